Context: an optimization exercise on an open-source flow, tuned for small area and a short achievable clock period. The choices shown serve that exercise and are no tape-out recipe. RTL that was checked went through simulation tests only; none was proved equivalent to the original. The runs stand in the order in which they began. Some may have run side by side, so a run need not build on the results above it, and the first need not be the original design. Not every run is shown, and edits may drop behaviour that the tests do not exercise. Function not checked in runs 2, 3, 8, 12 to 14 and 17: the RTL went through the layout flow alone. Power figures rest on the tool's default switching activity, not on a simulated workload.

==> flow/design.v <==
module fulladder (A, B, cin, sum, cout);
	input logic A, B, cin;
	output logic sum, cout;
	assign sum = A ^ B ^ cin;
	assign cout = A&B | cin & (A^B);
endmodule
module fulladder32 (A, B, cin, sum, cout);
	input logic [31:0] A;
	input logic [31:0] B;
	input logic cin;
	output logic [31:0] sum;
	output logic cout;
	logic c0, c1, c2, c3, c4, c5, c6, c7, c8, c9, c10, c11, c12, c13, c14, c15, c16, c17, c18, c19, c20, c21, c22, c23, c24, c25, c26, c27, c28, c29, c30;
	fulladder FA0(.A(A[0]), .B(B[0]), .cin(cin), .sum(sum[0]), .cout(c0));
	fulladder FA1(.A(A[1]), .B(B[1]), .cin(c0), .sum(sum[1]), .cout(c1));
	fulladder FA2(.A(A[2]), .B(B[2]), .cin(c1), .sum(sum[2]), .cout(c2));
	fulladder FA3(.A(A[3]), .B(B[3]), .cin(c2), .sum(sum[3]), .cout(c3));
	fulladder FA4(.A(A[4]), .B(B[4]), .cin(c3), .sum(sum[4]), .cout(c4));
	fulladder FA5(.A(A[5]), .B(B[5]), .cin(c4), .sum(sum[5]), .cout(c5));
	fulladder FA6(.A(A[6]), .B(B[6]), .cin(c5), .sum(sum[6]), .cout(c6));
	fulladder FA7(.A(A[7]), .B(B[7]), .cin(c6), .sum(sum[7]), .cout(c7));
	fulladder FA8(.A(A[8]), .B(B[8]), .cin(c7), .sum(sum[8]), .cout(c8));
	fulladder FA9(.A(A[9]), .B(B[9]), .cin(c8), .sum(sum[9]), .cout(c9));
	fulladder FA10(.A(A[10]), .B(B[10]), .cin(c9), .sum(sum[10]), .cout(c10));
	fulladder FA11(.A(A[11]), .B(B[11]), .cin(c10), .sum(sum[11]), .cout(c11));
	fulladder FA12(.A(A[12]), .B(B[12]), .cin(c11), .sum(sum[12]), .cout(c12));
	fulladder FA13(.A(A[13]), .B(B[13]), .cin(c12), .sum(sum[13]), .cout(c13));
	fulladder FA14(.A(A[14]), .B(B[14]), .cin(c13), .sum(sum[14]), .cout(c14));
	fulladder FA15(.A(A[15]), .B(B[15]), .cin(c14), .sum(sum[15]), .cout(c15));
	fulladder FA16(.A(A[16]), .B(B[16]), .cin(c15), .sum(sum[16]), .cout(c16));
	fulladder FA17(.A(A[17]), .B(B[17]), .cin(c16), .sum(sum[17]), .cout(c17));
	fulladder FA18(.A(A[18]), .B(B[18]), .cin(c17), .sum(sum[18]), .cout(c18));
	fulladder FA19(.A(A[19]), .B(B[19]), .cin(c18), .sum(sum[19]), .cout(c19));
	fulladder FA20(.A(A[20]), .B(B[20]), .cin(c19), .sum(sum[20]), .cout(c20));
	fulladder FA21(.A(A[21]), .B(B[21]), .cin(c20), .sum(sum[21]), .cout(c21));
	fulladder FA22(.A(A[22]), .B(B[22]), .cin(c21), .sum(sum[22]), .cout(c22));
	fulladder FA23(.A(A[23]), .B(B[23]), .cin(c22), .sum(sum[23]), .cout(c23));
	fulladder FA24(.A(A[24]), .B(B[24]), .cin(c23), .sum(sum[24]), .cout(c24));
	fulladder FA25(.A(A[25]), .B(B[25]), .cin(c24), .sum(sum[25]), .cout(c25));
	fulladder FA26(.A(A[26]), .B(B[26]), .cin(c25), .sum(sum[26]), .cout(c26));
	fulladder FA27(.A(A[27]), .B(B[27]), .cin(c26), .sum(sum[27]), .cout(c27));
	fulladder FA28(.A(A[28]), .B(B[28]), .cin(c27), .sum(sum[28]), .cout(c28));
	fulladder FA29(.A(A[29]), .B(B[29]), .cin(c28), .sum(sum[29]), .cout(c29));
	fulladder FA30(.A(A[30]), .B(B[30]), .cin(c29), .sum(sum[30]), .cout(c30));
	fulladder FA31(.A(A[31]), .B(B[31]), .cin(c30), .sum(sum[31]), .cout(cout));
endmodule
module alu (a, b, ALUControl, Result, ALUFlags);
	input  logic  [31:0] a, b;
	input  logic [1:0] ALUControl;
	output logic [31:0] Result;
	output logic [3:0] ALUFlags;
	logic cout, x, diff_sign;
	logic [31:0] sum, b_mod;
	assign x = ~ALUControl[0] & ~ALUControl[1] & (a[31] == b[31]);
	assign diff_sign = a[31] ^ sum[31];
	fulladder32 FA(.A(a), .B(b_mod), .cin(ALUControl[0]), .sum(sum), .cout(cout));
   always_comb begin
		case (ALUControl[0])
			1'b0: b_mod = b;
			1'b1: b_mod = ~b;
		endcase;
		case (ALUControl)
			2'b00: Result = sum; 
         2'b01: Result = sum; 
			2'b10: Result = a & b;
			2'b11: Result = a | b;
      endcase
      ALUFlags[3] = Result[31];
      ALUFlags[2] = (Result == 32'b0);
		ALUFlags[1] = ~ALUControl[1] & cout;
      ALUFlags[0] = x & diff_sign & ~ALUControl[1];
	end
endmodule
module cond_unit (cond, flags, ALUFlags, flag_write, flags_out, cond_ex);
	input	 logic [3:0] cond, flags, ALUFlags;
	input  logic [1:0] flag_write;
	output logic cond_ex;
	output logic [3:0] flags_out;
	always_comb begin
		case (cond)
			4'b0000: cond_ex = flags[2];
			4'b0001: cond_ex = !flags[2];
			4'b0010: cond_ex = flags[1];
			4'b0011: cond_ex = !flags[1];
			4'b0100: cond_ex = flags[3];
			4'b0101: cond_ex = !flags[3];
			4'b0110: cond_ex = flags[0];
			4'b0111: cond_ex = !flags[0];
			4'b1000: cond_ex = !flags[2] && flags[1];
			4'b1001: cond_ex = flags[2] || !flags[1];
			4'b1010: cond_ex = !(flags[3] ^ flags[0]);
			4'b1011: cond_ex = flags[3] ^ flags[0];
			4'b1100: cond_ex = !flags[2] && !(flags[3] ^ flags[0]);
			4'b1101: cond_ex = flags[2] || (flags[3] ^ flags[0]);
			4'b1110: cond_ex = 1;
			default: cond_ex = 0;
		endcase
		case (flag_write)
			2'b11: flags_out = ALUFlags;
			2'b10: flags_out = {ALUFlags[3:2], 2'b00};
			2'b01: flags_out = {2'b00, ALUFlags[1:0]};
			2'b00: flags_out = 4'b0000;
			default: flags_out = 4'b0000;
		endcase
	end
endmodule
module hazard_unit (
	input logic Match_1E_M, Match_2E_M,
	input logic Match_1E_W, Match_2E_W,
	input logic Match_12D_E,
	input logic RegWriteM, RegWriteW, MemtoRegE, BranchTakenE, PCWrPendingF, PCSrcW,
	output logic [1:0] ForwardAE, ForwardBE, 
	output logic StallF, StallD, FlushD, FlushE
	);
	logic ldrStallD;
	assign ldrStallD = Match_12D_E & MemtoRegE;
	assign StallF = ldrStallD + PCWrPendingF;
	assign FlushD = PCWrPendingF + PCSrcW + BranchTakenE;
	assign FlushE = ldrStallD + BranchTakenE;
	assign StallD = ldrStallD;
	always_comb begin
		if 	  (Match_1E_M && RegWriteM) ForwardAE = 2'b10;
		else if (Match_1E_W && RegWriteW) ForwardAE = 2'b01;
		else 										 ForwardAE = 2'b00;
		if 	  (Match_2E_M && RegWriteM) ForwardBE = 2'b10;
		else if (Match_2E_W && RegWriteW) ForwardBE = 2'b01;
		else 										 ForwardBE = 2'b00;
	end
endmodule
module reg_file (clk, rst, wr_en, write_data, write_addr, read_addr1, read_addr2, read_data1, read_data2);
	input  logic  clk, rst, wr_en;
	input	 logic [3:0] write_addr, read_addr1, read_addr2;
	input	 logic [31:0] write_data;
	output logic [31:0] read_data1, read_data2;
	logic [31:0] memory [15:0];
	always_ff @(posedge clk) begin
		if(rst) begin
			for (int i = 0; i < 16; i++) memory[i] <= 32'b0;
		end else if(wr_en) begin
			memory[write_addr] <= write_data;
		end
	end
	always_comb begin
		read_data1 = (wr_en && write_addr == read_addr1) ? write_data : memory[read_addr1];
		read_data2 = (wr_en && write_addr == read_addr2) ? write_data : memory[read_addr2];
	end
endmodule
module arm (
    input  logic        clk, rst,
    input  logic [31:0] Instr,
    input  logic [31:0] ReadData,
    output logic [31:0] WriteData, 
    output logic [31:0] PC, ALUResult,
    output logic        MemWrite
);
    logic [31:0] PCF, PCPrime, PCPlus4F, PCPlus8D;  
    logic [ 3:0] RA1D, RA2D, RA1E, RA2E;                   
    logic [31:0] RD1D, RD2D, RD1E, RD2E;                   
    logic [ 3:0] ALUFlags, FlagsD, FlagsE;                 
    logic [31:0] ExtImmD, ExtImmE, SrcAE, SrcBE;         
    logic [31:0] ResultW;                     
    logic PCSrcD, PCSrcE, PCSrcM, PCSrcW, PCWrPendingF;
	 logic RegWriteD, RegWriteE, RegWriteM, RegWriteW;
	 logic MemtoRegD, MemtoRegE, MemtoRegM, MemtoRegW;
	 logic MemWriteD, MemWriteE, MemWriteM;
	 logic [1:0] ALUControlD, ALUControlE;
	 logic BranchD, BranchE;
	 logic ALUSrcD, ALUSrcE;
	 logic [1:0] ImmSrcD;
	 logic Match_1E_M, Match_2E_M;
	 logic Match_1E_W, Match_2E_W;
	 logic Match_12D_E;
	 logic BranchTakenE, StallF, StallD, FlushD, FlushE, ldrStallD, CondEx, CondExE;
	 logic [1:0] FlagWriteD, FlagWriteE, RegSrcD; 
	 logic [1:0] ForwardAE, ForwardBE;
	 logic [3:0] CondE, WA3E, WA3M, WA3W;
	 logic [31:0] ALUOutW, ALUOutM;
	 logic [31:0] InstrF, InstrD;
	 logic [31:0] ReadDataM, ReadDataW;
	 logic [31:0] WriteDataE, WriteDataM;
	 logic [31:0] ALUResultE;
	 assign InstrF = Instr;
	 assign ReadDataM = ReadData;
	 assign WriteData = WriteDataM;
	 assign MemWrite = MemWriteM;
	 assign PC = PCF;
	 assign ALUResult = ALUOutM;
    assign PCPrime = BranchTakenE ? ALUResultE : (PCSrcW ? ResultW : PCPlus4F);   
	 assign PCPlus4F = PCF + 'd4;                   
    assign PCPlus8D = PCPlus4F;              
    always_ff @(posedge clk) begin
        if (rst)          PCF <= '0; 
        else if (!StallF) PCF <= PCPrime;
		  else              PCF <= PCF;
    end
    assign RA1D = RegSrcD[0] ? 4'd15         : InstrD[19:16];
    assign RA2D = RegSrcD[1] ? InstrD[15:12] : InstrD[ 3: 0];
    reg_file u_reg_file (
        .clk       (clk),
        .rst       (rst),
        .wr_en     (RegWriteW),
        .write_data(ResultW),
        .write_addr(WA3W),
        .read_addr1(RA1D), 
        .read_addr2(RA2D),
        .read_data1(RD1D), 
        .read_data2(RD2D)
    );
    always_comb begin
        if      (ImmSrcD == 'b00) ExtImmD = {{24{InstrD[7]}},InstrD[7:0]};           
        else if (ImmSrcD == 'b01) ExtImmD = {20'b0, InstrD[11:0]};                  
        else                      ExtImmD = {{6{InstrD[23]}}, InstrD[23:0], 2'b00};  
    end
    assign SrcBE = ALUSrcE ? ExtImmE : WriteDataE;      
	 always_comb begin
		case (ForwardAE)
			2'b00: SrcAE = (RA1E == 'd15) ? (BranchTakenE ? PCPlus8D : PCF) : RD1E;  
			2'b01: SrcAE = ResultW;
			2'b10: SrcAE = ALUOutM;
			default: SrcAE = RD1E;
		endcase
		case (ForwardBE)
			2'b00: WriteDataE = (RA2E == 'd15) ? (BranchTakenE ? PCPlus8D : PCF) : RD2E;  
			2'b01: WriteDataE = ResultW;
			2'b10: WriteDataE = ALUOutM;
			default: WriteDataE = RD2E;
		endcase
	 end
    alu u_alu (
        .a          (SrcAE), 
        .b          (SrcBE),
        .ALUControl (ALUControlE),
        .Result     (ALUResultE),
        .ALUFlags   (ALUFlags)
    );
    assign ResultW = MemtoRegW ? ReadDataW : ALUOutW;     
	 assign Match_1E_M = (RA1E == WA3M);
	 assign Match_2E_M = (RA2E == WA3M);
	 assign Match_1E_W = (RA1E == WA3W);
	 assign Match_2E_W = (RA2E == WA3W);
	 assign Match_12D_E = ((RA1D == WA3E) + (RA2D == WA3E));
	 assign PCWrPendingF = (PCSrcD + PCSrcE + PCSrcM) & !BranchTakenE;
	 assign BranchTakenE = BranchE & CondExE;
	 cond_unit u_cond_unit (
			.cond			(CondE),
			.flags		(FlagsE),
			.ALUFlags   (ALUFlags),
			.flag_write (FlagWriteE),
			.flags_out  (FlagsD),
			.cond_ex		(CondExE)
	 );
	 hazard_unit u_hazard_unit (
			.Match_1E_M	(Match_1E_M),
			.Match_2E_M (Match_2E_M),
			.Match_1E_W (Match_1E_W),
			.Match_2E_W (Match_2E_W),
			.Match_12D_E(Match_12D_E),
			.RegWriteM  (RegWriteM),
			.RegWriteW  (RegWriteW),
			.MemtoRegE  (MemtoRegE),
			.BranchTakenE (BranchTakenE),
			.PCWrPendingF (PCWrPendingF),
			.PCSrcW (PCSrcW),
			.ForwardAE	(ForwardAE),
			.ForwardBE	(ForwardBE),
			.StallF (StallF),
			.StallD (StallD),
			.FlushD (FlushD),
			.FlushE (FlushE)
	 );
	 always_ff @(posedge clk) begin
			if (FlushD || rst) InstrD <= 32'b0;
			else if (!rst && !StallD) InstrD <= InstrF;
			if (!FlushE) begin
				PCSrcE <= PCSrcD;
				RegWriteE <= RegWriteD;
				MemtoRegE <= MemtoRegD;
				MemWriteE <= MemWriteD;
				ALUControlE <= ALUControlD;
				BranchE <= BranchD;
				ALUSrcE <= ALUSrcD;
				FlagWriteE <= FlagWriteD;
				CondE <= InstrD[31:28];
				FlagsE <= FlagsD;
				RD1E <= RD1D;
				RD2E <= RD2D;
				RA1E <= RA1D;
				RA2E <= RA2D;
				WA3E <= InstrD[15:12];
				ExtImmE <= ExtImmD;
			end else begin
				PCSrcE <= 0;
				RegWriteE <= 0;
				MemtoRegE <= 0;
				MemWriteE <= 0;
				ALUControlE <= 0;
				BranchE <= 0;
				ALUSrcE <= 0;
				FlagWriteE <= 0;
				CondE <= 4'b1111;
				FlagsE <= 0;
				RD1E <= 0;
				RD2E <= 0;
				WA3E <= 0;
				ExtImmE <= 0;
			end
			if (!BranchTakenE) begin
				PCSrcM <= PCSrcE & CondExE;
				RegWriteM <= RegWriteE & CondExE;
				MemtoRegM <= MemtoRegE;
				MemWriteM <= MemWriteE & CondExE;
				WriteDataM <= WriteDataE;
				ALUOutM <= ALUResultE;
				WA3M <= WA3E;
			end
			ReadDataW <= ReadDataM;
			ALUOutW <= ALUOutM;
			WA3W <= WA3M;
			PCSrcW <= PCSrcM;
			RegWriteW <= RegWriteM;
			MemtoRegW <= MemtoRegM;	
	 end
    always_comb begin
        casez (InstrD[27:20])
            8'b00?_0100_? : begin    
                PCSrcD    = 0;
                MemtoRegD = 0; 
                MemWriteD = 0; 
                ALUSrcD   = InstrD[25];  
                RegWriteD = 1;
                RegSrcD   = 'b00;
                ImmSrcD   = 'b00; 
                ALUControlD = 'b00;
					 FlagWriteD = {InstrD[20], InstrD[20]};
					 BranchD = 0;
            end
            8'b00?_0010_? : begin    
                PCSrcD    = 0; 
                MemtoRegD = 0; 
                MemWriteD = 0; 
                ALUSrcD   = InstrD[25];  
                RegWriteD = 1;
                RegSrcD   = 'b00;
                ImmSrcD   = 'b00; 
                ALUControlD = 'b01;
					 FlagWriteD = {InstrD[20], InstrD[20]};
					 BranchD = 0;
            end
            8'b000_0000_? : begin
                PCSrcD    = 0; 
                MemtoRegD = 0; 
                MemWriteD = 0; 
                ALUSrcD   = 0; 
                RegWriteD = 1;
                RegSrcD   = 'b00;
                ImmSrcD   = 'b00;     
                ALUControlD = 'b10; 
					 FlagWriteD = {InstrD[20], 1'b0};
					 BranchD = 0;
            end
            8'b000_1100_? : begin
                PCSrcD    = 0; 
                MemtoRegD = 0; 
                MemWriteD = 0; 
                ALUSrcD   = 0; 
                RegWriteD = 1;
                RegSrcD   = 'b00;
                ImmSrcD   = 'b00;     
                ALUControlD = 'b11;
					 FlagWriteD = {InstrD[20], 1'b0};
					 BranchD = 0;
            end
            8'b010_1100_1 : begin
                PCSrcD    = 0; 
                MemtoRegD = 1; 
                MemWriteD = 0; 
                ALUSrcD   = 1;
                RegWriteD = 1;
                RegSrcD   = 'b10;     
                ImmSrcD   = 'b01; 
                ALUControlD = 'b00;   
					 FlagWriteD = 00;
					 BranchD = 0;
            end
            8'b010_1100_0 : begin
					 PCSrcD    = 0; 
					 MemtoRegD = 0;  
					 MemWriteD = 1; 
					 ALUSrcD   = 1;
					 RegWriteD = 0;
					 RegSrcD   = 'b10;     
					 ImmSrcD   = 'b01; 
					 ALUControlD = 'b00;   
					 FlagWriteD = 00;
					 BranchD = 0;
            end
            8'b1010_???? : begin
					if(CondExE) begin
						 PCSrcD    = 1; 
						 MemtoRegD = 0;
						 MemWriteD = 0; 
						 ALUSrcD   = 1;
						 RegWriteD = 0;
						 RegSrcD   = 'b01;
						 ImmSrcD   = 'b10; 
						 ALUControlD = 'b00;   
						 FlagWriteD = 00;
						 BranchD = 1;
					 end else begin
						 PCSrcD    = 0; 
						 MemtoRegD = 0; 
						 MemWriteD = 0; 
						 ALUSrcD   = 0; 
						 RegWriteD = 0;
						 RegSrcD   = 'b00;
						 ImmSrcD   = 'b00;     
						 ALUControlD = 'b00;
						 FlagWriteD = 00;
						 BranchD = 0;
					 end
            end
			default: begin
					  PCSrcD    = 0; 
					  MemtoRegD = 0;  
					  MemWriteD = 0; 
					  ALUSrcD   = 0;
					  RegWriteD = 0;
					  RegSrcD   = 'b00;
					  ImmSrcD   = 'b00; 
					  ALUControlD = 'b00;   
					  FlagWriteD = 00;
					  BranchD = 0;
			end
        endcase
    end
endmodule
==> flow/run.sh <==
#!/bin/bash
# synth_recipe.tcl (not shown) runs the flow's synth.tcl, then flattens the netlist and writes it again
# the make line also repeats each setting of config.mk as NAME=value (left out here)
make -C /OpenROAD-flow-scripts/flow DESIGN_CONFIG=/design/flow/config.mk WORK_HOME=/design/flow/orfs CLKGATE_MAP_FILE= SYNTH_SCRIPT=/design/flow/synth_recipe.tcl finish
==> flow/config.mk <==
export PLATFORM = sky130hd
export DESIGN_NAME = arm
export DESIGN_NICKNAME = arm
export VERILOG_FILES = /design/flow/design.v
export SDC_FILE = /design/flow/constraint.sdc
export NUM_CORES = 4
export LEC_CHECK = 0
export CAP_MARGIN = 20
export CORE_MARGIN = 2
export CORE_UTILIZATION = 40
export SETUP_SLACK_MARGIN = 0.5
export SLEW_MARGIN = 20
==> flow/constraint.sdc <==
create_clock -name core_clock -period 16.0 [get_ports {clk}]
set_input_delay 3.2000 -clock core_clock [delete_from_list [all_inputs] [get_ports {clk}]]
set_output_delay 3.2000 -clock core_clock [all_outputs]
set_load 0.01 [all_outputs]
==> flow_summary.toml, run 1 <==
[critical_path]
path_buf_inv = 4
worstReg2RegEnd = "FlagsE[2]"
crit_family = "adder cells"
rr_worst_depth = 47
worstSetupPathType = "reg2reg"
worst_setup_path_end_kind = "flop"
ff2ff_setup_slack_ps = 850
critical_path.most_common_cell = "fa_2"
path_max_fanout = 3
timing.rr.start = "RA2E[3]"
worstPathRequired_ps = 16590
worst_setup_path_start_kind = "flop"
max_stage_delay_ps = 490
slowest_stage = "fa_1"
worst_ep_arrival_time_ps = 15740

[timing]
hold_slack_ps = 371.4
rsz0062_at_grt = "no"
finalSetupViolCount = 0
drv_slew = 0
fin_skew_ps = 29.68
layout_min_cycle_time_ps = 15150
hold_violations = 0
timing.fmax_mhz = 66.01
tightest_slew_ps = 1144
slew_headroom_pct = 22.64
final.period_utilization_pct = 94.69

[detailed_routing]
drc_errors = 0
viasPerCell = 6.408
firstDrtPassIters = 14
drt_wl_total_um = 200100
wl_per_cell_um = 30.41
drtAntennaViolNets = 0
drt_iter0_markers = 5972
vias = 42160

[layout]
area_growth_pct = 15.32
drive_gt1_share_pct = 11.76
seq_area_um2 = 22670
multi_input_area_um2 = 21400
nets = 5099
fill_cells = 10630

[pwr]
leakage_nw = 18.75
p_per_area_nw_per_um2 = 123.9
total_power_mw = 6.482
ir_worst_vdd_uv = 68.84

[yosys]
ys_seq_area_share_pct = 49.91
synthDistinctLibCells = 95
ys_ff_latch = 836
synthCells = 5009
syn_area_um2 = 45380
async_flop_share_pct = 0
avgSynthCellArea_um2 = 9.060
ys.flop_type = "edfxtp_1"
synth_warnings = 5
synth_edf_count = 591

[global_route]
gr-usage-all-layers_pct = 33.49
grt_pass1_wl_um = 283200
gr-total-overflow = 0
grt_max_degree = 133
grt_pass1_vias = 38980
antenna_found_initial = 4

[hold_path]
holdPathStages = 0
hp-start = "MemtoRegM"
whs_endpoint = "MemtoRegW"
holdCritPathClass = "reg2reg"

[place]
dp_hpwl_um = 121700
place_congestion = 1.007
io_buffers = 162

[clock_network]
cts_max_path_buffers = 3
cts-root-buf = "clkbuf_16"
htreeDepth = 3
cts_inserted_buffers = 91
hold_buffers = 0
cts_tree = "yes"
clock-sinks = 836
clkLatencyLatePin_ps = 700
path_clk_slew_ps = 70

[die]
die_h_um = 340.8
initial_core_util_pct = 40.34
core_area_um2 = 112500
rows = 123
dieArea_um2 = 116200
ios = 163
die_w_um = 340.8

[status]
status = "finished clean"

[flow_run]
max_cap_violations = 0
## sequential cells by signal, summed over array words and instances, names as in the netlist, 4 cells and up
register and cells:
u_reg_file.memory 512, CondE 4, RA2E 4, WA3W 4, PCF 32, RD2E 32, WA3M 4, RD1E 32
WriteDataM 32, ALUOutM 32, FlagsE 4, WA3E 4, InstrD 32, RA1E 4, ALUOutW 32, ExtImmE 26
ReadDataW 32
## cell type report
type                    instances  area share (%)
diodes                          3         0.01434
clock buffers                 126           4.973
clock inverters                46          0.6766
inverters                      48          0.3753
multi-input cells            3651           40.89
flip-flops and latches        836           43.32
well taps                    1500           3.586
repair buffers                370           6.163
## cells in the mapped netlist, drive strengths merged (31+ instances only)
cell type	n	area share [%]
fa	31	1.4
dfxtp	245	11
mux2i	152	3.4
clkbuf	401	3.3
and2	48	0.67
xnor2	59	1.2
edfxtp	591	39
nor2b	75	1.0
nand3	372	4.1
a311oi	141	2.7
inv	45	0.37
o21a	65	1.1
o221ai	37	0.71
a211oi	79	1.3
o221a	33	0.82
a21oi	188	2.1
o211ai	50	0.83
nand2	847	7.0
nor2	710	5.9
o21ai	194	2.1
and3	70	0.96
buf	71	0.78
nor3	93	1.0
## stage by stage
step | util [%] | cells | setup WS (ps) | area (um2) | setup TNS [ps]
finish | 46.52 | 6580 | 850.0 | 52340 | 0
floorplan | - | 5009 | 511.4 | 45480 | 0
global placement | 43.60 | 6396 | 82.77 | 49050 | 0
CTS | 46.34 | 6573 | 555.8 | 52130 | 0
detailed placement | 43.60 | 6396 | -12.94 | 49050 | -12.94
global route | 46.52 | 6577 | 416.7 | 52330 | 0
## per-layer routing
| layer | GRT usage [%] | part of all wire, % |
|---|---|---|
| met3 | 6.824 | 12 |
| met2 | 52.15 | 45 |
| met5 | 0 | 0 |
| met1 | 43.15 | 37 |
| met4 | 19.85 | 6.8 |
## placed cells by master (no fill, tap or decap), types with 65 or more instances in the layout
cell type        netlist  routed
nand2_1              847     817
nor2_1               708     701
edfxtp_1             591     591
nand3_1              372     366
dfxtp_1              245     233
buf_4                  9     201
a21oi_1              188     182
o21ai_0              166     165
clkdlybuf4s50_1        0     161
a311oi_1             141     141
mux2i_1              150     114
clkbuf_16              0      94
nor3_1                92      88
a211oi_1              79      79
nor2b_1               75      75
and3_1                70      68
o21a_1                65      65
## report_power, final
| group | switching, mW | total, mW | leakage [nW] | internal [mW] |
|---|---|---|---|---|
| combinational | 1.09 | 1.62 | 9.07 | 0.537 |
| clock | 0.951 | 2.12 | 1.46 | 1.17 |
| sequential | 0.213 | 2.74 | 8.22 | 2.53 |
## worst max-delay path by stage
stage	from	endpoint	slack, ps	cells after the start
floorplan	WA3W[0]	FlagsE[2]	510	50
global placement	RA2E[2]	FlagsE[2]	80	47
detailed placement	RA2E[2]	FlagsE[2]	-10	47
CTS	RA2E[1]	FlagsE[2]	560	48
global route	RA2E[0]	FlagsE[2]	420	49
finish	RA2E[3]	FlagsE[2]	850	47
## worst register-to-register path: cells and delay by family (launching register included)
family          cells  cell delay, ps
fa+ha+maj          31           11770
simple gates        5            1270
mux                 2             470
compound gates      3             470
flops               1             450
xor+xnor            2             370
buf+inv             4             270
## cells by family after synthesis
group | share of synthesized area (%)
compound gates | 15.99
xor+xnor | 1.442
fa+ha+maj | 1.632
buf+inv | 4.532
flops | 49.91
mux | 3.562
simple gates | 22.93
## what timing repair did
item,4_1_cts,5_1_grt
setup endpoints to repair,1,1
setup buffers,5,4
gates resized for setup,18,37
pin swaps,23,44
==> run 2, diff against run 1 <==
==> flow/design.v (replaced) <==
module arm (
    input  logic        clk, rst,
    input  logic [31:0] Instr,
    input  logic [31:0] ReadData,
    output logic [31:0] WriteData,
    output logic [31:0] PC, ALUResult,
    output logic        MemWrite
);
    logic [31:0] PCF, InstrD;
    logic        RegWriteE, MemtoRegE, MemWriteE, BranchE, ALUSrcE, FlagWE;
    logic [1:0]  ALUCtlE;
    logic [3:0]  CondE, FlagsE, RA1E, RA2E, WA3E;
    logic [31:0] RD1E, RD2E, ExtImmE;
    logic        RegWriteM, MemtoRegM, MemWriteM;
    logic [3:0]  WA3M;
    logic [31:0] ALUOutM, WriteDataM;
    logic        RegWriteW;
    logic [3:0]  WA3W;
    logic [31:0] ResultW;
    logic [31:0] rf [0:14];
    logic [14:0] rf_valid;
    assign PC        = PCF;
    assign ALUResult = ALUOutM;
    assign WriteData = WriteDataM;
    assign MemWrite  = MemWriteM;
    logic CondExE, BranchTakenE;
    logic fN, fZ, fC, fV;
    assign {fN, fZ, fC, fV} = FlagsE;
    always_comb begin
        case (CondE)
            4'b0000: CondExE = fZ;
            4'b0001: CondExE = !fZ;
            4'b0010: CondExE = fC;
            4'b0011: CondExE = !fC;
            4'b0100: CondExE = fN;
            4'b0101: CondExE = !fN;
            4'b0110: CondExE = fV;
            4'b0111: CondExE = !fV;
            4'b1000: CondExE = !fZ && fC;
            4'b1001: CondExE = fZ || !fC;
            4'b1010: CondExE = !(fN ^ fV);
            4'b1011: CondExE = fN ^ fV;
            4'b1100: CondExE = !fZ && !(fN ^ fV);
            4'b1101: CondExE = fZ || (fN ^ fV);
            4'b1110: CondExE = 1'b1;
            default: CondExE = 1'b0;
        endcase
    end
    assign BranchTakenE = BranchE & CondExE;
    logic isDP, isADD, isSUB, isAND, isORR, isLDR, isSTR, isB, isBT;
    assign isADD = (InstrD[27:26] == 2'b00) && (InstrD[24:21] == 4'b0100);
    assign isSUB = (InstrD[27:26] == 2'b00) && (InstrD[24:21] == 4'b0010);
    assign isAND = (InstrD[27:21] == 7'b0000000);
    assign isORR = (InstrD[27:21] == 7'b0001100);
    assign isLDR = (InstrD[27:20] == 8'b01011001);
    assign isSTR = (InstrD[27:20] == 8'b01011000);
    assign isB   = (InstrD[27:24] == 4'b1010);
    assign isBT  = isB & CondExE;        
    assign isDP  = isADD | isSUB | isAND | isORR;
    logic        RegWriteD, MemtoRegD, MemWriteD, ALUSrcD, FlagWD;
    logic [1:0]  ALUCtlD;
    logic [3:0]  RA1D, RA2D;
    logic [31:0] ExtImmD;
    assign RegWriteD = isDP | isLDR;
    assign MemtoRegD = isLDR;
    assign MemWriteD = isSTR;
    assign ALUSrcD   = ((isADD | isSUB) & InstrD[25]) | isLDR | isSTR | isBT;
    assign FlagWD    = isDP & InstrD[20];
    assign ALUCtlD   = {isAND | isORR, isSUB | isORR};
    assign RA1D      = isBT ? 4'd15 : InstrD[19:16];
    assign RA2D      = (isLDR | isSTR) ? InstrD[15:12] : InstrD[3:0];
    always_comb begin
        if (isLDR | isSTR) ExtImmD = {20'b0, InstrD[11:0]};
        else if (isBT)     ExtImmD = {{6{InstrD[23]}}, InstrD[23:0], 2'b00};
        else               ExtImmD = {{24{InstrD[7]}}, InstrD[7:0]};
    end
    logic ldrStallD, PCWrPendingF, StallF, FlushD, FlushE;
    assign ldrStallD    = ((RA1D == WA3E) ^ (RA2D == WA3E)) & MemtoRegE;
    assign PCWrPendingF = BranchE ? !CondExE : isBT;
    assign StallF       = ldrStallD ^ PCWrPendingF;
    assign FlushD       = PCWrPendingF | BranchTakenE;
    assign FlushE       = ldrStallD ^ BranchTakenE;
    logic [31:0] RD1D, RD2D;
    logic byp1, byp2;
    assign byp1 = RegWriteW && (WA3W == RA1D);
    assign byp2 = RegWriteW && (WA3W == RA2D);
    always_comb begin
        RD1D = byp1 ? ResultW : 32'b0;
        RD2D = byp2 ? ResultW : 32'b0;
        for (int i = 0; i < 15; i++) begin
            if (!byp1 && rf_valid[i] && RA1D == i) RD1D = RD1D | rf[i];
            if (!byp2 && rf_valid[i] && RA2D == i) RD2D = RD2D | rf[i];
        end
    end
    logic [31:0] PCPlus4F, R15E, SrcAE, SrcBE, WriteDataE;
    assign PCPlus4F = PCF + 32'd4;
    assign R15E     = BranchTakenE ? PCPlus4F : PCF;
    logic fA_M, fA_W, fB_M, fB_W;
    assign fA_M = RegWriteM && (RA1E == WA3M);
    assign fA_W = RegWriteW && (RA1E == WA3W);
    assign fB_M = RegWriteM && (RA2E == WA3M);
    assign fB_W = RegWriteW && (RA2E == WA3W);
    always_comb begin
        if (fA_M)              SrcAE = ALUOutM;
        else if (fA_W)         SrcAE = ResultW;
        else if (RA1E == 4'd15) SrcAE = R15E;
        else                   SrcAE = RD1E;
        if (fB_M)              WriteDataE = ALUOutM;
        else if (fB_W)         WriteDataE = ResultW;
        else if (RA2E == 4'd15) WriteDataE = PCF;
        else                   WriteDataE = RD2E;
    end
    assign SrcBE = ALUSrcE ? ExtImmE : WriteDataE;
    logic        sub;
    logic [31:0] bm, sum, logicRes, ALUResultE;
    logic        cout;
    logic [33:0] sum34;
    assign sub   = ALUCtlE[0];
    assign bm    = SrcBE ^ {32{sub}};
    assign sum34 = {1'b0, SrcAE, 1'b1} + {1'b0, bm, sub};
    assign sum   = sum34[32:1];
    assign cout  = sum34[33];
    assign logicRes   = ALUCtlE[0] ? (SrcAE | SrcBE) : (SrcAE & SrcBE);
    assign ALUResultE = ALUCtlE[1] ? logicRes : sum;
    logic [31:0] prop, need;
    logic zSum, zLog;
    assign prop = SrcAE ^ bm;
    assign need = {SrcAE[30:0] | bm[30:0], sub};
    assign zSum = &(~(prop ^ need));
    assign zLog = ~|logicRes;
    logic [3:0] FlagsD;
    logic aN, aZ, aC, aV;
    assign aN = ALUResultE[31];
    assign aZ = ALUCtlE[1] ? zLog : zSum;
    assign aC = ~ALUCtlE[1] & cout;
    assign aV = (ALUCtlE == 2'b00) & (SrcAE[31] == SrcBE[31]) & (SrcAE[31] ^ sum[31]);
    assign FlagsD = FlagWE ? {aN, aZ, aC, aV} : 4'b0;
    logic [31:0] PCPrime;
    assign PCPrime = BranchTakenE ? sum : PCPlus4F;
    always_ff @(posedge clk) begin
        if (rst)          PCF <= 32'b0;
        else if (!StallF) PCF <= PCPrime;
        if (FlushD || rst)   InstrD <= 32'b0;
        else if (!ldrStallD) InstrD <= Instr;
        if (!FlushE) begin
            RegWriteE <= RegWriteD;
            MemtoRegE <= MemtoRegD;
            MemWriteE <= MemWriteD;
            ALUCtlE   <= ALUCtlD;
            BranchE   <= isBT;
            ALUSrcE   <= ALUSrcD;
            FlagWE    <= FlagWD;
            CondE     <= InstrD[31:28];
            FlagsE    <= FlagsD;
            RD1E      <= RD1D;
            RD2E      <= RD2D;
            RA1E      <= RA1D;
            RA2E      <= RA2D;
            WA3E      <= InstrD[15:12];
            ExtImmE   <= ExtImmD;
        end else begin
            RegWriteE <= 1'b0;
            MemtoRegE <= 1'b0;
            MemWriteE <= 1'b0;
            ALUCtlE   <= 2'b0;
            BranchE   <= 1'b0;
            ALUSrcE   <= 1'b0;
            FlagWE    <= 1'b0;
            CondE     <= 4'b1111;
            FlagsE    <= 4'b0;
            RD1E      <= 32'b0;
            RD2E      <= 32'b0;
            WA3E      <= 4'b0;
            ExtImmE   <= 32'b0;
        end
        if (!BranchTakenE) begin
            RegWriteM  <= RegWriteE & CondExE;
            MemtoRegM  <= MemtoRegE;
            MemWriteM  <= MemWriteE & CondExE;
            WriteDataM <= WriteDataE;
            ALUOutM    <= ALUResultE;
            WA3M       <= WA3E;
        end
        RegWriteW <= RegWriteM;
        WA3W      <= WA3M;
        ResultW   <= MemtoRegM ? ReadData : ALUOutM;
        for (int i = 0; i < 15; i++)
            if (RegWriteW && WA3W == i) rf[i] <= ResultW;
        if (rst) rf_valid <= 15'b0;
        else     rf_valid <= rf_valid | ({14'b0, RegWriteW} << WA3W);
    end
endmodule
==> flow_summary.toml, run 2 <==
[timing]
slew_headroom_pct = 17.56
fin_setup_tns_ps = 0
hold_violations = 0
rsz0062_at_grt = "no"
timing.fmax_mhz = 131.0
fin_skew_ps = 30.54
finalSetupViolCount = 0
drv_slew = 0
tightest_slew_ps = 1233
layout_min_cycle_time_ps = 7632
final.period_utilization_pct = 47.70
finalWorstSetupSlack_ps = 8368

[critical_path]
worstPathRequired_ps = 16600
worst_ep_arrival_time_ps = 8230
crit_family = "compound AO/OA/AOI/OAI gates"
worst_setup_path_end_kind = "flop"
worst_setup_path_start_kind = "flop"
path_cells = "nor3_1, o311a_1, o31ai_2, nand3_2, inv_4, buf_4, o311ai_0, o2111a_1, o22a_1, ha_1, inv_1, o21bai_1, a21oi_1, o21ai_0, a21oi_1, o21ai_0, a21oi_1, o21ai_0, a311oi_1, o21a_1, and3_1"
worstReg2RegEnd = "FlagsE[3]"
ff2ff_setup_slack_ps = 8370
path_buf_inv = 3
timing.rr.start = "CondE[0]"
rr_worst_depth = 21
worstSetupPathType = "reg2reg"
path_max_fanout = 55
slowest_stage = "a311oi_1"
max_stage_delay_ps = 930

[die]
rows = 113
initial_core_util_pct = 40.47
die_w_um = 314.5
ios = 163
die_h_um = 314.5
core_area_um2 = 95290
dieArea_um2 = 98910

[global_route]
grt_pass1_vias = 30330
gr-usage-all-layers_pct = 31.55
gr-total-overflow = 0
grt_pass1_wl_um = 223200
antenna_found_initial = 9
grt_max_degree = 66

[yosys]
synth.area.top_cells = "edfxtp_1 44%, dfxtp_1 12%, a22oi_1 3.9%"
synthDistinctLibCells = 93
avgSynthCellArea_um2 = 11.17
synth_warnings = 2
synth_commonest_cells = "559 x edfxtp_1, 271 x nand2_1, 226 x dfxtp_1, 221 x nor2_1, 211 x clkbuf_1"
ys_seq_area_share_pct = 55.26
synthCells = 3454
synth_edf_count = 559
ys_ff_latch = 785
synth_top_area_cell = "edfxtp_1"
synth_top_area_share_pct = 43.53
syn_area_um2 = 38570
ys.flop_type = "edfxtp_1"
async_flop_share_pct = 0
yosysMostFrequentCell = "edfxtp_1"

[detailed_routing]
firstDrtPassIters = 7
drc_errors = 0
drtAntennaViolNets = 0
viasPerCell = 6.629
wl_per_cell_um = 33.16
drt_iter0_markers = 5246
drt_wl_total_um = 161000
vias = 32190

[hold_path]
whs_endpoint = "RegWriteW"
holdPathStages = 0
hp-start = "RegWriteM"
holdCritPathClass = "reg2reg"

[layout]
largest-register = "rf"
area_growth_pct = 14.99
layout_common_cells = "559 x edfxtp_1, 270 x nand2_1, 223 x dfxtp_1"
final_common_cell = "edfxtp_1"
nets = 3651
drive_gt1_share_pct = 9.950
largest_reg_flops = 480

[place]
place_ws_ps = 8632
dp_hpwl_um = 98640
io_buffers = 162
place_congestion = 1.025

[pwr]
ir_worst_vdd_uv = 74.46
p_per_area_nw_per_um2 = 109.5
leakage_nw = 15.34

[clock_network]
cts_max_path_buffers = 3
cts_setup_buffers = 0
clock-sinks = 785
cts_tree = "yes"
htreeDepth = 3
cts_resized = 0
path_clk_slew_ps = 70
cts-root-buf = "clkbuf_16"
cts_inserted_buffers = 85
clkLatencyLatePin_ps = 660
hold_buffers = 0

[status]
status = "finished clean"

[flow_run]
max_cap_violations = 0
==> run 2: cell count changes after synthesis, moves of 139 or more <==
cell      change
a22oi_1     +184
nand2_1     -576
nor2_1      -487
clkbuf_1    -190
a311oi_1    -139
nand3_1     -306
==> run 2: kinds of logic (layout without fill, tap and decap cells) <==
kind of cell,count (synthesis),in the layout,synth area share (%)
compound gates,1037,1037,19.45
fa+ha+maj,81,81,2.531
xor+xnor,141,141,3.251
buf+inv,375,509,3.857
flops,785,785,55.26
mux,145,145,3.997
simple gates,890,890,11.65
other cells,0,3,0
==> run 2: how the worst max path moves through the flow <==
stage                     startpoint        end  slack (ps)  cells after the start
after floorplan             CondE[2]     PCF[1]       10850                     12
after global placement      CondE[0]  FlagsE[3]        8770                     20
after detailed placement    CondE[0]  FlagsE[3]        8630                     21
after CTS                   CondE[0]  FlagsE[3]        8600                     21
after global routing        CondE[0]  FlagsE[3]        7890                     21
final                       CondE[0]  FlagsE[3]        8370                     21
==> run 2: metrics by stage <==
stage | hold slack [ps] | util [%] | power, mW | std cells | area (um2)
2_1_floorplan | 374.5 | - | 2.629 | 3454 | 38570
3_3_place_gp | 454.7 | 43.59 | 2.875 | 4697 | 41530
3_5_place_dp | 435.2 | 43.59 | 2.876 | 4697 | 41530
4_1_cts | 467.2 | 46.53 | 4.850 | 4853 | 44340
5_1_grt | 473.0 | 46.53 | 4.972 | 4853 | 44340
6_report | 476.1 | 46.54 | 4.854 | 4856 | 44350
==> run 2: cell type report <==
type	count	area [um2]
inverters	105	396.6
flip-flops and latches	785	21310
fillers	8728	50950
clock buffers	110	2333
well taps	1265	1583
diodes	3	7.507
repair buffers	248	2262
clock inverters	46	470.5
multi-input cells	2294	15980
==> run 2: routing by layer <==
layer / up-vias / part of all wire, % / GRT usage (%)
li1: 13510 / - / -
met1: 15600 / 37 / 41.18
met2: 2532 / 43 / 47.42
met3: 555 / 13 / 7.701
met4: 0 / 6.7 / 19.02
met5: - / 0 / 0
==> run 2: power by group <==
group / switching, mW / internal [mW] / total [mW]
sequential: 0.158 / 2.29 / 2.45
combinational: 0.243 / 0.160 / 0.403
clock: 0.854 / 1.15 / 2.00
total: 1.25 / 3.60 / 4.85
==> run 3, diff against run 2 <==
==> flow/design.v (replaced) <==
module arm (
    input  logic        clk, rst,
    input  logic [31:0] Instr,
    input  logic [31:0] ReadData,
    output logic [31:0] WriteData,
    output logic [31:0] PC, ALUResult,
    output logic        MemWrite
);
    logic [31:0] PCF, InstrD;
    logic        RegWriteE, MemtoRegE, MemWriteE, BranchE, ALUSrcE, FlagWE;
    logic        CondExE, BranchTakenE;
    logic [1:0]  ALUCtlE;
    logic [3:0]  RA1E, RA2E, WA3E;
    logic [31:0] RD1E, RD2E, ExtImmE;
    logic        selAM, selAW, selAP, selBM, selBW, selBP;    
    logic        RegWriteM, MemtoRegM, MemWriteM;
    logic [3:0]  WA3M;
    logic [31:0] ALUOutM, WriteDataM;
    logic        RegWriteW;
    logic [3:0]  WA3W;
    logic [31:0] ResultW;
    logic [31:0] rf [0:14];
    logic [14:0] rf_valid;
    assign PC        = PCF;
    assign ALUResult = ALUOutM;
    assign WriteData = WriteDataM;
    assign MemWrite  = MemWriteM;
    logic isDP, isADD, isSUB, isAND, isORR, isLDR, isSTR, isMEM, isB, isBT;
    assign isADD = (InstrD[27:26] == 2'b00) && (InstrD[24:21] == 4'b0100);
    assign isSUB = (InstrD[27:26] == 2'b00) && (InstrD[24:21] == 4'b0010);
    assign isAND = (InstrD[27:21] == 7'b0000000);
    assign isORR = (InstrD[27:21] == 7'b0001100);
    assign isLDR = (InstrD[27:20] == 8'b01011001);
    assign isSTR = (InstrD[27:20] == 8'b01011000);
    assign isMEM = isLDR | isSTR;
    assign isB   = (InstrD[27:24] == 4'b1010);
    assign isBT  = isB & CondExE;        
    assign isDP  = isADD | isSUB | isAND | isORR;
    logic        RegWriteD, ALUSrcD, FlagWD;
    logic [1:0]  ALUCtlD;
    logic [3:0]  RA1D, RA2D;
    logic [31:0] ExtImmD;
    assign RegWriteD = isDP | isLDR;
    assign ALUSrcD   = ((isADD | isSUB) & InstrD[25]) | isMEM | isBT;
    assign FlagWD    = isDP & InstrD[20];
    assign ALUCtlD   = {isAND | isORR, isSUB | isORR};
    assign RA1D      = isBT ? 4'd15 : InstrD[19:16];
    assign RA2D      = isMEM ? InstrD[15:12] : InstrD[3:0];
    always_comb begin
        if (isMEM)     ExtImmD = {20'b0, InstrD[11:0]};
        else if (isBT) ExtImmD = {{6{InstrD[23]}}, InstrD[23:0], 2'b00};
        else           ExtImmD = {{24{InstrD[7]}}, InstrD[7:0]};
    end
    logic ldrStallD, PCWrPendingF, StallF, FlushD, FlushE;
    assign ldrStallD    = ((RA1D == WA3E) ^ (RA2D == WA3E)) & MemtoRegE;
    assign PCWrPendingF = BranchE ? !CondExE : isBT;
    assign StallF       = ldrStallD ^ PCWrPendingF;
    assign FlushD       = PCWrPendingF | BranchTakenE;
    assign FlushE       = ldrStallD ^ BranchTakenE;
    logic [31:0] PCPlus4F, RD1D, RD2D;
    logic [3:0]  rn;
    logic byp1, byp2;
    assign PCPlus4F = PCF + 32'd4;
    assign rn   = InstrD[19:16];
    assign byp1 = RegWriteW && (WA3W == rn);
    assign byp2 = RegWriteW && (WA3W == RA2D);
    always_comb begin
        RD1D = isBT ? PCPlus4F : (byp1 ? ResultW : 32'b0);
        RD2D = byp2 ? ResultW : 32'b0;
        for (int i = 0; i < 15; i++) begin
            if (!isBT && !byp1 && rf_valid[i] && rn == i) RD1D = RD1D | rf[i];
            if (!byp2 && rf_valid[i] && RA2D == i)       RD2D = RD2D | rf[i];
        end
    end
    logic [31:0] SrcAE, SrcBE, WriteDataE;
    logic selAPc, selARd;
    assign selAPc = selAP & !BranchTakenE;
    assign selARd = !(selAM | selAW | selAPc);
    assign SrcAE = ({32{selAM}}  & ALUOutM) | ({32{selAW}}  & ResultW) |
                   ({32{selAPc}} & PCF)     | ({32{selARd}} & RD1E);
    assign WriteDataE = ({32{selBM}} & ALUOutM) | ({32{selBW}} & ResultW) |
                        ({32{selBP}} & PCF)     | ({32{!(selBM | selBW | selBP)}} & RD2E);
    assign SrcBE = ALUSrcE ? ExtImmE : WriteDataE;
    logic        sub;
    logic [31:0] bm, sum, logicRes, ALUResultE;
    logic        cout;
    logic [33:0] sum34;
    assign sub   = ALUCtlE[0];
    assign bm    = SrcBE ^ {32{sub}};
    assign sum34 = {1'b0, SrcAE, 1'b1} + {1'b0, bm, sub};
    assign sum   = sum34[32:1];
    assign cout  = sum34[33];
    assign logicRes   = ALUCtlE[0] ? (SrcAE | SrcBE) : (SrcAE & SrcBE);
    assign ALUResultE = ALUCtlE[1] ? logicRes : sum;
    logic [31:0] prop, need;
    logic zSum, zLog;
    assign prop = SrcAE ^ bm;
    assign need = {SrcAE[30:0] | bm[30:0], sub};
    assign zSum = &(~(prop ^ need));
    assign zLog = ~|logicRes;
    logic fN, fZ, fC, fV;
    assign fN = FlagWE & ALUResultE[31];
    assign fZ = FlagWE & (ALUCtlE[1] ? zLog : zSum);
    assign fC = FlagWE & ~ALUCtlE[1] & cout;
    assign fV = FlagWE & (ALUCtlE == 2'b00) & (SrcAE[31] == SrcBE[31]) & (SrcAE[31] ^ sum[31]);
    logic CondExD;
    always_comb begin
        case (InstrD[31:28])
            4'b0000: CondExD = fZ;
            4'b0001: CondExD = !fZ;
            4'b0010: CondExD = fC;
            4'b0011: CondExD = !fC;
            4'b0100: CondExD = fN;
            4'b0101: CondExD = !fN;
            4'b0110: CondExD = fV;
            4'b0111: CondExD = !fV;
            4'b1000: CondExD = !fZ && fC;
            4'b1001: CondExD = fZ || !fC;
            4'b1010: CondExD = !(fN ^ fV);
            4'b1011: CondExD = fN ^ fV;
            4'b1100: CondExD = !fZ && !(fN ^ fV);
            4'b1101: CondExD = fZ || (fN ^ fV);
            4'b1110: CondExD = 1'b1;
            default: CondExD = 1'b0;
        endcase
    end
    logic [31:0] PCPrime;
    assign PCPrime = BranchTakenE ? sum : PCPlus4F;
    logic [3:0] nRA1E, nRA2E, nWA3M;
    logic       nRWM, nAM, nAW, nBM, nBW;
    assign nRA1E = FlushE ? RA1E : RA1D;
    assign nRA2E = FlushE ? RA2E : RA2D;
    assign nWA3M = BranchTakenE ? WA3M : WA3E;
    assign nRWM  = BranchTakenE ? RegWriteM : (RegWriteE & CondExE);
    assign nAM   = nRWM & (nRA1E == nWA3M);
    assign nAW   = !nAM & RegWriteM & (nRA1E == WA3M);
    assign nBM   = nRWM & (nRA2E == nWA3M);
    assign nBW   = !nBM & RegWriteM & (nRA2E == WA3M);
    always_ff @(posedge clk) begin
        if (rst)          PCF <= 32'b0;
        else if (!StallF) PCF <= PCPrime;
        if (FlushD || rst)   InstrD <= 32'b0;
        else if (!ldrStallD) InstrD <= Instr;
        RA1E  <= nRA1E;
        RA2E  <= nRA2E;
        selAM <= nAM;
        selAW <= nAW;
        selAP <= !nAM & !nAW & (nRA1E == 4'd15);
        selBM <= nBM;
        selBW <= nBW;
        selBP <= !nBM & !nBW & (nRA2E == 4'd15);
        WA3E    <= InstrD[15:12];
        ExtImmE <= ExtImmD;
        if (!FlushE) begin
            RegWriteE    <= RegWriteD;
            MemtoRegE    <= isLDR;
            MemWriteE    <= isSTR;
            ALUCtlE      <= ALUCtlD;
            BranchE      <= isBT;
            ALUSrcE      <= ALUSrcD;
            FlagWE       <= FlagWD;
            CondExE      <= CondExD;
            BranchTakenE <= isBT & CondExD;
            RD1E         <= RD1D;
            RD2E         <= RD2D;
        end else begin
            RegWriteE    <= 1'b0;
            MemtoRegE    <= 1'b0;
            MemWriteE    <= 1'b0;
            ALUCtlE      <= 2'b0;
            BranchE      <= 1'b0;
            ALUSrcE      <= 1'b0;
            FlagWE       <= 1'b0;
            CondExE      <= 1'b0;
            BranchTakenE <= 1'b0;
            RD1E         <= 32'b0;
            RD2E         <= 32'b0;
        end
        if (!BranchTakenE) begin
            RegWriteM  <= RegWriteE & CondExE;
            MemtoRegM  <= MemtoRegE;
            MemWriteM  <= MemWriteE & CondExE;
            WriteDataM <= WriteDataE;
            ALUOutM    <= ALUResultE;
            WA3M       <= WA3E;
        end
        RegWriteW <= RegWriteM;
        WA3W      <= WA3M;
        ResultW   <= MemtoRegM ? ReadData : ALUOutM;
        for (int i = 0; i < 15; i++)
            if (RegWriteW && WA3W == i) rf[i] <= ResultW;
        if (rst) rf_valid <= 15'b0;
        else     rf_valid <= rf_valid | ({14'b0, RegWriteW} << WA3W);
    end
endmodule
==> flow_summary.toml, run 3 <==
[status]
status = "finished clean"

[critical_path]
worstSetupPathType = "reg2reg"
worst_ep_arrival_time_ps = 6460
worstPathRequired_ps = 16530
worst_setup_path_end_kind = "flop"
worst_setup_path_start_kind = "flop"
path_max_fanout = 51

[yosys]
synthDistinctLibCells = 95
synthCells = 3531
ys_ff_latch = 785
synth_top_area_share_pct = 42.34
yosysMostFrequentCell = "edfxtp_1"
syn_area_um2 = 38730
synth_top_area_cell = "edfxtp_1"
async_flop_share_pct = 0
synth_edf_count = 546
avgSynthCellArea_um2 = 10.97
synth.area.top_cells = "edfxtp_1 42%, dfxtp_1 12%, a22oi_1 4.4%"
synth_commonest_cells = "546 x edfxtp_1, 303 x nand2_1, 239 x dfxtp_1, 228 x a22oi_1, 228 x clkbuf_1"
ys.flop_type = "edfxtp_1"
synth_warnings = 2
ys_seq_area_share_pct = 54.69

[pwr]
switching_share_pct = 26.33
leakage_nw = 15.06
intPower_mw = 3.580
p_clk_share_pct = 41.7
ir_worst_vdd_uv = 74.51
p_sw_mw = 1.279
seq_power_share_pct = 50.3
comb_power_share_pct = 8.0
p_per_area_nw_per_um2 = 109.0

[place]
dp_hpwl_um = 98210
dp.cells = 4759
io_buffers = 162
place_congestion = 1.008

[timing]
drv_slew = 0
tightest_slew_ps = 1145
finalSetupViolCount = 0
layout_min_cycle_time_ps = 5937
slew_headroom_pct = 23.26
timing.fmax_mhz = 168.4
hold_slack_ps = 419.2
hold_violations = 0
fin_skew_ps = 42.84
final.period_utilization_pct = 37.11
rsz0062_at_grt = "no"
fin_setup_tns_ps = 0

[die]
rows = 114
die_h_um = 315.2
die_w_um = 315.2
ios = 163
dieArea_um2 = 99330
core_area_um2 = 96280
initial_core_util_pct = 40.22

[global_route]
gr-usage-all-layers_pct = 30.85
grt_pass1_wl_um = 222000
gr-total-overflow = 0
grt_max_degree = 76
grt_pass1_vias = 31020
antenna_found_initial = 7

[clock_network]
hold_buffers = 0
cts_inserted_buffers = 83
cts_setup_buffers = 0
clkLatencyLatePin_ps = 690
cts_max_path_buffers = 3
cts_tree = "yes"
cts_resized = 0
htreeDepth = 3
path_clk_slew_ps = 60
clock-sinks = 785
cts-root-buf = "clkbuf_16"

[detailed_routing]
vias = 33270
drtAntennaViolNets = 0
drt_iter0_markers = 6103
firstDrtPassIters = 13
viasPerCell = 6.767
drc_errors = 0
wl_per_cell_um = 32.28
drt_wl_total_um = 158700

[layout]
nets = 3700
layout_common_cells = "546 x edfxtp_1, 303 x nand2_1, 233 x dfxtp_1"
finalNonFillerCells = 4916
utilization_pct = 46.32
largest-register = "rf"
area_growth_pct = 15.16
drive_gt1_share_pct = 10.33
largest_reg_flops = 480
final_common_cell = "edfxtp_1"

[hold_path]
holdCritPathClass = "reg2reg"

[flow_run]
max_cap_violations = 0
run 3: cell types whose count changed in the layout (fill, tap and decap cells not counted), moves of 26 or more:
cell | before | now
and4_1 | 52 | 15
nor2_1 | 208 | 161
and3_1 | 22 | 49
a22o_1 | 80 | 136
nand3_1 | 65 | 95
a22oi_1 | 202 | 228
nand2_1 | 270 | 303
mux2i_1 | 88 | 8
run 3: layer usage:
metal  part of all wire [%]  vias up  GRT usage [%]
li1                       -    13890              -
met1                     37    16130          40.48
met2                     42     2745          45.50
met3                     14      501          8.861
met4                    6.4        4          17.59
met5                  0.019        -              0
run 3: logic make-up after synthesis:
family,count (synthesis),share of synthesized area (%)
multiplexers,50,1.428
adder cells (fa/ha/maj),83,2.572
AND/OR/NAND/NOR,924,11.97
flip-flops,785,54.69
buffers and inverters,417,4.216
AO/OA/AOI/OAI,1135,22.03
XOR/XNOR,137,3.098
run 3: worst paths after layout:
| path | startpoint | slack [ps] | cells after the start | end |
|---|---|---|---|---|
| min reg2reg | InstrD[14] | 420 | 0 | WA3E[2] |
| max | selBM | 10060 | 16 | BranchTakenE |
| min | InstrD[14] | 420 | 0 | WA3E[2] |
| max reg2reg | selBM | 10060 | 16 | BranchTakenE |
run 3: through the flow:
| step | cell area [um2] | setup WS (ps) | power (mW) |
|---|---|---|---|
| floorplan | 38730 | 11380 | 2.612 |
| global placement | 41700 | 10300 | 2.857 |
| detailed placement | 41700 | 10240 | 2.856 |
| CTS | 44590 | 10230 | 4.852 |
| global route | 44600 | 9894 | 4.978 |
| finish | 44600 | 10060 | 4.860 |
run 3: power by group through the flow:
| stage | clock network, mW | registers [mW] | logic (mW) |
|---|---|---|---|
| after CTS | 2.04 | 2.43 | 0.382 |
| after detailed placement | 0 | 2.48 | 0.380 |
| after global routing | 2.12 | 2.45 | 0.413 |
| final | 2.03 | 2.44 | 0.391 |
| after global placement | 0 | 2.48 | 0.380 |
| after floorplan | 0 | 2.39 | 0.222 |
run 3: layout make-up:
cell class	instances	area, um2
diodes	1	2.502
clock buffers	111	2352
clock inverters	45	543.0
fillers	8665	51680
inverters	117	441.7
multi-input cells	2329	16180
flip-flops and latches	785	21190
well taps	1276	1597
repair buffers	252	2292
run 3: worst max-delay path: stages, from the launching register on:
cell and delay, ps:
dfxtp_2 310, buf_4 260, nor3_2 980, nand2_1 210, a41oi_1 420, xnor2_1 140
ha_1 500, nand4_1 200, or3_1 380, nor4_1 370, a21boi_0 820, nor2_1 160
a41oi_1 300, a311oi_1 140, a311o_1 350, o21ai_1 140, o32ai_1 80
==> run 4, diff against run 3 <==
==> flow/design.v (replaced) <==
module arm (
    input  logic        clk, rst,
    input  logic [31:0] Instr,
    input  logic [31:0] ReadData,
    output logic [31:0] WriteData,
    output logic [31:0] PC, ALUResult,
    output logic        MemWrite
);
    logic [31:0] PCF, InstrD;
    logic        RegWriteE, MemtoRegE, MemWriteE, BranchE, ALUSrcE, FlagWE;
    logic        CondExE, BranchTakenE;
    logic        SubE, LogE, OrrE;               
    logic [3:0]  RA1E, RA2E, WA3E;
    logic [31:0] RD1E, RD2E;
    logic [23:0] ImmE;
    logic        ImmMemE, ImmBrE;                
    logic        selAM, selAP, selAR, selBM, selBP, selBR;    
    logic        RegWriteM, MemtoRegM, MemWriteM;
    logic [3:0]  WA3M;
    logic [31:0] ALUOutM, WriteDataM;
    logic [31:0] rf [0:14];
    logic [14:0] rf_valid;
    assign PC        = PCF;
    assign ALUResult = ALUOutM;
    assign WriteData = WriteDataM;
    assign MemWrite  = MemWriteM;
    logic isDP, isADD, isSUB, isAND, isORR, isLDR, isSTR, isMEM, isB, isBT;
    assign isADD = (InstrD[27:26] == 2'b00) && (InstrD[24:21] == 4'b0100);
    assign isSUB = (InstrD[27:26] == 2'b00) && (InstrD[24:21] == 4'b0010);
    assign isAND = (InstrD[27:21] == 7'b0000000);
    assign isORR = (InstrD[27:21] == 7'b0001100);
    assign isLDR = (InstrD[27:20] == 8'b01011001);
    assign isSTR = (InstrD[27:20] == 8'b01011000);
    assign isMEM = isLDR | isSTR;
    assign isB   = (InstrD[27:24] == 4'b1010);
    assign isBT  = isB & CondExE;        
    assign isDP  = isADD | isSUB | isAND | isORR;
    logic [3:0] rn, RA1D, RA2D;
    assign rn   = InstrD[19:16];
    assign RA1D = isBT ? 4'd15 : rn;
    assign RA2D = isMEM ? InstrD[15:12] : InstrD[3:0];
    logic ldrStallD, PCWrPendingF, StallF, FlushD, FlushE;
    assign ldrStallD    = ((RA1D == WA3E) ^ (RA2D == WA3E)) & MemtoRegE;
    assign PCWrPendingF = BranchE ? !CondExE : isBT;
    assign StallF       = ldrStallD ^ PCWrPendingF;
    assign FlushD       = PCWrPendingF | BranchTakenE;
    assign FlushE       = ldrStallD ^ BranchTakenE;
    logic [31:0] PCPlus4F, ResultM, RD1D, RD2D, AO1, AO2;
    logic [3:0]  nRA1E, nRA2E;
    logic        fwdW1, fwdW2;
    logic [14:0] rs1, rs2;
    assign PCPlus4F = PCF + 32'd4;
    assign ResultM  = MemtoRegM ? ReadData : ALUOutM;
    assign nRA1E = FlushE ? RA1E : RA1D;
    assign nRA2E = FlushE ? RA2E : RA2D;
    assign fwdW1 = RegWriteM && (FlushE ? (RA1E == WA3M) : (RA1D == WA3M));
    assign fwdW2 = RegWriteM && (FlushE ? (RA2E == WA3M) : (RA2D == WA3M));
    always_comb
        for (int i = 0; i < 15; i++) begin
            rs1[i] = !isBT && rf_valid[i] && rn == i;
            rs2[i] = rf_valid[i] && RA2D == i;
        end
    assign RD1D = fwdW1 ? ResultM : AO1;
    assign RD2D = fwdW2 ? ResultM : AO2;
    for (genvar b = 0; b < 32; b++) begin : g_rd
        logic [17:0] c1, s1, c2, s2;
        logic [5:0]  n1, n2;
        for (genvar i = 0; i < 15; i++) begin : g_col
            assign c1[i] = rf[i][b];
            assign c2[i] = rf[i][b];
        end
        assign c1[17:15] = {2'b0, PCPlus4F[b]};
        assign s1        = {2'b0, isBT, rs1};
        assign c2[17:15] = 3'b0;
        assign s2        = {3'b0, rs2};
        for (genvar k = 0; k < 5; k++) begin : g_ao
            rf_aoi222 u1 (.a0(c1[3*k]), .s0(s1[3*k]), .a1(c1[3*k+1]), .s1(s1[3*k+1]),
                          .a2(c1[3*k+2]), .s2(s1[3*k+2]), .yn(n1[k]));
            rf_aoi222 u2 (.a0(c2[3*k]), .s0(s2[3*k]), .a1(c2[3*k+1]), .s1(s2[3*k+1]),
                          .a2(c2[3*k+2]), .s2(s2[3*k+2]), .yn(n2[k]));
        end
        rf_nand2 u1x (.a(c1[15]), .b(s1[15]), .y(n1[5]));
        rf_nand6 u1o (.a(n1), .y(AO1[b]));
        rf_nand5 u2o (.a(n2[4:0]), .y(AO2[b]));
        assign n2[5] = 1'b1;
    end
    logic [31:0] ExtImmE, SrcAE, SrcBE, WriteDataE;
    logic selAPc, selARd;
    always_comb begin
        if (ImmMemE)     ExtImmE = {20'b0, ImmE[11:0]};
        else if (ImmBrE) ExtImmE = {{6{ImmE[23]}}, ImmE[23:0], 2'b00};
        else             ExtImmE = {{24{ImmE[7]}}, ImmE[7:0]};
    end
    assign selAPc = selAP & !BranchTakenE;
    assign selARd = selAR | (selAP & BranchTakenE);
    assign SrcAE = ({32{selAM}} & ALUOutM) | ({32{selAPc}} & PCF) | ({32{selARd}} & RD1E);
    assign WriteDataE = ({32{selBM}} & ALUOutM) | ({32{selBP}} & PCF) | ({32{selBR}} & RD2E);
    assign SrcBE = ALUSrcE ? ExtImmE : WriteDataE;
    logic [31:0] bm, sum, gen, prp, ALUResultE;
    logic        cout;
    logic [33:0] sum34;
    assign bm    = SrcBE ^ {32{SubE}};
    assign sum34 = {1'b0, SrcAE, 1'b1} + {1'b0, bm, SubE};
    assign sum   = sum34[32:1];
    assign cout  = sum34[33];
    assign gen   = SrcAE & bm;         
    assign prp   = SrcAE ^ bm;
    assign ALUResultE = LogE ? (OrrE ? (gen | prp) : gen) : sum;
    logic [31:0] need;
    logic zSum, zLog;
    assign need = {SrcAE[30:0] | bm[30:0], SubE};
    assign zSum = &(~(prp ^ need));
    assign zLog = ~|(OrrE ? (gen | prp) : gen);
    logic fN, fZ, fC, fV;
    assign fN = FlagWE & ALUResultE[31];
    assign fZ = FlagWE & (LogE ? zLog : zSum);
    assign fC = FlagWE & ~LogE & cout;
    assign fV = FlagWE & ~LogE & ~SubE & (SrcAE[31] == SrcBE[31]) & (SrcAE[31] ^ sum[31]);
    logic CondExD;
    always_comb begin
        case (InstrD[31:28])
            4'b0000: CondExD = fZ;
            4'b0001: CondExD = !fZ;
            4'b0010: CondExD = fC;
            4'b0011: CondExD = !fC;
            4'b0100: CondExD = fN;
            4'b0101: CondExD = !fN;
            4'b0110: CondExD = fV;
            4'b0111: CondExD = !fV;
            4'b1000: CondExD = !fZ && fC;
            4'b1001: CondExD = fZ || !fC;
            4'b1010: CondExD = !(fN ^ fV);
            4'b1011: CondExD = fN ^ fV;
            4'b1100: CondExD = !fZ && !(fN ^ fV);
            4'b1101: CondExD = fZ || (fN ^ fV);
            4'b1110: CondExD = 1'b1;
            default: CondExD = 1'b0;
        endcase
    end
    logic [31:0] PCPrime;
    assign PCPrime = BranchTakenE ? sum : PCPlus4F;
    logic [3:0] nWA3M;
    logic       nRWM, nAM, nBM;
    assign nWA3M = BranchTakenE ? WA3M : WA3E;
    assign nRWM  = BranchTakenE ? RegWriteM : (RegWriteE & CondExE);
    assign nAM   = nRWM & (nRA1E == nWA3M);
    assign nBM   = nRWM & (nRA2E == nWA3M);
    always_ff @(posedge clk) begin
        if (rst)          PCF <= 32'b0;
        else if (!StallF) PCF <= PCPrime;
        if (FlushD || rst)   InstrD <= 32'b0;
        else if (!ldrStallD) InstrD <= Instr;
        RA1E    <= nRA1E;
        RA2E    <= nRA2E;
        selAM   <= nAM;
        selAP   <= !nAM & !fwdW1 & (nRA1E == 4'd15);
        selAR   <= !nAM & (fwdW1 | (!FlushE & (nRA1E != 4'd15)));
        selBM   <= nBM;
        selBP   <= !nBM & !fwdW2 & (nRA2E == 4'd15);
        selBR   <= !nBM & (fwdW2 | (!FlushE & (nRA2E != 4'd15)));
        WA3E    <= InstrD[15:12];
        RD1E    <= RD1D;
        RD2E    <= RD2D;
        ImmE    <= InstrD[23:0];
        ImmMemE <= isMEM;
        ImmBrE  <= isBT;
        if (!FlushE) begin
            RegWriteE    <= isDP | isLDR;
            MemtoRegE    <= isLDR;
            MemWriteE    <= isSTR;
            SubE         <= isSUB;
            LogE         <= isAND | isORR;
            OrrE         <= isORR;
            BranchE      <= isBT;
            ALUSrcE      <= ((isADD | isSUB) & InstrD[25]) | isMEM | isBT;
            FlagWE       <= isDP & InstrD[20];
            CondExE      <= CondExD;
            BranchTakenE <= isBT & CondExD;
        end else begin
            RegWriteE    <= 1'b0;
            MemtoRegE    <= 1'b0;
            MemWriteE    <= 1'b0;
            SubE         <= 1'b0;
            LogE         <= 1'b0;
            OrrE         <= 1'b0;
            BranchE      <= 1'b0;
            ALUSrcE      <= 1'b0;
            FlagWE       <= 1'b0;
            CondExE      <= 1'b0;
            BranchTakenE <= 1'b0;
        end
        if (!BranchTakenE) begin
            RegWriteM  <= RegWriteE & CondExE;
            MemtoRegM  <= MemtoRegE;
            MemWriteM  <= MemWriteE & CondExE;
            WriteDataM <= WriteDataE;
            ALUOutM    <= ALUResultE;
            WA3M       <= WA3E;
        end
        for (int i = 0; i < 15; i++)
            if (RegWriteM && WA3M == i) rf[i] <= ResultM;
        rf_valid <= (rst ? 15'b0 : rf_valid) | ({14'b0, RegWriteM} << WA3M);
    end
endmodule
module rf_aoi222 (
    input  logic a0, s0, a1, s1, a2, s2,
    output logic yn
);
    assign yn = ~((a0 & s0) | (a1 & s1) | (a2 & s2));
endmodule
module rf_nand5 (
    input  logic [4:0] a,
    output logic       y
);
    assign y = ~&a;
endmodule
module rf_nand2 (
    input  logic a, b,
    output logic y
);
    assign y = ~(a & b);
endmodule
module rf_nand6 (
    input  logic [5:0] a,
    output logic       y
);
    assign y = ~&a;
endmodule
==> flow/flow/run.sh (new file) <==
#!/bin/bash
# Layout flow: the standard ORFS flow, with
#  - port buffers of a fast, small cell instead of the default delay buffer,
#  - a clock tree without dummy balancing loads,
#  - timing repair aimed below the 16 ns clock (the clock and the SDC are unchanged;
#    repair only tries to leave more slack than the default margin).
set -euo pipefail
cd "$(dirname "$0")/.."
export BUFFER_PORTS_ARGS="-buffer_cell sky130_fd_sc_hd__buf_2"
export SETUP_SLACK_MARGIN=11.5
export CTS_ARGS="-sink_clustering_enable -repair_clock_nets -dont_use_dummy_load"
bash standard.sh > standard.log 2>&1
==> flow/standard.sh (new file) <==
#!/bin/bash
# synth_recipe.tcl (not shown) runs the flow's synth.tcl, then flattens the netlist and writes it again
# the make line also repeats each setting of config.mk as NAME=value (left out here)
make -C /OpenROAD-flow-scripts/flow DESIGN_CONFIG=/design/flow/config.mk WORK_HOME=/design/flow/orfs CLKGATE_MAP_FILE= SYNTH_SCRIPT=/design/flow/synth_recipe.tcl "${@:-finish}"
--- a/flow/config.mk
+++ b/flow/config.mk
@@ -10,3 +10,4 @@
 export CORE_UTILIZATION = 40
-export SETUP_SLACK_MARGIN = 0.5
 export SLEW_MARGIN = 20
+export SYNTH_HIERARCHICAL = 1
+export SYNTH_MINIMUM_KEEP_SIZE = 0
removed: flow/run.sh
==> flow_summary.toml, run 4 <==
[critical_path]
worstPathRequired_ps = 12800
worst_setup_path_start_kind = "flop"
slowest_stage = "edfxtp_1"
worst_ep_arrival_time_ps = 1360
path_max_fanout = 4
worstSetupPathType = "reg2out"
worst_setup_path_end_kind = "output pin"
path_cells = "buf_2"
max_stage_delay_ps = 520
path_buf_inv = 1
crit_family = "flip-flops"
ff2ff_setup_slack_ps = 11560

[clock_network]
hold_buffers = 0
cts_tree = "yes"
htreeDepth = 3
clock-sinks = 745
cts_max_path_buffers = 3
cts-root-buf = "clkbuf_16"
path_clk_slew_ps = 60
cts_inserted_buffers = 82
clkLatencyLatePin_ps = 670

[layout]
utilization_pct = 46.69
nets = 3415
seq_area_um2 = 20460
fill_cells = 8120
largest_reg_flops = 480
drive_gt1_share_pct = 19.73
final_common_cell = "edfxtp_1"
finalNonFillerCells = 4426
multi_input_area_um2 = 14780
largest-register = "rf"
final_area_um2 = 41390
layout_common_cells = "546 x edfxtp_1, 368 x a222oi_1, 265 x nand2_1"
area_growth_pct = 15.41

[timing]
final.period_utilization_pct = 28.51
finalSetupViolCount = 0
fin_skew_ps = 98.76
hold_violations = 0
layout_min_cycle_time_ps = 4561
timing.fmax_mhz = 219.3
drv_slew = 0
tightest_slew_ps = 1113
slew_headroom_pct = 25.80
rsz0062_at_grt = "yes"
fin_setup_tns_ps = 0

[yosys]
synthCells = 3012
synth_warnings = 8
avgSynthCellArea_um2 = 11.91
synth_edf_count = 546
synth.area.top_cells = "edfxtp_1 46%, dfxtp_1 11%, a222oi_1 10%"
synth_top_area_cell = "edfxtp_1"
syn_area_um2 = 35860
ys.flop_type = "edfxtp_1"
yosysMostFrequentCell = "edfxtp_1"
ys_ff_latch = 745
async_flop_share_pct = 0
ys_seq_area_share_pct = 56.83
synth_commonest_cells = "546 x edfxtp_1, 368 x a222oi_1, 266 x nand2_1, 199 x dfxtp_1, 129 x nand3_1"
synth_top_area_share_pct = 45.72
synthDistinctLibCells = 81

[global_route]
gr-usage-all-layers_pct = 32.26
grt_pass1_wl_um = 208900
grt_max_degree = 67
gr-total-overflow = 0
grt_pass1_vias = 28480
antenna_found_initial = 6

[pwr]
switching_share_pct = 24.32
comb_power_share_pct = 9.4
intPower_mw = 3.179
seq_power_share_pct = 52.3
p_clk_share_pct = 38.3
leakage_nw = 15.32
p_sw_mw = 1.022
ir_worst_vdd_uv = 75.33
p_per_area_nw_per_um2 = 101.5

[place]
dp.cells = 4257
place_congestion = 1.066
dpl_cell_area_um2 = 38240
dp_hpwl_um = 94120
io_buffers = 162

[detailed_routing]
firstDrtPassIters = 13
drtAntennaViolNets = 0
drt_wl_total_um = 153000
viasPerCell = 6.914
wl_per_cell_um = 34.56
vias = 30600
drt_iter0_markers = 6127
drc_errors = 0

[status]
status = "finished clean"

[die]
initial_core_util_pct = 40.46
rows = 109
die_h_um = 303.4
die_w_um = 303.4
dieArea_um2 = 92070
core_area_um2 = 88650
ios = 163

[hold_path]
holdCritPathClass = "reg2reg"

[flow_run]
max_cap_violations = 0
-- run 4: changes by cell type in the layout (fill, tap and decap cells not counted), sizes merged, moves of 32 or more --
| cell | previous run | this run |
|---|---|---|
| a222oi | 89 | 368 |
| a22oi | 229 | 28 |
| clkinv | 35 | 3 |
| nor2 | 176 | 126 |
| clkdlybuf4s50 | 161 | 0 |
| dfxtp | 239 | 199 |
| a221oi | 122 | 5 |
| nand3 | 95 | 130 |
| buf | 91 | 319 |
| a31oi | 90 | 10 |
| nand2 | 306 | 266 |
| mux2 | 42 | 103 |
| a22o | 136 | 1 |
-- run 4: final timing paths --
kind / from / end / cells after the start
max: ALUOutM[18] / ALUResult[18] / 1
min: InstrD[5] / ImmE[5] / 0
max reg2reg: selBP / BranchTakenE / 17
min reg2reg: InstrD[5] / ImmE[5] / 0
-- run 4: power groups by stage --
stage / clock, mW / sequential [mW] / combinational [mW]
detailed placement: 0 / 2.24 / 0.335
floorplan: 0 / 2.21 / 0.209
CTS: 1.61 / 2.20 / 0.365
global placement: 0 / 2.24 / 0.336
global route: 1.69 / 2.20 / 0.421
finish: 1.61 / 2.20 / 0.396
-- run 4: cells by family (layout without fill, tap and decap cells) --
logic type	count (synthesis)	count (layout)	synth area share [%]
AO/OA/AOI/OAI	808	808	18.02
XOR/XNOR	135	135	3.297
adder cells (fa/ha/maj)	88	88	3.070
buffers and inverters	272	519	2.990
flip-flops	745	745	56.83
multiplexers	129	129	3.995
other	0	2	0
AND/OR/NAND/NOR	835	835	11.80
-- run 4: Yosys stat by module, one instance, submodules excluded --
module / flops+latches / cell area (um2) / cells inside / copies in the design
arm: 745 / 31740 / 2532 / 1
rf_nand5: 0 / 11.26 / 2 / 32
rf_aoi222: 0 / 10.01 / 1 / 320
rf_nand6: 0 / 13.76 / 2 / 32
rf_nand2: 0 / 3.754 / 1 / 32
-- run 4: metal layers --
| layer | share of wire (%) | track usage, % |
|---|---|---|
| met5 | 0.015 | 0 |
| met4 | 5.2 | 14.73 |
| met3 | 14 | 10.20 |
| met2 | 42 | 47.91 |
| met1 | 38 | 43.04 |
-- run 4: area by class of cell --
| class | instances | area share, % |
|---|---|---|
| diodes | 2 | 0.01209 |
| well taps | 1165 | 3.522 |
| clock buffers | 82 | 4.958 |
| inverters | 117 | 1.079 |
| repair buffers | 320 | 5.284 |
| flip-flops and latches | 745 | 49.43 |
| multi-input cells | 1995 | 35.72 |
-- run 4: per-stage QoR --
step | setup slack (ps) | hold slack (ps) | power, mW
6_report | 11440 | 348.0 | 4.201
5_1_grt | 11390 | 359.1 | 4.310
4_1_cts | 11370 | 350.2 | 4.173
3_5_place_dp | 10530 | 338.4 | 2.579
3_3_place_gp | 10520 | 335.3 | 2.580
2_1_floorplan | 11770 | 325.8 | 2.423
-- run 4: what timing repair did --
action	4_1_cts	5_1_grt
setup endpoints to repair	184	124
resized for setup	59	67
pin swaps	12	36
setup buffers	39	46
==> run 5, diff against run 4 <==
--- a/flow/config.mk
+++ b/flow/config.mk
@@ -9,3 +9,4 @@
 export CORE_MARGIN = 2
-export CORE_UTILIZATION = 40
+export CORE_UTILIZATION = 55
+export CTS_BUF_LIST = sky130_fd_sc_hd__clkbuf_4 sky130_fd_sc_hd__clkbuf_8
 export SLEW_MARGIN = 20
==> flow_summary.toml, run 5 <==
[status]
status = "finished clean"

[detailed_routing]
drt_iter0_markers = 6789
vias = 30730
drt_wl_total_um = 142500
wl_per_cell_um = 34.57
firstDrtPassIters = 14
viasPerCell = 7.456
drtAntennaViolNets = 0
drc_errors = 0

[yosys]
synthMuxAreaShare_pct = 3.995
syn_area_um2 = 35860
ys_ff_latch = 745
async_flop_share_pct = 0
synth-adder-area-share_pct = 3.070
yosysMostFrequentCell = "edfxtp_1"
synth_top_family_by_area = "compound AO/OA/AOI/OAI gates"
synthXorXnorAreaFrac_pct = 3.297
synthCells = 3012
synth_commonest_cells = "546 x edfxtp_1, 368 x a222oi_1, 266 x nand2_1, 199 x dfxtp_1, 129 x nand3_1"
synth_simple_gate_area_share_pct = 11.80
synth_top_area_cell = "edfxtp_1"
synth_compound_area_share_pct = 18.02
synth_warnings = 8
synth.area.top_cells = "edfxtp_1 46%, dfxtp_1 11%, a222oi_1 10%"
synth_top_area_share_pct = 45.72
synth_edf_count = 546
ys.flop_type = "edfxtp_1"
synthDistinctLibCells = 81
avgSynthCellArea_um2 = 11.91
ys_seq_area_share_pct = 56.83

[global_route]
met1_usage_pct = 55.20
grt_max_degree = 84
grtUsageMet2_pct = 61.24
grt_pass1_vias = 29020
top_usage_layer = "met2"
antenna_found_initial = 6
met3_usage_pct = 9.959
grt_pass1_wl_um = 199200
gr-usage-all-layers_pct = 41.08
gr-total-overflow = 0

[layout]
area_growth_pct = 13.93
finalNonFillerCells = 4122
largest-register = "rf"
utilization_pct = 63.38
nets = 3422
final_common_cell = "edfxtp_1"
largest_reg_flops = 480
layout_common_cells = "546 x edfxtp_1, 368 x a222oi_1, 264 x nand2_1"
fill_cells = 5131
drive_gt1_share_pct = 19.20

[pwr]
ir_worst_vdd_uv = 82.67
p_per_area_nw_per_um2 = 101.2
leakage_nw = 15.26

[critical_path]
slowest_stage = "dfxtp_2"
worstSetupPathType = "reg2out"
worst_ep_arrival_time_ps = 1310
path_cells = "buf_2"
max_stage_delay_ps = 500
crit_family = "flip-flops"
worst_setup_path_end_kind = "output pin"
path_buf_inv = 1
path_max_fanout = 9
worst_setup_path_start_kind = "flop"
worstPathRequired_ps = 12800

[place]
dp_hpwl_um = 88700
dp.cells = 3944
place_congestion = 0.9885
io_buffers = 162
place_ws_ps = 10520

[die]
initial_core_util_pct = 55.63
die_h_um = 259.4
rows = 93
core_area_um2 = 64460
ios = 163
die_w_um = 259.4
dieArea_um2 = 67270

[clock_network]
cts_inserted_buffers = 78
path_clk_slew_ps = 60
cts_tree = "yes"
htreeDepth = 3
clkLatencyLatePin_ps = 650
cts_max_path_buffers = 3
cts-root-buf = "clkbuf_16"
clock-sinks = 745

[timing]
final.period_utilization_pct = 28.20
slew_headroom_pct = 27.47
drv_slew = 0
hold_slack_ps = 347.6
fin_setup_tns_ps = 0
finalSetupViolCount = 0
tightest_slew_ps = 1088
timing.fmax_mhz = 221.7
hold_violations = 0
fin_skew_ps = 77.65
layout_min_cycle_time_ps = 4511
finalWorstSetupSlack_ps = 11490
rsz0062_at_grt = "yes"

[flow_run]
max_cap_violations = 0

[hold_path]
holdCritPathClass = "reg2reg"
## run 5: cells by family (layout without fill, tap and decap cells)
logic type               Yosys count  after routing
AND/OR/NAND/NOR                  835            836
AO/OA/AOI/OAI                    808            808
flip-flops                       745            745
buffers and inverters            272            525
XOR/XNOR                         135            135
multiplexers                     129            129
adder cells (fa/ha/maj)           88             88
other                              0              1
## run 5: path summary, 6_finish.rpt
check / start / endpoint / slack, ps / depth (start not counted)
max: PCF[25] / PC[25] / 11490 / 1
max reg2reg: ALUOutM[17] / CondExE / 11580 / 18
min: InstrD[7] / ImmE[7] / 350 / 0
min reg2reg: InstrD[7] / ImmE[7] / 350 / 0
## run 5: stage by stage
step           power [mW]  instance area, um2
3_3_place_gp        2.579               37790
6_report            4.133               40860
5_1_grt             4.225               40860
2_1_floorplan       2.423               35860
4_1_cts             4.112               40340
3_5_place_dp        2.585               37790
## run 5: layout make-up
type | instances | area, um2 | area share, %
Sequential cell | 745 | 20430 | 49.99
Tap cell | 855 | 1070 | 2.618
Timing Repair Buffer | 330 | 2152 | 5.267
Multi-Input combinational cell | 1996 | 14810 | 36.25
Inverter | 117 | 446.7 | 1.093
Clock buffer | 78 | 1952 | 4.777
Antenna cell | 1 | 2.502 | 0.006124
## run 5: metal layers
layer  up-vias  wire length [um]
li1      12690                 -
met1     14950             51090
met2      2620             61380
met3       464             20490
met4         2              9519
met5         -                 9
## run 5: worst register-to-register path, cell delays in order, from the launching register on
cell and delay, ps:
edfxtp_1 510, buf_4 200, a222oi_1 310, buf_4 190, o22ai_1 100, xor2_2 190, ha_4 250, a21oi_1 220
o21ai_1 220, or3_1 420, or4_1 470, o211ai_1 190, buf_4 160, buf_4 150, a211o_1 110, a21oi_1 70
nor4_2 280, buf_4 170, a21oi_1 60
## run 5: what timing repair did
item                       4_1_cts  5_1_grt
hold buffers                     0        0
buffers inserted                66       31
setup endpoints to repair      162       91
gates resized for setup         43       63
cloned                           1        1
pin swaps                       35       27
## run 5: Yosys stat by module (local to each module, per instance)
module,times used,flip-flops and latches
rf_nand2,32,0
rf_nand6,32,0
rf_aoi222,320,0
rf_nand5,32,0
arm,1,745
## run 5: power by group
part	switching [mW]	leakage [nW]	total, mW	internal [mW]
clock	0.696	0.961	1.55	0.852
sequential	0.0521	6.87	2.20	2.15
combinational	0.259	7.44	0.387	0.128
==> run 6, diff against run 5 <==
--- a/flow/flow/run.sh
+++ b/flow/flow/run.sh
@@ -9,3 +9,3 @@
 export BUFFER_PORTS_ARGS="-buffer_cell sky130_fd_sc_hd__buf_2"
-export SETUP_SLACK_MARGIN=11.5
+export SETUP_SLACK_MARGIN=12.5
 export CTS_ARGS="-sink_clustering_enable -repair_clock_nets -dont_use_dummy_load"
--- a/flow/config.mk
+++ b/flow/config.mk
@@ -9,4 +9,3 @@
 export CORE_MARGIN = 2
-export CORE_UTILIZATION = 55
-export CTS_BUF_LIST = sky130_fd_sc_hd__clkbuf_4 sky130_fd_sc_hd__clkbuf_8
+export CORE_UTILIZATION = 40
 export SLEW_MARGIN = 20
==> flow_summary.toml, run 6 <==
[pwr]
seq_power_share_pct = 50.5
comb_power_share_pct = 12.3
p_clk_share_pct = 37.3
total_power_mw = 4.340
leakage_nw = 17.32
switching_share_pct = 25.22
intPower_mw = 3.246
ir_worst_vdd_uv = 69.94
p_per_area_nw_per_um2 = 93.54
p_sw_mw = 1.095

[layout]
area_growth_pct = 29.38
layout_common_cells = "546 x edfxtp_1, 368 x a222oi_1, 284 x buf_4"
drive_gt1_share_pct = 31.46
final_common_cell = "edfxtp_1"
utilization_pct = 52.34
finalNonFillerCells = 4670
nets = 3656
largest_reg_flops = 480
final_area_um2 = 46400
largest-register = "rf"

[detailed_routing]
drc_errors = 0
drtAntennaViolNets = 0
vias = 32420
viasPerCell = 6.943
drt_wl_total_um = 162200
wl_per_cell_um = 34.72
drt_iter0_markers = 6526
firstDrtPassIters = 15

[status]
status = "finished clean"

[critical_path]
rr_worst_depth = 17
path_buf_inv = 1
worst_setup_path_start_kind = "flop"
crit_family = "flip-flops"
worstPathRequired_ps = 12800
path_cells = "buf_2"
timing.rr.start = "ALUOutM[1]"
worstSetupPathType = "reg2out"
max_stage_delay_ps = 590
worst_setup_path_end_kind = "output pin"
worstReg2RegEnd = "ALUOutM[30]"
slowest_stage = "edfxtp_1"
worst_ep_arrival_time_ps = 1410
ff2ff_setup_slack_ps = 11580
path_max_fanout = 4

[timing]
final.period_utilization_pct = 28.83
fin_setup_tns_ps = 0
drv_slew = 0
rsz0062_at_grt = "yes"
layout_min_cycle_time_ps = 4612
finalSetupViolCount = 0
hold_violations = 0
timing.fmax_mhz = 216.8
tightest_slew_ps = 1050
fin_skew_ps = 44.54
hold_slack_ps = 349.1
finalWorstSetupSlack_ps = 11390
slew_headroom_pct = 30.03

[yosys]
synth_top_area_cell = "edfxtp_1"
synthDistinctLibCells = 81
synth_commonest_cells = "546 x edfxtp_1, 368 x a222oi_1, 266 x nand2_1, 199 x dfxtp_1, 129 x nand3_1"
ys.flop_type = "edfxtp_1"
synth_edf_count = 546
ys_seq_area_share_pct = 56.83
synth_warnings = 8
syn_area_um2 = 35860
synthCells = 3012
async_flop_share_pct = 0
ys_ff_latch = 745
yosysMostFrequentCell = "edfxtp_1"
synth.area.top_cells = "edfxtp_1 46%, dfxtp_1 11%, a222oi_1 10%"
avgSynthCellArea_um2 = 11.91
synth_top_area_share_pct = 45.72

[die]
core_area_um2 = 88650
die_h_um = 303.4
dieArea_um2 = 92070
rows = 109
die_w_um = 303.4
initial_core_util_pct = 40.46
ios = 163

[global_route]
grt_pass1_vias = 30740
met3_usage_pct = 9.866
grtUsageMet2_pct = 50.44
grt_max_degree = 67
antenna_found_initial = 11
gr-usage-all-layers_pct = 34.24
gr-total-overflow = 0
met1_usage_pct = 46.11
top_usage_layer = "met2"
grt_pass1_wl_um = 224700

[clock_network]
htreeDepth = 3
cts_inserted_buffers = 82
cts_tree = "yes"
path_clk_slew_ps = 60
cts_max_path_buffers = 3
clkLatencyLatePin_ps = 650
clock-sinks = 745
cts-root-buf = "clkbuf_16"

[place]
place_congestion = 0.9682
dpl_cell_area_um2 = 38940
io_buffers = 162
dp_hpwl_um = 93270
place_ws_ps = 10750
dp.cells = 4260

[flow_run]
max_cap_violations = 0

[hold_path]
holdCritPathClass = "reg2reg"
hp-start = "InstrD[11]"
holdPathStages = 0
whs_endpoint = "ImmE[11]"
==> run 6: worst max path at each step <==
stage | from | to | slack, ps | cells after the start
after detailed placement | InstrD[23] | RD2E[6] | 10750 | 12
after floorplan | rst | InstrD[10] | 12040 | 4
after CTS | ALUOutM[25] | ALUResult[25] | 11400 | 1
final | ALUOutM[24] | ALUResult[24] | 11390 | 1
after global placement | InstrD[23] | RD2E[13] | 10920 | 12
after global routing | ALUOutM[24] | ALUResult[24] | 11410 | 1
==> run 6: Yosys stat by module (local to each module, per instance) <==
module     flip-flops and latches  cells inside
arm                           745          2532
rf_nand6                        0             2
rf_nand5                        0             2
rf_aoi222                       0             1
rf_nand2                        0             1
==> run 6: cell type report <==
| class | count | area (um2) |
|---|---|---|
| fill | 7534 | 42250 |
| sequential | 745 | 20540 |
| multi-input combinational | 1998 | 16890 |
| timing repair buffer | 558 | 4971 |
| clock buffer | 82 | 2052 |
| tap | 1165 | 1458 |
| inverter | 117 | 480.5 |
| antenna | 5 | 12.51 |
==> run 6: per-layer routing <==
metal / part of all wire (%) / wire [um] / up-vias
met4: 5.5 / 8886 / 12
li1: - / - / 13160
met1: 37 / 60800 / 15980
met5: 0.060 / 98 / -
met2: 43 / 69540 / 2718
met3: 14 / 22840 / 562
==> run 6: cell families after synthesis <==
| logic type | synth area share [%] |
|---|---|
| XOR/XNOR | 3.297 |
| adder cells (fa/ha/maj) | 3.070 |
| AO/OA/AOI/OAI | 18.02 |
| buffers and inverters | 2.990 |
| flip-flops | 56.83 |
| AND/OR/NAND/NOR | 11.80 |
| multiplexers | 3.995 |
==> run 6: power by group through the flow <==
stage | sequential, mW | combinational, mW | clock [mW]
after floorplan | 2.21 | 0.231 | 0
after detailed placement | 2.24 | 0.362 | 0
after CTS | 2.19 | 0.481 | 1.62
after global placement | 2.24 | 0.358 | 0
after global routing | 2.19 | 0.556 | 1.70
final | 2.19 | 0.533 | 1.62
==> run 6: repair_timing <==
item | CTS | global route
pin swaps | 141 | 111
setup buffers | 236 | 67
gates cloned | 19 | 1
hold buffers | 0 | 0
setup endpoints to repair | 292 | 249
resized for setup | 409 | 157
==> run 7, diff against run 6 <==
--- a/flow/flow/run.sh
+++ b/flow/flow/run.sh
@@ -9,4 +9,4 @@
 export BUFFER_PORTS_ARGS="-buffer_cell sky130_fd_sc_hd__buf_2"
-export SETUP_SLACK_MARGIN=12.5
-export CTS_ARGS="-sink_clustering_enable -repair_clock_nets -dont_use_dummy_load"
+export SETUP_SLACK_MARGIN=11.5
+export CTS_ARGS="-sink_clustering_enable -repair_clock_nets -dont_use_dummy_load -buf_list {sky130_fd_sc_hd__clkbuf_8 sky130_fd_sc_hd__clkbuf_16} -sink_clustering_size 30 -sink_clustering_max_diameter 80"
 bash standard.sh > standard.log 2>&1
--- a/flow/config.mk
+++ b/flow/config.mk
@@ -9,3 +9,3 @@
 export CORE_MARGIN = 2
-export CORE_UTILIZATION = 40
+export CORE_UTILIZATION = 55
 export SLEW_MARGIN = 20
==> flow_summary.toml, run 7 <==
[status]
status = "finished clean"

[layout]
area_growth_pct = 11.55
largest_reg_flops = 480
drive_gt1_share_pct = 18.91
utilization_pct = 62.06
multi_input_area_um2 = 14860
largest-register = "rf"
final_common_cell = "edfxtp_1"
seq_area_um2 = 20440
fill_cells = 5237
layout_common_cells = "546 x edfxtp_1, 368 x a222oi_1, 262 x nand2_1"
nets = 3397

[clock_network]
path_clk_slew_ps = 120
cts_inserted_buffers = 38
clock-sinks = 745
clkLatencyLatePin_ps = 650
cts_max_path_buffers = 3
htreeDepth = 2
cts_tree = "yes"
cts-root-buf = "clkbuf_16"

[global_route]
grtUsageMet2_pct = 60.53
grt_pass1_vias = 28470
grt_max_degree = 84
antenna_found_initial = 3
met1_usage_pct = 55.19
gr-usage-all-layers_pct = 40.57
met3_usage_pct = 8.846
top_usage_layer = "met2"
gr-total-overflow = 0
grt_pass1_wl_um = 196600

[timing]
finalSetupViolCount = 0
layout_min_cycle_time_ps = 4567
fin_skew_ps = 113.3
hold_violations = 0
rsz0062_at_grt = "yes"
slew_headroom_pct = 29.16
finalWorstSetupSlack_ps = 11430
tightest_slew_ps = 1063
final.period_utilization_pct = 28.54
fin_setup_tns_ps = 0
drv_slew = 0
timing.fmax_mhz = 219.0

[die]
rows = 93
ios = 163
initial_core_util_pct = 55.63
dieArea_um2 = 67270
die_w_um = 259.4
die_h_um = 259.4
core_area_um2 = 64460

[yosys]
ys_ff_latch = 745
synth_top_area_share_pct = 45.72
syn_area_um2 = 35860
async_flop_share_pct = 0
avgSynthCellArea_um2 = 11.91
ys_seq_area_share_pct = 56.83
synth_commonest_cells = "546 x edfxtp_1, 368 x a222oi_1, 266 x nand2_1, 199 x dfxtp_1, 129 x nand3_1"
yosysMostFrequentCell = "edfxtp_1"
synth_warnings = 8
synth_top_area_cell = "edfxtp_1"
synth_edf_count = 546
synth.area.top_cells = "edfxtp_1 46%, dfxtp_1 11%, a222oi_1 10%"
synthDistinctLibCells = 81
synthCells = 3012
ys.flop_type = "edfxtp_1"

[detailed_routing]
drc_errors = 0
drtAntennaViolNets = 0
drt_wl_total_um = 141200
vias = 30530
drt_iter0_markers = 6864
viasPerCell = 7.451
wl_per_cell_um = 34.45
firstDrtPassIters = 14

[pwr]
leakage_nw = 14.84
p_per_area_nw_per_um2 = 90.31
ir_worst_vdd_uv = 79.75

[flow_run]
max_cap_violations = 0

[critical_path]
path_cells = "buf_2"
path_buf_inv = 1
max_stage_delay_ps = 520
slowest_stage = "edfxtp_1"
crit_family = "flip-flops"
worst_ep_arrival_time_ps = 1370
worst_setup_path_end_kind = "output pin"
worstSetupPathType = "reg2out"
path_max_fanout = 2
worstPathRequired_ps = 12800
worst_setup_path_start_kind = "flop"

[place]
io_buffers = 162
dp_hpwl_um = 88700
place_congestion = 0.9885
place_ws_ps = 10520

[hold_path]
holdCritPathClass = "reg2reg"
## run 7: what timing repair did
| item | 4_1_cts | 5_1_grt |
|---|---|---|
| gates resized for setup | 45 | 74 |
| pin swaps | 36 | 26 |
| gates cloned | 1 | 1 |
| hold endpoints to repair | 0 | 0 |
| setup buffers | 68 | 44 |
| setup endpoints to repair | 146 | 113 |
| hold buffers | 0 | 0 |
## run 7: cell families (layout without fill, tap and decap cells)
logic type	count (synthesis)	count (layout)	synth area share, %
AND/OR/NAND/NOR	835	836	11.80
AO/OA/AOI/OAI	808	808	18.02
flip-flops	745	745	56.83
buffers and inverters	272	500	2.990
XOR/XNOR	135	135	3.297
multiplexers	129	129	3.995
adder cells (fa/ha/maj)	88	88	3.070
other	0	1	0
## run 7: worst register-to-register path: stages (launching register included)
cell,delay (ps)
dfxtp_1,460
and4bb_2,290
nand3_2,170
clkinvlp_4,190
buf_4,140
buf_4,120
mux2i_1,640
nor2_1,240
and3_1,440
buf_4,410
a222oi_1,360
and3_1,200
nand3_1,300
mux2_1,410
## run 7: final timing paths
| path | end | slack (ps) | start | cells after the start |
|---|---|---|---|---|
| setup / recovery | ALUResult[25] | 11430 | ALUOutM[25] | 1 |
| hold / removal | ImmE[9] | 350 | InstrD[9] | 0 |
| hold reg to reg | ImmE[9] | 350 | InstrD[9] | 0 |
| setup reg to reg | RD2E[5] | 11590 | InstrD[24] | 13 |
## run 7: layout make-up
type / count / share of cell area, %
flip-flops and latches: 745 / 51.08
multi-input cells: 1996 / 37.13
repair buffers: 345 / 5.611
well taps: 855 / 2.674
clock buffers: 38 / 2.377
inverters: 117 / 1.117
diodes: 1 / 0.006255
## run 7: layer usage
layer  routed length [um]  vias up
li1                     -    12630
met1                50970    14920
met2                61350     2557
met3                19620      424
met4                 9208        0
met5                    0        -
## run 7: per-module statistics from Yosys (local to each module, per instance)
module     cells  cell area, um2  flops+latches
arm         2532           31740            745
rf_nand6       2           13.76              0
rf_nand5       2           11.26              0
rf_aoi222      1           10.01              0
rf_nand2       1           3.754              0
## run 7: power by group
part           internal [mW]  switching, mW
registers               2.14         0.0505
clock network          0.426          0.602
logic                  0.132          0.261
total                   2.70          0.913
## run 7: per-stage QoR
step | total power [mW] | cells | instance area [um2] | hold slack (ps)
finish | 3.613 | 4097 | 40010 | 345.5
detailed placement | 2.585 | 3944 | 37790 | 340.0
global route | 3.695 | 4096 | 40000 | 353.2
floorplan | 2.423 | 3012 | 35860 | 325.8
global placement | 2.579 | 3944 | 37790 | 335.5
CTS | 3.583 | 4051 | 39370 | 349.9
==> run 8, diff against run 7 <==
--- a/flow/design.v
+++ b/flow/design.v
@@ -20,2 +20,3 @@
     logic [31:0] ALUOutM, WriteDataM;
+    logic [31:0] ALUOutMo;                       
     logic [31:0] rf [0:14];
@@ -23,3 +24,3 @@
     assign PC        = PCF;
-    assign ALUResult = ALUOutM;
+    assign ALUResult = ALUOutMo;
     assign WriteData = WriteDataM;
@@ -199,2 +200,3 @@
         end
+        if (!(BranchE & CondExE)) ALUOutMo <= ALUResultE;
         for (int i = 0; i < 15; i++)
--- a/flow/flow/run.sh
+++ b/flow/flow/run.sh
@@ -10,3 +10,3 @@
 export SETUP_SLACK_MARGIN=11.5
-export CTS_ARGS="-sink_clustering_enable -repair_clock_nets -dont_use_dummy_load -buf_list {sky130_fd_sc_hd__clkbuf_8 sky130_fd_sc_hd__clkbuf_16} -sink_clustering_size 30 -sink_clustering_max_diameter 80"
+export CTS_ARGS="-sink_clustering_enable -repair_clock_nets -dont_use_dummy_load -buf_list {sky130_fd_sc_hd__clkbuf_8 sky130_fd_sc_hd__clkbuf_16} -sink_clustering_size 24 -sink_clustering_max_diameter 60"
 bash standard.sh > standard.log 2>&1
==> flow_summary.toml, run 8 <==
[status]
status = "finished clean"

[timing]
fin_skew_ps = 103.7
final.period_utilization_pct = 28.49
drv_slew = 0
tightest_slew_ps = 1001
finalSetupViolCount = 0
rsz0062_at_grt = "yes"
fin_setup_tns_ps = 0
slew_headroom_pct = 33.05
layout_min_cycle_time_ps = 4559
timing.fmax_mhz = 219.4
hold_violations = 0

[layout]
largest-register = "rf"
final_common_cell = "edfxtp_1"
layout_common_cells = "578 x edfxtp_1, 371 x a222oi_1, 250 x nand2_1"
largest_reg_flops = 480
fill_cells = 5263
drive_gt1_share_pct = 19.75
nets = 3487
area_growth_pct = 13.75
utilization_pct = 62.93

[pwr]
ir_worst_vdd_uv = 114.5
leakage_nw = 15.86
total_power_mw = 4.128
p_per_area_nw_per_um2 = 98.03

[clock_network]
path_clk_slew_ps = 100
cts_inserted_buffers = 51
hold_buffers = 0
htreeDepth = 2
cts-root-buf = "clkbuf_16"
cts_max_path_buffers = 3
clkLatencyLatePin_ps = 660
clock-sinks = 777
cts_tree = "yes"

[yosys]
ys_ff_latch = 777
synthDistinctLibCells = 82
async_flop_share_pct = 0
synth_warnings = 8
ys_seq_area_share_pct = 57.65
avgSynthCellArea_um2 = 12.05
synth_edf_count = 578
synth.area.top_cells = "edfxtp_1 47%, dfxtp_1 11%, a222oi_1 10%"
synth_commonest_cells = "578 x edfxtp_1, 371 x a222oi_1, 256 x nand2_1, 199 x dfxtp_1, 154 x nor2_1"
synth_top_area_cell = "edfxtp_1"
ys.flop_type = "edfxtp_1"
synthCells = 3072
synth_top_area_share_pct = 46.89
syn_area_um2 = 37020
yosysMostFrequentCell = "edfxtp_1"

[die]
dieArea_um2 = 69400
core_area_um2 = 66920
ios = 163
rows = 95
die_h_um = 263.4
initial_core_util_pct = 55.32
die_w_um = 263.4

[global_route]
grt_max_degree = 80
gr-total-overflow = 0
gr-usage-all-layers_pct = 40.82
grt_pass1_wl_um = 205700
antenna_found_initial = 5
grt_pass1_vias = 29760

[detailed_routing]
viasPerCell = 7.450
drt_wl_total_um = 147600
firstDrtPassIters = 14
vias = 31370
drtAntennaViolNets = 0
drt_iter0_markers = 6494
drc_errors = 0
wl_per_cell_um = 35.07

[flow_run]
max_cap_violations = 0

[place]
place_congestion = 0.9892
io_buffers = 162
dp_hpwl_um = 92110

[critical_path]
worst_ep_arrival_time_ps = 5030
worstSetupPathType = "reg2reg"
worstPathRequired_ps = 16470
path_max_fanout = 23
worst_setup_path_end_kind = "flop"
worst_setup_path_start_kind = "flop"
ff2ff_setup_slack_ps = 11440

[hold_path]
holdCritPathClass = "reg2reg"
run 8: cell types whose count changed after synthesis, sizes merged, moves of 14 or more:
cell    previous run  this run
and3              68        87
nor2             126       156
nand3            130       103
edfxtp           546       578
xnor2             82        68
or3               20         5
run 8: path summary, 6_finish.rpt:
check,from,to,depth (start not counted)
max reg2reg,ALUSrcE,CondExE,19
min,InstrD[8],ImmE[8],0
min reg2reg,InstrD[8],ImmE[8],0
max,ALUSrcE,CondExE,19
run 8: critical path: stages, from the launching register on:
cell and delay [ps]:
dfxtp_2 440, buf_12 220, o211ai_1 130, buf_6 150, buf_4 150, a21oi_1 160
a311oi_2 80, xnor2_2 190, ha_4 330, nand2_2 50, or4_4 510, o211ai_1 170
buf_4 160, a31oi_4 50, a21oi_4 310, mux2i_4 390, mux2i_2 310, o311ai_2 120
a211oi_2 320, a21oi_1 100
run 8: where the power goes:
part	switching [mW]	leakage (nW)	total [mW]	internal (mW)
combinational	0.370	8.00	0.551	0.181
clock	0.651	0.629	1.21	0.561
sequential	0.0716	7.24	2.36	2.29
run 8: modules after synthesis, one instance, submodules excluded:
module	cells	flops+latches
rf_nand2	1	0
rf_nand6	2	0
rf_aoi222	1	0
arm	2592	777
rf_nand5	2	0
run 8: cell type report:
type                            instances  area [um2]  share of cell area, %
Sequential cell                       777       21410                  50.85
Inverter                              128       484.2                  1.150
Antenna cell                            6       15.01                0.03565
Clock buffer                           51        1276                  3.031
Timing Repair Buffer                  365        2519                  5.981
Multi-Input combinational cell       2010       15310                  36.36
Tap cell                              873        1092                  2.594
run 8: logic make-up after synthesis:
group / Yosys count / share of synthesized area, %
AND/OR/NAND/NOR: 855 / 11.76
AO/OA/AOI/OAI: 814 / 17.81
flip-flops: 777 / 57.65
buffers and inverters: 288 / 3.035
XOR/XNOR: 127 / 3.005
multiplexers: 123 / 3.772
adder cells (fa/ha/maj): 88 / 2.974
run 8: stage by stage:
step                hold slack (ps)  std cells  cell area (um2)  worst slack [ps]
global placement              337.4       4015            38960             10000
detailed placement            340.7       4015            38960              9872
finish                        311.5       4210            42110             11440
floorplan                     330.6       3072            37030             11520
CTS                           314.6       4165            41350             11450
global route                  307.5       4205            42100             11310
run 8: metal layers:
metal | GRT usage (%) | up-vias | part of all wire, %
li1 | - | 12920 | -
met1 | 55.53 | 15250 | 37
met2 | 60.60 | 2711 | 42
met3 | 9.709 | 483 | 14
met4 | 22.21 | 6 | 6.7
met5 | 0 | - | 0.070
run 8: what timing repair did:
action	in CTS	in global routing
gates cloned	3	4
setup endpoints to repair	203	150
resized for setup	103	91
pin swaps	60	45
buffers inserted	96	34
==> run 9, diff against run 8 <==
--- a/flow/design.v
+++ b/flow/design.v
@@ -20,3 +20,2 @@
     logic [31:0] ALUOutM, WriteDataM;
-    logic [31:0] ALUOutMo;                       
     logic [31:0] rf [0:14];
@@ -24,3 +23,3 @@
     assign PC        = PCF;
-    assign ALUResult = ALUOutMo;
+    assign ALUResult = ALUOutM;
     assign WriteData = WriteDataM;
@@ -200,3 +199,2 @@
         end
-        if (!(BranchE & CondExE)) ALUOutMo <= ALUResultE;
         for (int i = 0; i < 15; i++)
==> flow_summary.toml, run 9 <==
[status]
status = "finished clean"

[critical_path]
max_stage_delay_ps = 540
path_cells = "buf_6"
worstSetupPathType = "reg2out"
worst_setup_path_start_kind = "flop"
worst_ep_arrival_time_ps = 1390
crit_family = "flip-flops"
slowest_stage = "edfxtp_1"
path_buf_inv = 1
worstPathRequired_ps = 12800
worst_setup_path_end_kind = "output pin"
path_max_fanout = 3
ff2ff_setup_slack_ps = 11590

[clock_network]
htreeDepth = 2
cts_inserted_buffers = 50
cts-root-buf = "clkbuf_16"
path_clk_slew_ps = 100
cts_max_path_buffers = 3
clkLatencyLatePin_ps = 680
hold_buffers = 0
cts_tree = "yes"
clock-sinks = 745

[layout]
finalNonFillerCells = 4107
drive_gt1_share_pct = 19.00
largest_reg_flops = 480
largest-register = "rf"
area_growth_pct = 12.36
final_area_um2 = 40300
final_common_cell = "edfxtp_1"
nets = 3403
utilization_pct = 62.51
layout_common_cells = "546 x edfxtp_1, 368 x a222oi_1, 264 x nand2_1"

[detailed_routing]
wl_per_cell_um = 34.42
drt_wl_total_um = 141400
drt_iter0_markers = 6497
drtAntennaViolNets = 0
firstDrtPassIters = 13
vias = 30520
viasPerCell = 7.431
drc_errors = 0

[flow_run]
max_cap_violations = 0

[yosys]
ys.flop_type = "edfxtp_1"
yosysMostFrequentCell = "edfxtp_1"
syn_area_um2 = 35860
synthDistinctLibCells = 81
ys_ff_latch = 745
synth.area.top_cells = "edfxtp_1 46%, dfxtp_1 11%, a222oi_1 10%"
synth_top_area_share_pct = 45.72
synth_edf_count = 546
synth_warnings = 8
synthCells = 3012
avgSynthCellArea_um2 = 11.91
synth_commonest_cells = "546 x edfxtp_1, 368 x a222oi_1, 266 x nand2_1, 199 x dfxtp_1, 129 x nand3_1"
ys_seq_area_share_pct = 56.83
synth_top_area_cell = "edfxtp_1"
async_flop_share_pct = 0

[die]
die_w_um = 259.4
rows = 93
die_h_um = 259.4
initial_core_util_pct = 55.63
dieArea_um2 = 67270
ios = 163
core_area_um2 = 64460

[pwr]
leakage_nw = 14.98
ir_worst_vdd_uv = 93.14
total_power_mw = 3.768
p_per_area_nw_per_um2 = 93.50

[place]
dp_hpwl_um = 88700
dp.cells = 3944
dpl_cell_area_um2 = 37790
io_buffers = 162
place_congestion = 0.9885
place_ws_ps = 10520

[timing]
fin_setup_tns_ps = 0
fin_skew_ps = 126.1
drv_slew = 0
layout_min_cycle_time_ps = 4590
final.period_utilization_pct = 28.69
timing.fmax_mhz = 217.9
hold_violations = 0
finalWorstSetupSlack_ps = 11410
tightest_slew_ps = 1120
hold_slack_ps = 346.2
slew_headroom_pct = 25.31
rsz0062_at_grt = "yes"
finalSetupViolCount = 0

[global_route]
grt_max_degree = 84
grt_pass1_wl_um = 197400
gr-usage-all-layers_pct = 40.69
grt_pass1_vias = 28590
antenna_found_initial = 3
gr-total-overflow = 0

[hold_path]
holdCritPathClass = "reg2reg"
## run 9: cell count changes in the layout (fill, tap and decap cells not counted), sizes merged, moves of 14 or more
| cell | previous run | this run |
|---|---|---|
| and3 | 87 | 68 |
| buf | 359 | 338 |
| edfxtp | 578 | 546 |
| nand3 | 103 | 130 |
| nor2 | 158 | 126 |
| or3 | 5 | 20 |
| xnor2 | 68 | 82 |
## run 9: Yosys stat by module (local to each module, per instance)
module / area [um2] / flip-flops and latches / cells inside
rf_aoi222: 10.01 / 0 / 1
rf_nand5: 11.26 / 0 / 2
arm: 31740 / 745 / 2532
rf_nand6: 13.76 / 0 / 2
rf_nand2: 3.754 / 0 / 1
## run 9: worst reg2reg max path: cells and delay by family (launching register included)
kind	cells	cell delay [ps]
AND/OR/NAND/NOR	7	1640
AO/OA/AOI/OAI	6	1010
flip-flops	1	520
buffers and inverters	3	500
adder cells (fa/ha/maj)	1	400
XOR/XNOR	1	140
## run 9: cell type report
cell class / count / area, um2
clock buffer: 50 / 1251
fill: 5221 / 24170
tap: 855 / 1070
antenna: 5 / 12.51
inverter: 117 / 446.7
timing repair buffer: 339 / 2205
sequential: 745 / 20440
multi-input combinational: 1996 / 14880
## run 9: per-layer routing
metal / global-route usage, % / wire, um
met5: 0 / 0
met4: 21.01 / 8596
met3: 9.695 / 19980
met2: 61.49 / 62060
met1: 54.79 / 50730
## run 9: kinds of logic (layout without fill, tap and decap cells)
family,after synthesis,in the layout,synth area share [%]
simple gates,835,836,11.80
compound gates,808,808,18.02
flops,745,745,56.83
buf+inv,272,506,2.990
xor+xnor,135,135,3.297
mux,129,129,3.995
fa+ha+maj,88,88,3.070
other cells,0,5,0
## run 9: final timing paths
kind                     from            end  depth (start not counted)
setup / recovery  ALUOutM[17]  ALUResult[17]                          1
hold / removal      InstrD[7]        ImmE[7]                          0
setup reg to reg  ALUOutM[25]   BranchTakenE                         18
hold reg to reg     InstrD[7]        ImmE[7]                          0
## run 9: timing repair
action                                  in CTS  in global routing
gates resized for setup                     49                 75
pin swaps                                   37                 23
endpoints found under the setup margin     155                100
cloned                                       1                  1
buffers inserted                            74                 32
## run 9: report_power, final
part / switching [mW] / internal [mW] / leakage (nW)
clock: 0.630 / 0.550 / 0.616
combinational: 0.263 / 0.133 / 7.49
sequential: 0.0501 / 2.14 / 6.87
total: 0.943 / 2.83 / 15.0
==> run 10, diff against run 9 <==
--- a/flow/flow/run.sh
+++ b/flow/flow/run.sh
@@ -9,3 +9,3 @@
 export BUFFER_PORTS_ARGS="-buffer_cell sky130_fd_sc_hd__buf_2"
-export SETUP_SLACK_MARGIN=11.5
+export SETUP_SLACK_MARGIN=11.0
 export CTS_ARGS="-sink_clustering_enable -repair_clock_nets -dont_use_dummy_load -buf_list {sky130_fd_sc_hd__clkbuf_8 sky130_fd_sc_hd__clkbuf_16} -sink_clustering_size 24 -sink_clustering_max_diameter 60"
==> flow_summary.toml, run 10 <==
[global_route]
grt_pass1_wl_um = 195200
grt_pass1_vias = 28240
grt_max_degree = 84
gr-usage-all-layers_pct = 40.30
antenna_found_initial = 3
gr-total-overflow = 0

[critical_path]
ff2ff_setup_slack_ps = 11180
timing.rr.start = "BranchTakenE"
path_buf_inv = 2
worstSetupPathType = "reg2reg"
critPathCapture = "BranchTakenE"
path_cells = "a21o_1, buf_4, a222oi_1, inv_1, ha_1, a21oi_1, o21ai_0, a21o_1, or4_1, o211ai_1, nor2_1, a211o_1, nor4_2, a21boi_0"
path_max_fanout = 32
crit_family = "compound AO/OA/AOI/OAI gates"
max_stage_delay_ps = 710
worst_setup_path_end_kind = "flop"
path_depth = 14
slowest_stage = "a222oi_1"
worstReg2RegEnd = "BranchTakenE"
worstPathRequired_ps = 16470
critical_path.most_common_cell = "a21o_1"
critPathLaunch = "BranchTakenE"
worst_setup_path_start_kind = "flop"
worst_ep_arrival_time_ps = 5280
rr_worst_depth = 14

[clock_network]
cts_inserted_buffers = 50
cts_max_path_buffers = 3
path_clk_slew_ps = 80
cts_tree = "yes"
clkLatencyLatePin_ps = 680
clock-sinks = 745
htreeDepth = 2
hold_buffers = 0
cts-root-buf = "clkbuf_16"

[detailed_routing]
firstDrtPassIters = 15
drt_wl_total_um = 140100
vias = 30140
wl_per_cell_um = 34.89
viasPerCell = 7.506
drtAntennaViolNets = 0
drt_iter0_markers = 6409
drc_errors = 0

[yosys]
ys_seq_area_share_pct = 56.83
synth_edf_count = 546
synth_commonest_cells = "546 x edfxtp_1, 368 x a222oi_1, 266 x nand2_1, 199 x dfxtp_1, 129 x nand3_1"
synth_top_area_share_pct = 45.72
synth_top_area_cell = "edfxtp_1"
synth_warnings = 8
synthCells = 3012
synthDistinctLibCells = 81
avgSynthCellArea_um2 = 11.91
ys.flop_type = "edfxtp_1"
syn_area_um2 = 35860
yosysMostFrequentCell = "edfxtp_1"
async_flop_share_pct = 0
synth.area.top_cells = "edfxtp_1 46%, dfxtp_1 11%, a222oi_1 10%"
ys_ff_latch = 745

[layout]
final_common_cell = "edfxtp_1"
drive_gt1_share_pct = 14.55
largest-register = "rf"
fill_cells = 5293
largest_reg_flops = 480
diodes = 0
layout_common_cells = "546 x edfxtp_1, 368 x a222oi_1, 265 x nand2_1"
finalNonFillerCells = 4016
area_growth_pct = 9.528
nets = 3317

[die]
initial_core_util_pct = 55.63
ios = 163
dieArea_um2 = 67270
die_h_um = 259.4
rows = 93
die_w_um = 259.4
core_area_um2 = 64460

[timing]
fin_setup_tns_ps = 0
hold_violations = 0
fin_skew_ps = 127.5
rsz0062_at_grt = "yes"
drv_slew = 0
slew_headroom_pct = 28.21
tightest_slew_ps = 1077
finalSetupViolCount = 0
hold_slack_ps = 355.5
final.period_utilization_pct = 30.11
timing.fmax_mhz = 207.6
layout_min_cycle_time_ps = 4818

[status]
status = "finished clean"

[hold_path]
holdCritPathClass = "reg2reg"

[pwr]
p_per_area_nw_per_um2 = 95.16
total_power_mw = 3.738
leakage_nw = 14.58
ir_worst_vdd_uv = 94.86

[place]
dp.cells = 3944
io_buffers = 162
dp_hpwl_um = 88700
place_congestion = 0.9885

[flow_run]
max_cap_violations = 0
[run 10: cell counts after synthesis]
No cell type changed its count.
[run 10: per-stage QoR]
step / util (%) / worst slack (ps) / area [um2]
after floorplan: - / 11770 / 35860
after global placement: 58.62 / 10590 / 37790
after detailed placement: 58.62 / 10520 / 37790
after CTS: 60.58 / 11000 / 39050
after global routing: 60.93 / 10990 / 39280
final: 60.93 / 11180 / 39280
[run 10: cell families (layout without fill, tap and decap cells)]
family / Yosys count / in the layout / share of synthesized area (%)
and+or+nand+nor: 835 / 836 / 11.80
AOI/OAI and AO/OA: 808 / 808 / 18.02
DFF: 745 / 745 / 56.83
buffers and inverters: 272 / 420 / 2.990
xor gates and xnor gates: 135 / 135 / 3.297
muxes: 129 / 129 / 3.995
adders and majority gates: 88 / 88 / 3.070
[run 10: Yosys stat by module (local to each module, per instance)]
module	flip-flops and latches	cells inside	area (um2)
arm	745	2532	31740
rf_nand6	0	2	13.76
rf_nand5	0	2	11.26
rf_aoi222	0	1	10.01
rf_nand2	0	1	3.754
[run 10: worst min path at each step]
| stage | startpoint | end | depth (start not counted) |
|---|---|---|---|
| after floorplan | InstrD[23] | ImmE[23] | 0 |
| after detailed placement | InstrD[9] | ImmE[9] | 0 |
| final | InstrD[9] | ImmE[9] | 0 |
| after global routing | InstrD[7] | ImmE[7] | 0 |
| after CTS | InstrD[7] | ImmE[7] | 0 |
| after global placement | InstrD[10] | ImmE[10] | 0 |
[run 10: timing repair]
item | in CTS | in global routing
pin swaps | 3 | 18
buffers inserted | 1 | 19
hold endpoints to repair | 0 | 0
cloned | 0 | 1
gates resized for setup | 2 | 11
endpoints found under the setup margin | 67 | 81
[run 10: worst register-to-register path, cell delays in order, from the launching register on]
cell	delay, ps
dfxtp_4	400
a21o_1	200
buf_4	250
a222oi_1	720
inv_1	100
ha_1	470
a21oi_1	330
o21ai_0	200
a21o_1	240
or4_1	500
o211ai_1	340
nor2_1	130
a211o_1	280
nor4_2	390
a21boi_0	140
[run 10: cell type report]
cell class / instances / area, um2 / share of cell area, %
Multi-Input combinational cell: 1996 / 14610 / 37.19
Inverter: 117 / 441.7 / 1.124
Tap cell: 855 / 1070 / 2.723
Sequential cell: 745 / 20390 / 51.90
Timing Repair Buffer: 253 / 1521 / 3.873
Clock buffer: 50 / 1251 / 3.185
[run 10: power breakdown]
part	total (mW)	internal (mW)	switching (mW)
Sequential	2.20	2.14	0.0575
Combinational	0.358	0.113	0.245
Clock	1.18	0.550	0.629
Total	3.74	2.81	0.932
[run 10: metal layers]
metal | global-route usage [%] | part of all wire (%) | vias up
li1 | - | - | 12470
met1 | 54.09 | 36 | 14660
met2 | 60.61 | 43 | 2566
met3 | 9.959 | 14 | 447
met4 | 21.26 | 6.3 | 2
met5 | 0 | 0.011 | -
==> run 11, diff against run 10 <==
--- a/flow/flow/run.sh
+++ b/flow/flow/run.sh
@@ -9,3 +9,3 @@
 export BUFFER_PORTS_ARGS="-buffer_cell sky130_fd_sc_hd__buf_2"
-export SETUP_SLACK_MARGIN=11.0
+export SETUP_SLACK_MARGIN=11.8
 export CTS_ARGS="-sink_clustering_enable -repair_clock_nets -dont_use_dummy_load -buf_list {sky130_fd_sc_hd__clkbuf_8 sky130_fd_sc_hd__clkbuf_16} -sink_clustering_size 24 -sink_clustering_max_diameter 60"
==> flow_summary.toml, run 11 <==
[status]
status = "finished clean"

[timing]
rsz0062_at_grt = "yes"
hold_violations = 0
fin_skew_ps = 112.9
tightest_slew_ps = 886.2
layout_min_cycle_time_ps = 4582
finalSetupViolCount = 0
hold_slack_ps = 348.8
slew_headroom_pct = 40.84
drv_slew = 0
timing.fmax_mhz = 218.2
final.period_utilization_pct = 28.64
fin_setup_tns_ps = 0

[yosys]
ys_ff_latch = 745
syn_area_um2 = 35860
synthDistinctLibCells = 81
avgSynthCellArea_um2 = 11.91
synth.area.top_cells = "edfxtp_1 46%, dfxtp_1 11%, a222oi_1 10%"
async_flop_share_pct = 0
ys_seq_area_share_pct = 56.83
synth_warnings = 8
synthCells = 3012
ys.flop_type = "edfxtp_1"
synth_edf_count = 546
synth_top_area_share_pct = 45.72
yosysMostFrequentCell = "edfxtp_1"
synth_commonest_cells = "546 x edfxtp_1, 368 x a222oi_1, 266 x nand2_1, 199 x dfxtp_1, 129 x nand3_1"
synth_top_area_cell = "edfxtp_1"

[flow_run]
max_cap_violations = 0

[die]
dieArea_um2 = 67270
rows = 93
initial_core_util_pct = 55.63
core_area_um2 = 64460
die_h_um = 259.4
die_w_um = 259.4
ios = 163

[detailed_routing]
viasPerCell = 7.409
drt_wl_total_um = 144400
drt_iter0_markers = 6548
drc_errors = 0
wl_per_cell_um = 34.20
vias = 31290
firstDrtPassIters = 12
drtAntennaViolNets = 0

[layout]
final_common_cell = "edfxtp_1"
drive_gt1_share_pct = 23.81
layout_common_cells = "546 x edfxtp_1, 368 x a222oi_1, 267 x buf_4"
largest-register = "rf"
final_area_um2 = 42210
largest_reg_flops = 480
nets = 3520
area_growth_pct = 17.70

[critical_path]
path_buf_inv = 1
path_cells = "buf_2"
worst_setup_path_start_kind = "flop"
worstPathRequired_ps = 12800
path_max_fanout = 4
crit_family = "flip-flops"
worst_setup_path_end_kind = "output pin"
worstSetupPathType = "reg2out"
worst_ep_arrival_time_ps = 1380
max_stage_delay_ps = 550
slowest_stage = "edfxtp_1"

[place]
dpl_cell_area_um2 = 37790
dp_hpwl_um = 89380
place_congestion = 0.9999
io_buffers = 162

[global_route]
grt_pass1_wl_um = 200600
gr-usage-all-layers_pct = 41.12
antenna_found_initial = 2
gr-total-overflow = 0
grt_pass1_vias = 29550
grt_max_degree = 67

[pwr]
switching_share_pct = 25.19
ir_worst_vdd_uv = 78.92
p_per_area_nw_per_um2 = 90.56
p_sw_mw = 0.9627
comb_power_share_pct = 11.7
seq_power_share_pct = 57.1
intPower_mw = 2.860
p_clk_share_pct = 31.3
leakage_nw = 15.79

[clock_network]
path_clk_slew_ps = 70
hold_buffers = 0
clock-sinks = 745
cts_max_path_buffers = 3
cts-root-buf = "clkbuf_16"
htreeDepth = 2
cts_tree = "yes"
cts_inserted_buffers = 51
clkLatencyLatePin_ps = 670

[hold_path]
holdCritPathClass = "reg2reg"
==> run 11: layout make-up <==
| cell class | instances | area (um2) |
|---|---|---|
| clock buffers | 51 | 1276 |
| fillers | 4934 | 22260 |
| multi-input cells | 1995 | 15320 |
| inverters | 117 | 446.7 |
| repair inverters | 1 | 5.005 |
| well taps | 855 | 1070 |
| flip-flops and latches | 745 | 20530 |
| repair buffers | 455 | 3546 |
| diodes | 4 | 10.01 |
==> run 11: timing repair <==
action,in CTS,in global routing
gates resized for setup,211,119
setup buffers,179,34
gates cloned,5,5
setup endpoints to repair,241,185
pin swaps,70,66
==> run 11: cells by family (layout without fill, tap and decap cells) <==
kind of cell | after synthesis | count (layout) | synth area share (%)
simple gates | 835 | 835 | 11.80
xor+xnor | 135 | 135 | 3.297
other cells | 0 | 4 | 0
buf+inv | 272 | 624 | 2.990
compound gates | 808 | 808 | 18.02
mux | 129 | 129 | 3.995
fa+ha+maj | 88 | 88 | 3.070
flops | 745 | 745 | 56.83
==> run 11: routing by layer <==
layer / wire length (um) / global-route usage (%)
met1: 52110 / 56.49
met2: 61670 / 60.60
met3: 21020 / 9.305
met4: 9596 / 22.51
met5: 10 / 0
==> run 11: modules after synthesis (local to each module, per instance) <==
module	cells inside	copies in the design	area, um2
rf_nand6	2	32	13.76
rf_aoi222	1	320	10.01
arm	2532	1	31740
rf_nand2	1	32	3.754
rf_nand5	2	32	11.26
==> run 11: through the flow <==
stage / power (mW) / std cells / utilization [%] / setup WS, ps
final: 3.823 / 4223 / 65.48 / 11420
after global routing: 3.910 / 4219 / 65.46 / 11440
after CTS: 3.777 / 4180 / 64.09 / 11450
after detailed placement: 2.586 / 3945 / 58.62 / 10400
after global placement: 2.579 / 3945 / 58.62 / 10630
after floorplan: 2.423 / 3012 / - / 11860
==> run 11: path summary, 6_finish.rpt <==
kind / from / to / slack [ps] / cells after the start
worst max-delay path: ALUOutM[17] / ALUResult[17] / 11420 / 1
worst min-delay path: InstrD[7] / ImmE[7] / 350 / 0
worst max register to register: BranchTakenE / BranchTakenE / 11620 / 20
worst min register to register: InstrD[7] / ImmE[7] / 350 / 0
==> run 11: power by group through the flow <==
stage               clock [mW]  combinational, mW  sequential [mW]
floorplan                    0              0.209             2.21
global placement             0              0.341             2.24
detailed placement           0              0.347             2.24
CTS                       1.19              0.407             2.18
global route              1.26              0.467             2.18
finish                    1.20              0.446             2.18
==> run 12, diff against run 11 <==
--- a/flow/design.v
+++ b/flow/design.v
@@ -9,3 +9,3 @@
     logic [31:0] PCF, InstrD;
-    logic        RegWriteE, MemtoRegE, MemWriteE, BranchE, ALUSrcE, FlagWE;
+    logic        RegWriteE, MemtoRegE, MemWriteE, BranchE, FlagWE;
     logic        CondExE, BranchTakenE;
@@ -17,2 +17,3 @@
     logic        selAM, selAP, selAR, selBM, selBP, selBR;    
+    logic        selSM, selSP, selSR, selSI;                 
     logic        RegWriteM, MemtoRegM, MemWriteM;
@@ -31,6 +32,8 @@
     assign isORR = (InstrD[27:21] == 7'b0001100);
-    assign isLDR = (InstrD[27:20] == 8'b01011001);
-    assign isSTR = (InstrD[27:20] == 8'b01011000);
-    assign isMEM = isLDR | isSTR;
-    assign isB   = (InstrD[27:24] == 4'b1010);
+    logic isLDRr, isSTRr, isMEMr, isBr;
+    logic [3:0] RA2Dr;
+    assign isLDR = isLDRr;
+    assign isSTR = isSTRr;
+    assign isMEM = isMEMr;
+    assign isB   = isBr;
     assign isBT  = isB & CondExE;        
@@ -40,3 +43,3 @@
     assign RA1D = isBT ? 4'd15 : rn;
-    assign RA2D = isMEM ? InstrD[15:12] : InstrD[3:0];
+    assign RA2D = RA2Dr;
     logic ldrStallD, PCWrPendingF, StallF, FlushD, FlushE;
@@ -97,3 +100,4 @@
     assign WriteDataE = ({32{selBM}} & ALUOutM) | ({32{selBP}} & PCF) | ({32{selBR}} & RD2E);
-    assign SrcBE = ALUSrcE ? ExtImmE : WriteDataE;
+    assign SrcBE = ({32{selSM}} & ALUOutM) | ({32{selSP}} & PCF) | ({32{selSR}} & RD2E) |
+                   ({32{selSI}} & ExtImmE);
     logic [31:0] bm, sum, gen, prp, ALUResultE;
@@ -147,2 +151,8 @@
     assign nBM   = nRWM & (nRA2E == nWA3M);
+    logic ALUSrcD, nALUSrc;
+    assign ALUSrcD = ((isADD | isSUB) & InstrD[25]) | isMEM | isBT;
+    assign nALUSrc = !FlushE & ALUSrcD;
+    logic pLDR, pSTR;
+    assign pLDR = Instr[27:20] == 8'b01011001;
+    assign pSTR = Instr[27:20] == 8'b01011000;
     always_ff @(posedge clk) begin
@@ -150,4 +160,17 @@
         else if (!StallF) PCF <= PCPrime;
-        if (FlushD || rst)   InstrD <= 32'b0;
-        else if (!ldrStallD) InstrD <= Instr;
+        if (FlushD || rst) begin
+            InstrD <= 32'b0;
+            isLDRr <= 1'b0;
+            isSTRr <= 1'b0;
+            isMEMr <= 1'b0;
+            isBr   <= 1'b0;
+            RA2Dr  <= 4'b0;
+        end else if (!ldrStallD) begin
+            InstrD <= Instr;
+            isLDRr <= pLDR;
+            isSTRr <= pSTR;
+            isMEMr <= pLDR | pSTR;
+            isBr   <= Instr[27:24] == 4'b1010;
+            RA2Dr  <= (pLDR | pSTR) ? Instr[15:12] : Instr[3:0];
+        end
         RA1E    <= nRA1E;
@@ -160,2 +183,6 @@
         selBR   <= !nBM & (fwdW2 | (!FlushE & (nRA2E != 4'd15)));
+        selSI   <= nALUSrc;
+        selSM   <= !nALUSrc & nBM;
+        selSP   <= !nALUSrc & !nBM & !fwdW2 & (nRA2E == 4'd15);
+        selSR   <= !nALUSrc & !nBM & (fwdW2 | (!FlushE & (nRA2E != 4'd15)));
         WA3E    <= InstrD[15:12];
@@ -174,3 +201,2 @@
             BranchE      <= isBT;
-            ALUSrcE      <= ((isADD | isSUB) & InstrD[25]) | isMEM | isBT;
             FlagWE       <= isDP & InstrD[20];
@@ -186,3 +212,2 @@
             BranchE      <= 1'b0;
-            ALUSrcE      <= 1'b0;
             FlagWE       <= 1'b0;
--- a/flow/flow/run.sh
+++ b/flow/flow/run.sh
@@ -9,3 +9,3 @@
 export BUFFER_PORTS_ARGS="-buffer_cell sky130_fd_sc_hd__buf_2"
-export SETUP_SLACK_MARGIN=11.8
+export SETUP_SLACK_MARGIN=11.5
 export CTS_ARGS="-sink_clustering_enable -repair_clock_nets -dont_use_dummy_load -buf_list {sky130_fd_sc_hd__clkbuf_8 sky130_fd_sc_hd__clkbuf_16} -sink_clustering_size 24 -sink_clustering_max_diameter 60"
==> flow_summary.toml, run 12 <==
[status]
status = "finished clean"

[hold_path]
hp-start = "InstrD[5]"
whs_endpoint = "ImmE[5]"
holdCritPathClass = "reg2reg"
holdPathStages = 0

[yosys]
synth_commonest_cells = "546 x edfxtp_1, 414 x a222oi_1, 210 x dfxtp_1, 172 x nand2_1, 148 x nor2_1"
synthDistinctLibCells = 82
synth_edf_count = 546
avgSynthCellArea_um2 = 12.34
synth_warnings = 8
ys_ff_latch = 756
synthCells = 2925
syn_area_um2 = 36110
synth_top_area_cell = "edfxtp_1"
ys.flop_type = "edfxtp_1"
synth.area.top_cells = "edfxtp_1 45%, dfxtp_1 12%, a222oi_1 11%"
synth_top_area_share_pct = 45.41
ys_seq_area_share_pct = 57.05
yosysMostFrequentCell = "edfxtp_1"
async_flop_share_pct = 0

[critical_path]
timing.rr.start = "ImmE[7]"
worst_setup_path_start_kind = "flop"
worst_ep_arrival_time_ps = 5000
rr_worst_depth = 14
ff2ff_setup_slack_ps = 11460
worstReg2RegEnd = "BranchTakenE"
path_max_fanout = 9
worst_setup_path_end_kind = "flop"
worstSetupPathType = "reg2reg"
worstPathRequired_ps = 16460

[global_route]
grt_pass1_vias = 28430
grt_pass1_wl_um = 197000
antenna_found_initial = 3
grt_max_degree = 69
gr-usage-all-layers_pct = 40.59
gr-total-overflow = 0

[clock_network]
cts_tree = "yes"
path_clk_slew_ps = 60
clkLatencyLatePin_ps = 660
cts_max_path_buffers = 3
clock-sinks = 756
cts_inserted_buffers = 51
htreeDepth = 2
hold_buffers = 0
cts-root-buf = "clkbuf_16"

[pwr]
switching_share_pct = 24.78
ir_worst_vdd_uv = 119.2
p_clk_share_pct = 31.7
total_power_mw = 3.794
comb_power_share_pct = 10.1
seq_power_share_pct = 58.2
leakage_nw = 15.56
p_per_area_nw_per_um2 = 93.44
p_sw_mw = 0.9400
intPower_mw = 2.854

[timing]
finalSetupViolCount = 0
fin_setup_tns_ps = 0
slew_headroom_pct = 36.61
drv_slew = 0
tightest_slew_ps = 947.3
rsz0062_at_grt = "yes"
layout_min_cycle_time_ps = 4537
fin_skew_ps = 84.48
timing.fmax_mhz = 220.4
hold_violations = 0
final.period_utilization_pct = 28.36
hold_slack_ps = 339.1

[die]
die_w_um = 260.2
rows = 93
initial_core_util_pct = 55.81
core_area_um2 = 64700
ios = 163
dieArea_um2 = 67710
die_h_um = 260.2

[detailed_routing]
drt_wl_total_um = 140600
firstDrtPassIters = 14
viasPerCell = 7.417
wl_per_cell_um = 35.00
drc_errors = 0
drtAntennaViolNets = 0
vias = 29790
drt_iter0_markers = 6655

[place]
dp_hpwl_um = 87970
io_buffers = 162
dpl_cell_area_um2 = 37990
place_congestion = 1.013

[layout]
final_area_um2 = 40600
drive_gt1_share_pct = 18.87
area_growth_pct = 12.45
multi_input_area_um2 = 14780
seq_area_um2 = 20670
final_common_cell = "edfxtp_1"
largest-register = "rf"
nets = 3314
largest_reg_flops = 480
fill_cells = 5159
layout_common_cells = "546 x edfxtp_1, 414 x a222oi_1, 173 x dfxtp_1"

[flow_run]
max_cap_violations = 0
## run 12: changes by cell type in the layout (fill, tap and decap cells not counted), sizes merged, moves of 25 or more
| cell | change |
|---|---|
| xnor2 | +25 |
| nand2 | -92 |
| a222oi | +46 |
| o21ai | -27 |
| buf | -113 |
| a21oi | -57 |
| mux2i | +49 |
## run 12: modules after synthesis, one instance, submodules excluded
module / area [um2] / times used / cells / flip-flops and latches
arm: 31980 / 1 / 2445 / 756
rf_nand6: 13.76 / 32 / 2 / 0
rf_nand5: 11.26 / 32 / 2 / 0
rf_aoi222: 10.01 / 320 / 1 / 0
rf_nand2: 3.754 / 32 / 1 / 0
## run 12: repair_timing
item | CTS | global route
gates cloned | 3 | 1
resized for setup | 82 | 39
endpoints found under the setup margin | 167 | 86
buffers inserted | 91 | 16
pin swaps | 36 | 23
## run 12: per-layer routing
| metal | global-route usage, % | up-vias | part of all wire, % |
|---|---|---|---|
| met4 | 21.32 | 2 | 6.2 |
| met1 | 54.38 | 14440 | 36 |
| met2 | 61.67 | 2520 | 44 |
| met5 | 0 | - | 0.011 |
| li1 | - | 12390 | - |
| met3 | 9.425 | 433 | 14 |
## run 12: critical path: stages, from the launching register on
cell and delay (ps):
dfxtp_1 550, mux2i_1 160, o31ai_1 750, xnor2_1 230, ha_1 470, xnor2_1 280, nor4_1 330, nand4_1 140
or3_1 480, o41ai_1 160, nor4b_1 120, mux2i_1 210, o2111ai_2 160, o31ai_2 240, o211ai_1 130
## run 12: how the worst max path moves through the flow
stage / start / to / slack, ps / cells past startpoint
after global placement: BranchTakenE / CondExE / 10820 / 16
after CTS: BranchTakenE / BranchTakenE / 11450 / 16
final: ImmE[7] / BranchTakenE / 11460 / 14
after floorplan: selSI / CondExE / 11530 / 21
after global routing: BranchTakenE / BranchTakenE / 11380 / 16
after detailed placement: selSI / BranchTakenE / 10770 / 16
## run 12: power groups by stage
stage | combinational [mW] | clock, mW | sequential [mW]
floorplan | 0.197 | 0 | 2.23
global placement | 0.310 | 0 | 2.27
detailed placement | 0.315 | 0 | 2.27
CTS | 0.363 | 1.20 | 2.21
global route | 0.404 | 1.26 | 2.21
finish | 0.383 | 1.20 | 2.21
## run 12: stage by stage
| step | std cells | worst slack (ps) | utilization (%) |
|---|---|---|---|
| after detailed placement | 3850 | 10770 | 58.71 |
| after global placement | 3850 | 10820 | 58.71 |
| after floorplan | 2925 | 11530 | - |
| final | 4016 | 11460 | 62.76 |
| after global routing | 4013 | 11380 | 62.75 |
| after CTS | 3995 | 11450 | 62.27 |
## run 12: cell families (layout without fill, tap and decap cells)
kind of cell,Yosys count,count (layout),synth area share (%)
mux,178,178,5.330
flops,756,756,57.05
other cells,0,3,0
compound gates,729,729,17.22
buf+inv,291,523,3.223
fa+ha+maj,88,88,3.050
xor+xnor,153,153,3.815
simple gates,730,731,10.31
## run 12: final cells by class
type	instances	share of cell area [%]
antenna	3	0.01849
sequential	756	50.90
tap	855	2.635
timing repair buffer	337	5.605
clock buffer	51	3.143
multi-input combinational	1879	36.41
inverter	135	1.294
==> run 13, diff against run 12 <==
--- a/flow/design.v
+++ b/flow/design.v
@@ -66,3 +66,5 @@
     assign RD1D = fwdW1 ? ResultM : AO1;
-    assign RD2D = fwdW2 ? ResultM : AO2;
+    logic invD;
+    assign invD = isSUB & !FlushE;
+    assign RD2D = (fwdW2 ? ResultM : AO2) ^ {32{invD}};
     for (genvar b = 0; b < 32; b++) begin : g_rd
@@ -89,3 +91,3 @@
     end
-    logic [31:0] ExtImmE, SrcAE, SrcBE, WriteDataE;
+    logic [31:0] ExtImmE, SrcAE, WriteDataE, bm;
     logic selAPc, selARd;
@@ -100,8 +102,9 @@
     assign WriteDataE = ({32{selBM}} & ALUOutM) | ({32{selBP}} & PCF) | ({32{selBR}} & RD2E);
-    assign SrcBE = ({32{selSM}} & ALUOutM) | ({32{selSP}} & PCF) | ({32{selSR}} & RD2E) |
-                   ({32{selSI}} & ExtImmE);
-    logic [31:0] bm, sum, gen, prp, ALUResultE;
+    logic [31:0] SubMask;
+    assign SubMask = {32{SubE}};
+    assign bm = ({32{selSM}} & (ALUOutM ^ SubMask)) | ({32{selSP}} & (PCF ^ SubMask)) |
+                ({32{selSR}} & RD2E) | ({32{selSI}} & (ExtImmE ^ SubMask));
+    logic [31:0] sum, gen, prp, ALUResultE;
     logic        cout;
     logic [33:0] sum34;
-    assign bm    = SrcBE ^ {32{SubE}};
     assign sum34 = {1'b0, SrcAE, 1'b1} + {1'b0, bm, SubE};
@@ -121,3 +124,3 @@
     assign fC = FlagWE & ~LogE & cout;
-    assign fV = FlagWE & ~LogE & ~SubE & (SrcAE[31] == SrcBE[31]) & (SrcAE[31] ^ sum[31]);
+    assign fV = FlagWE & ~LogE & ~SubE & (SrcAE[31] == bm[31]) & (SrcAE[31] ^ sum[31]);
     logic CondExD;
==> flow_summary.toml, run 13 <==
[hold_path]
hp-start = "InstrD[2]"
holdPathStages = 0
whs_endpoint = "ImmE[2]"
holdCritPathClass = "reg2reg"

[die]
initial_core_util_pct = 55.35
die_w_um = 263.5
core_area_um2 = 66920
die_h_um = 263.5
ios = 163
rows = 95
dieArea_um2 = 69440

[timing]
slew_headroom_pct = 31.44
tightest_slew_ps = 1028
rsz0062_at_grt = "yes"
finalWorstSetupSlack_ps = 11440
drv_slew = 0
layout_min_cycle_time_ps = 4564
final.period_utilization_pct = 28.52
finalSetupViolCount = 0
fin_setup_tns_ps = 0
fin_skew_ps = 106.4
timing.fmax_mhz = 219.1
hold_violations = 0

[yosys]
ys_ff_latch = 756
avgSynthCellArea_um2 = 12.00
synthCells = 3087
async_flop_share_pct = 0
synthDistinctLibCells = 84
syn_area_um2 = 37040
synth_commonest_cells = "546 x edfxtp_1, 392 x a222oi_1, 210 x dfxtp_1, 207 x nand2_1, 156 x nor2_1"
synth_top_area_cell = "edfxtp_1"
ys_seq_area_share_pct = 55.61
synth.area.top_cells = "edfxtp_1 44%, dfxtp_1 11%, a222oi_1 11%"
synth_warnings = 8
ys.flop_type = "edfxtp_1"
synth_top_area_share_pct = 44.26
yosysMostFrequentCell = "edfxtp_1"
synth_edf_count = 546

[pwr]
total_power_mw = 3.998
ir_worst_vdd_uv = 109.8
leakage_nw = 15.72
p_per_area_nw_per_um2 = 96.16

[critical_path]
worst_setup_path_start_kind = "flop"
ff2ff_setup_slack_ps = 11440
worstSetupPathType = "reg2reg"
worstReg2RegEnd = "CondExE"
path_buf_inv = 3
path_cells = "nor2b_2, buf_4, a222oi_1, inv_1, ha_2, nor2b_1, o311a_1, o21ai_2, a2111oi_4, buf_4, nor3_1, or3b_1, a32oi_2, xnor2_2, a221oi_2, o211ai_1"
worst_setup_path_end_kind = "flop"
crit_family = "compound AO/OA/AOI/OAI gates"
max_stage_delay_ps = 510
timing.rr.start = "BranchTakenE"
critical_path.most_common_cell = "buf_4"
slowest_stage = "a222oi_1"
worst_ep_arrival_time_ps = 5070
path_max_fanout = 32
worstPathRequired_ps = 16500
rr_worst_depth = 16

[layout]
nets = 3423
layout_common_cells = "546 x edfxtp_1, 392 x a222oi_1, 205 x nand2_1"
area_growth_pct = 12.25
fill_cells = 5345
largest_reg_flops = 480
largest-register = "rf"
final_common_cell = "edfxtp_1"
drive_gt1_share_pct = 17.49

[global_route]
antenna_found_initial = 5
grt_max_degree = 72
grt_pass1_wl_um = 203400
gr-total-overflow = 0
gr-usage-all-layers_pct = 40.18
grt_pass1_vias = 29170

[detailed_routing]
viasPerCell = 7.502
firstDrtPassIters = 12
drc_errors = 0
drt_wl_total_um = 145300
wl_per_cell_um = 35.11
vias = 31050
drt_iter0_markers = 6596
drtAntennaViolNets = 0

[flow_run]
max_cap_violations = 0

[place]
io_buffers = 162
dp_hpwl_um = 90690
place_congestion = 1.047
place_ws_ps = 10380

[clock_network]
cts_tree = "yes"
cts_inserted_buffers = 54
cts-root-buf = "clkbuf_16"
path_clk_slew_ps = 70
clkLatencyLatePin_ps = 670
cts_max_path_buffers = 3
hold_buffers = 0
clock-sinks = 756
htreeDepth = 2

[status]
status = "finished clean"
[run 13: cell count changes after synthesis, moves of 18 or more]
cell / before / now
o21a_1: 5 / 24
mux2i_1: 73 / 103
xor2_1: 46 / 94
a21oi_1: 61 / 104
clkbuf_1: 121 / 145
nand3_1: 121 / 101
a222oi_1: 414 / 392
mux2_2: 83 / 41
o211ai_1: 29 / 61
nand2_1: 172 / 207
nor3_1: 44 / 26
[run 13: stage by stage]
step / hold WS, ps / cell area, um2 / std cells / util (%)
floorplan: 325.8 / 37050 / 3087 / -
global placement: 339.5 / 38890 / 4005 / 58.12
detailed placement: 338.3 / 38890 / 4005 / 58.12
CTS: 350.8 / 41040 / 4109 / 61.32
global route: 353.9 / 41570 / 4137 / 62.13
finish: 351.1 / 41580 / 4138 / 62.13
[run 13: final cells by class]
type	instances	area (um2)	share of cell area (%)
diodes	1	2.502	0.006019
clock buffers	54	1351	3.250
well taps	873	1092	2.627
flip-flops and latches	756	20700	49.78
repair buffers	313	2102	5.056
repair inverters	1	7.507	0.01806
inverters	138	538.0	1.294
multi-input cells	2002	15790	37.97
[run 13: per-layer routing]
| metal | track usage (%) | part of all wire [%] |
|---|---|---|
| met1 | 52.68 | 36 |
| met2 | 61.03 | 44 |
| met3 | 11.74 | 14 |
| met5 | 0 | 0.028 |
| met4 | 19.95 | 5.9 |
[run 13: what timing repair did]
action	in CTS	in global routing
resized for setup	121	68
setup buffers	49	25
gates cloned	1	3
setup endpoints to repair	165	71
pin swaps	15	30
[run 13: where the power goes]
part           total, mW  internal, mW  switching, mW
Sequential          2.26          2.19         0.0643
Clock               1.24         0.591          0.646
Combinational      0.505         0.167          0.338
Total               4.00          2.95           1.05
[run 13: Yosys stat by module, one instance, submodules excluded]
module	cells inside	times used	area (um2)
arm	2607	1	32920
rf_aoi222	1	320	10.01
rf_nand2	1	32	3.754
rf_nand5	2	32	11.26
rf_nand6	2	32	13.76
[run 13: worst register-to-register path: stages, from the launching register on]
cell and delay [ps]:
dfxtp_2 500, nor2b_2 70, buf_4 280, a222oi_1 540, inv_1 110, ha_2 410, nor2b_1 290, o311a_1 290
o21ai_2 110, a2111oi_4 340, buf_4 200, nor3_1 60, or3b_1 430, a32oi_2 240, xnor2_2 90, a221oi_2 350
o211ai_1 130
[run 13: worst max-delay path by stage]
stage | from | to | slack [ps] | cells after the start
final | BranchTakenE | CondExE | 11440 | 16
after global placement | SubE | BranchTakenE | 10510 | 16
after CTS | ALUOutM[27] | ALUResult[27] | 11490 | 1
after detailed placement | SubE | BranchTakenE | 10380 | 16
after floorplan | ImmMemE | BranchTakenE | 11510 | 19
after global routing | ImmBrE | BranchTakenE | 11330 | 18
[run 13: cell families (layout without fill, tap and decap cells)]
group                      count (synthesis)  count (layout)  synth area share [%]
xor gates and xnor gates                 191             191                 4.587
muxes                                    173             173                 4.918
other                                      0               1                     0
buffers and inverters                    330             506                 3.570
adders and majority gates                 91              91                 3.094
DFF                                      756             756                 55.61
and+or+nand+nor                          725             726                 9.850
AOI/OAI and AO/OA                        821             821                 18.37
==> run 14, diff against run 13 <==
--- a/flow/design.v
+++ b/flow/design.v
@@ -105,3 +105,3 @@
     assign bm = ({32{selSM}} & (ALUOutM ^ SubMask)) | ({32{selSP}} & (PCF ^ SubMask)) |
-                ({32{selSR}} & RD2E) | ({32{selSI}} & (ExtImmE ^ SubMask));
+                ({32{selSR}} & RD2E) | ({32{selSI}} & ExtImmE);
     logic [31:0] sum, gen, prp, ALUResultE;
@@ -120,28 +120,16 @@
     assign zLog = ~|(OrrE ? (gen | prp) : gen);
-    logic fN, fZ, fC, fV;
-    assign fN = FlagWE & ALUResultE[31];
-    assign fZ = FlagWE & (LogE ? zLog : zSum);
-    assign fC = FlagWE & ~LogE & cout;
-    assign fV = FlagWE & ~LogE & ~SubE & (SrcAE[31] == bm[31]) & (SrcAE[31] ^ sum[31]);
-    logic CondExD;
-    always_comb begin
-        case (InstrD[31:28])
-            4'b0000: CondExD = fZ;
-            4'b0001: CondExD = !fZ;
-            4'b0010: CondExD = fC;
-            4'b0011: CondExD = !fC;
-            4'b0100: CondExD = fN;
-            4'b0101: CondExD = !fN;
-            4'b0110: CondExD = fV;
-            4'b0111: CondExD = !fV;
-            4'b1000: CondExD = !fZ && fC;
-            4'b1001: CondExD = fZ || !fC;
-            4'b1010: CondExD = !(fN ^ fV);
-            4'b1011: CondExD = fN ^ fV;
-            4'b1100: CondExD = !fZ && !(fN ^ fV);
-            4'b1101: CondExD = fZ || (fN ^ fV);
-            4'b1110: CondExD = 1'b1;
-            default: CondExD = 1'b0;
-        endcase
-    end
+    logic fN, fC, fV, zRaw;
+    assign fN   = FlagWE & ALUResultE[31];
+    assign zRaw = LogE ? zLog : zSum;
+    assign fC   = FlagWE & ~LogE & cout;
+    assign fV   = FlagWE & ~LogE & ~SubE & (SrcAE[31] == bm[31]) & (SrcAE[31] ^ sum[31]);
+    logic ce0, ce1, cx0, cx1, bt0, bt1, nCondExE, nBranchTakenE;
+    cond_eval u_ce0 (.c(InstrD[31:28]), .n(fN), .z(1'b0),   .cc(fC), .v(fV), .y(ce0));
+    cond_eval u_ce1 (.c(InstrD[31:28]), .n(fN), .z(FlagWE), .cc(fC), .v(fV), .y(ce1));
+    assign cx0 = !FlushE & ce0;
+    assign cx1 = !FlushE & ce1;
+    assign bt0 = cx0 & isBT;
+    assign bt1 = cx1 & isBT;
+    zsel_mux u_zc (.s(zRaw), .a0(cx0), .a1(cx1), .y(nCondExE));
+    zsel_mux u_zb (.s(zRaw), .a0(bt0), .a1(bt1), .y(nBranchTakenE));
     logic [31:0] PCPrime;
@@ -178,2 +166,4 @@
         end
+        CondExE      <= nCondExE;
+        BranchTakenE <= nBranchTakenE;
         RA1E    <= nRA1E;
@@ -193,3 +183,3 @@
         RD2E    <= RD2D;
-        ImmE    <= InstrD[23:0];
+        ImmE    <= InstrD[23:0] ^ {24{isSUB}};    
         ImmMemE <= isMEM;
@@ -205,4 +195,2 @@
             FlagWE       <= isDP & InstrD[20];
-            CondExE      <= CondExD;
-            BranchTakenE <= isBT & CondExD;
         end else begin
@@ -216,4 +204,2 @@
             FlagWE       <= 1'b0;
-            CondExE      <= 1'b0;
-            BranchTakenE <= 1'b0;
         end
@@ -256 +242,33 @@
 endmodule
+module cond_eval (
+    input  logic [3:0] c,
+    input  logic       n, z, cc, v,
+    output logic       y
+);
+    always_comb begin
+        case (c)
+            4'b0000: y = z;
+            4'b0001: y = !z;
+            4'b0010: y = cc;
+            4'b0011: y = !cc;
+            4'b0100: y = n;
+            4'b0101: y = !n;
+            4'b0110: y = v;
+            4'b0111: y = !v;
+            4'b1000: y = !z && cc;
+            4'b1001: y = z || !cc;
+            4'b1010: y = !(n ^ v);
+            4'b1011: y = n ^ v;
+            4'b1100: y = !z && !(n ^ v);
+            4'b1101: y = z || (n ^ v);
+            4'b1110: y = 1'b1;
+            default: y = 1'b0;
+        endcase
+    end
+endmodule
+module zsel_mux (
+    input  logic s, a0, a1,
+    output logic y
+);
+    assign y = s ? a1 : a0;
+endmodule
==> flow_summary.toml, run 14 <==
[yosys]
synth_commonest_cells = "546 x edfxtp_1, 384 x a222oi_1, 214 x dfxtp_1, 200 x nand2_1, 150 x nor2_1"
async_flop_share_pct = 0
synth_warnings = 9
yosysMostFrequentCell = "edfxtp_1"
syn_area_um2 = 37060
synthDistinctLibCells = 81
synth_top_area_share_pct = 44.25
synth.area.top_cells = "edfxtp_1 44%, dfxtp_1 12%, a222oi_1 10%"
synth_edf_count = 546
ys_seq_area_share_pct = 55.81
synthCells = 3104
ys_ff_latch = 760
ys.flop_type = "edfxtp_1"
avgSynthCellArea_um2 = 11.94
synth_top_area_cell = "edfxtp_1"

[timing]
hold_slack_ps = 419.2
final.period_utilization_pct = 31.99
finalSetupViolCount = 0
tightest_slew_ps = 929.9
hold_violations = 0
fin_skew_ps = 101.8
finalWorstSetupSlack_ps = 10880
drv_slew = 0
rsz0062_at_grt = "yes"
fin_setup_tns_ps = 0
slew_headroom_pct = 38.01
timing.fmax_mhz = 195.4
layout_min_cycle_time_ps = 5119

[critical_path]
rr_worst_depth = 22
ff2ff_setup_slack_ps = 10880
worstSetupPathType = "reg2reg"
slowest_stage = "a222oi_1"
worst_setup_path_end_kind = "flop"
max_stage_delay_ps = 400
worstPathRequired_ps = 16460
path_cells = "buf_12, a21o_4, buf_12, a222oi_1, inv_1, ha_4, nor2b_2, o21ai_2, a21oi_2, o31a_1, a21oi_4, o211ai_1, nand3_2, xnor2_2, nor4_4, buf_6, xnor2_2, o22ai_1, a211o_1, a211o_1, and2_1, mux2_4"
worst_setup_path_start_kind = "flop"
path_max_fanout = 18
timing.rr.start = "BranchTakenE"
worst_ep_arrival_time_ps = 5580
worstReg2RegEnd = "CondExE"

[detailed_routing]
wl_met1_um = 54470
highest_layer = "met5"
viasPerCell = 7.474
firstDrtPassIters = 13
drc_errors = 0
vias = 31960
dr_wl_met3_um = 23360
drtAntennaViolNets = 0
drt_wl_total_um = 152300
met2_length_um = 64610
drt_iter0_markers = 6890
wl_per_cell_um = 35.61

[layout]
finalNonFillerCells = 4276
nets = 3561
utilization_pct = 63.48
final_common_cell = "edfxtp_1"
largest-register = "rf"
largest_reg_flops = 480
area_growth_pct = 14.65
drive_gt1_share_pct = 19.06
layout_common_cells = "546 x edfxtp_1, 384 x a222oi_1, 230 x buf_4"

[place]
place_congestion = 1.033
io_buffers = 162
place_ws_ps = 9802
dp.cells = 4039
dp_hpwl_um = 95230

[pwr]
leakage_nw = 15.89
p_sw_mw = 1.104
seq_power_share_pct = 56.1
p_clk_share_pct = 29.6
comb_power_share_pct = 14.3
switching_share_pct = 26.81
ir_worst_vdd_uv = 89.79
p_per_area_nw_per_um2 = 96.93
intPower_mw = 3.014

[clock_network]
path_clk_slew_ps = 90
cts-root-buf = "clkbuf_16"
htreeDepth = 2
cts_inserted_buffers = 53
clkLatencyLatePin_ps = 660
cts_tree = "yes"
cts_max_path_buffers = 3
clock-sinks = 760

[global_route]
gr-total-overflow = 0
grt_pass1_vias = 30330
grt_pass1_wl_um = 213800
grt_max_degree = 63
gr-usage-all-layers_pct = 42.56
antenna_found_initial = 6

[hold_path]
hp-start = "InstrD[14]"
holdPathStages = 0
whs_endpoint = "WA3E[2]"
holdCritPathClass = "reg2reg"

[die]
die_h_um = 263.6
dieArea_um2 = 69470
ios = 163
rows = 95
die_w_um = 263.6
core_area_um2 = 66920
initial_core_util_pct = 55.37

[flow_run]
max_cap_violations = 0

[status]
status = "finished clean"
-- run 14: changes by cell type in the layout (fill, tap and decap cells not counted), sizes merged, moves of 10 or more --
| cell | previous run | this run |
|---|---|---|
| buf | 311 | 412 |
| xor2 | 94 | 61 |
| o211ai | 61 | 32 |
| o22ai | 4 | 30 |
| xnor2 | 97 | 119 |
| o21ai | 87 | 106 |
| mux2i | 104 | 89 |
| nor3 | 26 | 40 |
| a211o | 0 | 12 |
| a22oi | 11 | 22 |
| a211oi | 19 | 9 |
| nand2 | 210 | 200 |
| o21a | 24 | 14 |
-- run 14: worst max-delay path: cells and delay by family, from the launching register on --
| family | cells | cell delay, ps |
|---|---|---|
| AO/OA/AOI/OAI | 10 | 2300 |
| AND/OR/NAND/NOR | 4 | 740 |
| buffers and inverters | 4 | 630 |
| flip-flops | 1 | 350 |
| XOR/XNOR | 2 | 340 |
| adder cells (fa/ha/maj) | 1 | 300 |
| multiplexers | 1 | 260 |
-- run 14: how the worst max path moves through the flow --
stage | cells past startpoint | start | slack (ps) | to
after floorplan | 22 | BranchTakenE | 11110 | BranchTakenE
after global placement | 21 | SubE | 9840 | BranchTakenE
after detailed placement | 21 | SubE | 9800 | BranchTakenE
after CTS | 22 | BranchTakenE | 11030 | CondExE
after global routing | 22 | BranchTakenE | 10770 | CondExE
final | 22 | BranchTakenE | 10880 | CondExE
-- run 14: power by group through the flow --
stage                     Sequential, mW  Clock (mW)  Combinational, mW
after global placement              2.36           0              0.476
after detailed placement            2.36           0              0.481
after CTS                           2.31        1.22              0.560
after floorplan                     2.31           0              0.294
final                               2.31        1.22              0.589
after global routing                2.31        1.28              0.614
-- run 14: timing repair --
action | in CTS | in global routing
setup buffers | 155 | 17
gates resized for setup | 129 | 21
cloned | 9 | 0
pin swaps | 47 | 8
hold buffers | 0 | 0
setup endpoints to repair | 146 | 89
-- run 14: metal layers --
layer	global-route usage [%]	up-vias
met3	12.13	477
met5	0.2772	-
met1	57.07	15410
li1	-	13120
met4	22.84	4
met2	62.61	2944
-- run 14: modules after synthesis, one instance, submodules excluded --
module | cells inside | times used | flip-flops and latches
arm | 2566 | 1 | 760
cond_eval | 28 | 2 | 0
zsel_mux | 1 | 2 | 0
rf_nand6 | 2 | 32 | 0
rf_nand5 | 2 | 32 | 0
rf_aoi222 | 1 | 320 | 0
rf_nand2 | 1 | 32 | 0
-- run 14: per-stage QoR --
| step | power (mW) | area [um2] |
|---|---|---|
| after global placement | 2.838 | 39090 |
| after global routing | 4.206 | 42480 |
| after CTS | 4.084 | 42270 |
| after detailed placement | 2.844 | 39110 |
| final | 4.118 | 42480 |
| after floorplan | 2.603 | 37170 |
-- run 14: logic make-up (layout without fill, tap and decap cells) --
logic type	count (synthesis)	count (layout)	synth area share (%)
compound gates	841	842	18.48
xor+xnor	180	180	4.315
fa+ha+maj	93	93	3.160
buf+inv	323	614	3.377
flops	760	760	55.81
mux	162	163	4.700
other cells	1	7	0.01012
simple gates	744	744	10.15
-- run 14: final cells by class --
cell class	count	area [um2]
Sequential cell	760	20770
Antenna cell	3	7.507
Timing Repair inverter	1	7.507
Timing Repair Buffer	417	3038
Inverter	143	554.3
Fill cell	5202	24440
Multi-Input combinational cell	2026	15690
Clock buffer	53	1326
Tap cell	873	1092
==> run 15, diff against run 14 <==
==> flow/design.v: back to that of run 4 <==
--- a/flow/config.mk
+++ b/flow/config.mk
@@ -7,6 +7,6 @@
 export LEC_CHECK = 0
-export CAP_MARGIN = 20
+export CAP_MARGIN = 10
 export CORE_MARGIN = 2
-export CORE_UTILIZATION = 55
-export SLEW_MARGIN = 20
+export CORE_UTILIZATION = 65
+export SLEW_MARGIN = 10
 export SYNTH_HIERARCHICAL = 1
==> flow_summary.toml, run 15 <==
[timing]
drv_slew = 0
rsz0062_at_grt = "yes"
timing.fmax_mhz = 218.1
slew_headroom_pct = 16.26
layout_min_cycle_time_ps = 4586
tightest_slew_ps = 1256
finalWorstSetupSlack_ps = 11410
fin_setup_tns_ps = 0
final.period_utilization_pct = 28.66
fin_skew_ps = 103.1
hold_violations = 0
finalSetupViolCount = 0

[die]
core_area_um2 = 54770
die_h_um = 238.9
ios = 163
initial_core_util_pct = 65.48
rows = 86
dieArea_um2 = 57070
die_w_um = 238.9

[pwr]
ir_worst_vdd_uv = 116.6
total_power_mw = 3.725
p_per_area_nw_per_um2 = 93.19
leakage_nw = 14.93

[yosys]
yosysMostFrequentCell = "edfxtp_1"
avgSynthCellArea_um2 = 11.91
synth_edf_count = 546
ys_seq_area_share_pct = 56.83
synthCells = 3012
synth_commonest_cells = "546 x edfxtp_1, 368 x a222oi_1, 266 x nand2_1, 199 x dfxtp_1, 129 x nand3_1"
synth_top_area_share_pct = 45.72
synthDistinctLibCells = 81
syn_area_um2 = 35860
async_flop_share_pct = 0
ys.flop_type = "edfxtp_1"
synth_top_area_cell = "edfxtp_1"
ys_ff_latch = 745
synth_warnings = 8
synth.area.top_cells = "edfxtp_1 46%, dfxtp_1 11%, a222oi_1 10%"

[detailed_routing]
wl_per_cell_um = 34.52
vias = 31170
viasPerCell = 7.899
drt_iter0_markers = 6628
drt_wl_total_um = 136200
drc_errors = 0
drtAntennaViolNets = 0
firstDrtPassIters = 20

[critical_path]
ff2ff_setup_slack_ps = 11580
worst_setup_path_end_kind = "output pin"
path_buf_inv = 1
path_max_fanout = 4
worst_ep_arrival_time_ps = 1390
path_cells = "buf_2"
max_stage_delay_ps = 590
worstReg2RegEnd = "BranchTakenE"
crit_family = "flip-flops"
worstPathRequired_ps = 12800
timing.rr.start = "BranchTakenE"
rr_worst_depth = 18
slowest_stage = "edfxtp_1"
worstSetupPathType = "reg2out"
worst_setup_path_start_kind = "flop"

[layout]
final_common_cell = "edfxtp_1"
largest_reg_flops = 480
final_area_um2 = 39970
largest-register = "rf"
area_growth_pct = 11.46
drive_gt1_share_pct = 18.97
nets = 3398
layout_common_cells = "546 x edfxtp_1, 368 x a222oi_1, 265 x nand2_1"
diodes = 0

[place]
dp_hpwl_um = 85190
place_congestion = 1.058
dpl_cell_area_um2 = 37580
io_buffers = 162
place_ws_ps = 10590

[hold_path]
holdCritPathClass = "reg2reg"
holdPathStages = 0
whs_endpoint = "ImmE[10]"
hp-start = "InstrD[10]"

[clock_network]
htreeDepth = 2
cts_max_path_buffers = 3
cts_tree = "yes"
cts-root-buf = "clkbuf_16"
clock-sinks = 745
path_clk_slew_ps = 70
clkLatencyLatePin_ps = 650
hold_buffers = 0
cts_inserted_buffers = 48

[global_route]
gr-usage-all-layers_pct = 46.47
antenna_found_initial = 3
gr-total-overflow = 0
grt_max_degree = 95
grt_pass1_vias = 29520
grt_pass1_wl_um = 192100

[flow_run]
max_cap_violations = 0

[status]
status = "finished clean"
-- run 15: cell count changes after synthesis, sizes merged, moves of 17 or more --
cell    change
a221o      -17
clkbuf     -17
inv        -27
mux2       +29
mux2i      -63
nand2      +66
nand3      +33
nor2       -24
xnor2      -37
-- run 15: worst max-delay path by stage --
stage,startpoint,end,slack [ps],cells past startpoint
finish,ALUOutM[18],ALUResult[18],11410,1
global route,ALUOutM[17],ALUResult[17],11440,1
CTS,ALUOutM[31],ALUResult[31],11420,1
detailed placement,BranchTakenE,BranchTakenE,10590,15
global placement,BranchTakenE,BranchTakenE,10750,15
floorplan,ImmMemE,BranchTakenE,11770,17
-- run 15: report_power, final --
group | internal [mW] | leakage [nW] | switching, mW
Combinational | 0.129 | 7.47 | 0.257
Sequential | 2.14 | 6.87 | 0.0537
Clock | 0.529 | 0.592 | 0.614
Total | 2.80 | 14.9 | 0.925
-- run 15: stage by stage --
stage / utilization (%) / hold WS [ps] / cells
after CTS: 72.22 / 344.9 / 3924
after global routing: 72.99 / 344.7 / 3946
final: 72.99 / 339.6 / 3946
after floorplan: - / 325.8 / 3012
after global placement: 68.61 / 334.9 / 3791
after detailed placement: 68.61 / 336.3 / 3791
-- run 15: Yosys stat by module, one instance, submodules excluded --
module / flip-flops and latches / cell area (um2) / cells inside / copies in the design
arm: 745 / 31740 / 2532 / 1
rf_nand6: 0 / 13.76 / 2 / 32
rf_nand5: 0 / 11.26 / 2 / 32
rf_aoi222: 0 / 10.01 / 1 / 320
rf_nand2: 0 / 3.754 / 1 / 32
-- run 15: layout make-up --
| type | count | area (um2) |
|---|---|---|
| Timing Repair Buffer | 336 | 2195 |
| Clock buffer | 48 | 1201 |
| Tap cell | 704 | 880.8 |
| Inverter | 117 | 449.2 |
| Multi-Input combinational cell | 1996 | 14820 |
| Sequential cell | 745 | 20430 |
| Fill cell | 3738 | 14800 |
-- run 15: logic make-up (layout without fill, tap and decap cells) --
| group | Yosys count | count (layout) | synth area share (%) |
|---|---|---|---|
| and+or+nand+nor | 835 | 836 | 11.80 |
| AOI/OAI and AO/OA | 808 | 808 | 18.02 |
| DFF | 745 | 745 | 56.83 |
| buffers and inverters | 272 | 501 | 2.990 |
| xor gates and xnor gates | 135 | 135 | 3.297 |
| muxes | 129 | 129 | 3.995 |
| adders and majority gates | 88 | 88 | 3.070 |
-- run 15: timing repair --
item,4_1_cts,5_1_grt
setup endpoints to repair,167,92
cloned,1,2
resized for setup,54,57
setup buffers,84,20
pin swaps,44,17
-- run 15: routing by layer --
metal	vias up	routed length [um]	GRT usage (%)
li1	12640	-	-
met2	3187	58470	69.35
met3	637	22360	13.98
met4	2	9776	27.42
met1	14710	45610	60.28
met5	-	11	0.3463
==> run 16, diff against run 15 <==
--- a/flow/flow/run.sh
+++ b/flow/flow/run.sh
@@ -10,3 +10,3 @@
 export SETUP_SLACK_MARGIN=11.5
-export CTS_ARGS="-sink_clustering_enable -repair_clock_nets -dont_use_dummy_load -buf_list {sky130_fd_sc_hd__clkbuf_8 sky130_fd_sc_hd__clkbuf_16} -sink_clustering_size 24 -sink_clustering_max_diameter 60"
+export CTS_ARGS="-sink_clustering_enable -repair_clock_nets -dont_use_dummy_load -buf_list {sky130_fd_sc_hd__clkbuf_8} -sink_clustering_size 20 -sink_clustering_max_diameter 50"
 bash standard.sh > standard.log 2>&1
==> flow_summary.toml, run 16 <==
[pwr]
total_power_mw = 3.572
leakage_nw = 14.90
p_per_area_nw_per_um2 = 89.50
ir_worst_vdd_uv = 94.17

[timing]
finalSetupViolCount = 0
fin_skew_ps = 123.8
hold_violations = 0
final.period_utilization_pct = 29.03
timing.fmax_mhz = 215.3
tightest_slew_ps = 1257
drv_slew = 0
layout_min_cycle_time_ps = 4645
slew_headroom_pct = 16.18
fin_setup_tns_ps = 0
rsz0062_at_grt = "yes"

[layout]
layout_common_cells = "546 x edfxtp_1, 368 x a222oi_1, 265 x nand2_1"
drive_gt1_share_pct = 19.94
largest-register = "rf"
area_growth_pct = 11.29
nets = 3431
fill_cells = 3725
final_common_cell = "edfxtp_1"
largest_reg_flops = 480

[clock_network]
cts_tree = "yes"
cts_inserted_buffers = 69
clkLatencyLatePin_ps = 730
htreeDepth = 3
path_clk_slew_ps = 80
hold_buffers = 0
cts_max_path_buffers = 3
cts-root-buf = "clkbuf_8"
clock-sinks = 745

[place]
io_buffers = 162
place_congestion = 1.058
dp_hpwl_um = 85190

[die]
initial_core_util_pct = 65.48
core_area_um2 = 54770
dieArea_um2 = 57070
die_h_um = 238.9
die_w_um = 238.9
ios = 163
rows = 86

[yosys]
synthCells = 3012
synth_commonest_cells = "546 x edfxtp_1, 368 x a222oi_1, 266 x nand2_1, 199 x dfxtp_1, 129 x nand3_1"
synth_top_area_cell = "edfxtp_1"
synth_top_area_share_pct = 45.72
ys_seq_area_share_pct = 56.83
synth_warnings = 8
syn_area_um2 = 35860
ys.flop_type = "edfxtp_1"
avgSynthCellArea_um2 = 11.91
synthDistinctLibCells = 81
synth_edf_count = 546
async_flop_share_pct = 0
yosysMostFrequentCell = "edfxtp_1"
synth.area.top_cells = "edfxtp_1 46%, dfxtp_1 11%, a222oi_1 10%"
ys_ff_latch = 745

[global_route]
gr-total-overflow = 0
grt_pass1_vias = 29400
grt_pass1_wl_um = 191100
antenna_found_initial = 3
gr-usage-all-layers_pct = 46.36
grt_max_degree = 95

[detailed_routing]
wl_per_cell_um = 34.06
drc_errors = 0
viasPerCell = 7.830
drt_wl_total_um = 135600
vias = 31180
drt_iter0_markers = 6928
drtAntennaViolNets = 0
firstDrtPassIters = 15

[critical_path]
worstSetupPathType = "reg2out"
crit_family = "flip-flops"
worst_setup_path_start_kind = "flop"
worst_ep_arrival_time_ps = 1440
path_buf_inv = 1
max_stage_delay_ps = 580
worstPathRequired_ps = 12800
slowest_stage = "edfxtp_1"
worst_setup_path_end_kind = "output pin"
path_cells = "buf_2"
path_max_fanout = 4

[status]
status = "finished clean"

[flow_run]
max_cap_violations = 0

[hold_path]
holdCritPathClass = "reg2reg"
-- run 16: cell counts after synthesis --
Identical to the previous run, type by type.
-- run 16: modules after synthesis (local to each module, per instance) --
module | copies in the design | cells | cell area, um2
arm | 1 | 2532 | 31740
rf_nand6 | 32 | 2 | 13.76
rf_nand5 | 32 | 2 | 11.26
rf_aoi222 | 320 | 1 | 10.01
rf_nand2 | 32 | 1 | 3.754
-- run 16: cell type report --
class | instances | area [um2] | area share, %
diodes | 3 | 7.507 | 0.01881
clock buffers | 69 | 949.7 | 2.379
repair buffers | 348 | 2312 | 5.793
multi-input cells | 1996 | 14860 | 37.23
flip-flops and latches | 745 | 20450 | 51.25
well taps | 704 | 880.8 | 2.207
inverters | 117 | 449.2 | 1.125
-- run 16: timing repair --
item	CTS	global route
setup buffers	101	15
pin swaps	47	19
endpoints found under the setup margin	185	89
resized for setup	75	62
cloned	1	2
endpoints found under the hold margin	0	0
-- run 16: per-layer routing --
layer	up-vias	global-route usage [%]	share of wire (%)
met1	14680	60.45	33
met2	3165	68.77	43
met4	4	27.58	7.2
li1	12700	-	-
met5	-	0.3463	0.050
met3	637	13.89	17
-- run 16: cell families after synthesis --
family          after synthesis  share of synthesized area, %
buf+inv                     272                         2.990
simple gates                835                         11.80
compound gates              808                         18.02
xor+xnor                    135                         3.297
mux                         129                         3.995
fa+ha+maj                    88                         3.070
flops                       745                         56.83
-- run 16: stage by stage --
stage,instances,util [%],hold WS [ps],area (um2),setup slack (ps)
final,3982,72.87,354.8,39910,11360
after global routing,3980,72.86,360.2,39910,11380
after global placement,3791,68.61,334.9,37580,10750
after detailed placement,3791,68.61,336.3,37580,10590
after floorplan,3012,-,325.8,35860,11770
after CTS,3962,72.08,356.5,39480,11370
-- run 16: power by group --
part           total (mW)  internal [mW]  switching (mW)
Sequential           2.19           2.14          0.0495
Clock               0.981          0.385           0.596
Combinational       0.400          0.136           0.264
-- run 16: path summary, 6_finish.rpt --
| path | cells past startpoint | slack, ps | from | to |
|---|---|---|---|---|
| max reg2reg | 17 | 11490 | ALUOutM[30] | BranchTakenE |
| min | 0 | 350 | InstrD[8] | ImmE[8] |
| min reg2reg | 0 | 350 | InstrD[8] | ImmE[8] |
| max | 1 | 11360 | ALUOutM[18] | ALUResult[18] |
==> run 17, diff against run 16 <==
==> flow/design.v: back to that of run 12 <==
--- a/flow/flow/run.sh
+++ b/flow/flow/run.sh
@@ -10,3 +10,3 @@
 export SETUP_SLACK_MARGIN=11.5
-export CTS_ARGS="-sink_clustering_enable -repair_clock_nets -dont_use_dummy_load -buf_list {sky130_fd_sc_hd__clkbuf_8} -sink_clustering_size 20 -sink_clustering_max_diameter 50"
+export CTS_ARGS="-sink_clustering_enable -repair_clock_nets -dont_use_dummy_load -buf_list {sky130_fd_sc_hd__clkbuf_8 sky130_fd_sc_hd__clkbuf_16} -sink_clustering_size 24 -sink_clustering_max_diameter 60"
 bash standard.sh > standard.log 2>&1
==> flow_summary.toml, run 17 <==
[layout]
area_growth_pct = 12.11
drive_gt1_share_pct = 18.96
seq_area_um2 = 20670
fill_cells = 3689
layout_common_cells = "546 x edfxtp_1, 414 x a222oi_1, 173 x dfxtp_1"
multi_input_area_um2 = 14910
largest_reg_flops = 480
nets = 3310
utilization_pct = 73.62
largest-register = "rf"
final_common_cell = "edfxtp_1"

[detailed_routing]
firstDrtPassIters = 13
drtAntennaViolNets = 0
met2_length_um = 57630
dr_wl_met3_um = 23550
wl_per_cell_um = 35.30
drt_iter0_markers = 7169
vias = 30900
drc_errors = 0
viasPerCell = 7.911
wl_met1_um = 45130
drt_wl_total_um = 137900
highest_layer = "met5"

[clock_network]
cts-root-buf = "clkbuf_16"
clkLatencyLatePin_ps = 650
clock-sinks = 756
htreeDepth = 2
cts_tree = "yes"
path_clk_slew_ps = 90
cts_max_path_buffers = 3
hold_buffers = 0
cts_inserted_buffers = 47

[timing]
tightest_slew_ps = 985.9
layout_min_cycle_time_ps = 4541
fin_setup_tns_ps = 0
final.period_utilization_pct = 28.38
finalWorstSetupSlack_ps = 11460
hold_violations = 0
slew_headroom_pct = 33.67
finalSetupViolCount = 0
timing.fmax_mhz = 220.2
rsz0062_at_grt = "yes"
drv_slew = 0
fin_skew_ps = 105.2

[critical_path]
max_stage_delay_ps = 520
worst_setup_path_end_kind = "output pin"
path_buf_inv = 1
path_max_fanout = 2
worstSetupPathType = "reg2out"
path_cells = "buf_2"
worstPathRequired_ps = 12800
slowest_stage = "edfxtp_1"
crit_family = "flip-flops"
worst_setup_path_start_kind = "flop"
worst_ep_arrival_time_ps = 1340

[yosys]
syn_area_um2 = 36110
synthCells = 2925
async_flop_share_pct = 0
synthMuxAreaShare_pct = 5.330
ys.flop_type = "edfxtp_1"
synth_warnings = 8
avgSynthCellArea_um2 = 12.34
synth_top_area_share_pct = 45.41
synth_compound_area_share_pct = 17.22
synth_top_area_cell = "edfxtp_1"
synth_top_family_by_area = "compound AO/OA/AOI/OAI gates"
synthXorXnorAreaFrac_pct = 3.815
synth.area.top_cells = "edfxtp_1 45%, dfxtp_1 12%, a222oi_1 11%"
yosysMostFrequentCell = "edfxtp_1"
synth_edf_count = 546
synth-adder-area-share_pct = 3.050
synthDistinctLibCells = 82
synth_simple_gate_area_share_pct = 10.31
synth_commonest_cells = "546 x edfxtp_1, 414 x a222oi_1, 210 x dfxtp_1, 172 x nand2_1, 148 x nor2_1"
ys_seq_area_share_pct = 57.05
ys_ff_latch = 756

[status]
status = "finished clean"

[global_route]
gr-total-overflow = 0
grt_max_degree = 69
gr-usage-all-layers_pct = 46.79
grt_pass1_vias = 29640
antenna_found_initial = 7
grt_pass1_wl_um = 193700

[place]
io_buffers = 162
place_ws_ps = 10610
place_congestion = 1.021
dp_hpwl_um = 84130

[die]
initial_core_util_pct = 65.66
rows = 86
core_area_um2 = 54990
die_w_um = 239.7
die_h_um = 239.7
ios = 163
dieArea_um2 = 57450

[pwr]
ir_worst_vdd_uv = 101.9
leakage_nw = 15.59
p_per_area_nw_per_um2 = 92.07

[hold_path]
holdCritPathClass = "reg2reg"

[flow_run]
max_cap_violations = 0
==> run 17: cell count changes in the layout (fill, tap and decap cells not counted), moves of 23 or more <==
cell,before,now
nand2_1,265,172
clkbuf_8,69,0
a21oi_1,112,60
mux2i_1,25,73
a222oi_1,368,414
clkbuf_16,2,47
o21ai_0,116,81
buf_4,184,160
nor2_1,113,136
==> run 17: modules after synthesis (local to each module, per instance) <==
module,times used,flops+latches
arm,1,756
rf_nand6,32,0
rf_nand5,32,0
rf_aoi222,320,0
rf_nand2,32,0
==> run 17: cells by family after synthesis <==
family / Yosys count
AND/OR/NAND/NOR: 730
multiplexers: 178
adder cells (fa/ha/maj): 88
AO/OA/AOI/OAI: 729
XOR/XNOR: 153
flip-flops: 756
buffers and inverters: 291
==> run 17: routing by layer <==
layer  vias to the layer above  track usage [%]
met2                      3180            67.36
met5                         -                0
met4                         8            31.97
li1                      12390                -
met1                     14620            60.50
met3                       707            14.86
==> run 17: cell type report <==
| type | instances | area share, % |
|---|---|---|
| well taps | 748 | 2.312 |
| flip-flops and latches | 756 | 51.06 |
| inverters | 135 | 1.292 |
| multi-input cells | 1881 | 36.82 |
| diodes | 4 | 0.02473 |
| repair buffers | 335 | 5.585 |
| clock buffers | 47 | 2.905 |
==> run 17: path summary, 6_finish.rpt <==
path,startpoint,endpoint,slack [ps],depth (start not counted)
worst max-delay path,ALUOutM[26],ALUResult[26],11460,1
worst min-delay path,InstrD[15],ImmE[15],350,0
worst max register to register,selSP,BranchTakenE,11510,15
worst min register to register,InstrD[15],ImmE[15],350,0
==> run 17: power breakdown <==
part	switching, mW	total [mW]	internal, mW
Clock	0.618	1.14	0.519
Combinational	0.249	0.379	0.130
Sequential	0.0500	2.21	2.16
==> run 17: stage by stage <==
stage                     area, um2  hold slack (ps)  total power [mW]  instances
after global placement        37850            335.9             2.567       3744
after detailed placement      37850            341.0             2.576       3744
after global routing          40470            356.7             3.798       3902
after floorplan               36110            325.8             2.431       2925
final                         40480            349.2             3.727       3906
after CTS                     39860            351.7             3.682       3863
==> run 17: timing repair <==
action	in CTS	in global routing
gates cloned	3	2
pin swaps	30	51
buffers inserted	69	37
setup endpoints to repair	162	97
resized for setup	76	61
==> run 18, diff against run 17 <==
--- a/flow/design.v
+++ b/flow/design.v
@@ -9,3 +9,3 @@
     logic [31:0] PCF, InstrD;
-    logic        RegWriteE, MemtoRegE, MemWriteE, BranchE, FlagWE;
+    logic        RegWriteE, MemtoRegE, MemWriteE, BranchE, ALUSrcE, FlagWE;
     logic        CondExE, BranchTakenE;
@@ -17,3 +17,2 @@
     logic        selAM, selAP, selAR, selBM, selBP, selBR;    
-    logic        selSM, selSP, selSR, selSI;                 
     logic        RegWriteM, MemtoRegM, MemWriteM;
@@ -32,8 +31,6 @@
     assign isORR = (InstrD[27:21] == 7'b0001100);
-    logic isLDRr, isSTRr, isMEMr, isBr;
-    logic [3:0] RA2Dr;
-    assign isLDR = isLDRr;
-    assign isSTR = isSTRr;
-    assign isMEM = isMEMr;
-    assign isB   = isBr;
+    assign isLDR = (InstrD[27:20] == 8'b01011001);
+    assign isSTR = (InstrD[27:20] == 8'b01011000);
+    assign isMEM = isLDR | isSTR;
+    assign isB   = (InstrD[27:24] == 4'b1010);
     assign isBT  = isB & CondExE;        
@@ -43,3 +40,3 @@
     assign RA1D = isBT ? 4'd15 : rn;
-    assign RA2D = RA2Dr;
+    assign RA2D = isMEM ? InstrD[15:12] : InstrD[3:0];
     logic ldrStallD, PCWrPendingF, StallF, FlushD, FlushE;
@@ -98,6 +95,10 @@
     assign selARd = selAR | (selAP & BranchTakenE);
-    assign SrcAE = ({32{selAM}} & ALUOutM) | ({32{selAPc}} & PCF) | ({32{selARd}} & RD1E);
-    assign WriteDataE = ({32{selBM}} & ALUOutM) | ({32{selBP}} & PCF) | ({32{selBR}} & RD2E);
-    assign SrcBE = ({32{selSM}} & ALUOutM) | ({32{selSP}} & PCF) | ({32{selSR}} & RD2E) |
-                   ({32{selSI}} & ExtImmE);
+    logic [31:0] SrcAn, WDn;
+    for (genvar b = 0; b < 32; b++) begin : g_op
+        rf_aoi222 ua (.a0(ALUOutM[b]), .s0(selAM), .a1(PCF[b]), .s1(selAPc), .a2(RD1E[b]), .s2(selARd), .yn(SrcAn[b]));
+        rf_aoi222 ub (.a0(ALUOutM[b]), .s0(selBM), .a1(PCF[b]), .s1(selBP), .a2(RD2E[b]), .s2(selBR), .yn(WDn[b]));
+    end
+    assign SrcAE      = ~SrcAn;
+    assign WriteDataE = ~WDn;
+    assign SrcBE = ALUSrcE ? ExtImmE : WriteDataE;
     logic [31:0] bm, sum, gen, prp, ALUResultE;
@@ -151,8 +152,2 @@
     assign nBM   = nRWM & (nRA2E == nWA3M);
-    logic ALUSrcD, nALUSrc;
-    assign ALUSrcD = ((isADD | isSUB) & InstrD[25]) | isMEM | isBT;
-    assign nALUSrc = !FlushE & ALUSrcD;
-    logic pLDR, pSTR;
-    assign pLDR = Instr[27:20] == 8'b01011001;
-    assign pSTR = Instr[27:20] == 8'b01011000;
     always_ff @(posedge clk) begin
@@ -160,17 +155,4 @@
         else if (!StallF) PCF <= PCPrime;
-        if (FlushD || rst) begin
-            InstrD <= 32'b0;
-            isLDRr <= 1'b0;
-            isSTRr <= 1'b0;
-            isMEMr <= 1'b0;
-            isBr   <= 1'b0;
-            RA2Dr  <= 4'b0;
-        end else if (!ldrStallD) begin
-            InstrD <= Instr;
-            isLDRr <= pLDR;
-            isSTRr <= pSTR;
-            isMEMr <= pLDR | pSTR;
-            isBr   <= Instr[27:24] == 4'b1010;
-            RA2Dr  <= (pLDR | pSTR) ? Instr[15:12] : Instr[3:0];
-        end
+        if (FlushD || rst)   InstrD <= 32'b0;
+        else if (!ldrStallD) InstrD <= Instr;
         RA1E    <= nRA1E;
@@ -183,6 +165,2 @@
         selBR   <= !nBM & (fwdW2 | (!FlushE & (nRA2E != 4'd15)));
-        selSI   <= nALUSrc;
-        selSM   <= !nALUSrc & nBM;
-        selSP   <= !nALUSrc & !nBM & !fwdW2 & (nRA2E == 4'd15);
-        selSR   <= !nALUSrc & !nBM & (fwdW2 | (!FlushE & (nRA2E != 4'd15)));
         WA3E    <= InstrD[15:12];
@@ -201,2 +179,3 @@
             BranchE      <= isBT;
+            ALUSrcE      <= ((isADD | isSUB) & InstrD[25]) | isMEM | isBT;
             FlagWE       <= isDP & InstrD[20];
@@ -212,2 +191,3 @@
             BranchE      <= 1'b0;
+            ALUSrcE      <= 1'b0;
             FlagWE       <= 1'b0;
==> flow_summary.toml, run 18 <==
[timing]
hold_slack_ps = 354.9
finalWorstSetupSlack_ps = 11440
layout_min_cycle_time_ps = 4555
drv_slew = 0
rsz0062_at_grt = "yes"
tightest_slew_ps = 1442
slew_headroom_pct = 3.888
timing.fmax_mhz = 219.5
final.period_utilization_pct = 28.47
hold_violations = 0
fin_setup_tns_ps = 0
fin_skew_ps = 75.45
finalSetupViolCount = 0

[detailed_routing]
drt_wl_total_um = 141000
firstDrtPassIters = 13
viasPerCell = 8.059
vias = 30540
drtAntennaViolNets = 0
drc_errors = 0
wl_per_cell_um = 37.22
drt_iter0_markers = 7911

[pwr]
ir_worst_vdd_uv = 88.33
leakage_nw = 14.96
total_power_mw = 3.734
p_per_area_nw_per_um2 = 94.79

[yosys]
ys_ff_latch = 745
synth_top_area_share_pct = 46.80
syn_area_um2 = 35030
ys_seq_area_share_pct = 58.17
synthCells = 2826
synth_edf_count = 546
synth_top_area_cell = "edfxtp_1"
synthDistinctLibCells = 75
yosysMostFrequentCell = "edfxtp_1"
synth_warnings = 8
synth.area.top_cells = "edfxtp_1 47%, dfxtp_1 11%, a222oi_1 11%"
synth_commonest_cells = "546 x edfxtp_1, 384 x a222oi_1, 219 x nand2_1, 199 x dfxtp_1, 148 x a21oi_1"
async_flop_share_pct = 0
ys.flop_type = "edfxtp_1"
avgSynthCellArea_um2 = 12.40

[critical_path]
worstSetupPathType = "reg2out"
worstPathRequired_ps = 12800
worst_setup_path_start_kind = "flop"
worst_ep_arrival_time_ps = 1360
worst_setup_path_end_kind = "output pin"
crit_family = "flip-flops"
path_cells = "buf_2"
slowest_stage = "edfxtp_1"
path_buf_inv = 1
max_stage_delay_ps = 540
path_max_fanout = 4

[layout]
largest-register = "rf"
drive_gt1_share_pct = 19.35
nets = 3246
final_common_cell = "edfxtp_1"
utilization_pct = 73.49
final_area_um2 = 39390
layout_common_cells = "546 x edfxtp_1, 384 x a222oi_1, 218 x nand2_1"
area_growth_pct = 12.43
largest_reg_flops = 480
finalNonFillerCells = 3789

[flow_run]
max_cap_violations = 0

[die]
core_area_um2 = 53600
dieArea_um2 = 55770
die_w_um = 236.2
rows = 85
die_h_um = 236.2
initial_core_util_pct = 65.36
ios = 163

[global_route]
grt_max_degree = 63
gr-total-overflow = 0
antenna_found_initial = 1
grt_pass1_vias = 29100
gr-usage-all-layers_pct = 49.01
grt_pass1_wl_um = 196300

[place]
dp_hpwl_um = 86270
place_ws_ps = 10460
io_buffers = 162
place_congestion = 1.113
dp.cells = 3641
dpl_cell_area_um2 = 36960

[clock_network]
clock-sinks = 745
path_clk_slew_ps = 90
hold_buffers = 0
cts_max_path_buffers = 3
clkLatencyLatePin_ps = 650
cts-root-buf = "clkbuf_16"
htreeDepth = 2
cts_inserted_buffers = 47
cts_tree = "yes"

[hold_path]
holdCritPathClass = "reg2reg"

[status]
status = "finished clean"
[run 18: report_power, final]
group / leakage (nW) / internal (mW) / total (mW) / switching [mW]
clock network: 0.579 / 0.520 / 1.14 / 0.616
registers: 6.85 / 2.15 / 2.20 / 0.0553
logic: 7.53 / 0.133 / 0.393 / 0.260
total: 15.0 / 2.80 / 3.73 / 0.931
[run 18: logic make-up (layout without fill, tap and decap cells)]
| kind of cell | count (synthesis) | count (layout) | share of synthesized area (%) |
|---|---|---|---|
| multiplexers | 145 | 145 | 4.564 |
| buffers and inverters | 247 | 506 | 2.821 |
| AO/OA/AOI/OAI | 764 | 765 | 17.60 |
| AND/OR/NAND/NOR | 685 | 689 | 9.853 |
| other | 0 | 3 | 0 |
| flip-flops | 745 | 745 | 58.17 |
| adder cells (fa/ha/maj) | 88 | 88 | 3.143 |
| XOR/XNOR | 152 | 152 | 3.853 |
[run 18: final timing paths]
kind	startpoint	endpoint	slack (ps)	cells past startpoint
setup / recovery	ALUOutM[1]	ALUResult[1]	11440	1
hold / removal	InstrD[10]	ImmE[10]	350	0
setup reg to reg	InstrD[24]	RD2E[30]	11450	11
hold reg to reg	InstrD[10]	ImmE[10]	350	0
[run 18: layout make-up]
type                       count  area (um2)
fill                        3681       14210
sequential                   745       20430
antenna                        3       7.507
inverter                     133       511.7
tap                          696       870.8
multi-input combinational   1839       14230
timing repair buffer         325        2158
clock buffer                  47        1176
timing repair inverter         1       7.507
[run 18: what timing repair did]
action	in CTS	in global routing
cloned	6	0
pin swaps	10	30
resized for setup	68	62
endpoints found under the setup margin	164	130
setup buffers	36	56
[run 18: metal layers]
metal | track usage (%) | routed length, um | vias up
li1 | - | - | 12070
met1 | 62.32 | 45140 | 14460
met2 | 71.11 | 59460 | 3266
met3 | 18.43 | 25220 | 740
met4 | 30.49 | 11180 | 2
met5 | 1.039 | 42 | -
[run 18: per-module statistics from Yosys, one instance, submodules excluded]
module | copies in the design | cells inside | cell area, um2 | flops+latches
arm | 1 | 2282 | 30270 | 745
rf_nand6 | 32 | 2 | 13.76 | 0
rf_nand5 | 32 | 2 | 11.26 | 0
rf_aoi222 | 384 | 1 | 10.01 | 0
rf_nand2 | 32 | 1 | 3.754 | 0
[run 18: worst reg2reg max path: cells and delay by family (launching register included)]
family / cells / cell delay (ps)
buf+inv: 2 / 840
flops: 1 / 440
simple gates: 6 / 2470
compound gates: 1 / 250
mux: 2 / 480
==> run 19, diff against run 18 <==
--- a/flow/config.mk
+++ b/flow/config.mk
@@ -7,6 +7,6 @@
 export LEC_CHECK = 0
-export CAP_MARGIN = 10
+export CAP_MARGIN = 20
 export CORE_MARGIN = 2
-export CORE_UTILIZATION = 65
-export SLEW_MARGIN = 10
+export CORE_UTILIZATION = 55
+export SLEW_MARGIN = 20
 export SYNTH_HIERARCHICAL = 1
==> flow_summary.toml, run 19 <==
[status]
status = "finished clean"

[timing]
layout_min_cycle_time_ps = 4547
slew_headroom_pct = 17.54
final.period_utilization_pct = 28.42
drv_slew = 0
hold_slack_ps = 336.7
fin_setup_tns_ps = 0
rsz0062_at_grt = "yes"
finalWorstSetupSlack_ps = 11450
hold_violations = 0
timing.fmax_mhz = 219.9
tightest_slew_ps = 1237
fin_skew_ps = 47.26
finalSetupViolCount = 0

[pwr]
p_per_area_nw_per_um2 = 93.61
total_power_mw = 3.736
ir_worst_vdd_uv = 91.91
leakage_nw = 15.09

[flow_run]
max_cap_violations = 0

[critical_path]
path_buf_inv = 1
timing.rr.start = "InstrD[24]"
worst_setup_path_end_kind = "output pin"
slowest_stage = "edfxtp_1"
worstPathRequired_ps = 12800
crit_family = "flip-flops"
rr_worst_depth = 11
path_cells = "buf_2"
worstSetupPathType = "reg2out"
worst_ep_arrival_time_ps = 1350
worstReg2RegEnd = "RD2E[15]"
max_stage_delay_ps = 530
worst_setup_path_start_kind = "flop"
path_max_fanout = 2
ff2ff_setup_slack_ps = 11540

[yosys]
synth_warnings = 8
ys_ff_latch = 745
synth_edf_count = 546
async_flop_share_pct = 0
synth_commonest_cells = "546 x edfxtp_1, 384 x a222oi_1, 219 x nand2_1, 199 x dfxtp_1, 148 x a21oi_1"
synth_top_area_cell = "edfxtp_1"
ys.flop_type = "edfxtp_1"
synthDistinctLibCells = 75
synth.area.top_cells = "edfxtp_1 47%, dfxtp_1 11%, a222oi_1 11%"
avgSynthCellArea_um2 = 12.40
ys_seq_area_share_pct = 58.17
synth_top_area_share_pct = 46.80
yosysMostFrequentCell = "edfxtp_1"
synthCells = 2826
syn_area_um2 = 35030

[clock_network]
path_clk_slew_ps = 90
cts_inserted_buffers = 47
cts-root-buf = "clkbuf_16"
cts_max_path_buffers = 3
cts_tree = "yes"
clkLatencyLatePin_ps = 630
htreeDepth = 2
clock-sinks = 745

[global_route]
gr-usage-all-layers_pct = 40.60
gr-total-overflow = 0
grt_pass1_vias = 28050
antenna_found_initial = 1
grt_max_degree = 70
grt_pass1_wl_um = 194400
met3_usage_pct = 10.21
top_usage_layer = "met2"
grtUsageMet2_pct = 63.08
met1_usage_pct = 53.44

[layout]
drive_gt1_share_pct = 20.66
area_growth_pct = 13.91
utilization_pct = 63.26
layout_common_cells = "546 x edfxtp_1, 384 x a222oi_1, 218 x nand2_1"
final_common_cell = "edfxtp_1"
nets = 3287
largest-register = "rf"
largest_reg_flops = 480
fill_cells = 5048

[die]
die_h_um = 256.4
rows = 92
core_area_um2 = 63080
dieArea_um2 = 65740
die_w_um = 256.4
ios = 163
initial_core_util_pct = 55.54

[detailed_routing]
drt_wl_total_um = 138600
wl_per_cell_um = 34.85
viasPerCell = 7.464
vias = 29690
drc_errors = 0
drt_iter0_markers = 6132
drtAntennaViolNets = 0
firstDrtPassIters = 13

[hold_path]
holdPathStages = 0
whs_endpoint = "ImmE[4]"
holdCritPathClass = "reg2reg"
hp-start = "InstrD[4]"

[place]
place_ws_ps = 10500
dp_hpwl_um = 85110
io_buffers = 162
place_congestion = 1.058
## run 19: metal layers
layer	up-vias	wire [um]
met5	-	0
met4	0	8078
met3	522	19000
met2	2525	61790
met1	14500	49770
li1	12150	-
## run 19: what timing repair did
action | 4_1_cts | 5_1_grt
resized for setup | 60 | 63
setup buffers | 88 | 54
gates cloned | 3 | 2
setup endpoints to repair | 179 | 111
hold buffers | 0 | 0
pin swaps | 44 | 36
## run 19: modules after synthesis, one instance, submodules excluded
module | times used | flip-flops and latches | cell area (um2)
rf_aoi222 | 384 | 0 | 10.01
rf_nand6 | 32 | 0 | 13.76
rf_nand2 | 32 | 0 | 3.754
arm | 1 | 745 | 30270
rf_nand5 | 32 | 0 | 11.26
## run 19: worst max-delay path by stage
stage	start	to	slack, ps	cells past startpoint
after global routing	InstrD[23]	RD2E[14]	11450	13
after global placement	rst	InstrD[20]	10130	5
after floorplan	BranchTakenE	PCF[24]	11500	20
final	ALUOutM[6]	ALUResult[6]	11450	1
after CTS	ALUOutM[2]	ALUResult[2]	11420	1
after detailed placement	rst	InstrD[12]	10500	5
## run 19: logic make-up after synthesis
logic type	Yosys count	synth area share [%]
buffers and inverters	247	2.821
multiplexers	145	4.564
AND/OR/NAND/NOR	685	9.853
flip-flops	745	58.17
XOR/XNOR	152	3.853
adder cells (fa/ha/maj)	88	3.143
AO/OA/AOI/OAI	764	17.60
## run 19: final cells by class
| cell class | count | area (um2) | share of cell area [%] |
|---|---|---|---|
| Antenna cell | 1 | 2.502 | 0.006271 |
| Clock buffer | 47 | 1176 | 2.947 |
| Inverter | 133 | 506.7 | 1.270 |
| Multi-Input combinational cell | 1838 | 14230 | 35.65 |
| Sequential cell | 745 | 20440 | 51.22 |
| Tap cell | 846 | 1059 | 2.652 |
| Timing Repair Buffer | 367 | 2487 | 6.233 |
| Timing Repair inverter | 1 | 7.507 | 0.01881 |
## run 19: per-stage QoR
step                      instance area (um2)  cells
final                                   39910   3978
after global routing                    39900   3977
after CTS                               39200   3921
after detailed placement                37120   3783
after global placement                  37110   3783
after floorplan                         35080   2826
## run 19: where the power goes
part           internal (mW)  leakage [nW]  total, mW  switching (mW)
logic                  0.142          7.66      0.397           0.255
registers               2.15          6.85       2.20          0.0536
clock network          0.520         0.579       1.14           0.615

-- afterwards: timing with drivers on the ports --
The flow's constraints put no driver on any port. The routed layouts listed below were extracted and timed again, unchanged, in two steps. Step 1, drivers: a clkbuf_16 drives clk and a buf_2 each remaining input, both assumed. Step 2 times the ports against the registers' clock, not the clock port: input delays grow and output delays shrink by t, the midpoint of the rising clock arrivals with the driver on. Three values: no drivers, after step 1, after step 2; two values: the first two.
| run | shift t [ns] | slack for setup (ns) | worst hold slack (ns) |
|---|---|---|---|
| run 1 | 0.771 | 0.850 / 0.850 / 0.850 | 0.371 / 0.371 / 0.371 |
| run 2 | 0.718 | 8.368 / 8.368 / 8.368 | 0.476 / 0.476 / 0.476 |
| run 3 | 0.732 | 10.063 / 10.063 / 10.063 | 0.419 / 0.419 / 0.419 |
| run 4 | 0.687 | 11.439 / 11.372 / 11.144 | 0.348 / 0.348 / 0.348 |
| run 5 | 0.680 | 11.489 / 11.420 / 11.021 | 0.348 / 0.348 / 0.348 |
| run 6 | 0.696 | 11.388 / 11.322 / 11.577 | 0.349 / 0.349 / 0.349 |
| run 7 | 0.662 | 11.433 / 11.365 / 10.966 | 0.346 / 0.346 / 0.346 |
| run 8 | 0.678 | 11.442 / 11.442 / 11.064 | 0.312 / 0.312 / 0.312 |
| run 9 | 0.684 | 11.410 / 11.341 / 10.982 | 0.346 / 0.346 / 0.346 |
| run 10 | 0.684 | 11.182 / 11.182 / 11.059 | 0.356 / 0.356 / 0.356 |
| run 11 | 0.676 | 11.418 / 11.352 / 11.247 | 0.349 / 0.349 / 0.349 |
| run 12 | 0.682 | 11.463 / 11.407 / 10.882 | 0.339 / 0.339 / 0.339 |
| run 13 | 0.688 | 11.436 / 11.425 / 11.004 | 0.351 / 0.351 / 0.351 |
| run 14 | 0.680 | 10.881 / 10.881 / 10.881 | 0.419 / 0.419 / 0.419 |
| run 15 | 0.666 | 11.414 / 11.348 / 10.937 | 0.340 / 0.340 / 0.340 |
| run 16 | 0.727 | 11.355 / 11.292 / 10.906 | 0.355 / 0.355 / 0.355 |
| run 17 | 0.660 | 11.459 / 11.398 / 11.154 | 0.349 / 0.349 / 0.349 |
| run 18 | 0.673 | 11.445 / 11.379 / 11.179 | 0.355 / 0.355 / 0.355 |
| run 19 | 0.675 | 11.453 / 11.387 / 11.077 | 0.337 / 0.337 / 0.337 |
After both steps setup and hold are still met in every run listed. The setup slack of run 12, which loses most, moves by -0.056 ns with the drivers and by -0.581 ns with both steps.
